This design comes from an exercise in tuning for small area and a short achievable clock period on the open sky130 flow, not from production work.
Where RTL was checked, it was by simulation tests only, not by an equivalence proof against the original.
Runs are listed by start time; runs that overlapped did not see each other's results, and the first one shown may already differ from the original design.
The series may have gaps, and a smaller design here may also do less where the tests do not look.
Only the layout flow was run in runs 2 to 8; the RTL was not checked for function there.

[flow/run.sh]
#!/bin/bash
# synth_recipe.tcl (not shown) runs the flow's synth.tcl, then flattens the netlist and writes it again
# the make line also repeats each setting of config.mk as NAME=value (left out here)
make -C /OpenROAD-flow-scripts/flow DESIGN_CONFIG=/design/flow/config.mk WORK_HOME=/design/flow/orfs CLKGATE_MAP_FILE= SYNTH_SCRIPT=/design/flow/synth_recipe.tcl finish
[flow/config.mk]
export PLATFORM = sky130hd
export DESIGN_NAME = fir_gen
export DESIGN_NICKNAME = fir_gen
export VERILOG_FILES = /design/flow/design.v
export SDC_FILE = /design/flow/constraint.sdc
export NUM_CORES = 4
export LEC_CHECK = 0
export CAP_MARGIN = 20
export CORE_MARGIN = 2
export CORE_UTILIZATION = 40
export SLEW_MARGIN = 20
[flow/constraint.sdc]
create_clock -name core_clock -period 6.0 [get_ports {clk}]
set_input_delay 1.2000 -clock core_clock [delete_from_list [all_inputs] [get_ports {clk}]]
set_output_delay 1.2000 -clock core_clock [all_outputs]
set_load 0.01 [all_outputs]
[flow/design.v]
module fir_gen 
#(parameter W1 = 9,  
            W2 = 18,   
            W3 = 19,   
            W4 = 11,   
            L  = 15)   
  (input clk,                      
   input reset,                    
   input Load_x,                   
   input  signed [W1-1:0] x_in,    
   input  signed [W1-1:0] c_in,    
   output signed [W4-1:0] y_out);  
  reg  signed [W1-1:0]  x;
  wire signed [W3-1:0]  y;
  reg  signed [W1-1:0] c [0:14];   
  wire signed [W2-1:0] p [0:14];   
  reg  signed [W3-1:0] a [0:14];   
  always @(posedge clk or posedge reset) 
    begin: Load
    integer k;   
    if (reset) begin   
      for (k=0; k<=L-1; k=k+1) c[k] <= 0;
      x <= 0;
    end else if (! Load_x) begin
      c[14] <= c_in;   
      c[13] <= c[14];  
      c[12] <= c[13];
      c[11] <= c[12];
      c[10] <= c[11];
      c[9] <= c[10];
      c[8] <= c[9];
      c[7] <= c[8];
      c[6] <= c[7];
      c[5] <= c[6];
      c[4] <= c[5];
      c[3] <= c[4];
      c[2] <= c[3];
      c[1] <= c[2];
      c[0] <= c[1];
    end else
      x <= x_in;  
  end
  always @(posedge clk or posedge reset) 
  begin: SOP
    integer k;   
    if (reset)   
      for (k=0; k<=3; k=k+1) a[k] <= 0;
    else begin  
      a[0] <= p[0] + a[1];
      a[1] <= p[1] + a[2];
      a[2] <= p[2] + a[3];
      a[3] <= p[3] + a[4];
      a[4] <= p[4] + a[5];
      a[5] <= p[5] + a[6];
      a[6] <= p[6] + a[7];
      a[7] <= p[7] + a[8];
      a[8] <= p[8] + a[9];
      a[9] <= p[9] + a[10];
      a[10] <= p[10] + a[11];
      a[11] <= p[11] + a[12];
      a[12] <= p[12] + a[13];
      a[13] <= p[13] + a[14];
      a[14] <= p[14];  
    end
  end
  assign y = a[0];
  genvar I;  
  generate
    for (I=0; I<L; I=I+1) begin : MulGen
      assign p[I] = x * c[I];
    end
  endgenerate
  assign y_out = y[W3-1:W3-W4];
endmodule
==> out/results.ini, run 1 <==
[place]
io_buffers=31
place_area_um2=73400
place_hpwl_um=121000
place_congestion=0.841

[floorplanning]
rows=152
start_util_pct=40.4
die-area_um2=177000
die_w_um=421
die_y_um=421
core-area_um2=172000
boundaryPins=32

[worst_setup_path]
r2r-end=a[9][18]$_DFFE_PN_
cp_max_fo=45
critPathBufInv=4
r2r_setup_slack_ns=0.27
cp_top_family=adder cells
r2r.worst_path.cells=18
crit_required_ns=6.42
cpMaxStageDelayCell=dfrtp_4
slowest_delay_ns=0.65
end_kind=register
cp_cell_sequence=buf_12 > nand2_1 > fa_1 > fa_1 > inv_1 > fa_1 > fa_1 > inv_1 > fa_1 > inv_1 > ha_1 > and3_1 > a221o_1 > a21o_1 > a211o_1 > a31o_2 > a21oi_2 > xnor2_1
cp_common_cell=fa_1
cp-start-kind=register
setup.worst_path.class=register to register
worstReg2RegStart=x[2]$_DFFE_PP0P_
critPathArrivalTime_ns=6.15

[clock_tree]
root_buffer=clkbuf_16
cts.reportedPaths.clkPinSlew_ns=0.06
cts_tree=yes
cts_sinks=420
htreeDepth=2
clock_latency_ns=0.70
cts_buffers=58
holdBufCountCts=0
cts_buffer_depth=3

[hold_path]
whs_endpoint=a[2][0]$_DFF_PP0_
holdPathStages=1
hold_start=a[3][0]$_DFF_PP0_
hold_class=register to register

[yosys]
avgSynthCellArea_um2=9.76
synth_warnings=3
synthFlopType=dfrtp_1
syn_inst=7122
synthArstFlopShare_pct=50.5
synth.top_cells.by_count=inv_1, fa_1, nand2_1
syn_area_um2=69500
synth_top_cell_area_share_pct=37.1
ys_top_cells_by_area=fa_1, ha_1, inv_1, edfxtp_1, dfrtp_1
ys_seq_area_share_pct=16.6
synth_edf_count=208
synth_largest_area_cell=fa_1
ys_ff_latch=420
synth.distinct_cells=71
synth.most_common_cell=inv_1

[layout]
antennaDiodeCount=0
area_delta_synth_final_pct=8.60
layout-drive-gt1-share_pct=6.40
finalNetCount=9154
seq_area_um2=11600
multi_input_comb_area_um2=49800
final_area_um2=75500
fillers=16400

[timing]
setup-violations-final=0
clock_skew_ns=0.0453
finalCritPeriodShare_pct=95.6
final_max_slew_viol_count=0
clock.fmax_mhz=174
fin_crit_ns=5.73
setup_tns_ns=0
rsz0062_at_grt=no
slew_headroom_pct=47.0
report.final.hold_viol_count=0
tightest_slew_ns=0.794

[detailed_routing]
first_pass_iters=5
avgViaCountPerCell=4.80
wire_per_inst_um=16.1
ant_nets=0
first_iter_violations=1903
drt_wl_total_um=152000
vias=45500
drcViolationCount=0

[global_route]
overflow=0
grt_pass1_vias=50800
grt_pass1_wl_um=261000
antenna_found_initial=0
grt_max_degree=104
groute.usage.overall_pct=18.3

[run_status]
status=timing/DRC/antenna clean

[run]
maxCapViolCount=0

-- routing by layer --
metal,share of wire (%),vias to the layer above,track usage (%)
met1,44,23300,24.0
met5,0,-,0
met3,3.8,173,1.81
met4,2.3,0,4.03
met2,50,753,32.5
li1,-,21200,-
-- timing repair --
action / CTS / global route
setup buffers: 0 / 3
gates resized for setup: 0 / 7
setup endpoints to repair: 0 / 10
-- registers in the layout (all words and copies together), names as in the netlist --
signal / flops
c: 135
a: 276
x: 9
-- layout by cell type (no fill, tap or decap), types with 8 or more instances in the layout --
master | synthesis | final
mux2_2 | 132 | 132
clkbuf_1 | 270 | 8
dfrtp_4 | 0 | 9
a211oi_1 | 22 | 22
o21ai_0 | 80 | 79
buf_12 | 0 | 29
a31o_2 | 10 | 10
nor2_1 | 210 | 210
nand2_1 | 748 | 746
inv_1 | 1886 | 1885
nor2b_1 | 26 | 26
dfrtp_1 | 212 | 203
a31oi_1 | 8 | 8
buf_4 | 0 | 153
a21o_1 | 70 | 70
ha_1 | 735 | 735
clkdlybuf4s50_1 | 0 | 30
nor3_1 | 22 | 22
edfxtp_1 | 208 | 208
fa_1 | 1287 | 1286
clkbuf_16 | 0 | 61
xnor2_1 | 235 | 235
a21oi_1 | 156 | 156
clkinv_1 | 13 | 17
and2_1 | 413 | 413
o21bai_1 | 38 | 38
o21a_1 | 35 | 35
nand3_1 | 20 | 20
clkinvlp_4 | 0 | 8
and3_1 | 18 | 18
nand2b_1 | 50 | 50
xor2_1 | 63 | 63
o31ai_1 | 17 | 17
-- worst reg2reg max path, delay by kind of cell, from the launching register on --
| family | cells | cell delay, ns |
|---|---|---|
| AOI/OAI and AO/OA | 5 | 1.19 |
| xor gates and xnor gates | 1 | 0.07 |
| adders and majority gates | 6 | 2.70 |
| buffers and inverters | 4 | 0.47 |
| DFF | 1 | 0.65 |
| and+or+nand+nor | 2 | 0.37 |
-- kinds of logic after synthesis --
| kind of cell | Yosys count | share of synthesized area, % |
|---|---|---|
| muxes | 134 | 2.17 |
| and+or+nand+nor | 1544 | 10.4 |
| AOI/OAI and AO/OA | 520 | 4.95 |
| adders and majority gates | 2022 | 50.3 |
| xor gates and xnor gates | 298 | 3.75 |
| buffers and inverters | 2184 | 11.8 |
| DFF | 420 | 16.6 |
-- metrics by stage --
stage	utilization (%)	hold slack, ns	setup slack [ns]	std cells
6_report	43.9	0.526	0.266	9471
5_1_grt	43.9	0.548	0.00168	9471
4_1_cts	43.8	0.528	0.147	9469
3_5_place_dp	42.6	0.505	0.130	9359
3_3_place_gp	42.6	0.469	0.217	9359
2_1_floorplan	-	0.456	-2.19	7122
-- worst max path at each step --
stage	endpoint	depth (start not counted)	from	slack [ns]
5_1_grt	a[4][18]$_DFFE_PN_	18	x[8]$_DFFE_PP0P_	0.002
4_1_cts	a[6][17]$_DFFE_PN_	17	x[6]$_DFFE_PP0P_	0.15
6_report	a[9][18]$_DFFE_PN_	18	x[2]$_DFFE_PP0P_	0.27
3_3_place_gp	a[4][18]$_DFFE_PN_	18	x[6]$_DFFE_PP0P_	0.22
2_1_floorplan	a[10][0]$_DFFE_PN_	1	reset	-2.19
3_5_place_dp	a[6][17]$_DFFE_PN_	17	x[6]$_DFFE_PP0P_	0.13
-- area by class of cell --
class                           instances  share of cell area, %
Sequential cell                       420                   15.3
Inverter                             1899                   9.45
Clock inverter                         36                  0.567
Multi-Input combinational cell       4518                   65.9
Tap cell                             2310                   3.83
Timing Repair Buffer                  214                   2.72
Clock buffer                           74                   2.15
Power of run 1 is left out: the tool's default activity adds up to more than one toggle a clock period on the data nets, which glitch-free logic cannot reach.
## Run 2: large edit since run 1, in outline
flow/design.v: 74 -> 3503 lines; modules unchanged: 0
  fir_gen: edited, 74 -> 3503 lines, shown in part
==> module fir_gen as of run 2, first 49 of 3503 lines <==
module fir_gen (
  input clk, input reset, input Load_x,
  input signed [8:0] x_in, input signed [8:0] c_in,
  output signed [10:0] y_out);
  reg [8:0] c [0:14];
  reg [8:0] x;
  reg [18:0] s14, k14;
  reg [18:0] s13, k13;
  reg [18:0] s12, k12;
  reg [18:0] s11, k11;
  reg [18:0] s10, k10;
  reg [18:0] s9, k9;
  reg [18:0] s8, k8;
  reg [18:0] s7, k7;
  reg [18:0] s6, k6;
  reg [18:0] s5, k5;
  reg [18:0] s4, k4;
  reg [18:0] s3, k3;
  reg [18:0] s2, k2;
  reg [18:0] s1, k1;
  reg [18:0] q0;
  reg [18:0] q1;
  reg [18:0] q2;
  reg [10:0] y;
  assign y_out = y;
  integer k;
  always @(posedge clk or posedge reset)
    if (reset) begin
      for (k = 0; k < 15; k = k + 1) c[k] <= 9'd0;
    end else if (!Load_x) begin
      c[14] <= c_in;
      for (k = 0; k < 14; k = k + 1) c[k] <= c[k+1];
    end
  wire b14_o1 = c[14][0] ^ 1'b0;
  wire b14_w2 = c[14][1] & ~c[14][0];
  wire b14_p3 = ((b14_o1 & x[0])) ^ c[14][1];
  wire b14_p4 = ((b14_o1 & x[1]) | (b14_w2 & x[0])) ^ c[14][1];
  wire b14_p5 = ((b14_o1 & x[2]) | (b14_w2 & x[1])) ^ c[14][1];
  wire b14_p6 = ((b14_o1 & x[3]) | (b14_w2 & x[2])) ^ c[14][1];
  wire b14_p7 = ((b14_o1 & x[4]) | (b14_w2 & x[3])) ^ c[14][1];
  wire b14_p8 = ((b14_o1 & x[5]) | (b14_w2 & x[4])) ^ c[14][1];
  wire b14_p9 = ((b14_o1 & x[6]) | (b14_w2 & x[5])) ^ c[14][1];
  wire b14_p10 = ((b14_o1 & x[7]) | (b14_w2 & x[6])) ^ c[14][1];
  wire b14_p11 = ((b14_o1 & x[8]) | (b14_w2 & x[7])) ^ c[14][1];
  wire b14_p12 = ~(((b14_o1 & x[8]) | (b14_w2 & x[8])) ^ c[14][1]);
  wire b14_o13 = c[14][2] ^ c[14][1];
  wire b14_w14 = (c[14][3] & ~c[14][2] & ~c[14][1]) | (~c[14][3] & c[14][2] & c[14][1]);
  wire b14_p15 = ((b14_o13 & x[0])) ^ c[14][3];
  wire b14_p16 = ((b14_o13 & x[1]) | (b14_w14 & x[0])) ^ c[14][3];
==> out/results.ini, run 2 <==
[run_status]
status=timing/DRC/antenna clean

[layout]
antennaDiodeCount=0
largest_reg_flops=135
seq_area_um2=15300
multi_input_comb_area_um2=40200
finalNetCount=7866
layout_commonest_cell=inv_1
area_delta_synth_final_pct=6.51
final_cell_mix=inv_1, fa_1, nand2_1, o21ai_0, dfxtp_1
layout-drive-gt1-share_pct=6.81
fillers=14900
regMostFlops=c

[detailed_routing]
ant_nets=0
vias=47700
avgViaCountPerCell=5.33
first_pass_iters=6
drcViolationCount=0
drt_wl_total_um=165000
first_iter_violations=3690
wire_per_inst_um=18.4

[clock_tree]
cts_buffers=85
cts_tree=yes
holdBufCountCts=0
htreeDepth=3
clock_latency_ns=0.70
cts_sinks=727
cts_resized=0
cts_setup_buffers=0
cts.reportedPaths.clkPinSlew_ns=0.06
cts_buffer_depth=3
root_buffer=clkbuf_16

[floorplanning]
die_w_um=399
die-area_um2=159000
rows=144
core-area_um2=154000
die_y_um=399
start_util_pct=40.4
boundaryPins=32

[yosys]
synth_edf_count=0
synth_warnings=2
avgSynthCellArea_um2=8.55
synth_largest_area_cell=fa_1
ys_ff_latch=727
synth.distinct_cells=55
synth.top_cells.by_count=inv_1, fa_1, nand2_1
synth.most_common_cell=inv_1
ys_top_cells_by_area=fa_1, dfxtp_1, inv_1, dfrtp_1, o21ai_0
synthFlopType=dfxtp_1
syn_inst=7290
synth_top_cell_area_share_pct=24.5
ys_seq_area_share_pct=24.4
syn_area_um2=62400
synthArstFlopShare_pct=18.6

[timing]
tightest_slew_ns=1.12
finalCritPeriodShare_pct=77.0
final_max_slew_viol_count=0
rsz0062_at_grt=no
slew_headroom_pct=25.2
report.final.hold_viol_count=0
clock_skew_ns=0.0300
setup_tns_ns=0
clock.fmax_mhz=217
setup-violations-final=0
fin_crit_ns=4.62

[place]
place_congestion=0.835
place_hpwl_um=113000
io_buffers=31

[worst_setup_path]
crit_required_ns=6.57
cpMaxStageDelayCell=dfxtp_4
cp-start-kind=register
setup.worst_path.class=register to register
slowest_delay_ns=0.85
cp_common_cell=fa_1
cp_max_fo=66
end_kind=register
critPathBufInv=3
critPathArrivalTime_ns=5.18
cp_top_family=adder cells
cp_cell_sequence=buf_4 > nand2_1 > nand2_1 > o21ai_0 > o22ai_1 > a21oi_1 > fa_1 > inv_1 > fa_1 > fa_1 > inv_1 > fa_1

[global_route]
grt_pass1_vias=46800
grt_max_degree=101
groute.usage.overall_pct=21.0
overflow=0
antenna_found_initial=0
grt_pass1_wl_um=265000

[hold_path]
hold_class=register to register

[run]
maxCapViolCount=0

==> run 2: path summary, 6_finish.rpt <==
path | slack, ns | startpoint | end | cells after the start
worst max-delay path | 1.38 | x[6]$_DFF_P_ | k8[10]$_DFF_P_ | 12
worst min-delay path | 0.32 | k2[0]$_DFF_P_ | k1[0]$_DFF_P_ | 0
worst max register to register | 1.38 | x[6]$_DFF_P_ | k8[10]$_DFF_P_ | 12
worst min register to register | 0.32 | k2[0]$_DFF_P_ | k1[0]$_DFF_P_ | 0
max in group asynchronous | 3.91 | reset | c[4][4]$_DFFE_PP0N_ | 3
min in group asynchronous | 0.93 | reset | c[13][5]$_DFFE_PP0N_ | 2
==> run 2: worst register-to-register path: cells and delay by family (launching register included) <==
family | cells | cell delay, ns
flops | 1 | 0.85
buf+inv | 3 | 0.98
fa+ha+maj | 4 | 2.07
simple gates | 2 | 0.25
compound gates | 3 | 0.34
==> run 2: cell type report <==
type	count	share of cell area (%)
Clock buffer	119	3.78
Sequential cell	727	23.0
Inverter	1041	5.89
Timing Repair Buffer	170	2.30
Multi-Input combinational cell	4814	60.6
Tap cell	2044	3.85
Clock inverter	41	0.612
==> run 2: stage by stage <==
step	util [%]	hold slack [ns]	instance area (um^2)	setup WS, ns	instances
6_report	43.0	0.319	66400	1.38	8956
5_1_grt	43.0	0.318	66400	1.16	8956
4_1_cts	43.0	0.318	66400	1.43	8955
3_5_place_dp	41.1	0.316	63500	1.46	8795
3_3_place_gp	41.1	0.311	63500	1.51	8795
2_1_floorplan	-	0.310	62400	1.19	7290
==> run 2: cells by family (layout without fill, tap and decap cells) <==
| family | after synthesis | in the layout | synth area share [%] |
|---|---|---|---|
| buf+inv | 1749 | 1371 | 11.1 |
| compound gates | 1737 | 1737 | 16.2 |
| simple gates | 1473 | 1473 | 9.44 |
| fa+ha+maj | 1199 | 1199 | 32.5 |
| flops | 727 | 727 | 24.4 |
| xor+xnor | 213 | 213 | 2.99 |
| mux | 192 | 192 | 3.37 |
==> run 2: layer usage <==
metal | vias up | track usage, % | share of wire [%]
li1 | 22600 | - | -
met1 | 23500 | 28.3 | 44
met2 | 1377 | 35.5 | 48
met3 | 252 | 2.20 | 5.0
met4 | 0 | 6.25 | 2.5
met5 | - | 0 | 0
Power of run 2 is not shown: the default activity estimate is doubtful for this run.
==> run 3: changes to the inputs <==
--- a/flow/config.mk
+++ b/flow/config.mk
@@ -7,5 +7,7 @@
 export LEC_CHECK = 0
+export ABC_CLOCK_PERIOD_IN_PS = 2800
 export CAP_MARGIN = 20
 export CORE_MARGIN = 2
-export CORE_UTILIZATION = 40
+export CORE_UTILIZATION = 55
+export SETUP_SLACK_MARGIN = 3.2
 export SLEW_MARGIN = 20
==> out/results.ini, run 3 <==
[run_status]
status=timing/DRC/antenna clean

[timing]
fin_crit_ns=3.73
setup_tns_ns=0
slew_headroom_pct=41.0
report.final.hold_viol_count=0
final_max_slew_viol_count=0
clock_skew_ns=0.0305
holdWs_ns=0.321
finalCritPeriodShare_pct=62.1
rsz0062_at_grt=yes
setup-violations-final=0
clock.fmax_mhz=268
tightest_slew_ns=0.884

[clock_tree]
cts_buffer_depth=3
holdBufCountCts=0
htreeDepth=3
root_buffer=clkbuf_16
cts_tree=yes
cts_sinks=727
clock_latency_ns=0.69
cts_buffers=90
cts.reportedPaths.clkPinSlew_ns=0.06

[run]
maxCapViolCount=0

[hold_path]
hold_class=register to register

[yosys]
synth_top_cell_area_share_pct=24.5
synth.most_common_cell=inv_1
synth_warnings=2
synthFlopType=dfxtp_1
syn_area_um2=62400
synth_edf_count=0
synth.distinct_cells=55
synthArstFlopShare_pct=18.6
avgSynthCellArea_um2=8.55
synth.top_cells.by_count=inv_1, fa_1, nand2_1
ys_seq_area_share_pct=24.4
ys_top_cells_by_area=fa_1, dfxtp_1, inv_1, dfrtp_1, o21ai_0
syn_inst=7290
ys_ff_latch=727
synth_largest_area_cell=fa_1

[detailed_routing]
avgViaCountPerCell=6.06
first_pass_iters=9
wire_per_inst_um=25.4
vias=55500
ant_nets=0
drcViolationCount=0
drt_wl_total_um=232000
first_iter_violations=6376

[place]
dp_cells=8239
place_area_um2=63800
place_hpwl_um=111000
io_buffers=31
place_congestion=0.846

[global_route]
grt_pass1_vias=52700
antenna_found_initial=8
grt_max_degree=100
overflow=0
grt_pass1_wl_um=330000
groute.usage.overall_pct=37.7

[worst_setup_path]
critPathBufInv=4
slowest_delay_ns=0.57
crit_required_ns=6.56
cp_top_family=adder cells
end_kind=register
setup.worst_path.class=register to register
critPathArrivalTime_ns=4.29
cp_max_fo=18
cp-start-kind=register
cp_cell_sequence=buf_12 > inv_16 > a211oi_2 > nor2_1 > a221oi_2 > fa_1 > inv_2 > fa_2 > fa_2 > inv_1 > fa_1
cpMaxStageDelayCell=fa_2

[floorplanning]
core-area_um2=112000
rows=123
die_w_um=341
die-area_um2=116000
die_y_um=341
boundaryPins=32
start_util_pct=55.4

[layout]
largest_reg_flops=135
final_area_um2=82600
regMostFlops=c
final_cell_mix=inv_1, nand2_1, dfxtp_1, nor2_1, o21ai_0
layout-drive-gt1-share_pct=36.0
fillers=7884
finalNetCount=8601
layout_commonest_cell=inv_1
area_delta_synth_final_pct=32.4
stdcell_count=9156

run 3: worst paths after layout:
check	slack, ns	startpoint	to	depth (start not counted)
worst min register to register	0.32	k10[0]$_DFF_P_	k9[0]$_DFF_P_	0
max in group asynchronous	3.83	reset	c[5][6]$_DFFE_PP0N_	3
min in group asynchronous	0.87	reset	c[13][5]$_DFFE_PP0N_	2
worst max register to register	2.27	x[8]$_DFF_P_	k1[10]$_DFF_P_	11
worst max-delay path	2.27	x[8]$_DFF_P_	k1[10]$_DFF_P_	11
worst min-delay path	0.32	k10[0]$_DFF_P_	k9[0]$_DFF_P_	0
run 3: cell families after synthesis:
group           share of synthesized area [%]
compound gates                           16.2
simple gates                             9.44
buf+inv                                  11.1
xor+xnor                                 2.99
flops                                    24.4
fa+ha+maj                                32.5
mux                                      3.37
run 3: stage by stage:
step                setup WS [ns]  util, %
floorplan                    2.67        -
global placement             2.03     56.8
detailed placement           1.97     56.8
CTS                          2.51     69.2
global route                 2.27     73.4
finish                       2.27     73.4
run 3: area by class of cell:
type / instances / area [um^2] / share of cell area [%]
Multi-Input combinational cell: 4814 / 45400 / 54.9
Timing Repair Buffer: 898 / 12600 / 15.2
Tap cell: 1500 / 1880 / 2.27
Antenna cell: 5 / 12.5 / 0.0151
Inverter: 1041 / 4030 / 4.88
Clock buffer: 124 / 2650 / 3.21
Clock inverter: 45 / 583 / 0.706
Timing Repair inverter: 2 / 28.8 / 0.0348
Sequential cell: 727 / 15500 / 18.7
run 3: timing repair:
item | 4_1_cts | 5_1_grt
gates resized for setup | 1339 | 815
buffers inserted | 451 | 173
pin swaps | 438 | 440
setup endpoints to repair | 455 | 419
cloned | 96 | 23
run 3: worst register-to-register path, delay by kind of cell (launching register included):
family / cells / cell delay [ns]
flops: 1 / 0.50
buf+inv: 4 / 0.40
compound gates: 2 / 0.64
fa+ha+maj: 4 / 1.98
simple gates: 1 / 0.07
run 3: layer usage:
| layer | routed length (um) | GRT usage [%] |
|---|---|---|
| met5 | 34 | 0 |
| met2 | 101000 | 58.0 |
| met1 | 90900 | 51.8 |
| met4 | 13700 | 17.3 |
| met3 | 26600 | 7.18 |
Power of run 3 is not shown: the default activity estimate is doubtful for this run.
--- run 4: outline of the changes from run 3 ---
flow/design.v: 3503 -> 3097 lines; modules unchanged: 0
  fir_gen: edited, 3503 -> 3089 lines, shown in part
  fir_fa: new, 4 lines
  fir_ha: new, 4 lines
==> module fir_gen, changes in run 4, first 63 of 6554 lines <==
@@ -6,19 +6,34 @@
   reg [8:0] x;
-  reg [18:0] s14, k14;
-  reg [18:0] s13, k13;
-  reg [18:0] s12, k12;
-  reg [18:0] s11, k11;
-  reg [18:0] s10, k10;
-  reg [18:0] s9, k9;
-  reg [18:0] s8, k8;
-  reg [18:0] s7, k7;
-  reg [18:0] s6, k6;
-  reg [18:0] s5, k5;
-  reg [18:0] s4, k4;
-  reg [18:0] s3, k3;
-  reg [18:0] s2, k2;
-  reg [18:0] s1, k1;
+  reg [10:0] x3;
+  wire [10:0] x3_in = {x_in[8], x_in[8], x_in} + {x_in[8], x_in, 1'b0};
+  reg [18:0] a14_0;
+  reg [18:0] a14_1;
+  reg [18:0] a13_0;
+  reg [18:0] a13_1;
+  reg [18:0] a12_0;
+  reg [18:0] a12_1;
+  reg [18:0] a11_0;
+  reg [18:0] a11_1;
+  reg [18:0] a10_0;
+  reg [18:0] a10_1;
+  reg [18:0] a9_0;
+  reg [18:0] a9_1;
+  reg [18:0] a8_0;
+  reg [18:0] a8_1;
+  reg [18:0] a7_0;
+  reg [18:0] a7_1;
+  reg [18:0] a6_0;
+  reg [18:0] a6_1;
+  reg [18:0] a5_0;
+  reg [18:0] a5_1;
+  reg [18:0] a4_0;
+  reg [18:0] a4_1;
+  reg [18:0] a3_0;
+  reg [18:0] a3_1;
+  reg [18:0] a2_0;
+  reg [18:0] a2_1;
+  reg [18:0] a1_0;
+  reg [18:0] a1_1;
   reg [18:0] q0;
   reg [18:0] q1;
-  reg [18:0] q2;
   reg [10:0] y;
@@ -33,2892 +48,2472 @@
     end
-  wire b14_o1 = c[14][0] ^ 1'b0;
-  wire b14_w2 = c[14][1] & ~c[14][0];
-  wire b14_p3 = ((b14_o1 & x[0])) ^ c[14][1];
-  wire b14_p4 = ((b14_o1 & x[1]) | (b14_w2 & x[0])) ^ c[14][1];
-  wire b14_p5 = ((b14_o1 & x[2]) | (b14_w2 & x[1])) ^ c[14][1];
-  wire b14_p6 = ((b14_o1 & x[3]) | (b14_w2 & x[2])) ^ c[14][1];
-  wire b14_p7 = ((b14_o1 & x[4]) | (b14_w2 & x[3])) ^ c[14][1];
-  wire b14_p8 = ((b14_o1 & x[5]) | (b14_w2 & x[4])) ^ c[14][1];
-  wire b14_p9 = ((b14_o1 & x[6]) | (b14_w2 & x[5])) ^ c[14][1];
-  wire b14_p10 = ((b14_o1 & x[7]) | (b14_w2 & x[6])) ^ c[14][1];
-  wire b14_p11 = ((b14_o1 & x[8]) | (b14_w2 & x[7])) ^ c[14][1];
==> module fir_fa as of run 4 <==
module fir_fa (input a, input b, input c, output s, output co);
  assign s = a ^ b ^ c;
  assign co = (a & b) | (a & c) | (b & c);
endmodule
==> module fir_ha as of run 4 <==
module fir_ha (input a, input b, output s, output co);
  assign s = a ^ b;
  assign co = a & b;
endmodule
--- a/flow/config.mk
+++ b/flow/config.mk
@@ -7,3 +7,3 @@
 export LEC_CHECK = 0
-export ABC_CLOCK_PERIOD_IN_PS = 2800
+export ABC_CLOCK_PERIOD_IN_PS = 2700
 export CAP_MARGIN = 20
@@ -11,3 +11,5 @@
 export CORE_UTILIZATION = 55
-export SETUP_SLACK_MARGIN = 3.2
+export SETUP_SLACK_MARGIN = 3.3
 export SLEW_MARGIN = 20
+export SYNTH_HIERARCHICAL = 1
+export SYNTH_MINIMUM_KEEP_SIZE = 0
==> out/results.ini, run 4 <==
[run_status]
status=timing/DRC/antenna clean

[timing]
fin_crit_ns=3.51
final_max_slew_viol_count=0
setup-violations-final=0
rsz0062_at_grt=yes
finalCritPeriodShare_pct=58.4
slew_headroom_pct=36.3
setup_tns_ns=0
clock.fmax_mhz=285
tightest_slew_ns=0.956
report.final.hold_viol_count=0
clock_skew_ns=0.0243

[detailed_routing]
wire_per_inst_um=26.9
drt_wl_total_um=185000
avgViaCountPerCell=6.26
drcViolationCount=0
first_pass_iters=6
vias=43200
ant_nets=0
first_iter_violations=4113

[floorplanning]
boundaryPins=32
die-area_um2=98100
die_w_um=313
start_util_pct=55.4
rows=113
die_y_um=313
core-area_um2=94900

[worst_setup_path]
worst-path-stages=12
cp-start-kind=register
slowest_delay_ns=0.56
crit_required_ns=6.56
r2r.worst_path.cells=12
worstReg2RegStart=c[5][2]$_DFFE_PP0N_
crit_path_end=a5_1[6]$_DFF_P_
critPathBufInv=4
cp_common_cell=buf_6
cp_top_family=adder cells
cpMaxStageDelayCell=fa_2
critPathLaunch=c[5][2]$_DFFE_PP0N_
cp_cell_sequence=buf_6 > buf_6 > buf_6 > buf_6 > xnor2_4 > nor3_4 > a22o_1 > a221oi_2 > xnor2_2 > fa_2 > fa_2 > fa_2
critPathArrivalTime_ns=4.06
r2r-end=a5_1[6]$_DFF_P_
setup.worst_path.class=register to register
cp_max_fo=5
r2r_setup_slack_ns=2.49
end_kind=register

[run]
maxCapViolCount=0

[place]
place_area_um2=56300
place_hpwl_um=102000
place_congestion=0.845
io_buffers=31

[clock_tree]
htreeDepth=3
cts_buffers=87
cts_sinks=727
holdBufCountCts=0
root_buffer=clkbuf_16
cts_tree=yes
cts.reportedPaths.clkPinSlew_ns=0.06
cts_buffer_depth=3
clock_latency_ns=0.69

[layout]
regMostFlops=c
final_area_um2=71100
layout_commonest_cell=dfxtp_1
fin_util_pct=75.0
finalNetCount=6404
largest_reg_flops=135
final_cell_mix=dfxtp_1, buf_4, fa_2, xnor2_1, nand2_1
area_delta_synth_final_pct=35.3
layout-drive-gt1-share_pct=41.5

[yosys]
synth.top_cells.by_count=dfxtp_1, fa_1, xnor2_1
synth.most_common_cell=dfxtp_1
ys_seq_area_share_pct=29.0
synth_edf_count=0
ys_ff_latch=727
ys_top_cells_by_area=dfxtp_1, fa_1, xnor2_1, ha_1, dfrtp_1
syn_inst=5184
synth_top_cell_area_share_pct=22.5
synth.distinct_cells=70
avgSynthCellArea_um2=10.1
synth_largest_area_cell=dfxtp_1
synthFlopType=dfxtp_1
synth_warnings=9
synthArstFlopShare_pct=18.6
syn_area_um2=52600

[global_route]
groute.usage.overall_pct=37.3
grt_max_degree=111
grt_pass1_wl_um=275000
grt_pass1_vias=43100
overflow=0
antenna_found_initial=2

[hold_path]
hold_class=register to register

-- run 4: modules after synthesis (local to each module, per instance) --
| module | flops+latches | times used | area (um^2) | cells inside |
|---|---|---|---|---|
| fir_ha | 0 | 245 | 12.5 | 1 |
| fir_gen | 727 | 1 | 38700 | 4398 |
| fir_fa | 0 | 541 | 20.0 | 1 |
-- run 4: worst min path at each step --
stage                     depth (start not counted)               end             start  slack [ns]
final                                             0   a3_1[0]$_DFF_P_   a4_1[0]$_DFF_P_        0.33
after global routing                              0  a13_1[0]$_DFF_P_  a14_1[0]$_DFF_P_        0.33
after floorplan                                   0  a10_1[0]$_DFF_P_  a11_1[0]$_DFF_P_        0.31
after detailed placement                          0   a1_1[0]$_DFF_P_   a2_1[0]$_DFF_P_        0.31
after global placement                            0  a13_1[0]$_DFF_P_  a14_1[0]$_DFF_P_        0.31
after CTS                                         0   a1_1[0]$_DFF_P_   a2_1[0]$_DFF_P_        0.33
-- run 4: layout make-up --
cell class | count | area [um^2]
Antenna cell | 1 | 2.50
Clock buffer | 112 | 2440
Clock inverter | 51 | 591
Fill cell | 6380 | 23700
Inverter | 113 | 517
Multi-Input combinational cell | 3810 | 41200
Sequential cell | 727 | 15500
Tap cell | 1265 | 1580
Timing Repair Buffer | 822 | 9270
Timing Repair inverter | 3 | 22.5
-- run 4: worst register-to-register path: cells and delay by family, from the launching register on --
kind,cells,cell delay (ns)
xor gates and xnor gates,2,0.40
AOI/OAI and AO/OA,2,0.47
buffers and inverters,4,0.49
DFF,1,0.47
adders and majority gates,3,1.47
and+or+nand+nor,1,0.09
-- run 4: timing repair --
item | 4_1_cts | 5_1_grt
resized for setup | 1009 | 329
pin swaps | 488 | 384
gates cloned | 36 | 3
setup buffers | 526 | 143
endpoints found under the setup margin | 482 | 416
-- run 4: metrics by stage --
step,cells,hold slack (ns),setup slack (ns)
after CTS,6757,0.329,2.52
after global placement,6032,0.310,1.54
after global routing,6903,0.332,2.40
after floorplan,5184,0.310,2.57
final,6904,0.326,2.49
after detailed placement,6032,0.314,1.53
-- run 4: metal layers --
layer	global-route usage, %	routed length [um]
met5	0	0
met1	49.7	75300
met3	6.24	13800
met2	59.9	86800
met4	16.7	9540
-- run 4: cell families after synthesis --
family | count (synthesis) | synth area share, %
AOI/OAI and AO/OA | 1202 | 15.9
xor gates and xnor gates | 570 | 9.49
adders and majority gates | 824 | 27.3
buffers and inverters | 650 | 4.85
DFF | 727 | 29.0
muxes | 237 | 5.06
and+or+nand+nor | 974 | 8.39
Power of run 4 is not shown: default switching activity piles up to over one toggle a cycle in this logic, so the estimate is an artifact.
==> run 5: too many edits to list; what changed since run 4 <==
flow/design.v: 3097 -> 2749 lines; modules unchanged: 2
  fir_gen: edited, 3089 -> 2741 lines, shown in part
==> module fir_gen, changes in run 5, first 45 of 5718 lines <==
@@ -4,3 +4,4 @@
   output signed [10:0] y_out);
-  reg [8:0] c [0:14];
+  reg [11:0] cm [0:14];   
+  reg [2:0] cs [0:14];    
   reg [8:0] x;
@@ -38,2 +39,16 @@
   reg [18:0] q1;
+  wire [9:0] cx = {c_in, 1'b0};
+  wire [11:0] cin_m;
+  wire [2:0] cin_s;
+  genvar j;
+  generate for (j = 0; j < 3; j = j + 1) begin : rec
+    wire p = cx[3*j+2] ^ cx[3*j+3];
+    wire q = cx[3*j+1] ^ cx[3*j+3];
+    wire r = cx[3*j] ^ cx[3*j+3];
+    assign cin_m[4*j]   = ~p & (q ^ r);
+    assign cin_m[4*j+1] = (~p & q & r) | (p & ~q & ~r);
+    assign cin_m[4*j+2] = p & (q ^ r);
+    assign cin_m[4*j+3] = p & q & r;
+    assign cin_s[j] = cx[3*j+3];
+  end endgenerate
   reg [10:0] y;
@@ -43,2477 +58,2118 @@
     if (reset) begin
-      for (k = 0; k < 15; k = k + 1) c[k] <= 9'd0;
+      for (k = 0; k < 15; k = k + 1) begin cm[k] <= 12'd0; cs[k] <= 3'd0; end
     end else if (!Load_x) begin
-      c[14] <= c_in;
-      for (k = 0; k < 14; k = k + 1) c[k] <= c[k+1];
+      cm[14] <= cin_m;
+      cs[14] <= cin_s;
+      for (k = 0; k < 14; k = k + 1) begin cm[k] <= cm[k+1]; cs[k] <= cs[k+1]; end
     end
-  wire b14_e1 = c[14][1] ^ c[14][2];
-  wire b14_e2 = c[14][0] ^ c[14][2];
-  wire b14_e3 = 1'b0 ^ c[14][2];
-  wire b14_m4 = ~b14_e1 & (b14_e2 ^ b14_e3);
-  wire b14_m5 = (~b14_e1 & b14_e2 & b14_e3) | (b14_e1 & ~b14_e2 & ~b14_e3);
-  wire b14_m6 = b14_e1 & (b14_e2 ^ b14_e3);
-  wire b14_m7 = b14_e1 & b14_e2 & b14_e3;
-  wire b14_p8 = ((b14_m4 & x[0]) | (b14_m6 & x3[0])) ^ c[14][2];
-  wire b14_p9 = ((b14_m4 & x[1]) | (b14_m5 & x[0]) | (b14_m6 & x3[1])) ^ c[14][2];
-  wire b14_p10 = ((b14_m4 & x[2]) | (b14_m5 & x[1]) | (b14_m6 & x3[2]) | (b14_m7 & x[0])) ^ c[14][2];
-  wire b14_p11 = ((b14_m4 & x[3]) | (b14_m5 & x[2]) | (b14_m6 & x3[3]) | (b14_m7 & x[1])) ^ c[14][2];
--- a/flow/config.mk
+++ b/flow/config.mk
@@ -7,3 +7,2 @@
 export LEC_CHECK = 0
-export ABC_CLOCK_PERIOD_IN_PS = 2700
 export CAP_MARGIN = 20
@@ -11,3 +10,3 @@
 export CORE_UTILIZATION = 55
-export SETUP_SLACK_MARGIN = 3.3
+export SETUP_SLACK_MARGIN = 2.6
 export SLEW_MARGIN = 20
==> out/results.ini, run 5 <==
[yosys]
synth.distinct_cells=53
ys_top_cells_by_area=dfxtp_1, fa_1, dfrtp_1, xnor2_1, ha_1
synth_edf_count=0
ys_ff_latch=813
ys_seq_area_share_pct=35.8
syn_area_um2=48600
synth_warnings=11
avgSynthCellArea_um2=12.5
synthArstFlopShare_pct=27.7
synth_top_cell_area_share_pct=24.2
synthFlopType=dfxtp_1
syn_inst=3901
synth.most_common_cell=dfxtp_1
synth.top_cells.by_count=dfxtp_1, fa_1, xnor2_1
synth_largest_area_cell=dfxtp_1

[detailed_routing]
first_pass_iters=7
ant_nets=0
drt_wl_total_um=141000
avgViaCountPerCell=6.52
wire_per_inst_um=29.0
drcViolationCount=0
vias=31800
first_iter_violations=2707

[worst_setup_path]
setup.worst_path.class=input port to register
end_kind=register
crit_required_ns=6.62
critPathArrivalTime_ns=3.95
cp_max_fo=11
cp-start-kind=input port

[layout]
final_area_um2=52600
layout-drive-gt1-share_pct=12.7
stdcell_count=4876
largest_reg_flops=180
final_cell_mix=dfxtp_1, fa_1, xnor2_1, a221oi_1, a22o_1
reg.largest.list=cm x180, cs x45
fillers=6944
area_delta_synth_final_pct=8.28
regMostFlops=cm
layout_commonest_cell=dfxtp_1
finalNetCount=4462
antennaDiodeCount=0

[clock_tree]
cts_buffers=93
cts_sinks=813
cts_buffer_depth=3
htreeDepth=3
cts.reportedPaths.clkPinSlew_ns=0.06
cts_tree=yes
root_buffer=clkbuf_16
clock_latency_ns=0.68

[timing]
tightest_slew_ns=1.14
clock_skew_ns=0.0258
holdWs_ns=0.321
report.final.hold_viol_count=0
slew_headroom_pct=23.8
final_max_slew_viol_count=0
finalCritPeriodShare_pct=55.6
clock.fmax_mhz=300
fin_crit_ns=3.34
rsz0062_at_grt=no
setup-violations-final=0
setup_tns_ns=0

[place]
io_buffers=31
place_area_um2=49000
place_congestion=0.875
place_hpwl_um=86900
dp_cells=4679

[global_route]
antenna_found_initial=7
grt_pass1_wl_um=214000
grt_pass1_vias=33900
overflow=0
groute.usage.overall_pct=31.1
grt_max_degree=122

[hold_path]
hold_class=register to register

[floorplanning]
die_w_um=301
start_util_pct=55.7
core-area_um2=87200
boundaryPins=32
die_y_um=301
die-area_um2=90700
rows=108

[run]
maxCapViolCount=0

[run_status]
status=timing/DRC/antenna clean

## run 5: layout make-up
class,count,area [um^2],area share (%)
clock buffers,132,2710,5.15
clock inverters,44,445,0.847
inverters,75,285,0.542
multi-input cells,2580,29200,55.6
flip-flops and latches,813,17500,33.2
well taps,1155,1450,2.75
repair buffers,77,1000,1.91
## run 5: what timing repair did
item	4_1_cts	5_1_grt
pin swaps	1	11
gates resized for setup	22	23
setup buffers	10	11
endpoints found under the hold margin	0	0
hold buffers	0	0
setup endpoints to repair	231	80
## run 5: logic make-up (layout without fill, tap and decap cells)
group,Yosys count,after routing,share of synthesized area (%)
AO/OA/AOI/OAI,910,910,15.6
flip-flops,813,813,35.8
adder cells (fa/ha/maj),801,801,28.7
XOR/XNOR,544,544,9.82
buffers and inverters,508,328,4.12
multiplexers,212,212,4.91
AND/OR/NAND/NOR,113,113,1.00
## run 5: stage by stage
stage / utilization [%] / setup WS, ns
after floorplan: - / 1.86
after global placement: 56.2 / 1.42
after detailed placement: 56.2 / 1.35
after CTS: 60.1 / 2.58
after global routing: 60.3 / 2.60
final: 60.3 / 2.66
## run 5: final timing paths
check / startpoint / to / slack (ns) / depth (start not counted)
hold reg to reg: a8_1[0]$_DFF_P_ / a7_1[0]$_DFF_P_ / 0.32 / 0
max in group asynchronous: reset / cm[6][9]$_DFFE_PP0N_ / 3.83 / 3
hold / removal: a8_1[0]$_DFF_P_ / a7_1[0]$_DFF_P_ / 0.32 / 0
min in group asynchronous: reset / cm[14][7]$_DFFE_PP0N_ / 0.93 / 2
setup reg to reg: x3[0]$_DFF_P_ / a10_1[7]$_DFF_P_ / 2.68 / 6
setup / recovery: x_in[8] / q1[9]$_DFF_P_ / 2.66 / 8
## run 5: worst max-delay path, cell delays in order
cell and delay (ns):
clkdlybuf4s50_1 0.68, ha_1 0.37, nor4_2 0.28, nor3_2 0.12, a221oi_2 0.27, xnor2_1 0.16
ha_2 0.33, fa_2 0.53
## run 5: layer usage
layer / routed length [um] / global-route usage, %
met1: 57200 / 41.1
met2: 68000 / 51.5
met3: 10200 / 5.33
met4: 5930 / 11.6
met5: 0 / 0
## run 5: modules after synthesis, one instance, submodules excluded
module | cell area (um^2) | flops+latches | cells inside | times used
fir_ha | 12.5 | 0 | 1 | 248
fir_fa | 20.0 | 0 | 1 | 523
fir_gen | 35000 | 813 | 3130 | 1
Power of run 5 is left out for the same reason.
==> run 6: changes to the inputs <==
--- a/flow/config.mk
+++ b/flow/config.mk
@@ -10,3 +10,2 @@
 export CORE_UTILIZATION = 55
-export SETUP_SLACK_MARGIN = 2.6
 export SLEW_MARGIN = 20
==> out/results.ini, run 6 <==
[run_status]
status=timing/DRC/antenna clean

[yosys]
synth_top_cell_area_share_pct=24.2
synthFlopType=dfxtp_1
ys_ff_latch=813
synth_largest_area_cell=dfxtp_1
syn_inst=3901
synth_compound_area_share_pct=15.6
synth.top_cells.by_count=dfxtp_1, fa_1, xnor2_1
synth.most_common_cell=dfxtp_1
synth_top_family_by_area=adder cells
synth_edf_count=0
synth_mux_area_share_pct=4.91
ys_seq_area_share_pct=35.8
avgSynthCellArea_um2=12.5
synth-xor-area-share_pct=9.82
synth.distinct_cells=53
ys_top_cells_by_area=dfxtp_1, fa_1, dfrtp_1, xnor2_1, ha_1
synth-simple-area-share_pct=1.00
synthAdderAreaFrac_pct=28.7
syn_area_um2=48600
synthArstFlopShare_pct=27.7
synth_warnings=11

[timing]
tightest_slew_ns=1.14
finalCritPeriodShare_pct=66.1
setup-violations-final=0
slew_headroom_pct=23.8
clock_skew_ns=0.0271
final_max_slew_viol_count=0
fin_crit_ns=3.96
rsz0062_at_grt=no
setup_tns_ns=0
report.final.hold_viol_count=0
clock.fmax_mhz=252

[detailed_routing]
drcViolationCount=0
wire_per_inst_um=27.8
ant_nets=0
drt_wl_total_um=135000
vias=31500
first_iter_violations=2533
first_pass_iters=7
avgViaCountPerCell=6.48

[place]
place_hpwl_um=87600
io_buffers=31
place_congestion=0.883
dp_cells=4683
place_area_um2=49000

[worst_setup_path]
cpMaxStageDelayCell=clkdlybuf4s50_1
crit_required_ns=6.54
cp_cell_sequence=clkdlybuf4s50_1 > ha_1 > fa_1 > a21oi_2 > o211ai_2 > nor4_2 > nor3_2 > a221oi_2 > xnor2_1 > ha_1 > fa_1
critPathArrivalTime_ns=4.50
cp_max_fo=13
cp-start-kind=input port
end_kind=register
critPathBufInv=1
setup.worst_path.class=input port to register
cp_top_family=adder cells
slowest_delay_ns=0.66

[global_route]
grt_pass1_vias=33500
groute.usage.overall_pct=30.4
grt_pass1_wl_um=209000
grt_max_degree=155
antenna_found_initial=5
overflow=0

[clock_tree]
holdBufCountCts=0
cts_setup_buffers=0
cts_buffers=92
cts_buffer_depth=3
cts_resized=0
htreeDepth=3
root_buffer=clkbuf_16
cts_tree=yes
clock_latency_ns=0.68
cts_sinks=813
cts.reportedPaths.clkPinSlew_ns=0.06

[layout]
reg.largest.list=cm x180, cs x45
regMostFlops=cm
area_delta_synth_final_pct=7.34
antennaDiodeCount=0
seq_area_um2=17500
fillers=7018
fin_util_pct=59.8
stdcell_count=4857
finalNetCount=4445
largest_reg_flops=180
layout_commonest_cell=dfxtp_1
layout-drive-gt1-share_pct=11.6
multi_input_comb_area_um2=29200
final_area_um2=52100
final_cell_mix=dfxtp_1, fa_1, xnor2_1, a221oi_1, a22o_1

[floorplanning]
die-area_um2=90700
die_y_um=301
boundaryPins=32
rows=108
die_w_um=301
core-area_um2=87200
start_util_pct=55.7

[run]
maxCapViolCount=0

[hold_path]
hold_class=register to register

run 6: cell count changes in the layout (fill, tap and decap cells not counted), sizes merged:
| cell | previous run | this run |
|---|---|---|
| buf | 50 | 31 |
| clkbuf | 136 | 135 |
| clkinv | 28 | 19 |
| clkinvlp | 5 | 7 |
| clkdlybuf4s50 | 22 | 30 |
| dlygate4sd2 | 1 | 0 |
| inv | 79 | 80 |
run 6: worst reg2reg max path, cell delays in order (launching register included):
cell and delay, ns:
dfxtp_4 0.94, buf_4 0.53, o41ai_1 0.18, xnor2_1 0.40, inv_1 0.13, fa_1 0.58
fa_1 0.44, fa_1 0.49
run 6: cells by family (layout without fill, tap and decap cells):
group | after synthesis | in the layout
adders and majority gates | 801 | 801
muxes | 212 | 212
and+or+nand+nor | 113 | 113
xor gates and xnor gates | 544 | 544
AOI/OAI and AO/OA | 910 | 910
buffers and inverters | 508 | 309
DFF | 813 | 813
run 6: Yosys stat by module (local to each module, per instance):
module   cells  flops+latches  times used
fir_gen   3130            813           1
fir_ha       1              0         248
fir_fa       1              0         523
run 6: through the flow:
step	setup slack [ns]	hold slack (ns)
detailed placement	1.38	0.312
global placement	1.44	0.310
CTS	2.10	0.325
finish	2.04	0.324
floorplan	1.86	0.310
global route	1.82	0.331
run 6: layout make-up:
cell class	count	share of cell area, %
flip-flops and latches	813	33.5
multi-input cells	2580	55.9
repair buffers	61	1.24
inverters	75	0.547
clock buffers	135	5.20
clock inverters	38	0.792
well taps	1155	2.77
run 6: path summary, 6_finish.rpt:
path                            startpoint  slack [ns]               endpoint  cells past startpoint
hold reg to reg            a6_1[0]$_DFF_P_        0.32        a5_1[0]$_DFF_P_                      0
min in group asynchronous            reset        0.82  cm[12][7]$_DFFE_PP0N_                      2
setup reg to reg              x[8]$_DFF_P_        2.20      a13_1[11]$_DFF_P_                      7
setup / recovery                   x_in[1]        2.04          q1[9]$_DFF_P_                     11
max in group asynchronous            reset        3.94   cm[5][8]$_DFFE_PP0N_                      3
hold / removal             a6_1[0]$_DFF_P_        0.32        a5_1[0]$_DFF_P_                      0
run 6: per-layer routing:
layer,GRT usage (%),part of all wire [%],up-vias
met4,10.6,3.7,0
met3,5.34,6.6,339
li1,-,-,13500
met5,0,0,-
met1,39.7,41,16400
met2,50.9,49,1247
Power of run 6 is left out for the same reason.
==> run 7: too many edits to list; what changed since run 6 <==
flow/design.v: 2749 -> 2323 lines; modules unchanged: 2
  fir_gen: edited, 2741 -> 2315 lines, shown in part
==> module fir_gen, changes in run 7, first 32 of 4683 lines <==
@@ -101,45 +101,45 @@
   wire r14_s37, r14_c37;
-  fir_ha u37 (.a(b14_p7), .b(b14_p16), .s(r14_s37), .co(r14_c37));
+  fir_fa u37 (.a(cs[14][1]), .b(b14_p4), .c(b14_p13), .s(r14_s37), .co(r14_c37));
   wire r14_s38, r14_c38;
-  fir_ha u38 (.a(b14_p8), .b(b14_p17), .s(r14_s38), .co(r14_c38));
+  fir_fa u38 (.a(b14_p5), .b(b14_p14), .c(r14_c37), .s(r14_s38), .co(r14_c38));
   wire r14_s39, r14_c39;
-  fir_ha u39 (.a(b14_p9), .b(b14_p18), .s(r14_s39), .co(r14_c39));
+  fir_fa u39 (.a(b14_p6), .b(b14_p15), .c(r14_c38), .s(r14_s39), .co(r14_c39));
   wire r14_s40, r14_c40;
-  fir_ha u40 (.a(b14_p10), .b(b14_p19), .s(r14_s40), .co(r14_c40));
+  fir_fa u40 (.a(cs[14][2]), .b(b14_p7), .c(b14_p16), .s(r14_s40), .co(r14_c40));
   wire r14_s41, r14_c41;
-  fir_ha u41 (.a(b14_p11), .b(b14_p20), .s(r14_s41), .co(r14_c41));
+  fir_ha u41 (.a(b14_p25), .b(r14_s40), .s(r14_s41), .co(r14_c41));
   wire r14_s42, r14_c42;
-  fir_fa u42 (.a(b14_p12), .b(b14_p21), .c(b14_p30), .s(r14_s42), .co(r14_c42));
+  fir_fa u42 (.a(b14_p8), .b(b14_p17), .c(b14_p26), .s(r14_s42), .co(r14_c42));
   wire r14_s43, r14_c43;
-  fir_ha u43 (.a(b14_p22), .b(b14_p31), .s(r14_s43), .co(r14_c43));
+  fir_fa u43 (.a(r14_c40), .b(r14_s42), .c(r14_c41), .s(r14_s43), .co(r14_c43));
   wire r14_s44, r14_c44;
-  fir_ha u44 (.a(b14_p23), .b(b14_p32), .s(r14_s44), .co(r14_c44));
+  fir_fa u44 (.a(b14_p9), .b(b14_p18), .c(b14_p27), .s(r14_s44), .co(r14_c44));
   wire r14_s45, r14_c45;
-  fir_ha u45 (.a(b14_p4), .b(b14_p13), .s(r14_s45), .co(r14_c45));
+  fir_ha u45 (.a(r14_c42), .b(r14_s44), .s(r14_s45), .co(r14_c45));
   wire r14_s46, r14_c46;
-  fir_ha u46 (.a(b14_p5), .b(b14_p14), .s(r14_s46), .co(r14_c46));
+  fir_fa u46 (.a(b14_p10), .b(b14_p19), .c(b14_p28), .s(r14_s46), .co(r14_c46));
   wire r14_s47, r14_c47;
--- a/flow/config.mk
+++ b/flow/config.mk
@@ -10,2 +10,3 @@
 export CORE_UTILIZATION = 55
+export SETUP_SLACK_MARGIN = 2.8
 export SLEW_MARGIN = 20
==> out/results.ini, run 7 <==
[floorplanning]
core-area_um2=80300
die-area_um2=83200
start_util_pct=55.5
die_y_um=289
boundaryPins=32
die_w_um=289
rows=104

[yosys]
ys_ff_latch=728
syn_inst=3621
synthAdderAreaFrac_pct=26.7
synthFlopType=dfxtp_1
synth_compound_area_share_pct=16.8
syn_area_um2=44500
synth-simple-area-share_pct=1.19
ys_top_cells_by_area=fa_1, dfxtp_1, dfrtp_1, xnor2_1, a221oi_1
avgSynthCellArea_um2=12.3
synth.most_common_cell=fa_1
synthArstFlopShare_pct=30.9
synth_warnings=11
synth_largest_area_cell=fa_1
synth-xor-area-share_pct=10.6
synth.distinct_cells=44
synth_top_cell_area_share_pct=23.9
synth_edf_count=0
synth.top_cells.by_count=fa_1, dfxtp_1, xnor2_1
ys_seq_area_share_pct=35.3
synth_mux_area_share_pct=5.36
synth_top_family_by_area=adder cells

[global_route]
antenna_found_initial=0
grtUsageMet3_pct=5.47
met2_usage_pct=52.2
groute.usage.overall_pct=31.1
busiest_layer=met2
overflow=0
grt_max_degree=136
grt_pass1_vias=31200
grt_pass1_wl_um=196000
use_met1_pct=40.1

[clock_tree]
cts_buffer_depth=3
cts.reportedPaths.clkPinSlew_ns=0.06
cts_tree=yes
cts_sinks=728
root_buffer=clkbuf_16
htreeDepth=3
cts_buffers=82
clock_latency_ns=0.63

[timing]
setup_tns_ns=0
tightest_slew_ns=0.907
finalCritPeriodShare_pct=56.4
report.final.hold_viol_count=0
clock_skew_ns=0.0244
final_max_slew_viol_count=0
slew_headroom_pct=39.5
setup-violations-final=0
rsz0062_at_grt=yes
fin_crit_ns=3.38
clock.fmax_mhz=296

[layout]
layout-drive-gt1-share_pct=14.0
final_cell_mix=fa_1, dfxtp_1, xnor2_1, a22o_1, a221oi_1
finalNetCount=4031
reg.largest.list=cm x180, cs x45
regMostFlops=cm
area_delta_synth_final_pct=9.10
layout_commonest_cell=fa_1
fillers=6282
antennaDiodeCount=0
largest_reg_flops=180

[detailed_routing]
first_iter_violations=3038
first_pass_iters=6
avgViaCountPerCell=6.65
drt_wl_total_um=132000
drcViolationCount=0
vias=30000
ant_nets=0
wire_per_inst_um=29.2

[worst_setup_path]
cpMaxStageDelayCell=fa_2
crit_required_ns=6.56
critPathArrivalTime_ns=3.94
end_kind=register
cp-start-kind=input port
setup.worst_path.class=input port to register
cp_common_cell=fa_2
critPathLaunch=x_in[1]
slowest_delay_ns=0.53
worstReg2RegStart=x[2]$_DFF_P_
cp_max_fo=4
cp_cell_sequence=buf_12 > ha_4 > fa_2 > a21o_1 > a221o_1 > nor4_4 > nor3_4 > a221oi_2 > xnor2_1 > ha_2 > fa_2

[run_status]
status=timing/DRC/antenna clean

[hold_path]
hold_start=a13_1[18]$_DFF_P_
hold_class=register to register

[place]
io_buffers=31
place_hpwl_um=81400
place_congestion=0.866

[run]
maxCapViolCount=0

run 7: cell types whose count changed after synthesis, moves of 6 or more:
cell      delta
buf_2       -74
ha_1       -179
xnor2_1      -6
buf_1       +15
fa_1         +8
o21ai_1      -8
inv_1       -12
a21boi_0     +6
clkbuf_1    +58
dfxtp_1     -85
run 7: area by class of cell:
cell class	count	area [um^2]	area share, %
repair buffers	107	1240	2.55
inverters	63	240	0.495
clock buffers	128	2510	5.17
well taps	1060	1330	2.73
multi-input cells	2398	27200	56.0
flip-flops and latches	728	15800	32.4
clock inverters	24	305	0.628
run 7: metrics by stage:
stage / setup WS (ns) / utilization [%] / instance area, um^2 / hold WS [ns] / std cells
3_3_place_gp: 1.16 / 56.2 / 45100 / 0.421 / 4324
3_5_place_dp: 1.14 / 56.2 / 45100 / 0.419 / 4324
5_1_grt: 2.52 / 60.5 / 48600 / 0.432 / 4508
4_1_cts: 2.69 / 60.1 / 48200 / 0.420 / 4489
2_1_floorplan: 1.86 / - / 44600 / 0.399 / 3621
6_report: 2.62 / 60.5 / 48600 / 0.418 / 4508
run 7: path summary, 6_finish.rpt:
check	end	slack, ns	cells past startpoint
max	q1[9]$_DFF_P_	2.62	11
min reg2reg	a12_0[18]$_DFF_P_	0.42	1
min in group asynchronous	cm[5][9]$_DFFE_PP0N_	1.12	3
max in group asynchronous	cm[14][2]$_DFFE_PP0N_	4.14	3
min	a12_0[18]$_DFF_P_	0.42	1
max reg2reg	a11_0[5]$_DFF_P_	2.87	7
run 7: what timing repair did:
action,CTS,global route
endpoints found under the setup margin,178,59
pin swaps,7,13
resized for setup,62,17
hold buffers,0,0
setup buffers,13,18
gates cloned,0,1
run 7: cells by family (layout without fill, tap and decap cells):
logic type / Yosys count / count (layout)
compound gates: 901 / 901
xor+xnor: 538 / 538
fa+ha+maj: 630 / 630
buf+inv: 495 / 322
flops: 728 / 728
mux: 212 / 212
simple gates: 117 / 117
run 7: layer usage:
| layer | part of all wire (%) | vias up |
|---|---|---|
| met4 | 4.6 | 0 |
| met5 | 0 | - |
| li1 | - | 12500 |
| met2 | 49 | 1540 |
| met3 | 7.6 | 373 |
| met1 | 39 | 15500 |
run 7: worst max-delay path: cells and delay by family:
family / cells / cell delay [ns]
AOI/OAI and AO/OA: 3 / 0.83
xor gates and xnor gates: 1 / 0.16
adders and majority gates: 4 / 1.33
buffers and inverters: 1 / 0.11
and+or+nand+nor: 2 / 0.30
run 7: per-module statistics from Yosys, one instance, submodules excluded:
module   flip-flops and latches  copies in the design  area (um^2)  cells
fir_gen                     728                     1        33000   3020
fir_ha                        0                    70         12.5      1
fir_fa                        0                   531         20.0      1
Power of run 7 is not shown: the default activity estimate is doubtful for this run.
==> run 8: changes to the inputs <==
--- a/flow/config.mk
+++ b/flow/config.mk
@@ -9,4 +9,4 @@
 export CORE_MARGIN = 2
-export CORE_UTILIZATION = 55
-export SETUP_SLACK_MARGIN = 2.8
+export CORE_UTILIZATION = 60
+export SETUP_SLACK_MARGIN = 3.1
 export SLEW_MARGIN = 20
==> out/results.ini, run 8 <==
[floorplanning]
rows=99
die_y_um=276
die-area_um2=76400
boundaryPins=32
core-area_um2=73200
die_w_um=276
start_util_pct=60.8

[timing]
final_max_slew_viol_count=0
setup-violations-final=0
fin_crit_ns=3.37
slew_headroom_pct=36.7
tightest_slew_ns=0.948
setup_tns_ns=0
report.final.hold_viol_count=0
finalCritPeriodShare_pct=56.2
clock_skew_ns=0.0332
clock.fmax_mhz=297
rsz0062_at_grt=yes

[detailed_routing]
drcViolationCount=0
ant_nets=0
wire_per_inst_um=29.8
met3_length_um=11400
first_iter_violations=3388
wl_met1_um=53600
dr_wl_met2_um=61700
vias=30500
first_pass_iters=7
drt_wl_total_um=133000
avgViaCountPerCell=6.83
dr.max_layer_used=met4

[yosys]
synth.most_common_cell=fa_1
synth.distinct_cells=44
synthArstFlopShare_pct=30.9
syn_area_um2=44500
synth_warnings=11
ys_seq_area_share_pct=35.3
ys_ff_latch=728
avgSynthCellArea_um2=12.3
ys_top_cells_by_area=fa_1, dfxtp_1, dfrtp_1, xnor2_1, a221oi_1
synth_largest_area_cell=fa_1
synthFlopType=dfxtp_1
synth_edf_count=0
syn_inst=3621
synth_top_cell_area_share_pct=23.9
synth.top_cells.by_count=fa_1, dfxtp_1, xnor2_1

[worst_setup_path]
cpMaxStageDelayCell=fa_2
cp-start-kind=input port
critPathBufInv=1
r2r_setup_slack_ns=3.09
r2r-end=y[10]$_DFF_P_
r2r.worst_path.cells=10
slowest_delay_ns=0.53
cp_top_family=adder cells
setup.worst_path.class=input port to register
cp_common_cell=fa_2
end_kind=register
crit_required_ns=6.57
critPathArrivalTime_ns=3.95
worstReg2RegStart=a1_0[11]$_DFF_P_
cp_max_fo=5
cp_cell_sequence=buf_12 > ha_4 > fa_2 > a21o_1 > a221o_1 > nor4_4 > nor3_4 > a221oi_2 > xnor2_1 > ha_2 > fa_2

[layout]
reg.largest.list=cm x180, cs x45
layout_commonest_cell=fa_1
area_delta_synth_final_pct=11.2
largest_reg_flops=180
finalNetCount=4077
regMostFlops=cm
layout-drive-gt1-share_pct=17.6
final_cell_mix=fa_1, dfxtp_1, xnor2_1, a22o_1, a221oi_1

[clock_tree]
cts_tree=yes
root_buffer=clkbuf_16
cts_buffer_depth=3
cts_buffers=82
clock_latency_ns=0.64
htreeDepth=3
cts.reportedPaths.clkPinSlew_ns=0.06
cts_sinks=728

[hold_path]
hold_start=a5_0[18]$_DFF_P_
whs_endpoint=a4_0[18]$_DFF_P_
hold_class=register to register
holdPathStages=1

[run]
maxCapViolCount=0

[global_route]
overflow=0
grt_pass1_wl_um=201000
groute.usage.overall_pct=34.7
grt_max_degree=149
grt_pass1_vias=31400
antenna_found_initial=3

[place]
place_congestion=0.839
place_hpwl_um=77400
io_buffers=31

[run_status]
status=timing/DRC/antenna clean

-- run 8: cell counts after synthesis --
No cell type changed its count.
-- run 8: layer usage --
metal  global-route usage [%]  up-vias
met5                        0        -
met4                     14.5        0
met3                     5.85      357
met2                     54.3     1655
met1                     48.2    15800
li1                         -    12600
-- run 8: kinds of logic (layout without fill, tap and decap cells) --
family,Yosys count,after routing,synth area share (%)
adder cells (fa/ha/maj),630,630,26.7
buffers and inverters,495,369,4.18
flip-flops,728,728,35.3
AO/OA/AOI/OAI,901,901,16.8
AND/OR/NAND/NOR,117,117,1.19
multiplexers,212,212,5.36
other,0,3,0
XOR/XNOR,538,538,10.6
-- run 8: worst max path at each step --
stage / from / endpoint / cells after the start
floorplan: reset / cm[0][0]$_DFFE_PP0N_ / 1
global placement: x_in[1] / q1[7]$_DFF_P_ / 11
detailed placement: x_in[1] / q1[7]$_DFF_P_ / 11
CTS: x_in[1] / q1[9]$_DFF_P_ / 11
global route: x_in[1] / q1[9]$_DFF_P_ / 11
finish: x_in[1] / q1[9]$_DFF_P_ / 11
-- run 8: worst reg2reg max path: stages, from the launching register on --
cell,delay [ns]
dfxtp_2,0.33
fa_1,0.56
fa_1,0.46
ha_4,0.30
and3_4,0.19
buf_4,0.11
nand2_1,0.08
o221ai_4,0.25
nor4b_2,0.09
a311o_1,0.29
xnor2_1,0.13
-- run 8: timing repair --
action | CTS | global route
hold buffers | 0 | 0
gates cloned | 1 | 2
endpoints found under the setup margin | 335 | 112
pin swaps | 37 | 31
resized for setup | 120 | 83
buffers inserted | 59 | 20
-- run 8: area by class of cell --
class | count | area, um^2
clock inverter | 24 | 290
inverter | 63 | 240
fill | 5282 | 23700
timing repair buffer | 153 | 1890
clock buffer | 129 | 2410
multi-input combinational | 2398 | 27700
sequential | 728 | 15800
antenna | 3 | 7.51
tap | 959 | 1200
-- run 8: metrics by stage --
stage / util [%] / hold WS [ns] / setup slack, ns / std cells / area, um^2
2_1_floorplan: - / 0.399 / 1.86 / 3621 / 44600
3_3_place_gp: 61.4 / 0.419 / 1.13 / 4218 / 45000
3_5_place_dp: 61.4 / 0.419 / 1.09 / 4218 / 45000
4_1_cts: 66.7 / 0.428 / 2.67 / 4431 / 48800
5_1_grt: 67.6 / 0.450 / 2.53 / 4456 / 49500
6_report: 67.7 / 0.424 / 2.63 / 4457 / 49500
-- run 8: per-module statistics from Yosys, one instance, submodules excluded --
module | times used | cells | flip-flops and latches
fir_ha | 70 | 1 | 0
fir_fa | 531 | 1 | 0
fir_gen | 1 | 3020 | 728
Power of run 8 is not shown: the default activity estimate is doubtful for this run.
## Run 9: large edit since run 8, in outline
flow/design.v: 2323 -> 2410 lines; modules unchanged: 2
  fir_gen: edited, 2315 -> 2398 lines, shown in part
  fir_cpa: new, 4 lines
==> module fir_gen, changes in run 9, first 35 of 969 lines <==
@@ -9,2 +9,4 @@
   wire [10:0] x3_in = {x_in[8], x_in[8], x_in} + {x_in[8], x_in, 1'b0};
+  reg [8:0] xn;     
+  reg [10:0] x3n;   
   reg [18:0] a14_0;
@@ -53,2 +55,16 @@
   end endgenerate
+  reg [14:0] c0r;
+  wire [9:0] c1_raw;
+  wire [14:0] c1_r4;
+  generate for (j = 0; j < 3; j = j + 1) begin : raw1
+    wire [2:0] mag = {cm[1][4*j+3], cm[1][4*j+1] | cm[1][4*j+2], cm[1][4*j] | cm[1][4*j+2]};
+    wire [9:0] v = cs[1][j] ? (~{7'd0, mag} + 10'd1) : {7'd0, mag};
+  end endgenerate
+  assign c1_raw = raw1[0].v + (raw1[1].v << 3) + (raw1[2].v << 6);
+  wire [10:0] c1x = {c1_raw[8], c1_raw[8:0], 1'b0};
+  generate for (j = 0; j < 5; j = j + 1) begin : rec4
+    assign c1_r4[3*j]   = c1x[2*j+1] ^ c1x[2*j];
+    assign c1_r4[3*j+1] = (c1x[2*j+2] & ~c1x[2*j+1] & ~c1x[2*j]) | (~c1x[2*j+2] & c1x[2*j+1] & c1x[2*j]);
+    assign c1_r4[3*j+2] = c1x[2*j+2];
+  end endgenerate
   reg [10:0] y;
@@ -59,2 +75,3 @@
       for (k = 0; k < 15; k = k + 1) begin cm[k] <= 12'd0; cs[k] <= 3'd0; end
+      c0r <= 15'd0;
     end else if (!Load_x) begin
@@ -63,39 +80,40 @@
       for (k = 0; k < 14; k = k + 1) begin cm[k] <= cm[k+1]; cs[k] <= cs[k+1]; end
+      c0r <= c1_r4;
     end
-  wire b14_p1 = ((cm[14][0] & x[0]) | (cm[14][2] & x3[0])) ^ cs[14][0];
-  wire b14_p2 = ((cm[14][0] & x[1]) | (cm[14][1] & x[0]) | (cm[14][2] & x3[1])) ^ cs[14][0];
-  wire b14_p3 = ((cm[14][0] & x[2]) | (cm[14][1] & x[1]) | (cm[14][2] & x3[2]) | (cm[14][3] & x[0])) ^ cs[14][0];
-  wire b14_p4 = ((cm[14][0] & x[3]) | (cm[14][1] & x[2]) | (cm[14][2] & x3[3]) | (cm[14][3] & x[1])) ^ cs[14][0];
-  wire b14_p5 = ((cm[14][0] & x[4]) | (cm[14][1] & x[3]) | (cm[14][2] & x3[4]) | (cm[14][3] & x[2])) ^ cs[14][0];
==> module fir_cpa as of run 9 <==
module fir_cpa (input [18:0] a, input [18:0] b, output [10:0] s);
  wire [18:0] t = a + b;
  assign s = t[18:8];
endmodule
--- a/flow/config.mk
+++ b/flow/config.mk
@@ -9,4 +9,4 @@
 export CORE_MARGIN = 2
-export CORE_UTILIZATION = 60
-export SETUP_SLACK_MARGIN = 3.1
+export CORE_UTILIZATION = 55
+export SETUP_SLACK_MARGIN = 2.9
 export SLEW_MARGIN = 20
==> out/results.ini, run 9 <==
[floorplanning]
boundaryPins=32
die-area_um2=85400
rows=105
die_y_um=292
die_w_um=292
start_util_pct=55.6
core-area_um2=82100

[place]
place_congestion=0.885
io_buffers=31
dp_cells=4625
place_hpwl_um=82600
pre_cts_ws_ns=1.81

[layout]
fillers=6547
largest_reg_flops=168
seq_area_um2=16200
layout_commonest_cell=fa_1
regMostFlops=cm
area_delta_synth_final_pct=9.28
reg.largest.list=cm x168, cs x42
final_cell_mix=fa_1, dfxtp_1, xnor2_1, a221oi_1, dfrtp_1
layout-drive-gt1-share_pct=12.8
stdcell_count=4811
multi_input_comb_area_um2=27700
finalNetCount=4354
fin_util_pct=60.8

[yosys]
ys_ff_latch=749
synth_warnings=11
synth.most_common_cell=fa_1
ys_seq_area_share_pct=35.3
synth.distinct_cells=63
synthArstFlopShare_pct=29.9
ys_top_cells_by_area=fa_1, dfxtp_1, dfrtp_1, xnor2_1, a221oi_1
avgSynthCellArea_um2=11.8
synthFlopType=dfxtp_1
synth_largest_area_cell=fa_1
synth_top_cell_area_share_pct=24.2
syn_area_um2=45700
synth_edf_count=0
synth.top_cells.by_count=fa_1, dfxtp_1, xnor2_1
syn_inst=3859

[global_route]
grt_pass1_wl_um=202000
groute.usage.overall_pct=30.8
overflow=0
antenna_found_initial=4
grt_pass1_vias=33100
grt_max_degree=138

[worst_setup_path]
cp-start-kind=register
crit_required_ns=6.51
slowest_delay_ns=0.45
end_kind=register
cpMaxStageDelayCell=dfrtp_2
cp_max_fo=3
setup.worst_path.class=register to register
critPathBufInv=1
cp_top_family=adder cells
cp_cell_sequence=or2_4 > inv_2 > ha_4 > ha_4 > nand2_1 > o21ai_1 > ha_1 > ha_1 > a21o_1 > a21oi_2 > xnor2_2 > xnor3_1 > mux2_4
critPathArrivalTime_ns=3.62

[timing]
clock_skew_ns=0.0317
rsz0062_at_grt=yes
report.final.hold_viol_count=0
finalCritPeriodShare_pct=51.8
setup_tns_ns=0
final_max_slew_viol_count=0
slew_headroom_pct=32.7
setup-violations-final=0
clock.fmax_mhz=322
tightest_slew_ns=1.01
worst_slack_ns=2.89
fin_crit_ns=3.11

[clock_tree]
root_buffer=clkbuf_16
cts_buffers=86
htreeDepth=3
cts.reportedPaths.clkPinSlew_ns=0.06
clock_latency_ns=0.65
cts_tree=yes
cts_sinks=749
cts_buffer_depth=3
holdBufCountCts=0

[run_status]
status=timing/DRC/antenna clean

[detailed_routing]
avgViaCountPerCell=6.45
wire_per_inst_um=27.0
first_pass_iters=6
ant_nets=0
first_iter_violations=2944
vias=31000
drt_wl_total_um=130000
drcViolationCount=0

[run]
maxCapViolCount=0

[hold_path]
hold_class=register to register

[run 9: cell count changes in the layout (fill, tap and decap cells not counted), sizes merged, moves of 54 or more]
cell   before  now
a22o      297  154
o22ai       0  141
nor2       13   81
inv        67  125
buf       127   72
mux2      212  158
[run 9: logic make-up (layout without fill, tap and decap cells)]
family	after synthesis	in the layout	share of synthesized area, %
adder cells (fa/ha/maj)	666	666	27.3
XOR/XNOR	565	565	10.9
AO/OA/AOI/OAI	952	952	15.9
AND/OR/NAND/NOR	228	228	2.13
flip-flops	749	749	35.3
other	1	4	0.00821
buffers and inverters	538	417	4.50
multiplexers	160	160	3.94
[run 9: final cells by class]
class / instances / share of cell area, %
flip-flops and latches: 749 / 32.4
inverters: 154 / 1.22
well taps: 1070 / 2.68
clock buffers: 116 / 4.99
multi-input cells: 2573 / 55.6
diodes: 2 / 0.0100
clock inverters: 44 / 0.995
repair buffers: 103 / 2.10
[run 9: metrics by stage]
step	hold slack [ns]	cell area, um^2
6_report	0.425	49900
5_1_grt	0.442	49900
4_1_cts	0.431	49600
3_5_place_dp	0.424	46400
3_3_place_gp	0.419	46400
2_1_floorplan	0.360	45900
[run 9: metal layers]
metal  vias up  part of all wire (%)  GRT usage, %
met1     16000                    41          41.0
met2      1390                    48          50.2
met4         4                   3.8          11.6
met3       364                   7.6          6.07
li1      13300                     -             -
met5         -                 0.018             0
[run 9: final timing paths]
path,slack (ns),cells past startpoint,from,end
min in group asynchronous,1.04,2,reset,cs[14][0]$_DFFE_PP0N_
min,0.42,1,a3_0[18]$_DFF_P_,a2_0[18]$_DFF_P_
max reg2reg,2.89,13,cm[1][4]$_DFFE_PP0N_,c0r[12]$_DFFE_PP0N_
max,2.89,13,cm[1][4]$_DFFE_PP0N_,c0r[12]$_DFFE_PP0N_
min reg2reg,0.42,1,a3_0[18]$_DFF_P_,a2_0[18]$_DFF_P_
max in group asynchronous,3.67,3,reset,cm[7][4]$_DFFE_PP0N_
[run 9: Yosys stat by module (local to each module, per instance)]
module / copies in the design / cells inside / flops+latches
fir_ha: 67 / 1 / 0
fir_cpa: 1 / 111 / 0
fir_fa: 549 / 1 / 0
fir_gen: 1 / 3132 / 749
[run 9: timing repair]
action | in CTS | in global routing
setup buffers | 13 | 11
gates resized for setup | 65 | 48
endpoints found under the setup margin | 223 | 85
pin swaps | 4 | 12
Power of run 9 is not shown: the default activity estimate is doubtful for this run.
==> run 10: changes to the inputs <==
--- a/flow/config.mk
+++ b/flow/config.mk
@@ -10,3 +10,3 @@
 export CORE_UTILIZATION = 55
-export SETUP_SLACK_MARGIN = 2.9
+export SETUP_SLACK_MARGIN = 3.2
 export SLEW_MARGIN = 20
==> out/results.ini, run 10 <==
[detailed_routing]
wire_per_inst_um=28.2
drt_wl_total_um=138000
avgViaCountPerCell=6.57
drcViolationCount=0
first_iter_violations=2963
first_pass_iters=6
vias=32000
ant_nets=0

[worst_setup_path]
cp_cell_sequence=buf_4 > o41a_1 > fa_1 > ha_4 > a21oi_2 > xnor2_2 > xnor3_1 > mux2_4
setup.worst_path.class=register to register
cp-start-kind=register
critPathArrivalTime_ns=3.51
cp_max_fo=12
end_kind=register
critPathBufInv=1
cp_top_family=adder cells
slowest_delay_ns=0.56
cpMaxStageDelayCell=fa_1
crit_required_ns=6.50

[yosys]
synth-simple-area-share_pct=2.13
synthArstFlopShare_pct=29.9
synth_warnings=11
synth_largest_area_cell=fa_1
synth.most_common_cell=fa_1
synth.distinct_cells=63
avgSynthCellArea_um2=11.8
synth-xor-area-share_pct=10.9
ys_seq_area_share_pct=35.3
synth_mux_area_share_pct=3.94
ys_top_cells_by_area=fa_1, dfxtp_1, dfrtp_1, xnor2_1, a221oi_1
synth.top_cells.by_count=fa_1, dfxtp_1, xnor2_1
synth_top_cell_area_share_pct=24.2
synthFlopType=dfxtp_1
synthAdderAreaFrac_pct=27.3
ys_ff_latch=749
synth_top_family_by_area=adder cells
synth_edf_count=0
syn_inst=3859
synth_compound_area_share_pct=15.9
syn_area_um2=45700

[timing]
clock_skew_ns=0.0327
tightest_slew_ns=0.939
final_max_slew_viol_count=0
slew_headroom_pct=37.4
setup-violations-final=0
clock.fmax_mhz=332
setup_tns_ns=0
report.final.hold_viol_count=0
rsz0062_at_grt=yes
fin_crit_ns=3.01
finalCritPeriodShare_pct=50.2

[layout]
regMostFlops=cm
layout-drive-gt1-share_pct=21.7
final_cell_mix=fa_1, dfxtp_1, xnor2_1, a221oi_1, mux2_2
largest_reg_flops=168
finalNetCount=4424
layout_commonest_cell=fa_1
area_delta_synth_final_pct=14.9
reg.largest.list=cm x168, cs x42

[floorplanning]
start_util_pct=55.6
die_w_um=292
boundaryPins=32
die_y_um=292
die-area_um2=85400
rows=105
core-area_um2=82100

[clock_tree]
htreeDepth=3
cts_buffer_depth=3
cts_buffers=85
cts_tree=yes
holdBufCountCts=0
cts.reportedPaths.clkPinSlew_ns=0.06
clock_latency_ns=0.65
cts_sinks=749
root_buffer=clkbuf_16

[hold_path]
hold_class=register to register

[global_route]
grt_pass1_wl_um=208000
groute.usage.overall_pct=31.8
grt_pass1_vias=33500
antenna_found_initial=3
grt_max_degree=132
overflow=0

[place]
place_congestion=0.881
place_hpwl_um=82600
io_buffers=31

[run_status]
status=timing/DRC/antenna clean

[run]
maxCapViolCount=0

run 10: cell type report:
| type | count | area [um^2] |
|---|---|---|
| clock buffers | 108 | 2400 |
| diodes | 1 | 2.50 |
| repair inverters | 1 | 11.3 |
| fillers | 6273 | 29600 |
| clock inverters | 50 | 709 |
| flip-flops and latches | 749 | 16300 |
| well taps | 1070 | 1340 |
| repair buffers | 173 | 1990 |
| multi-input cells | 2573 | 29100 |
| inverters | 154 | 671 |
run 10: final timing paths:
kind / slack, ns / endpoint / cells after the start / from
hold reg to reg: 0.43 / a5_0[18]$_DFF_P_ / 1 / a6_1[18]$_DFF_P_
max in group asynchronous: 3.65 / cs[1][1]$_DFFE_PP0N_ / 3 / reset
setup reg to reg: 2.99 / c0r[12]$_DFFE_PP0N_ / 8 / cm[1][4]$_DFFE_PP0N_
setup / recovery: 2.99 / c0r[12]$_DFFE_PP0N_ / 8 / cm[1][4]$_DFFE_PP0N_
min in group asynchronous: 1.03 / cm[14][2]$_DFFE_PP0N_ / 2 / reset
hold / removal: 0.43 / a5_0[18]$_DFF_P_ / 1 / a6_1[18]$_DFF_P_
run 10: per-layer routing:
layer / wire length, um / global-route usage, % / part of all wire, % / vias to the layer above
met1: 55500 / 42.5 / 40 / 16600
met5: 37 / 0 / 0.027 / -
met3: 10200 / 5.85 / 7.4 / 410
li1: - / - / - / 13400
met4: 6180 / 11.9 / 4.5 / 6
met2: 65700 / 52.0 / 48 / 1563
run 10: what timing repair did:
action	in CTS	in global routing
resized for setup	209	268
buffers inserted	52	35
pin swaps	22	54
endpoints found under the setup margin	384	182
gates cloned	4	3
run 10: per-module statistics from Yosys (local to each module, per instance):
| module | times used | cells inside | flip-flops and latches | cell area (um^2) |
|---|---|---|---|---|
| fir_gen | 1 | 3132 | 749 | 33000 |
| fir_cpa | 1 | 111 | 0 | 815 |
| fir_fa | 549 | 1 | 0 | 20.0 |
| fir_ha | 67 | 1 | 0 | 12.5 |
run 10: per-stage QoR:
stage | instance area [um^2] | setup WS [ns] | util, % | hold slack, ns | std cells
after floorplan | 46000 | 1.88 | - | 0.360 | 3860
after global placement | 46400 | 1.82 | 56.6 | 0.418 | 4626
after detailed placement | 46400 | 1.81 | 56.6 | 0.425 | 4626
after CTS | 50900 | 3.01 | 61.9 | 0.434 | 4840
after global routing | 52500 | 2.94 | 63.9 | 0.452 | 4878
final | 52500 | 2.99 | 63.9 | 0.429 | 4879
run 10: kinds of logic (layout without fill, tap and decap cells):
family / after synthesis / after routing
mux: 160 / 160
compound gates: 952 / 952
buf+inv: 538 / 486
fa+ha+maj: 666 / 666
xor+xnor: 565 / 565
simple gates: 228 / 228
flops: 749 / 749
other cells: 1 / 3
Power of run 10 is not shown: the default activity estimate is doubtful for this run.
==> run 11: changes to the inputs <==
--- a/flow/design.v
+++ b/flow/design.v
@@ -55,15 +55,15 @@
   end endgenerate
-  reg [14:0] c0r;
-  wire [9:0] c1_raw;
-  wire [14:0] c1_r4;
-  generate for (j = 0; j < 3; j = j + 1) begin : raw1
-    wire [2:0] mag = {cm[1][4*j+3], cm[1][4*j+1] | cm[1][4*j+2], cm[1][4*j] | cm[1][4*j+2]};
-    wire [9:0] v = cs[1][j] ? (~{7'd0, mag} + 10'd1) : {7'd0, mag};
+  reg [8:0] c0raw;
+  wire [9:0] c0_raw;
+  wire [14:0] c0r;
+  generate for (j = 0; j < 3; j = j + 1) begin : raw0
+    wire [2:0] mag = {cm[0][4*j+3], cm[0][4*j+1] | cm[0][4*j+2], cm[0][4*j] | cm[0][4*j+2]};
+    wire [9:0] v = cs[0][j] ? (~{7'd0, mag} + 10'd1) : {7'd0, mag};
   end endgenerate
-  assign c1_raw = raw1[0].v + (raw1[1].v << 3) + (raw1[2].v << 6);
-  wire [10:0] c1x = {c1_raw[8], c1_raw[8:0], 1'b0};
+  assign c0_raw = raw0[0].v + (raw0[1].v << 3) + (raw0[2].v << 6);
+  wire [10:0] c0x = {c0raw[8], c0raw, 1'b0};
   generate for (j = 0; j < 5; j = j + 1) begin : rec4
-    assign c1_r4[3*j]   = c1x[2*j+1] ^ c1x[2*j];
-    assign c1_r4[3*j+1] = (c1x[2*j+2] & ~c1x[2*j+1] & ~c1x[2*j]) | (~c1x[2*j+2] & c1x[2*j+1] & c1x[2*j]);
-    assign c1_r4[3*j+2] = c1x[2*j+2];
+    assign c0r[3*j]   = c0x[2*j+1] ^ c0x[2*j];
+    assign c0r[3*j+1] = (c0x[2*j+2] & ~c0x[2*j+1] & ~c0x[2*j]) | (~c0x[2*j+2] & c0x[2*j+1] & c0x[2*j]);
+    assign c0r[3*j+2] = c0x[2*j+2];
   end endgenerate
@@ -75,3 +75,2 @@
       for (k = 0; k < 15; k = k + 1) begin cm[k] <= 12'd0; cs[k] <= 3'd0; end
-      c0r <= 15'd0;
     end else if (!Load_x) begin
@@ -80,3 +79,2 @@
       for (k = 0; k < 14; k = k + 1) begin cm[k] <= cm[k+1]; cs[k] <= cs[k+1]; end
-      c0r <= c1_r4;
     end
@@ -1841,69 +1839,71 @@
   wire f_s1175, f_c1175;
-  fir_fa u1175 (.a(q0[0]), .b(q1[0]), .c(a1_0[0]), .s(f_s1175), .co(f_c1175));
+  fir_ha u1175 (.a(q0[0]), .b(q1[0]), .s(f_s1175), .co(f_c1175));
   wire f_s1176, f_c1176;
-  fir_fa u1176 (.a(q0[1]), .b(a1_0[1]), .c(f_c1175), .s(f_s1176), .co(f_c1176));
+  fir_ha u1176 (.a(q0[4]), .b(q1[4]), .s(f_s1176), .co(f_c1176));
   wire f_s1177, f_c1177;
-  fir_fa u1177 (.a(q0[2]), .b(q1[2]), .c(a1_0[2]), .s(f_s1177), .co(f_c1177));
+  fir_ha u1177 (.a(q0[5]), .b(q1[5]), .s(f_s1177), .co(f_c1177));
   wire f_s1178, f_c1178;
-  fir_fa u1178 (.a(q0[3]), .b(q1[3]), .c(a1_0[3]), .s(f_s1178), .co(f_c1178));
+  fir_fa u1178 (.a(q0[6]), .b(q1[6]), .c(a1_0[6]), .s(f_s1178), .co(f_c1178));
   wire f_s1179, f_c1179;
-  fir_fa u1179 (.a(q0[4]), .b(q1[4]), .c(a1_0[4]), .s(f_s1179), .co(f_c1179));
+  fir_ha u1179 (.a(q0[7]), .b(q1[7]), .s(f_s1179), .co(f_c1179));
   wire f_s1180, f_c1180;
-  fir_fa u1180 (.a(a1_1[4]), .b(f_c1178), .c(f_s1179), .s(f_s1180), .co(f_c1180));
+  fir_fa u1180 (.a(q0[8]), .b(q1[8]), .c(a1_0[8]), .s(f_s1180), .co(f_c1180));
   wire f_s1181, f_c1181;
-  fir_fa u1181 (.a(q0[5]), .b(q1[5]), .c(a1_0[5]), .s(f_s1181), .co(f_c1181));
+  fir_fa u1181 (.a(q0[9]), .b(q1[9]), .c(a1_0[9]), .s(f_s1181), .co(f_c1181));
   wire f_s1182, f_c1182;
-  fir_ha u1182 (.a(f_c1179), .b(f_s1181), .s(f_s1182), .co(f_c1182));
+  fir_fa u1182 (.a(q0[10]), .b(q1[10]), .c(a1_0[10]), .s(f_s1182), .co(f_c1182));
   wire f_s1183, f_c1183;
-  fir_fa u1183 (.a(q0[6]), .b(q1[6]), .c(a1_0[6]), .s(f_s1183), .co(f_c1183));
+  fir_fa u1183 (.a(q0[11]), .b(q1[11]), .c(a1_0[11]), .s(f_s1183), .co(f_c1183));
   wire f_s1184, f_c1184;
-  fir_fa u1184 (.a(a1_1[6]), .b(f_c1181), .c(f_s1183), .s(f_s1184), .co(f_c1184));
+  fir_fa u1184 (.a(q0[12]), .b(q1[12]), .c(a1_0[12]), .s(f_s1184), .co(f_c1184));
   wire f_s1185, f_c1185;
-  fir_fa u1185 (.a(q0[7]), .b(q1[7]), .c(a1_0[7]), .s(f_s1185), .co(f_c1185));
+  fir_fa u1185 (.a(q0[13]), .b(q1[13]), .c(a1_0[13]), .s(f_s1185), .co(f_c1185));
   wire f_s1186, f_c1186;
-  fir_ha u1186 (.a(f_c1183), .b(f_s1185), .s(f_s1186), .co(f_c1186));
+  fir_fa u1186 (.a(q0[14]), .b(q1[14]), .c(a1_0[14]), .s(f_s1186), .co(f_c1186));
   wire f_s1187, f_c1187;
-  fir_fa u1187 (.a(q0[8]), .b(q1[8]), .c(a1_0[8]), .s(f_s1187), .co(f_c1187));
+  fir_fa u1187 (.a(q0[15]), .b(q1[15]), .c(a1_0[15]), .s(f_s1187), .co(f_c1187));
   wire f_s1188, f_c1188;
-  fir_fa u1188 (.a(a1_1[8]), .b(f_c1185), .c(f_s1187), .s(f_s1188), .co(f_c1188));
+  fir_fa u1188 (.a(q0[16]), .b(q1[16]), .c(a1_0[16]), .s(f_s1188), .co(f_c1188));
   wire f_s1189, f_c1189;
-  fir_fa u1189 (.a(q0[9]), .b(q1[9]), .c(a1_0[9]), .s(f_s1189), .co(f_c1189));
-  wire f_s1190, f_c1190;
-  fir_fa u1190 (.a(a1_1[9]), .b(f_c1187), .c(f_s1189), .s(f_s1190), .co(f_c1190));
+  fir_fa u1189 (.a(q0[17]), .b(q1[17]), .c(a1_0[17]), .s(f_s1189), .co(f_c1189));
+  wire f_s1190 = q0[18] ^ 1'b1;
   wire f_s1191, f_c1191;
-  fir_fa u1191 (.a(q0[10]), .b(q1[10]), .c(a1_0[10]), .s(f_s1191), .co(f_c1191));
+  fir_ha u1191 (.a(f_s1175), .b(a1_0[0]), .s(f_s1191), .co(f_c1191));
   wire f_s1192, f_c1192;
-  fir_fa u1192 (.a(a1_1[10]), .b(f_c1189), .c(f_s1191), .s(f_s1192), .co(f_c1192));
+  fir_fa u1192 (.a(f_c1175), .b(q0[1]), .c(a1_0[1]), .s(f_s1192), .co(f_c1192));
   wire f_s1193, f_c1193;
-  fir_fa u1193 (.a(q0[11]), .b(q1[11]), .c(a1_0[11]), .s(f_s1193), .co(f_c1193));
+  fir_fa u1193 (.a(q0[2]), .b(q1[2]), .c(a1_0[2]), .s(f_s1193), .co(f_c1193));
   wire f_s1194, f_c1194;
-  fir_fa u1194 (.a(a1_1[11]), .b(f_c1191), .c(f_s1193), .s(f_s1194), .co(f_c1194));
+  fir_fa u1194 (.a(q0[3]), .b(q1[3]), .c(a1_0[3]), .s(f_s1194), .co(f_c1194));
   wire f_s1195, f_c1195;
-  fir_fa u1195 (.a(q0[12]), .b(q1[12]), .c(a1_0[12]), .s(f_s1195), .co(f_c1195));
+  fir_fa u1195 (.a(f_s1176), .b(a1_0[4]), .c(a1_1[4]), .s(f_s1195), .co(f_c1195));
   wire f_s1196, f_c1196;
-  fir_fa u1196 (.a(a1_1[12]), .b(f_c1193), .c(f_s1195), .s(f_s1196), .co(f_c1196));
+  fir_fa u1196 (.a(f_c1176), .b(f_s1177), .c(a1_0[5]), .s(f_s1196), .co(f_c1196));
   wire f_s1197, f_c1197;
-  fir_fa u1197 (.a(q0[13]), .b(q1[13]), .c(a1_0[13]), .s(f_s1197), .co(f_c1197));
+  fir_fa u1197 (.a(f_c1177), .b(f_s1178), .c(a1_1[6]), .s(f_s1197), .co(f_c1197));
   wire f_s1198, f_c1198;
-  fir_fa u1198 (.a(a1_1[13]), .b(f_c1195), .c(f_s1197), .s(f_s1198), .co(f_c1198));
+  fir_fa u1198 (.a(f_c1178), .b(f_s1179), .c(a1_0[7]), .s(f_s1198), .co(f_c1198));
   wire f_s1199, f_c1199;
-  fir_fa u1199 (.a(q0[14]), .b(q1[14]), .c(a1_0[14]), .s(f_s1199), .co(f_c1199));
+  fir_fa u1199 (.a(f_c1179), .b(f_s1180), .c(a1_1[8]), .s(f_s1199), .co(f_c1199));
   wire f_s1200, f_c1200;
-  fir_fa u1200 (.a(a1_1[14]), .b(f_c1197), .c(f_s1199), .s(f_s1200), .co(f_c1200));
+  fir_fa u1200 (.a(f_c1180), .b(f_s1181), .c(a1_1[9]), .s(f_s1200), .co(f_c1200));
   wire f_s1201, f_c1201;
-  fir_fa u1201 (.a(q0[15]), .b(q1[15]), .c(a1_0[15]), .s(f_s1201), .co(f_c1201));
+  fir_fa u1201 (.a(f_c1181), .b(f_s1182), .c(a1_1[10]), .s(f_s1201), .co(f_c1201));
   wire f_s1202, f_c1202;
-  fir_fa u1202 (.a(a1_1[15]), .b(f_c1199), .c(f_s1201), .s(f_s1202), .co(f_c1202));
+  fir_fa u1202 (.a(f_c1182), .b(f_s1183), .c(a1_1[11]), .s(f_s1202), .co(f_c1202));
   wire f_s1203, f_c1203;
-  fir_fa u1203 (.a(q0[16]), .b(q1[16]), .c(a1_0[16]), .s(f_s1203), .co(f_c1203));
+  fir_fa u1203 (.a(f_c1183), .b(f_s1184), .c(a1_1[12]), .s(f_s1203), .co(f_c1203));
   wire f_s1204, f_c1204;
-  fir_fa u1204 (.a(a1_1[16]), .b(f_c1201), .c(f_s1203), .s(f_s1204), .co(f_c1204));
+  fir_fa u1204 (.a(f_c1184), .b(f_s1185), .c(a1_1[13]), .s(f_s1204), .co(f_c1204));
   wire f_s1205, f_c1205;
-  fir_fa u1205 (.a(q0[17]), .b(q1[17]), .c(a1_0[17]), .s(f_s1205), .co(f_c1205));
+  fir_fa u1205 (.a(f_c1185), .b(f_s1186), .c(a1_1[14]), .s(f_s1205), .co(f_c1205));
   wire f_s1206, f_c1206;
-  fir_fa u1206 (.a(a1_1[17]), .b(f_c1203), .c(f_s1205), .s(f_s1206), .co(f_c1206));
-  wire f_s1207 = 1'b1 ^ q0[18] ^ a1_0[18];
-  wire f_s1208 = f_c1205 ^ f_s1207;
-  wire [18:0] fa = {f_s1208, f_c1204, f_c1202, f_c1200, f_c1198, f_c1196, f_c1194, f_c1192, f_c1190, f_c1188, f_c1186, f_s1186, f_c1182, f_s1182, f_s1180, f_c1177, f_s1177, f_s1176, a1_1[0]};
-  wire [18:0] fb = {f_c1206, f_s1206, f_s1204, f_s1202, f_s1200, f_s1198, f_s1196, f_s1194, f_s1192, f_s1190, f_s1188, f_c1184, f_s1184, f_c1180, 1'b0, f_s1178, f_c1176, 1'b0, f_s1175};
+  fir_fa u1206 (.a(f_c1186), .b(f_s1187), .c(a1_1[15]), .s(f_s1206), .co(f_c1206));
+  wire f_s1207, f_c1207;
+  fir_fa u1207 (.a(f_c1187), .b(f_s1188), .c(a1_1[16]), .s(f_s1207), .co(f_c1207));
+  wire f_s1208, f_c1208;
+  fir_fa u1208 (.a(f_c1188), .b(f_s1189), .c(a1_1[17]), .s(f_s1208), .co(f_c1208));
+  wire f_s1209 = f_c1189 ^ f_s1190 ^ a1_0[18];
+  wire [18:0] fa = {f_c1208, f_c1207, f_c1206, f_c1205, f_c1204, f_c1203, f_c1202, f_c1201, f_c1200, f_c1199, f_c1198, f_c1197, f_c1196, f_c1195, f_c1194, f_c1193, f_c1192, f_c1191, f_s1191};
+  wire [18:0] fb = {f_s1209, f_s1208, f_s1207, f_s1206, f_s1205, f_s1204, f_s1203, f_s1202, f_s1201, f_s1200, f_s1199, f_s1198, f_s1197, f_s1196, f_s1195, f_s1194, f_s1193, f_s1192, a1_1[0]};
   wire [10:0] fs_hi;
@@ -1914,2 +1914,3 @@
       x3 <= x3_in;
+      c0raw <= c0_raw[8:0];
       xn <= ~x_in;
@@ -2403,4 +2404,210 @@
 module fir_cpa (input [18:0] a, input [18:0] b, output [10:0] s);
-  wire [18:0] t = a + b;
-  assign s = t[18:8];
+  wire [18:0] p0 = a ^ b;
+  wire [18:0] g0 = a & b;
+  wire [18:0] g1, p1;
+  assign g1[0] = g0[0];
+  assign p1[0] = p0[0];
+  assign g1[1] = g0[1] | (p0[1] & g0[0]);
+  assign p1[1] = p0[1] & p0[0];
+  assign g1[2] = g0[2] | (p0[2] & g0[1]);
+  assign p1[2] = p0[2] & p0[1];
+  assign g1[3] = g0[3] | (p0[3] & g0[2]);
+  assign p1[3] = p0[3] & p0[2];
+  assign g1[4] = g0[4] | (p0[4] & g0[3]);
+  assign p1[4] = p0[4] & p0[3];
+  assign g1[5] = g0[5] | (p0[5] & g0[4]);
+  assign p1[5] = p0[5] & p0[4];
+  assign g1[6] = g0[6] | (p0[6] & g0[5]);
+  assign p1[6] = p0[6] & p0[5];
+  assign g1[7] = g0[7] | (p0[7] & g0[6]);
+  assign p1[7] = p0[7] & p0[6];
+  assign g1[8] = g0[8] | (p0[8] & g0[7]);
+  assign p1[8] = p0[8] & p0[7];
+  assign g1[9] = g0[9] | (p0[9] & g0[8]);
+  assign p1[9] = p0[9] & p0[8];
+  assign g1[10] = g0[10] | (p0[10] & g0[9]);
+  assign p1[10] = p0[10] & p0[9];
+  assign g1[11] = g0[11] | (p0[11] & g0[10]);
+  assign p1[11] = p0[11] & p0[10];
+  assign g1[12] = g0[12] | (p0[12] & g0[11]);
+  assign p1[12] = p0[12] & p0[11];
+  assign g1[13] = g0[13] | (p0[13] & g0[12]);
+  assign p1[13] = p0[13] & p0[12];
+  assign g1[14] = g0[14] | (p0[14] & g0[13]);
+  assign p1[14] = p0[14] & p0[13];
+  assign g1[15] = g0[15] | (p0[15] & g0[14]);
+  assign p1[15] = p0[15] & p0[14];
+  assign g1[16] = g0[16] | (p0[16] & g0[15]);
+  assign p1[16] = p0[16] & p0[15];
+  assign g1[17] = g0[17] | (p0[17] & g0[16]);
+  assign p1[17] = p0[17] & p0[16];
+  assign g1[18] = g0[18] | (p0[18] & g0[17]);
+  assign p1[18] = p0[18] & p0[17];
+  wire [18:0] g2, p2;
+  assign g2[0] = g1[0];
+  assign p2[0] = p1[0];
+  assign g2[1] = g1[1];
+  assign p2[1] = p1[1];
+  assign g2[2] = g1[2] | (p1[2] & g1[0]);
+  assign p2[2] = p1[2] & p1[0];
+  assign g2[3] = g1[3] | (p1[3] & g1[1]);
+  assign p2[3] = p1[3] & p1[1];
+  assign g2[4] = g1[4] | (p1[4] & g1[2]);
+  assign p2[4] = p1[4] & p1[2];
+  assign g2[5] = g1[5] | (p1[5] & g1[3]);
+  assign p2[5] = p1[5] & p1[3];
+  assign g2[6] = g1[6] | (p1[6] & g1[4]);
+  assign p2[6] = p1[6] & p1[4];
+  assign g2[7] = g1[7] | (p1[7] & g1[5]);
+  assign p2[7] = p1[7] & p1[5];
+  assign g2[8] = g1[8] | (p1[8] & g1[6]);
+  assign p2[8] = p1[8] & p1[6];
+  assign g2[9] = g1[9] | (p1[9] & g1[7]);
+  assign p2[9] = p1[9] & p1[7];
+  assign g2[10] = g1[10] | (p1[10] & g1[8]);
+  assign p2[10] = p1[10] & p1[8];
+  assign g2[11] = g1[11] | (p1[11] & g1[9]);
+  assign p2[11] = p1[11] & p1[9];
+  assign g2[12] = g1[12] | (p1[12] & g1[10]);
+  assign p2[12] = p1[12] & p1[10];
+  assign g2[13] = g1[13] | (p1[13] & g1[11]);
+  assign p2[13] = p1[13] & p1[11];
+  assign g2[14] = g1[14] | (p1[14] & g1[12]);
+  assign p2[14] = p1[14] & p1[12];
+  assign g2[15] = g1[15] | (p1[15] & g1[13]);
+  assign p2[15] = p1[15] & p1[13];
+  assign g2[16] = g1[16] | (p1[16] & g1[14]);
+  assign p2[16] = p1[16] & p1[14];
+  assign g2[17] = g1[17] | (p1[17] & g1[15]);
+  assign p2[17] = p1[17] & p1[15];
+  assign g2[18] = g1[18] | (p1[18] & g1[16]);
+  assign p2[18] = p1[18] & p1[16];
+  wire [18:0] g3, p3;
+  assign g3[0] = g2[0];
+  assign p3[0] = p2[0];
+  assign g3[1] = g2[1];
+  assign p3[1] = p2[1];
+  assign g3[2] = g2[2];
+  assign p3[2] = p2[2];
+  assign g3[3] = g2[3];
+  assign p3[3] = p2[3];
+  assign g3[4] = g2[4] | (p2[4] & g2[0]);
+  assign p3[4] = p2[4] & p2[0];
+  assign g3[5] = g2[5] | (p2[5] & g2[1]);
+  assign p3[5] = p2[5] & p2[1];
+  assign g3[6] = g2[6] | (p2[6] & g2[2]);
+  assign p3[6] = p2[6] & p2[2];
+  assign g3[7] = g2[7] | (p2[7] & g2[3]);
+  assign p3[7] = p2[7] & p2[3];
+  assign g3[8] = g2[8] | (p2[8] & g2[4]);
+  assign p3[8] = p2[8] & p2[4];
+  assign g3[9] = g2[9] | (p2[9] & g2[5]);
+  assign p3[9] = p2[9] & p2[5];
+  assign g3[10] = g2[10] | (p2[10] & g2[6]);
+  assign p3[10] = p2[10] & p2[6];
+  assign g3[11] = g2[11] | (p2[11] & g2[7]);
+  assign p3[11] = p2[11] & p2[7];
+  assign g3[12] = g2[12] | (p2[12] & g2[8]);
+  assign p3[12] = p2[12] & p2[8];
+  assign g3[13] = g2[13] | (p2[13] & g2[9]);
+  assign p3[13] = p2[13] & p2[9];
+  assign g3[14] = g2[14] | (p2[14] & g2[10]);
+  assign p3[14] = p2[14] & p2[10];
+  assign g3[15] = g2[15] | (p2[15] & g2[11]);
+  assign p3[15] = p2[15] & p2[11];
+  assign g3[16] = g2[16] | (p2[16] & g2[12]);
+  assign p3[16] = p2[16] & p2[12];
+  assign g3[17] = g2[17] | (p2[17] & g2[13]);
+  assign p3[17] = p2[17] & p2[13];
+  assign g3[18] = g2[18] | (p2[18] & g2[14]);
+  assign p3[18] = p2[18] & p2[14];
+  wire [18:0] g4, p4;
+  assign g4[0] = g3[0];
+  assign p4[0] = p3[0];
+  assign g4[1] = g3[1];
+  assign p4[1] = p3[1];
+  assign g4[2] = g3[2];
+  assign p4[2] = p3[2];
+  assign g4[3] = g3[3];
+  assign p4[3] = p3[3];
+  assign g4[4] = g3[4];
+  assign p4[4] = p3[4];
+  assign g4[5] = g3[5];
+  assign p4[5] = p3[5];
+  assign g4[6] = g3[6];
+  assign p4[6] = p3[6];
+  assign g4[7] = g3[7];
+  assign p4[7] = p3[7];
+  assign g4[8] = g3[8] | (p3[8] & g3[0]);
+  assign p4[8] = p3[8] & p3[0];
+  assign g4[9] = g3[9] | (p3[9] & g3[1]);
+  assign p4[9] = p3[9] & p3[1];
+  assign g4[10] = g3[10] | (p3[10] & g3[2]);
+  assign p4[10] = p3[10] & p3[2];
+  assign g4[11] = g3[11] | (p3[11] & g3[3]);
+  assign p4[11] = p3[11] & p3[3];
+  assign g4[12] = g3[12] | (p3[12] & g3[4]);
+  assign p4[12] = p3[12] & p3[4];
+  assign g4[13] = g3[13] | (p3[13] & g3[5]);
+  assign p4[13] = p3[13] & p3[5];
+  assign g4[14] = g3[14] | (p3[14] & g3[6]);
+  assign p4[14] = p3[14] & p3[6];
+  assign g4[15] = g3[15] | (p3[15] & g3[7]);
+  assign p4[15] = p3[15] & p3[7];
+  assign g4[16] = g3[16] | (p3[16] & g3[8]);
+  assign p4[16] = p3[16] & p3[8];
+  assign g4[17] = g3[17] | (p3[17] & g3[9]);
+  assign p4[17] = p3[17] & p3[9];
+  assign g4[18] = g3[18] | (p3[18] & g3[10]);
+  assign p4[18] = p3[18] & p3[10];
+  wire [18:0] g5, p5;
+  assign g5[0] = g4[0];
+  assign p5[0] = p4[0];
+  assign g5[1] = g4[1];
+  assign p5[1] = p4[1];
+  assign g5[2] = g4[2];
+  assign p5[2] = p4[2];
+  assign g5[3] = g4[3];
+  assign p5[3] = p4[3];
+  assign g5[4] = g4[4];
+  assign p5[4] = p4[4];
+  assign g5[5] = g4[5];
+  assign p5[5] = p4[5];
+  assign g5[6] = g4[6];
+  assign p5[6] = p4[6];
+  assign g5[7] = g4[7];
+  assign p5[7] = p4[7];
+  assign g5[8] = g4[8];
+  assign p5[8] = p4[8];
+  assign g5[9] = g4[9];
+  assign p5[9] = p4[9];
+  assign g5[10] = g4[10];
+  assign p5[10] = p4[10];
+  assign g5[11] = g4[11];
+  assign p5[11] = p4[11];
+  assign g5[12] = g4[12];
+  assign p5[12] = p4[12];
+  assign g5[13] = g4[13];
+  assign p5[13] = p4[13];
+  assign g5[14] = g4[14];
+  assign p5[14] = p4[14];
+  assign g5[15] = g4[15];
+  assign p5[15] = p4[15];
+  assign g5[16] = g4[16] | (p4[16] & g4[0]);
+  assign p5[16] = p4[16] & p4[0];
+  assign g5[17] = g4[17] | (p4[17] & g4[1]);
+  assign p5[17] = p4[17] & p4[1];
+  assign g5[18] = g4[18] | (p4[18] & g4[2]);
+  assign p5[18] = p4[18] & p4[2];
+  assign s[0] = p0[8] ^ g5[7];
+  assign s[1] = p0[9] ^ g5[8];
+  assign s[2] = p0[10] ^ g5[9];
+  assign s[3] = p0[11] ^ g5[10];
+  assign s[4] = p0[12] ^ g5[11];
+  assign s[5] = p0[13] ^ g5[12];
+  assign s[6] = p0[14] ^ g5[13];
+  assign s[7] = p0[15] ^ g5[14];
+  assign s[8] = p0[16] ^ g5[15];
+  assign s[9] = p0[17] ^ g5[16];
+  assign s[10] = p0[18] ^ g5[17];
 endmodule
--- a/flow/config.mk
+++ b/flow/config.mk
@@ -10,3 +10,3 @@
 export CORE_UTILIZATION = 55
-export SETUP_SLACK_MARGIN = 3.2
+export SETUP_SLACK_MARGIN = 2.9
 export SLEW_MARGIN = 20
==> out/results.ini, run 11 <==
[run_status]
status=timing/DRC/antenna clean

[yosys]
synth_top_cell_area_share_pct=23.4
syn_area_um2=47200
ys_seq_area_share_pct=34.6
synth.most_common_cell=fa_1
syn_inst=3876
synth_largest_area_cell=fa_1
synth.top_cells.by_count=fa_1, dfxtp_1, xnor2_1
avgSynthCellArea_um2=12.2
synthArstFlopShare_pct=29.6
synth.distinct_cells=64
ys_ff_latch=759
ys_top_cells_by_area=fa_1, dfxtp_1, dfrtp_1, xnor2_1, a221oi_2
synth_warnings=11
synth_edf_count=0
synthFlopType=dfxtp_1

[layout]
reg.largest.list=cm x180, cs x45
regMostFlops=cm
finalNetCount=4353
layout-drive-gt1-share_pct=15.9
final_cell_mix=fa_1, dfxtp_1, xnor2_1, dfrtp_1, mux2_2
fillers=7019
largest_reg_flops=180
antennaDiodeCount=0
area_delta_synth_final_pct=7.87
layout_commonest_cell=fa_1

[detailed_routing]
wire_per_inst_um=27.3
ant_nets=0
drt_wl_total_um=133000
vias=31100
first_iter_violations=2633
first_pass_iters=6
avgViaCountPerCell=6.38
drcViolationCount=0

[hold_path]
holdPathStages=1
hold_class=register to register
hold_start=a9_0[18]$_DFF_P_
whs_endpoint=a8_0[18]$_DFF_P_

[timing]
final_max_slew_viol_count=0
clock_skew_ns=0.0259
clock.fmax_mhz=322
setup-violations-final=0
finalCritPeriodShare_pct=51.8
tightest_slew_ns=1.08
rsz0062_at_grt=yes
holdWs_ns=0.423
fin_crit_ns=3.11
report.final.hold_viol_count=0
setup_tns_ns=0
slew_headroom_pct=27.9

[floorplanning]
die-area_um2=88200
rows=107
die_w_um=297
core-area_um2=85100
boundaryPins=32
start_util_pct=55.5
die_y_um=297

[clock_tree]
holdBufCountCts=0
cts.reportedPaths.clkPinSlew_ns=0.06
clock_latency_ns=0.66
cts_sinks=759
cts_tree=yes
root_buffer=clkbuf_16
cts_buffers=87
htreeDepth=3
cts_buffer_depth=3

[worst_setup_path]
worstReg2RegStart=x3[7]$_DFF_P_
r2r-end=a2_1[8]$_DFF_P_
cp_max_fo=21
end_kind=register
r2r_setup_slack_ns=2.89
cp-start-kind=register
setup.worst_path.class=register to register
crit_required_ns=6.52
r2r.worst_path.cells=6
critPathArrivalTime_ns=3.62

[global_route]
grt_max_degree=146
grt_pass1_wl_um=208000
overflow=0
antenna_found_initial=0
grt_pass1_vias=33300
groute.usage.overall_pct=30.6

[place]
place_hpwl_um=86000
io_buffers=31
place_congestion=0.843

[run]
maxCapViolCount=0

[run 11: cell type report]
cell class | count | area, um^2 | area share [%]
multi-input combinational | 2585 | 28600 | 56.1
sequential | 759 | 16400 | 32.2
clock buffer | 129 | 2570 | 5.05
tap | 1144 | 1430 | 2.81
timing repair buffer | 83 | 893 | 1.75
inverter | 149 | 618 | 1.21
clock inverter | 33 | 478 | 0.938
[run 11: worst max-delay path by stage]
stage	start	to	slack [ns]	cells after the start
final	x3[7]$_DFF_P_	a2_1[8]$_DFF_P_	2.89	6
after global routing	q0[11]$_DFF_P_	y[10]$_DFF_P_	2.89	9
after floorplan	reset	cm[0][0]$_DFFE_PP0N_	1.86	1
after detailed placement	x_in[6]	q1[10]$_DFF_P_	1.47	8
after CTS	x_in[8]	q1[10]$_DFF_P_	2.88	8
after global placement	x_in[6]	q1[10]$_DFF_P_	1.51	8
[run 11: cell families after synthesis]
kind of cell             count (synthesis)  synth area share, %
XOR/XNOR                               528                 9.79
AO/OA/AOI/OAI                          961                 17.3
multiplexers                           194                 4.58
adder cells (fa/ha/maj)                668                 26.5
AND/OR/NAND/NOR                        234                 2.14
flip-flops                             759                 34.6
buffers and inverters                  532                 5.19
[run 11: metal layers]
| metal | share of wire (%) | wire (um) | up-vias | global-route usage [%] |
|---|---|---|---|---|
| met5 | 0 | 0 | - | 0 |
| met4 | 3.6 | 4830 | 0 | 10.8 |
| met3 | 7.0 | 9270 | 328 | 5.35 |
| met2 | 48 | 63700 | 1266 | 49.5 |
| met1 | 42 | 55500 | 16200 | 41.8 |
| li1 | - | - | 13400 | - |
[run 11: modules after synthesis (local to each module, per instance)]
module	cells inside	cell area [um^2]	times used	flops+latches
fir_gen	3177	34700	1	759
fir_fa	1	20.0	547	0
fir_ha	1	12.5	70	0
fir_cpa	82	667	1	0
[run 11: critical path, cell delays in order, from the launching register on]
cell and delay [ns]:
dfxtp_2 0.98, a22o_1 0.26, a221oi_2 0.05, xnor2_1 0.22, fa_1 0.46, fa_1 0.54
fa_1 0.42
[run 11: stage by stage]
| stage | util (%) | setup WS, ns | area [um^2] | std cells |
|---|---|---|---|---|
| floorplan | - | 1.86 | 47400 | 3876 |
| global placement | 55.8 | 1.51 | 47500 | 4714 |
| detailed placement | 55.9 | 1.47 | 47600 | 4715 |
| CTS | 59.7 | 2.88 | 50800 | 4881 |
| global route | 59.8 | 2.89 | 50900 | 4882 |
| finish | 59.8 | 2.89 | 50900 | 4882 |
[run 11: repair_timing]
item | CTS | global route
cloned | 1 | 0
pin swaps | 4 | 2
buffers inserted | 3 | 1
resized for setup | 74 | 38
endpoints found under the setup margin | 241 | 66
endpoints found under the hold margin | 0 | 0
Power of run 11 is not shown: the default activity estimate is doubtful for this run.
==> run 12: changes to the inputs <==
--- a/flow/config.mk
+++ b/flow/config.mk
@@ -9,4 +9,4 @@
 export CORE_MARGIN = 2
-export CORE_UTILIZATION = 55
-export SETUP_SLACK_MARGIN = 2.9
+export CORE_UTILIZATION = 68
+export SETUP_SLACK_MARGIN = 3.0
 export SLEW_MARGIN = 20
==> out/results.ini, run 12 <==
[timing]
setup_tns_ns=0
clock.fmax_mhz=332
tightest_slew_ns=0.873
slew_headroom_pct=41.8
final_max_slew_viol_count=0
clock_skew_ns=0.0327
finalCritPeriodShare_pct=50.2
setup-violations-final=0
rsz0062_at_grt=no
fin_crit_ns=3.01
report.final.hold_viol_count=0

[yosys]
ys_seq_area_share_pct=34.6
synth_compound_area_share_pct=17.3
synthFlopType=dfxtp_1
ys_top_cells_by_area=fa_1, dfxtp_1, dfrtp_1, xnor2_1, a221oi_2
synthAdderAreaFrac_pct=26.5
syn_inst=3876
synth_top_family_by_area=adder cells
ys_ff_latch=759
synth_edf_count=0
synth.top_cells.by_count=fa_1, dfxtp_1, xnor2_1
avgSynthCellArea_um2=12.2
synth_warnings=11
synth_largest_area_cell=fa_1
synth-xor-area-share_pct=9.79
synth-simple-area-share_pct=2.14
synth_mux_area_share_pct=4.58
syn_area_um2=47200
synthArstFlopShare_pct=29.6
synth.most_common_cell=fa_1
synth.distinct_cells=64
synth_top_cell_area_share_pct=23.4

[clock_tree]
holdBufCountCts=0
clock_latency_ns=0.64
cts_tree=yes
cts_sinks=759
cts.reportedPaths.clkPinSlew_ns=0.06
cts_buffers=82
root_buffer=clkbuf_16
cts_buffer_depth=3
htreeDepth=3

[floorplanning]
die_y_um=268
boundaryPins=32
start_util_pct=68.7
rows=96
die_w_um=268
die-area_um2=71600
core-area_um2=68700

[worst_setup_path]
cp_max_fo=39
r2r.worst_path.cells=9
cp-start-kind=register
crit_required_ns=6.50
critPathArrivalTime_ns=3.52
end_kind=register
setup.worst_path.class=register to register

[layout]
stdcell_count=4668
finalNetCount=4357
reg.largest.list=cm x180, cs x45
layout-drive-gt1-share_pct=17.0
regMostFlops=cm
fillers=4646
largest_reg_flops=180
final_cell_mix=fa_1, dfxtp_1, xnor2_1, dfrtp_1, mux2_2
area_delta_synth_final_pct=8.04
layout_commonest_cell=fa_1
antennaDiodeCount=0

[place]
place_hpwl_um=81300
place_congestion=0.876
io_buffers=31
dp_cells=4495

[global_route]
grt_pass1_vias=34100
grt_pass1_wl_um=200000
antenna_found_initial=2
groute.usage.overall_pct=36.6
grt_max_degree=181
overflow=0

[run]
maxCapViolCount=0

[detailed_routing]
drt_wl_total_um=129000
wire_per_inst_um=27.6
first_pass_iters=6
drcViolationCount=0
vias=31800
avgViaCountPerCell=6.80
first_iter_violations=3673
ant_nets=0

[hold_path]
hold_class=register to register
holdPathStages=1

[run_status]
status=timing/DRC/antenna clean

-- run 12: changes by cell type in the layout (fill, tap and decap cells not counted), moves of 5 or more --
cell,change
clkbuf_1,-11
clkbuf_16,+7
o41ai_2,+6
dfxtp_2,-7
o41ai_1,-7
dfxtp_4,+6
dfrtp_2,+10
dfrtp_1,-10
clkinv_2,+5
clkbuf_8,-8
buf_8,+7
-- run 12: path summary, 6_finish.rpt --
path / slack, ns / endpoint / start
setup / recovery: 2.99 / a10_1[9]$_DFF_P_ / xn[7]$_DFF_P_
hold / removal: 0.43 / a8_0[18]$_DFF_P_ / a9_0[18]$_DFF_P_
setup reg to reg: 2.99 / a10_1[9]$_DFF_P_ / xn[7]$_DFF_P_
hold reg to reg: 0.43 / a8_0[18]$_DFF_P_ / a9_0[18]$_DFF_P_
max in group asynchronous: 3.49 / cm[1][4]$_DFFE_PP0N_ / reset
min in group asynchronous: 1.00 / cs[13][0]$_DFFE_PP0N_ / reset
-- run 12: critical path: stages, from the launching register on --
cell      delay [ns]
dfxtp_4         0.41
buf_12          0.20
inv_2           0.06
buf_12          0.18
a22o_1          0.27
a221oi_2        0.20
xnor2_1         0.14
fa_2            0.42
fa_1            0.52
fa_1            0.42
-- run 12: routing by layer --
layer	global-route usage (%)	routed length [um]	vias to the layer above
met5	0	18	-
met4	19.4	7320	2
met3	7.39	11100	510
met2	58.3	60600	1716
met1	47.7	49900	16200
li1	-	-	13400
-- run 12: final cells by class --
cell class                 count  area [um^2]  area share (%)
multi-input combinational   2585        28700            56.3
clock buffer                 117         2570            5.04
tap                          931         1160            2.28
sequential                   759        16400            32.2
clock inverter                35          378           0.741
inverter                     149          643            1.26
timing repair buffer          92         1090            2.14
-- run 12: repair_timing --
action                     4_1_cts  5_1_grt
setup endpoints to repair      314      105
cloned                           1        1
setup buffers                    3       15
pin swaps                        1        4
gates resized for setup        112       76
-- run 12: kinds of logic (layout without fill, tap and decap cells) --
family | Yosys count | count (layout)
DFF | 759 | 759
xor gates and xnor gates | 528 | 528
and+or+nand+nor | 234 | 234
buffers and inverters | 532 | 393
AOI/OAI and AO/OA | 961 | 961
muxes | 194 | 194
adders and majority gates | 668 | 668
-- run 12: per-module statistics from Yosys, one instance, submodules excluded --
module   cells  times used  flip-flops and latches  area, um^2
fir_gen   3177           1                     759       34700
fir_cpa     82           1                       0         667
fir_fa       1         547                       0        20.0
fir_ha       1          70                       0        12.5
-- run 12: through the flow --
| step | setup slack [ns] | utilization (%) | hold slack, ns | instance area (um^2) |
|---|---|---|---|---|
| 6_report | 2.99 | 74.3 | 0.426 | 51000 |
| 3_3_place_gp | 1.45 | 68.8 | 0.415 | 47300 |
| 3_5_place_dp | 1.41 | 68.8 | 0.414 | 47300 |
| 5_1_grt | 2.94 | 74.3 | 0.449 | 51000 |
| 2_1_floorplan | 1.86 | - | 0.326 | 47400 |
| 4_1_cts | 2.99 | 73.5 | 0.428 | 50500 |
Power of run 12 is not shown: the default activity estimate is doubtful for this run.
==> run 13: changes to the inputs <==
==> flow/design.v: back to that of run 9 <==
==> out/results.ini, run 13 <==
[run_status]
status=timing/DRC/antenna clean

[detailed_routing]
avgViaCountPerCell=6.89
dr_wl_met2_um=60900
wire_per_inst_um=27.7
drcViolationCount=0
first_pass_iters=9
ant_nets=0
met3_length_um=11900
drt_wl_total_um=128000
dr.max_layer_used=met5
wl_met1_um=49000
first_iter_violations=3598
vias=31900

[timing]
fin_crit_ns=3.02
clock_skew_ns=0.0374
slew_headroom_pct=35.8
report.final.hold_viol_count=0
holdWs_ns=0.424
worst_slack_ns=2.98
final_max_slew_viol_count=0
finalCritPeriodShare_pct=50.4
tightest_slew_ns=0.963
setup_tns_ns=0
setup-violations-final=0
clock.fmax_mhz=331
rsz0062_at_grt=yes

[clock_tree]
cts_tree=yes
cts.reportedPaths.clkPinSlew_ns=0.06
cts_buffers=83
holdBufCountCts=0
clock_latency_ns=0.65
root_buffer=clkbuf_16
cts_buffer_depth=3
htreeDepth=3
cts_sinks=749

[worst_setup_path]
critPathArrivalTime_ns=3.53
cp-start-kind=register
end_kind=register
cp_max_fo=3
worstReg2RegStart=cm[1][4]$_DFFE_PP0N_
setup.worst_path.class=register to register
crit_required_ns=6.51
critPathLaunch=cm[1][4]$_DFFE_PP0N_

[yosys]
synth_edf_count=0
ys_seq_area_share_pct=35.3
synth_top_cell_area_share_pct=24.2
synth_largest_area_cell=fa_1
avgSynthCellArea_um2=11.8
synth.top_cells.by_count=fa_1, dfxtp_1, xnor2_1
synth.most_common_cell=fa_1
synth_warnings=11
synthArstFlopShare_pct=29.9
ys_ff_latch=749
synth.distinct_cells=63
ys_top_cells_by_area=fa_1, dfxtp_1, dfrtp_1, xnor2_1, a221oi_1
syn_inst=3859
syn_area_um2=45700
synthFlopType=dfxtp_1

[layout]
layout_commonest_cell=fa_1
finalNetCount=4368
reg.largest.list=cm x168, cs x42
final_cell_mix=fa_1, dfxtp_1, xnor2_1, a221oi_1, dfrtp_1
fin_util_pct=74.7
layout-drive-gt1-share_pct=13.8
regMostFlops=cm
fillers=4494
largest_reg_flops=168
area_delta_synth_final_pct=9.29

[hold_path]
hold_start=a9_0[18]$_DFF_P_
hold_class=register to register

[global_route]
grt_max_degree=131
grt_pass1_vias=33700
overflow=0
antenna_found_initial=3
groute.usage.overall_pct=37.3
grt_pass1_wl_um=199000

[floorplanning]
start_util_pct=68.4
boundaryPins=32
die-area_um2=69200
die_w_um=263
rows=95
core-area_um2=66800
die_y_um=263

[place]
place_hpwl_um=80100
pre_cts_ws_ns=1.81
place_congestion=0.907
io_buffers=31

[run]
maxCapViolCount=0

==> run 13: cell type report <==
type / count / area, um^2 / share of cell area (%)
clock inverter: 35 / 404 / 0.810
clock buffer: 119 / 2440 / 4.90
timing repair buffer: 120 / 1290 / 2.58
multi-input combinational: 2573 / 27900 / 55.9
tap: 873 / 1090 / 2.19
sequential: 749 / 16200 / 32.4
antenna: 3 / 7.51 / 0.0150
inverter: 154 / 607 / 1.22
==> run 13: metal layers <==
metal	up-vias	GRT usage [%]
met1	16100	49.3
met3	494	7.58
met2	1943	60.1
met4	4	16.4
li1	13300	-
met5	-	0
==> run 13: critical path, cell delays in order (launching register included) <==
cell and delay [ns]:
dfrtp_2 0.43, or2_4 0.26, inv_4 0.06, ha_4 0.13
ha_4 0.18, nand2_1 0.05, o21ai_1 0.07, ha_1 0.32
ha_1 0.28, a21o_1 0.17, a21oi_2 0.19, xnor2_2 0.15
xnor3_1 0.33, mux2_4 0.27
==> run 13: kinds of logic after synthesis <==
group	Yosys count	share of synthesized area, %
compound gates	952	15.9
flops	749	35.3
fa+ha+maj	666	27.3
xor+xnor	565	10.9
buf+inv	538	4.50
simple gates	228	2.13
mux	160	3.94
other cells	1	0.00821
==> run 13: worst paths after layout <==
path,depth (start not counted),slack (ns),to
max,13,2.98,c0r[12]$_DFFE_PP0N_
min,1,0.42,a8_0[18]$_DFF_P_
max reg2reg,13,2.98,c0r[12]$_DFFE_PP0N_
min reg2reg,1,0.42,a8_0[18]$_DFF_P_
max in group asynchronous,3,3.65,cm[1][4]$_DFFE_PP0N_
min in group asynchronous,2,1.02,cm[14][1]$_DFFE_PP0N_
==> run 13: repair_timing <==
action | 4_1_cts | 5_1_grt
setup endpoints to repair | 279 | 125
buffers inserted | 18 | 14
pin swaps | 4 | 10
gates resized for setup | 81 | 84
cloned | 0 | 4
==> run 13: per-module statistics from Yosys (local to each module, per instance) <==
module | times used | cells inside | area [um^2]
fir_gen | 1 | 3132 | 33000
fir_cpa | 1 | 111 | 815
fir_ha | 67 | 1 | 12.5
fir_fa | 549 | 1 | 20.0
==> run 13: stage by stage <==
stage | area [um^2] | cells
after floorplan | 46000 | 3860
after global placement | 46200 | 4433
after detailed placement | 46200 | 4433
after CTS | 49400 | 4605
after global routing | 49900 | 4623
final | 49900 | 4626
Power of run 13 is left out: the tool's default activity adds up to more than one toggle a clock period on the data nets, which glitch-free logic cannot reach.
==> run 14: changes to the inputs <==
==> flow/design.v: back to that of run 11 <==
--- a/flow/config.mk
+++ b/flow/config.mk
@@ -9,3 +9,3 @@
 export CORE_MARGIN = 2
-export CORE_UTILIZATION = 68
+export CORE_UTILIZATION = 76
 export SETUP_SLACK_MARGIN = 3.0
==> out/results.ini, run 14 <==
[yosys]
synthFlopType=dfxtp_1
synth_top_cell_area_share_pct=23.4
ys_seq_area_share_pct=34.6
synth.most_common_cell=fa_1
synth_edf_count=0
synth.distinct_cells=64
ys_ff_latch=759
syn_area_um2=47200
synthArstFlopShare_pct=29.6
avgSynthCellArea_um2=12.2
syn_inst=3876
synth_warnings=11
ys_top_cells_by_area=fa_1, dfxtp_1, dfrtp_1, xnor2_1, a221oi_2
synth_largest_area_cell=fa_1
synth.top_cells.by_count=fa_1, dfxtp_1, xnor2_1

[global_route]
antenna_found_initial=3
grt_pass1_vias=34900
overflow=0
grt_max_degree=139
groute.usage.overall_pct=42.2
grt_pass1_wl_um=205000

[worst_setup_path]
r2r-end=a11_1[10]$_DFF_P_
r2r.worst_path.cells=9
setup.worst_path.class=register to register
worstReg2RegStart=xn[8]$_DFF_P_
slowest_delay_ns=0.53
crit_path_end=a11_1[10]$_DFF_P_
r2r_setup_slack_ns=2.96
cp-start-kind=register
end_kind=register
cp_common_cell=fa_1
critPathArrivalTime_ns=3.56
cp_max_fo=18
cpMaxStageDelayCell=fa_1
crit_required_ns=6.52
critPathLaunch=xn[8]$_DFF_P_
cp_cell_sequence=buf_12 > inv_4 > buf_12 > o21ai_0 > o221ai_1 > xor2_1 > fa_1 > fa_1 > fa_1

[clock_tree]
cts.reportedPaths.clkPinSlew_ns=0.06
cts_buffer_depth=3
cts_buffers=81
clock_latency_ns=0.65
cts_tree=yes
htreeDepth=3
root_buffer=clkbuf_16
cts_sinks=759

[place]
place_hpwl_um=82400
place_congestion=0.888
io_buffers=31

[floorplanning]
core-area_um2=61600
die_y_um=253
die-area_um2=64100
rows=91
boundaryPins=32
die_w_um=253
start_util_pct=76.7

[detailed_routing]
ant_nets=0
wire_per_inst_um=29.5
vias=33300
drt_wl_total_um=135000
avgViaCountPerCell=7.26
first_iter_violations=4482
drcViolationCount=0
first_pass_iters=10

[hold_path]
hold_start=a9_0[18]$_DFF_P_
hold_class=register to register

[layout]
finalNetCount=4367
final_cell_mix=fa_1, dfxtp_1, xnor2_1, dfrtp_1, mux2_2
area_delta_synth_final_pct=7.95
layout-drive-gt1-share_pct=17.5
fillers=3198
largest_reg_flops=180
layout_commonest_cell=fa_1
regMostFlops=cm
reg.largest.list=cm x180, cs x45
fin_util_pct=82.8

[timing]
setup-violations-final=0
final_max_slew_viol_count=0
fin_crit_ns=3.04
setup_tns_ns=0
finalCritPeriodShare_pct=50.7
clock_skew_ns=0.0258
slew_headroom_pct=39.5
tightest_slew_ns=0.908
clock.fmax_mhz=329
report.final.hold_viol_count=0
rsz0062_at_grt=yes
holdWs_ns=0.427

[run]
maxCapViolCount=0

[run_status]
status=timing/DRC/antenna clean

run 14: changes by cell type in the layout (fill, tap and decap cells not counted), sizes merged, moves of 8 or more:
cell and delta:
o21ai +21, mux2 +17, xor2 +8, mux2i +17
xnor2 -44, dfxtp +9, a22oi -26, a221oi +19
clkinvlp -8, buf -15
run 14: worst min-delay path by stage:
| stage | slack [ns] | depth (start not counted) | endpoint |
|---|---|---|---|
| 2_1_floorplan | 0.33 | 0 | q1[0]$_DFF_P_ |
| 3_3_place_gp | 0.41 | 1 | a8_0[18]$_DFF_P_ |
| 3_5_place_dp | 0.42 | 1 | a8_0[18]$_DFF_P_ |
| 4_1_cts | 0.43 | 1 | a8_0[18]$_DFF_P_ |
| 5_1_grt | 0.44 | 1 | a12_0[18]$_DFF_P_ |
| 6_report | 0.43 | 1 | a8_0[18]$_DFF_P_ |
run 14: per-stage QoR:
stage | worst slack, ns | instances | cell area [um^2]
after global placement | 1.49 | 4410 | 47200
final | 2.96 | 4584 | 51000
after CTS | 2.95 | 4566 | 50400
after detailed placement | 1.49 | 4410 | 47200
after floorplan | 1.86 | 3876 | 47400
after global routing | 2.98 | 4583 | 51000
run 14: cells by family (layout without fill, tap and decap cells):
group           after synthesis  after routing  synth area share [%]
compound gates              961            961                  17.3
xor+xnor                    528            528                  9.79
mux                         194            194                  4.58
buf+inv                     532            402                  5.19
simple gates                234            234                  2.14
flops                       759            759                  34.6
fa+ha+maj                   668            668                  26.5
other cells                   0              1                     0
run 14: final cells by class:
cell class	instances	area [um^2]	share of cell area (%)
Tap cell	837	1050	2.05
Antenna cell	1	2.50	0.00491
Clock inverter	29	320	0.628
Inverter	149	628	1.23
Multi-Input combinational cell	2585	28900	56.6
Clock buffer	121	2420	4.75
Timing Repair Buffer	103	1290	2.54
Sequential cell	759	16400	32.2
run 14: metal layers:
layer	wire [um]	global-route usage, %	vias up
met5	22	0	-
met4	9690	27.1	4
met3	15300	10.9	782
met2	62000	65.1	2485
met1	48200	53.4	16600
li1	-	-	13400
run 14: modules after synthesis (local to each module, per instance):
module   flip-flops and latches  copies in the design  cells inside
fir_gen                     759                     1          3177
fir_cpa                       0                     1            82
fir_fa                        0                   547             1
fir_ha                        0                    70             1
run 14: critical path, delay by kind of cell (launching register included):
| family | cells | cell delay (ns) |
|---|---|---|
| buffers and inverters | 3 | 0.51 |
| XOR/XNOR | 1 | 0.25 |
| flip-flops | 1 | 0.40 |
| AO/OA/AOI/OAI | 2 | 0.33 |
| adder cells (fa/ha/maj) | 3 | 1.41 |
run 14: timing repair:
item                                    in CTS  in global routing
gates cloned                                 2                  3
buffers inserted                             4                 13
endpoints found under the hold margin        0                  0
endpoints found under the setup margin     328                118
hold buffers                                 0                  0
pin swaps                                    1                  5
gates resized for setup                    127                 98
Power of run 14 is not shown: the default activity estimate is doubtful for this run.
==> run 15: changes to the inputs <==
==> flow/design.v: back to that of run 9 <==
--- a/flow/config.mk
+++ b/flow/config.mk
@@ -9,3 +9,4 @@
 export CORE_MARGIN = 2
-export CORE_UTILIZATION = 76
+export CORE_UTILIZATION = 68
+export PLACE_DENSITY = 0.75
 export SETUP_SLACK_MARGIN = 3.0
==> out/results.ini, run 15 <==
[clock_tree]
cts.reportedPaths.clkPinSlew_ns=0.06
htreeDepth=3
root_buffer=clkbuf_16
cts_buffer_depth=3
cts_buffers=82
holdBufCountCts=0
cts_sinks=749
cts_tree=yes
clock_latency_ns=0.65

[place]
place_hpwl_um=79200
io_buffers=31
place_congestion=0.887

[worst_setup_path]
cp-start-kind=register
end_kind=register
crit_required_ns=6.51
critPathArrivalTime_ns=3.51
setup.worst_path.class=register to register
cp_max_fo=3

[yosys]
synth_largest_area_cell=fa_1
synth.top_cells.by_count=fa_1, dfxtp_1, xnor2_1
ys_top_cells_by_area=fa_1, dfxtp_1, dfrtp_1, xnor2_1, a221oi_1
synth_top_cell_area_share_pct=24.2
synth.most_common_cell=fa_1
synthArstFlopShare_pct=29.9
synth.distinct_cells=63
ys_seq_area_share_pct=35.3
ys_ff_latch=749
synth_edf_count=0
syn_area_um2=45700
avgSynthCellArea_um2=11.8
synth_warnings=11
syn_inst=3859
synthFlopType=dfxtp_1

[detailed_routing]
wire_per_inst_um=27.9
avgViaCountPerCell=6.93
wl_met1_um=48300
first_iter_violations=3797
dr_wl_met2_um=60500
drcViolationCount=0
dr.max_layer_used=met5
first_pass_iters=9
vias=32000
ant_nets=0
drt_wl_total_um=129000
met3_length_um=12800

[floorplanning]
start_util_pct=68.4
die-area_um2=69200
core-area_um2=66800
rows=95
die_y_um=263
boundaryPins=32
die_w_um=263

[global_route]
grt_pass1_vias=34000
grt_max_degree=135
antenna_found_initial=1
grt_pass1_wl_um=200000
groute.usage.overall_pct=37.3
overflow=0

[timing]
clock.fmax_mhz=332
rsz0062_at_grt=yes
clock_skew_ns=0.0349
final_max_slew_viol_count=0
report.final.hold_viol_count=0
holdWs_ns=0.426
finalCritPeriodShare_pct=50.1
tightest_slew_ns=0.935
slew_headroom_pct=37.7
fin_crit_ns=3.01
setup-violations-final=0
setup_tns_ns=0

[layout]
largest_reg_flops=168
fillers=4390
reg.largest.list=cm x168, cs x42
layout_commonest_cell=fa_1
multi_input_comb_area_um2=28000
finalNetCount=4370
area_delta_synth_final_pct=9.52
final_cell_mix=fa_1, dfxtp_1, xnor2_1, a221oi_1, dfrtp_1
fin_util_pct=74.9
seq_area_um2=16200
layout-drive-gt1-share_pct=14.2
regMostFlops=cm

[hold_path]
hold_class=register to register

[run]
maxCapViolCount=0

[run_status]
status=timing/DRC/antenna clean

-- run 15: cell count changes after synthesis, sizes merged, moves of 4 or more --
cell / change
a22oi: +26
a221oi: -19
nand2: -7
clkinv: +4
buf: -123
dfxtp: -9
a21oi: -4
nor3: +6
mux2: -17
xnor2: +44
clkbuf: +124
xor2: -8
mux2i: -17
o21ai: -21
-- run 15: cell type report --
| class | instances | share of cell area [%] |
|---|---|---|
| Antenna cell | 1 | 0.00500 |
| Clock buffer | 123 | 5.03 |
| Clock inverter | 27 | 0.480 |
| Inverter | 154 | 1.23 |
| Multi-Input combinational cell | 2573 | 55.9 |
| Sequential cell | 749 | 32.4 |
| Tap cell | 873 | 2.18 |
| Timing Repair Buffer | 121 | 2.70 |
| Timing Repair inverter | 2 | 0.0300 |
-- run 15: cells by family (layout without fill, tap and decap cells) --
group,Yosys count,count (layout),share of synthesized area [%]
flip-flops,749,749,35.3
buffers and inverters,538,427,4.50
XOR/XNOR,565,565,10.9
other,1,3,0.00821
multiplexers,160,160,3.94
adder cells (fa/ha/maj),666,666,27.3
AO/OA/AOI/OAI,952,952,15.9
AND/OR/NAND/NOR,228,228,2.13
-- run 15: modules after synthesis (local to each module, per instance) --
module,cells,area [um^2],times used
fir_fa,1,20.0,549
fir_gen,3132,33000,1
fir_ha,1,12.5,67
fir_cpa,111,815,1
-- run 15: final timing paths --
| path | from | end | slack [ns] | depth (start not counted) |
|---|---|---|---|---|
| max | cm[1][6]$_DFFE_PP0N_ | c0r[12]$_DFFE_PP0N_ | 2.99 | 14 |
| min | a7_0[18]$_DFF_P_ | a6_0[18]$_DFF_P_ | 0.43 | 1 |
| max reg2reg | cm[1][6]$_DFFE_PP0N_ | c0r[12]$_DFFE_PP0N_ | 2.99 | 14 |
| min reg2reg | a7_0[18]$_DFF_P_ | a6_0[18]$_DFF_P_ | 0.43 | 1 |
| max in group asynchronous | reset | cm[6][4]$_DFFE_PP0N_ | 3.67 | 3 |
| min in group asynchronous | reset | cs[14][1]$_DFFE_PP0N_ | 1.09 | 2 |
-- run 15: critical path, stage by stage, from the launching register on --
cell and delay [ns]:
dfrtp_2 0.42, or2_4 0.26, inv_2 0.07, ha_4 0.13, ha_4 0.18, nand2_1 0.07
o21ai_1 0.08, ha_1 0.31, inv_1 0.10, fa_2 0.23, inv_1 0.05, a21o_1 0.18
a21oi_2 0.19, xnor3_1 0.33, mux2_4 0.27
-- run 15: metal layers --
metal / up-vias / global-route usage, %
li1: 13300 / -
met1: 16200 / 48.6
met2: 1966 / 59.6
met3: 591 / 8.39
met4: 2 / 18.3
met5: - / 0
-- run 15: metrics by stage --
step | setup WS, ns | std cells | instance area, um^2
finish | 2.99 | 4623 | 50000
global route | 2.92 | 4622 | 50000
CTS | 2.92 | 4607 | 49400
detailed placement | 1.79 | 4430 | 46200
global placement | 1.81 | 4430 | 46200
floorplan | 1.88 | 3860 | 46000
-- run 15: what timing repair did --
| item | in CTS | in global routing |
|---|---|---|
| setup buffers | 24 | 13 |
| endpoints found under the setup margin | 297 | 108 |
| resized for setup | 94 | 109 |
| pin swaps | 8 | 12 |
| cloned | 3 | 2 |
Power of run 15 is not shown: default switching activity piles up to over one toggle a cycle in this logic, so the estimate is an artifact.
--- run 16: outline of the changes from run 15 ---
flow/design.v: 2410 -> 2670 lines; modules unchanged: 2
  fir_gen: edited, 2398 -> 2442 lines, shown in part
  fir_cpa: edited, 4 -> 214 lines
  fir_xor2: new, 3 lines
  fir_and2: new, 3 lines
==> module fir_gen, changes in run 16, first 39 of 4323 lines <==
@@ -9,2 +9,8 @@
   wire [10:0] x3_in = {x_in[8], x_in[8], x_in} + {x_in[8], x_in, 1'b0};
+  reg [9:0] xc;     
+  reg [10:0] x3c;   
+  reg [9:0] xd;     
+  reg [10:0] x3d;   
+  wire [9:0] xc_in = ~{x_in[8], x_in} + 10'd1;
+  wire [10:0] x3c_in = ~{x_in[8], x_in[8], x_in} + ~{x_in[8], x_in, 1'b0} + 11'd2;
   reg [8:0] xn;     
@@ -56,14 +62,14 @@
   reg [14:0] c0r;
-  wire [9:0] c1_raw;
-  wire [14:0] c1_r4;
-  generate for (j = 0; j < 3; j = j + 1) begin : raw1
-    wire [2:0] mag = {cm[1][4*j+3], cm[1][4*j+1] | cm[1][4*j+2], cm[1][4*j] | cm[1][4*j+2]};
-    wire [9:0] v = cs[1][j] ? (~{7'd0, mag} + 10'd1) : {7'd0, mag};
+  wire [9:0] c0_raw;
+  wire [14:0] c0_r4;
+  generate for (j = 0; j < 3; j = j + 1) begin : raw0
+    wire [2:0] mag = {cm[0][4*j+3], cm[0][4*j+1] | cm[0][4*j+2], cm[0][4*j] | cm[0][4*j+2]};
+    wire [9:0] v = cs[0][j] ? (~{7'd0, mag} + 10'd1) : {7'd0, mag};
   end endgenerate
-  assign c1_raw = raw1[0].v + (raw1[1].v << 3) + (raw1[2].v << 6);
-  wire [10:0] c1x = {c1_raw[8], c1_raw[8:0], 1'b0};
+  assign c0_raw = raw0[0].v + (raw0[1].v << 3) + (raw0[2].v << 6);
+  wire [10:0] c0x = {c0_raw[8], c0_raw[8:0], 1'b0};
   generate for (j = 0; j < 5; j = j + 1) begin : rec4
-    assign c1_r4[3*j]   = c1x[2*j+1] ^ c1x[2*j];
-    assign c1_r4[3*j+1] = (c1x[2*j+2] & ~c1x[2*j+1] & ~c1x[2*j]) | (~c1x[2*j+2] & c1x[2*j+1] & c1x[2*j]);
-    assign c1_r4[3*j+2] = c1x[2*j+2];
+    assign c0_r4[3*j]   = c0x[2*j+1] ^ c0x[2*j];
+    assign c0_r4[3*j+1] = (c0x[2*j+2] & ~c0x[2*j+1] & ~c0x[2*j]) | (~c0x[2*j+2] & c0x[2*j+1] & c0x[2*j]);
+    assign c0_r4[3*j+2] = c0x[2*j+2];
   end endgenerate
@@ -75,3 +81,2 @@
       for (k = 0; k < 15; k = k + 1) begin cm[k] <= 12'd0; cs[k] <= 3'd0; end
-      c0r <= 15'd0;
     end else if (!Load_x) begin
@@ -80,280 +85,270 @@
==> module fir_cpa as of run 16 <==
module fir_cpa (input [18:0] a, input [18:0] b, output [10:0] s);
  wire [18:0] p0, g0;
  genvar i;
  generate for (i = 0; i < 19; i = i + 1) begin : pg
    fir_xor2 ux (.a(a[i]), .b(b[i]), .s(p0[i]));
    fir_and2 ua (.a(a[i]), .b(b[i]), .s(g0[i]));
  end endgenerate
  wire [18:0] g1, p1;
  assign g1[0] = g0[0];
  assign p1[0] = p0[0];
  assign g1[1] = g0[1] | (p0[1] & g0[0]);
  assign p1[1] = p0[1] & p0[0];
  assign g1[2] = g0[2] | (p0[2] & g0[1]);
  assign p1[2] = p0[2] & p0[1];
  assign g1[3] = g0[3] | (p0[3] & g0[2]);
  assign p1[3] = p0[3] & p0[2];
  assign g1[4] = g0[4] | (p0[4] & g0[3]);
  assign p1[4] = p0[4] & p0[3];
  assign g1[5] = g0[5] | (p0[5] & g0[4]);
  assign p1[5] = p0[5] & p0[4];
  assign g1[6] = g0[6] | (p0[6] & g0[5]);
  assign p1[6] = p0[6] & p0[5];
  assign g1[7] = g0[7] | (p0[7] & g0[6]);
  assign p1[7] = p0[7] & p0[6];
  assign g1[8] = g0[8] | (p0[8] & g0[7]);
  assign p1[8] = p0[8] & p0[7];
  assign g1[9] = g0[9] | (p0[9] & g0[8]);
  assign p1[9] = p0[9] & p0[8];
  assign g1[10] = g0[10] | (p0[10] & g0[9]);
  assign p1[10] = p0[10] & p0[9];
  assign g1[11] = g0[11] | (p0[11] & g0[10]);
  assign p1[11] = p0[11] & p0[10];
  assign g1[12] = g0[12] | (p0[12] & g0[11]);
  assign p1[12] = p0[12] & p0[11];
  assign g1[13] = g0[13] | (p0[13] & g0[12]);
  assign p1[13] = p0[13] & p0[12];
  assign g1[14] = g0[14] | (p0[14] & g0[13]);
  assign p1[14] = p0[14] & p0[13];
  assign g1[15] = g0[15] | (p0[15] & g0[14]);
  assign p1[15] = p0[15] & p0[14];
  assign g1[16] = g0[16] | (p0[16] & g0[15]);
  assign p1[16] = p0[16] & p0[15];
  assign g1[17] = g0[17] | (p0[17] & g0[16]);
  assign p1[17] = p0[17] & p0[16];
  assign g1[18] = g0[18] | (p0[18] & g0[17]);
  assign p1[18] = p0[18] & p0[17];
  wire [18:0] g2, p2;
  assign g2[0] = g1[0];
  assign p2[0] = p1[0];
  assign g2[1] = g1[1];
  assign p2[1] = p1[1];
  assign g2[2] = g1[2] | (p1[2] & g1[0]);
  assign p2[2] = p1[2] & p1[0];
  assign g2[3] = g1[3] | (p1[3] & g1[1]);
  assign p2[3] = p1[3] & p1[1];
  assign g2[4] = g1[4] | (p1[4] & g1[2]);
  assign p2[4] = p1[4] & p1[2];
  assign g2[5] = g1[5] | (p1[5] & g1[3]);
  assign p2[5] = p1[5] & p1[3];
  assign g2[6] = g1[6] | (p1[6] & g1[4]);
  assign p2[6] = p1[6] & p1[4];
  assign g2[7] = g1[7] | (p1[7] & g1[5]);
  assign p2[7] = p1[7] & p1[5];
  assign g2[8] = g1[8] | (p1[8] & g1[6]);
  assign p2[8] = p1[8] & p1[6];
  assign g2[9] = g1[9] | (p1[9] & g1[7]);
  assign p2[9] = p1[9] & p1[7];
  assign g2[10] = g1[10] | (p1[10] & g1[8]);
  assign p2[10] = p1[10] & p1[8];
  assign g2[11] = g1[11] | (p1[11] & g1[9]);
  assign p2[11] = p1[11] & p1[9];
  assign g2[12] = g1[12] | (p1[12] & g1[10]);
  assign p2[12] = p1[12] & p1[10];
  assign g2[13] = g1[13] | (p1[13] & g1[11]);
  assign p2[13] = p1[13] & p1[11];
  assign g2[14] = g1[14] | (p1[14] & g1[12]);
  assign p2[14] = p1[14] & p1[12];
  assign g2[15] = g1[15] | (p1[15] & g1[13]);
  assign p2[15] = p1[15] & p1[13];
  assign g2[16] = g1[16] | (p1[16] & g1[14]);
  assign p2[16] = p1[16] & p1[14];
  assign g2[17] = g1[17] | (p1[17] & g1[15]);
  assign p2[17] = p1[17] & p1[15];
  assign g2[18] = g1[18] | (p1[18] & g1[16]);
  assign p2[18] = p1[18] & p1[16];
  wire [18:0] g3, p3;
  assign g3[0] = g2[0];
  assign p3[0] = p2[0];
  assign g3[1] = g2[1];
  assign p3[1] = p2[1];
  assign g3[2] = g2[2];
  assign p3[2] = p2[2];
  assign g3[3] = g2[3];
  assign p3[3] = p2[3];
  assign g3[4] = g2[4] | (p2[4] & g2[0]);
  assign p3[4] = p2[4] & p2[0];
  assign g3[5] = g2[5] | (p2[5] & g2[1]);
  assign p3[5] = p2[5] & p2[1];
  assign g3[6] = g2[6] | (p2[6] & g2[2]);
  assign p3[6] = p2[6] & p2[2];
  assign g3[7] = g2[7] | (p2[7] & g2[3]);
  assign p3[7] = p2[7] & p2[3];
  assign g3[8] = g2[8] | (p2[8] & g2[4]);
  assign p3[8] = p2[8] & p2[4];
  assign g3[9] = g2[9] | (p2[9] & g2[5]);
  assign p3[9] = p2[9] & p2[5];
  assign g3[10] = g2[10] | (p2[10] & g2[6]);
  assign p3[10] = p2[10] & p2[6];
  assign g3[11] = g2[11] | (p2[11] & g2[7]);
  assign p3[11] = p2[11] & p2[7];
  assign g3[12] = g2[12] | (p2[12] & g2[8]);
  assign p3[12] = p2[12] & p2[8];
  assign g3[13] = g2[13] | (p2[13] & g2[9]);
  assign p3[13] = p2[13] & p2[9];
  assign g3[14] = g2[14] | (p2[14] & g2[10]);
  assign p3[14] = p2[14] & p2[10];
  assign g3[15] = g2[15] | (p2[15] & g2[11]);
  assign p3[15] = p2[15] & p2[11];
  assign g3[16] = g2[16] | (p2[16] & g2[12]);
  assign p3[16] = p2[16] & p2[12];
  assign g3[17] = g2[17] | (p2[17] & g2[13]);
  assign p3[17] = p2[17] & p2[13];
  assign g3[18] = g2[18] | (p2[18] & g2[14]);
  assign p3[18] = p2[18] & p2[14];
  wire [18:0] g4, p4;
  assign g4[0] = g3[0];
  assign p4[0] = p3[0];
  assign g4[1] = g3[1];
  assign p4[1] = p3[1];
  assign g4[2] = g3[2];
  assign p4[2] = p3[2];
  assign g4[3] = g3[3];
  assign p4[3] = p3[3];
  assign g4[4] = g3[4];
  assign p4[4] = p3[4];
  assign g4[5] = g3[5];
  assign p4[5] = p3[5];
  assign g4[6] = g3[6];
  assign p4[6] = p3[6];
  assign g4[7] = g3[7];
  assign p4[7] = p3[7];
  assign g4[8] = g3[8] | (p3[8] & g3[0]);
  assign p4[8] = p3[8] & p3[0];
  assign g4[9] = g3[9] | (p3[9] & g3[1]);
  assign p4[9] = p3[9] & p3[1];
  assign g4[10] = g3[10] | (p3[10] & g3[2]);
  assign p4[10] = p3[10] & p3[2];
  assign g4[11] = g3[11] | (p3[11] & g3[3]);
  assign p4[11] = p3[11] & p3[3];
  assign g4[12] = g3[12] | (p3[12] & g3[4]);
  assign p4[12] = p3[12] & p3[4];
  assign g4[13] = g3[13] | (p3[13] & g3[5]);
  assign p4[13] = p3[13] & p3[5];
  assign g4[14] = g3[14] | (p3[14] & g3[6]);
  assign p4[14] = p3[14] & p3[6];
  assign g4[15] = g3[15] | (p3[15] & g3[7]);
  assign p4[15] = p3[15] & p3[7];
  assign g4[16] = g3[16] | (p3[16] & g3[8]);
  assign p4[16] = p3[16] & p3[8];
  assign g4[17] = g3[17] | (p3[17] & g3[9]);
  assign p4[17] = p3[17] & p3[9];
  assign g4[18] = g3[18] | (p3[18] & g3[10]);
  assign p4[18] = p3[18] & p3[10];
  wire [18:0] g5, p5;
  assign g5[0] = g4[0];
  assign p5[0] = p4[0];
  assign g5[1] = g4[1];
  assign p5[1] = p4[1];
  assign g5[2] = g4[2];
  assign p5[2] = p4[2];
  assign g5[3] = g4[3];
  assign p5[3] = p4[3];
  assign g5[4] = g4[4];
  assign p5[4] = p4[4];
  assign g5[5] = g4[5];
  assign p5[5] = p4[5];
  assign g5[6] = g4[6];
  assign p5[6] = p4[6];
  assign g5[7] = g4[7];
  assign p5[7] = p4[7];
  assign g5[8] = g4[8];
  assign p5[8] = p4[8];
  assign g5[9] = g4[9];
  assign p5[9] = p4[9];
  assign g5[10] = g4[10];
  assign p5[10] = p4[10];
  assign g5[11] = g4[11];
  assign p5[11] = p4[11];
  assign g5[12] = g4[12];
  assign p5[12] = p4[12];
  assign g5[13] = g4[13];
  assign p5[13] = p4[13];
  assign g5[14] = g4[14];
  assign p5[14] = p4[14];
  assign g5[15] = g4[15];
  assign p5[15] = p4[15];
  assign g5[16] = g4[16] | (p4[16] & g4[0]);
  assign p5[16] = p4[16] & p4[0];
  assign g5[17] = g4[17] | (p4[17] & g4[1]);
  assign p5[17] = p4[17] & p4[1];
  assign g5[18] = g4[18] | (p4[18] & g4[2]);
  assign p5[18] = p4[18] & p4[2];
  assign s[0] = p0[8] ^ g5[7];
  assign s[1] = p0[9] ^ g5[8];
  assign s[2] = p0[10] ^ g5[9];
  assign s[3] = p0[11] ^ g5[10];
  assign s[4] = p0[12] ^ g5[11];
  assign s[5] = p0[13] ^ g5[12];
  assign s[6] = p0[14] ^ g5[13];
  assign s[7] = p0[15] ^ g5[14];
  assign s[8] = p0[16] ^ g5[15];
  assign s[9] = p0[17] ^ g5[16];
  assign s[10] = p0[18] ^ g5[17];
endmodule
==> module fir_xor2 as of run 16 <==
module fir_xor2 (input a, input b, output s);
  assign s = a ^ b;
endmodule
==> module fir_and2 as of run 16 <==
module fir_and2 (input a, input b, output s);
  assign s = a & b;
endmodule
--- a/flow/config.mk
+++ b/flow/config.mk
@@ -10,3 +10,2 @@
 export CORE_UTILIZATION = 68
-export PLACE_DENSITY = 0.75
 export SETUP_SLACK_MARGIN = 3.0
==> out/results.ini, run 16 <==
[clock_tree]
cts_buffer_depth=3
root_buffer=clkbuf_16
cts_sinks=814
cts.reportedPaths.clkPinSlew_ns=0.06
htreeDepth=3
cts_buffers=87
clock_latency_ns=0.64
cts_tree=yes

[layout]
reg.largest.list=cm x180, cs x45
regMostFlops=cm
layout-drive-gt1-share_pct=11.8
largest_reg_flops=180
final_cell_mix=dfxtp_1, fa_1, xnor2_1, a221oi_1, dfrtp_1
finalNetCount=4596
area_delta_synth_final_pct=8.42
layout_commonest_cell=dfxtp_1

[place]
place_congestion=0.897
io_buffers=31
place_hpwl_um=87100

[yosys]
syn_area_um2=48100
syn_inst=4107
ys_ff_latch=814
ys_seq_area_share_pct=36.2
synth.top_cells.by_count=dfxtp_1, fa_1, xnor2_1
synth_edf_count=0
synth_warnings=11
synth_top_cell_area_share_pct=24.5
synth.distinct_cells=68
ys_top_cells_by_area=dfxtp_1, fa_1, dfrtp_1, xnor2_1, a221oi_1
synthFlopType=dfxtp_1
avgSynthCellArea_um2=11.7
synth.most_common_cell=dfxtp_1
synth_largest_area_cell=dfxtp_1
synthArstFlopShare_pct=27.6

[global_route]
grt_pass1_vias=34800
grt_max_degree=144
antenna_found_initial=1
overflow=0
groute.usage.overall_pct=36.5
grt_pass1_wl_um=206000

[worst_setup_path]
cp-start-kind=register
cp_common_cell=fa_1
slowest_delay_ns=0.66
cp_max_fo=14
setup.worst_path.class=register to register
crit_required_ns=6.51
critPathArrivalTime_ns=3.54
end_kind=register
cp_cell_sequence=clkinvlp_2 > a221oi_1 > xnor2_1 > fa_1 > fa_1
cpMaxStageDelayCell=clkinvlp_2
r2r_setup_slack_ns=2.98

[detailed_routing]
ant_nets=0
wire_per_inst_um=26.7
first_iter_violations=4121
drcViolationCount=0
vias=33400
drt_wl_total_um=131000
avgViaCountPerCell=6.77
first_pass_iters=9

[timing]
setup-violations-final=0
clock.fmax_mhz=331
finalCritPeriodShare_pct=50.4
final_max_slew_viol_count=0
clock_skew_ns=0.0260
fin_crit_ns=3.02
setup_tns_ns=0
tightest_slew_ns=0.952
slew_headroom_pct=36.4
report.final.hold_viol_count=0
rsz0062_at_grt=yes

[floorplanning]
start_util_pct=68.7
die_w_um=270
core-area_um2=70000
die_y_um=270
rows=97
boundaryPins=32
die-area_um2=72900

[run_status]
status=timing/DRC/antenna clean

[run]
maxCapViolCount=0

[hold_path]
hold_class=register to register

[run 16: cell types whose count changed in the layout (fill, tap and decap cells not counted), sizes merged, moves of 10 or more]
cell    before  now
a221oi     295  314
a22oi       54   44
and2         2   20
buf         92   64
clkinv      49   65
dfxtp      525  589
mux2       158  146
nand2      103  133
o21ai      130  165
xnor2      455  522
xor2       109   99
[run 16: worst paths after layout]
kind	startpoint	end	cells after the start
worst max-delay path	xn[5]$_DFF_P_	a7_1[10]$_DFF_P_	5
worst min-delay path	a3_0[18]$_DFF_P_	a2_0[18]$_DFF_P_	1
worst max register to register	xn[5]$_DFF_P_	a7_1[10]$_DFF_P_	5
worst min register to register	a3_0[18]$_DFF_P_	a2_0[18]$_DFF_P_	1
max in group asynchronous	reset	cs[4][2]$_DFFE_PP0N_	4
min in group asynchronous	reset	cm[13][2]$_DFFE_PP0N_	2
[run 16: per-stage QoR]
stage               util, %  cells  hold slack, ns  cell area (um^2)  setup slack, ns
detailed placement     69.3   4737           0.416             48500             1.71
global route           74.5   4922           0.450             52200             2.96
global placement       69.3   4737           0.409             48500             1.67
CTS                    74.2   4913           0.424             52000             2.99
floorplan                 -   4107           0.329             48300             1.86
finish                 74.5   4923           0.421             52200             2.98
[run 16: cell families after synthesis]
group | Yosys count | share of synthesized area (%)
xor+xnor | 621 | 11.3
buf+inv | 565 | 4.62
mux | 148 | 3.46
fa+ha+maj | 666 | 25.9
flops | 814 | 36.2
simple gates | 286 | 2.58
compound gates | 1007 | 15.9
[run 16: what timing repair did]
item                       in CTS  in global routing
hold buffers                    0                  0
pin swaps                       1                  5
gates cloned                    4                  1
setup endpoints to repair     216                 83
setup buffers                  10                  8
resized for setup              81                 54
[run 16: cell type report]
class / instances / area (um^2)
antenna: 1 / 2.50
clock buffer: 131 / 2760
clock inverter: 31 / 477
fill: 4703 / 17900
inverter: 183 / 749
multi-input combinational: 2728 / 28700
sequential: 814 / 17500
tap: 940 / 1180
timing repair buffer: 90 / 788
timing repair inverter: 5 / 32.5
[run 16: modules after synthesis, one instance, submodules excluded]
| module | cell area, um^2 | cells inside |
|---|---|---|
| fir_fa | 20.0 | 1 |
| fir_cpa | 443 | 60 |
| fir_gen | 35600 | 3393 |
| fir_ha | 12.5 | 1 |
| fir_xor2 | 8.76 | 1 |
| fir_and2 | 6.26 | 1 |
[run 16: metal layers]
metal / GRT usage [%] / up-vias / wire [um]
met5: 0 / - / 0
met4: 14.0 / 0 / 5440
met3: 8.01 / 471 / 13300
met2: 58.7 / 1994 / 62600
met1: 48.8 / 16900 / 49900
li1: - / 14000 / -
[run 16: worst max-delay path, delay by kind of cell (launching register included)]
family	cells	cell delay, ns
adders and majority gates	2	1.01
buffers and inverters	1	0.66
DFF	1	0.55
AOI/OAI and AO/OA	1	0.53
xor gates and xnor gates	1	0.14
Power of run 16 is not shown: the default activity estimate is doubtful for this run.
==> run 17: too many edits to list; what changed since run 16 <==
flow/design.v: 2670 -> 2627 lines; modules unchanged: 5
  fir_gen: edited, 2442 -> 2399 lines, shown in part
==> module fir_gen as of run 17, first 64 of 2399 lines <==
module fir_gen (
  input clk, input reset, input Load_x,
  input signed [8:0] x_in, input signed [8:0] c_in,
  output signed [10:0] y_out);
  reg [11:0] cm [0:14];   
  reg [2:0] cs [0:14];    
  reg [8:0] x;
  reg [10:0] x3;
  wire [10:0] x3_in = {x_in[8], x_in[8], x_in} + {x_in[8], x_in, 1'b0};
  reg [8:0] xn;     
  reg [10:0] x3n;   
  reg [18:0] a14_0;
  reg [18:0] a14_1;
  reg [18:0] a13_0;
  reg [18:0] a13_1;
  reg [18:0] a12_0;
  reg [18:0] a12_1;
  reg [18:0] a11_0;
  reg [18:0] a11_1;
  reg [18:0] a10_0;
  reg [18:0] a10_1;
  reg [18:0] a9_0;
  reg [18:0] a9_1;
  reg [18:0] a8_0;
  reg [18:0] a8_1;
  reg [18:0] a7_0;
  reg [18:0] a7_1;
  reg [18:0] a6_0;
  reg [18:0] a6_1;
  reg [18:0] a5_0;
  reg [18:0] a5_1;
  reg [18:0] a4_0;
  reg [18:0] a4_1;
  reg [18:0] a3_0;
  reg [18:0] a3_1;
  reg [18:0] a2_0;
  reg [18:0] a2_1;
  reg [18:0] a1_0;
  reg [18:0] a1_1;
  reg [18:0] q0;
  reg [18:0] q1;
  wire [9:0] cx = {c_in, 1'b0};
  wire [11:0] cin_m;
  wire [2:0] cin_s;
  genvar j;
  generate for (j = 0; j < 3; j = j + 1) begin : rec
    wire p = cx[3*j+2] ^ cx[3*j+3];
    wire q = cx[3*j+1] ^ cx[3*j+3];
    wire r = cx[3*j] ^ cx[3*j+3];
    assign cin_m[4*j]   = ~p & (q ^ r);
    assign cin_m[4*j+1] = (~p & q & r) | (p & ~q & ~r);
    assign cin_m[4*j+2] = p & (q ^ r);
    assign cin_m[4*j+3] = p & q & r;
    assign cin_s[j] = cx[3*j+3];
  end endgenerate
  reg [14:0] c0r;
  wire [9:0] c0_raw;
  wire [14:0] c0_r4;
  generate for (j = 0; j < 3; j = j + 1) begin : raw0
    wire [2:0] mag = {cm[0][4*j+3], cm[0][4*j+1] | cm[0][4*j+2], cm[0][4*j] | cm[0][4*j+2]};
    wire [9:0] v = cs[0][j] ? (~{7'd0, mag} + 10'd1) : {7'd0, mag};
  end endgenerate
  assign c0_raw = raw0[0].v + (raw0[1].v << 3) + (raw0[2].v << 6);
  wire [10:0] c0x = {c0_raw[8], c0_raw[8:0], 1'b0};
--- a/flow/config.mk
+++ b/flow/config.mk
@@ -10,3 +10,3 @@
 export CORE_UTILIZATION = 68
-export SETUP_SLACK_MARGIN = 3.0
+export SETUP_SLACK_MARGIN = 3.2
 export SLEW_MARGIN = 20
==> out/results.ini, run 17 <==
[run_status]
status=timing/DRC/antenna clean

[global_route]
antenna_found_initial=1
grt_pass1_vias=33900
grt_pass1_wl_um=203000
grt_max_degree=149
overflow=0
groute.usage.overall_pct=37.7

[detailed_routing]
avgViaCountPerCell=6.87
vias=32200
ant_nets=0
first_iter_violations=3418
drt_wl_total_um=135000
wire_per_inst_um=28.7
drcViolationCount=0
first_pass_iters=9

[clock_tree]
htreeDepth=3
clock_latency_ns=0.65
root_buffer=clkbuf_16
cts_buffers=84
cts.reportedPaths.clkPinSlew_ns=0.06
cts_sinks=764
cts_tree=yes
cts_buffer_depth=3

[timing]
setup-violations-final=0
tightest_slew_ns=1.15
setup_tns_ns=0
clock_skew_ns=0.0381
fin_crit_ns=2.90
report.final.hold_viol_count=0
final_max_slew_viol_count=0
rsz0062_at_grt=yes
clock.fmax_mhz=345
slew_headroom_pct=23.1
finalCritPeriodShare_pct=48.4

[yosys]
ys_ff_latch=764
synth.most_common_cell=fa_1
synthFlopType=dfxtp_1
synth_edf_count=0
synth_warnings=11
synth_top_cell_area_share_pct=23.5
ys_seq_area_share_pct=35.0
synthArstFlopShare_pct=29.5
synth.top_cells.by_count=fa_1, dfxtp_1, xnor2_1
synth_largest_area_cell=fa_1
syn_inst=3856
syn_area_um2=46900
ys_top_cells_by_area=fa_1, dfxtp_1, dfrtp_1, xnor2_1, a221oi_2
synth.distinct_cells=58
avgSynthCellArea_um2=12.2

[worst_setup_path]
slowest_delay_ns=0.54
critPathArrivalTime_ns=3.39
cp_max_fo=11
cp_cell_sequence=o41ai_2 > xnor2_2 > fa_1 > fa_1 > xnor2_1 > xnor2_2
r2r_setup_slack_ns=3.10
cpMaxStageDelayCell=o41ai_2
cp_top_family=adder cells
setup.worst_path.class=register to register
cp-start-kind=register
end_kind=register
r2r-end=a1_0[18]$_DFF_P_
critPathBufInv=0
worstReg2RegStart=cm[1][11]$_DFFE_PP0N_
r2r.worst_path.cells=6
crit_required_ns=6.49

[layout]
regMostFlops=cm
layout_commonest_cell=fa_1
largest_reg_flops=180
multi_input_comb_area_um2=29200
area_delta_synth_final_pct=11.9
final_cell_mix=fa_1, dfxtp_1, xnor2_1, a221oi_2, mux2_2
antennaDiodeCount=0
seq_area_um2=16600
fillers=4259
reg.largest.list=cm x180, cs x45
layout-drive-gt1-share_pct=22.8
finalNetCount=4405

[floorplanning]
die-area_um2=71200
core-area_um2=68500
die_w_um=267
die_y_um=267
rows=96
boundaryPins=32
start_util_pct=68.6

[hold_path]
whs_endpoint=a6_0[18]$_DFF_P_
hold_start=a7_0[18]$_DFF_P_
holdPathStages=1
hold_class=register to register

[place]
place_hpwl_um=80800
io_buffers=31
place_congestion=0.893

[run]
maxCapViolCount=0

## run 17: cell types whose count changed in the layout (fill, tap and decap cells not counted), moves of 36 or more
cell      change
a221oi_1    -190
a221oi_2    +167
buf_4        +41
dfrtp_1      -75
dfrtp_2      +71
dfxtp_1      -48
nand2_1      -36
xnor2_1      -81
## run 17: cells by family (layout without fill, tap and decap cells)
group,Yosys count,count (layout),share of synthesized area (%)
multiplexers,170,170,4.08
adder cells (fa/ha/maj),650,650,26.1
flip-flops,764,764,35.0
buffers and inverters,534,484,4.74
XOR/XNOR,582,582,10.9
AO/OA/AOI/OAI,932,932,17.1
AND/OR/NAND/NOR,224,224,2.08
## run 17: worst reg2reg max path: stages, from the launching register on
cell	delay (ns)
dfrtp_2	0.51
o41ai_2	0.54
xnor2_2	0.21
fa_1	0.42
fa_1	0.44
xnor2_1	0.19
xnor2_2	0.44
## run 17: worst max path at each step
stage	endpoint	startpoint	depth (start not counted)	slack, ns
CTS	a7_1[15]$_DFF_P_	cm[7][4]$_DFFE_PP0N_	6	3.20
floorplan	cm[0][0]$_DFFE_PP0N_	reset	1	1.86
global route	a1_0[18]$_DFF_P_	cm[1][11]$_DFFE_PP0N_	6	3.09
detailed placement	q1[8]$_DFF_P_	x_in[6]	6	1.73
finish	a1_0[18]$_DFF_P_	cm[1][11]$_DFFE_PP0N_	6	3.10
global placement	q1[8]$_DFF_P_	x_in[6]	6	1.71
## run 17: Yosys stat by module, one instance, submodules excluded
module    cells  area, um^2  copies in the design  flops+latches
fir_gen    3143       34400                     1            764
fir_cpa      60         443                     1              0
fir_fa        1        20.0                   547              0
fir_ha        1        12.5                    70              0
fir_xor2      1        8.76                    18              0
fir_and2      1        6.26                    18              0
## run 17: what timing repair did
| action | 4_1_cts | 5_1_grt |
|---|---|---|
| buffers inserted | 25 | 58 |
| pin swaps | 3 | 21 |
| cloned | 2 | 7 |
| hold buffers | 0 | 0 |
| setup endpoints to repair | 376 | 141 |
| resized for setup | 196 | 184 |
## run 17: cell type report
type / instances / area share [%]
clock buffer: 133 / 5.10
clock inverter: 25 / 0.600
inverter: 154 / 1.26
multi-input combinational: 2558 / 55.6
sequential: 764 / 31.6
tap: 882 / 2.10
timing repair buffer: 171 / 3.70
timing repair inverter: 1 / 0.00953
## run 17: through the flow
stage          setup slack [ns]  utilization, %  std cells  hold WS [ns]  area [um^2]
3_3_place_gp               1.71            69.0       4438         0.415        47300
5_1_grt                    3.09            76.7       4688         0.437        52500
3_5_place_dp               1.73            69.0       4438         0.412        47300
6_report                   3.10            76.7       4688         0.419        52500
4_1_cts                    3.20            74.7       4623         0.421        51200
2_1_floorplan              1.86               -       3856         0.326        47200
## run 17: per-layer routing
layer	up-vias	wire length (um)	share of wire [%]	track usage [%]
met5	-	13	0.0097	0
met1	16300	50300	37	48.1
met4	2	8270	6.1	18.8
met3	598	12500	9.3	8.23
met2	1884	63500	47	61.1
li1	13400	-	-	-
Power of run 17 is not shown: the default activity estimate is doubtful for this run.
==> run 18: changes to the inputs <==
--- a/flow/config.mk
+++ b/flow/config.mk
@@ -10,3 +10,3 @@
 export CORE_UTILIZATION = 68
-export SETUP_SLACK_MARGIN = 3.2
+export SETUP_SLACK_MARGIN = 3.4
 export SLEW_MARGIN = 20
==> out/results.ini, run 18 <==
[global_route]
antenna_found_initial=7
groute.usage.overall_pct=42.6
grt_pass1_vias=36200
grt_pass1_wl_um=226000
overflow=0
grt_max_degree=148

[place]
dp_cells=4442
place_hpwl_um=80600
io_buffers=31
place_congestion=0.891
place_area_um2=47300

[detailed_routing]
vias=37100
ant_nets=0
avgViaCountPerCell=7.35
first_iter_violations=5199
wire_per_inst_um=34.2
drcViolationCount=0
first_pass_iters=10
drt_wl_total_um=173000

[clock_tree]
cts_tree=yes
root_buffer=clkbuf_16
htreeDepth=3
cts.reportedPaths.clkPinSlew_ns=0.06
cts_sinks=764
cts_buffers=83
cts_buffer_depth=3
clock_latency_ns=0.68

[layout]
layout-drive-gt1-share_pct=40.8
final_area_um2=59000
largest_reg_flops=180
reg.largest.list=cm x180, cs x45
final_cell_mix=dfxtp_1, xnor2_1, fa_1, buf_4, fa_2
fillers=3024
finalNetCount=4759
regMostFlops=cm
stdcell_count=5046
area_delta_synth_final_pct=25.7
layout_commonest_cell=dfxtp_1

[yosys]
synth_top_cell_area_share_pct=23.5
syn_inst=3856
synthArstFlopShare_pct=29.5
synth_warnings=11
ys_ff_latch=764
synth_largest_area_cell=fa_1
synth_edf_count=0
synth.most_common_cell=fa_1
ys_seq_area_share_pct=35.0
synth.top_cells.by_count=fa_1, dfxtp_1, xnor2_1
synth.distinct_cells=58
synthFlopType=dfxtp_1
avgSynthCellArea_um2=12.2
syn_area_um2=46900
ys_top_cells_by_area=fa_1, dfxtp_1, dfrtp_1, xnor2_1, a221oi_2

[worst_setup_path]
setup.worst_path.class=register to register
r2r_setup_slack_ns=3.13
r2r.worst_path.cells=9
cp-start-kind=register
crit_required_ns=6.52
r2r-end=a1_1[10]$_DFF_P_
end_kind=register
critPathArrivalTime_ns=3.39
slowest_delay_ns=0.55
worstReg2RegStart=x[8]$_DFF_P_
cpMaxStageDelayCell=fa_2
cp_cell_sequence=buf_12 > buf_4 > buf_4 > o21ai_0 > nand2_2 > xor2_2 > fa_2 > fa_2 > fa_1
cp_max_fo=5

[floorplanning]
die_y_um=267
rows=96
boundaryPins=32
die-area_um2=71200
start_util_pct=68.6
die_w_um=267
core-area_um2=68500

[hold_path]
whs_endpoint=a3_0[18]$_DFF_P_
holdPathStages=1
hold_class=register to register
hold_start=a4_1[18]$_DFF_P_

[timing]
clock_skew_ns=0.0296
rsz0062_at_grt=yes
setup_tns_ns=0
finalCritPeriodShare_pct=47.8
setup-violations-final=0
slew_headroom_pct=19.0
clock.fmax_mhz=349
tightest_slew_ns=1.22
report.final.hold_viol_count=0
fin_crit_ns=2.87
final_max_slew_viol_count=0

[run]
maxCapViolCount=0

[run_status]
status=timing/DRC/antenna clean

==> run 18: cell types whose count changed in the layout (fill, tap and decap cells not counted), sizes merged <==
| cell | previous run | this run |
|---|---|---|
| clkdlybuf4s15 | 1 | 0 |
| clkinv | 37 | 28 |
| dlygate4sd2 | 0 | 11 |
| clkbuf | 140 | 127 |
| clkdlybuf4s50 | 21 | 10 |
| bufbuf | 2 | 17 |
| inv | 125 | 137 |
| buf | 140 | 478 |
| bufinv | 6 | 9 |
| clkinvlp | 12 | 20 |
| diode | 0 | 5 |
==> run 18: kinds of logic (layout without fill, tap and decap cells) <==
group,count (synthesis),count (layout),synth area share (%)
fa+ha+maj,650,650,26.1
simple gates,224,224,2.08
other cells,0,5,0
flops,764,764,35.0
buf+inv,534,837,4.74
compound gates,932,932,17.1
xor+xnor,582,582,10.9
mux,170,170,4.08
==> run 18: critical path, delay by kind of cell, from the launching register on <==
kind | cells | cell delay, ns
AOI/OAI and AO/OA | 1 | 0.15
adders and majority gates | 3 | 1.37
and+or+nand+nor | 1 | 0.13
buffers and inverters | 3 | 0.44
xor gates and xnor gates | 1 | 0.18
DFF | 1 | 0.45
==> run 18: modules after synthesis (local to each module, per instance) <==
module | times used | flip-flops and latches | cells inside
fir_gen | 1 | 764 | 3143
fir_cpa | 1 | 0 | 60
fir_fa | 547 | 0 | 1
fir_ha | 70 | 0 | 1
fir_xor2 | 18 | 0 | 1
fir_and2 | 18 | 0 | 1
==> run 18: metrics by stage <==
step / worst slack [ns] / hold WS, ns / utilization (%)
finish: 3.13 / 0.426 / 86.2
global route: 2.83 / 0.437 / 86.2
CTS: 3.27 / 0.431 / 80.6
detailed placement: 1.65 / 0.422 / 69.1
global placement: 1.68 / 0.414 / 69.1
floorplan: 1.86 / 0.326 / -
==> run 18: cell type report <==
class                           count  area (um^2)  share of cell area, %
Antenna cell                        5         12.5                 0.0212
Clock buffer                      119         2520                   4.27
Clock inverter                     37          475                  0.806
Inverter                          154          772                   1.31
Multi-Input combinational cell   2558        31500                   53.3
Sequential cell                   764        16800                   28.4
Tap cell                          882         1100                   1.87
Timing Repair Buffer              524         5880                   9.97
Timing Repair inverter              3         25.0                 0.0424
==> run 18: per-layer routing <==
metal	share of wire (%)	track usage, %	vias up
met4	11	29.5	8
li1	-	-	14100
met3	13	11.3	1392
met1	33	52.6	18400
met5	0.047	0	-
met2	44	65.5	3176
==> run 18: what timing repair did <==
item                       CTS  global route
pin swaps                  164           262
setup endpoints to repair  439           285
cloned                      29             7
resized for setup          662           449
hold buffers                 0             0
buffers inserted           211           196
==> run 18: worst max-delay path by stage <==
stage	slack, ns	cells after the start	end	start
after floorplan	1.86	1	cm[0][0]$_DFFE_PP0N_	reset
after global placement	1.68	6	q1[10]$_DFF_P_	x_in[6]
after detailed placement	1.65	6	q1[10]$_DFF_P_	x_in[6]
after CTS	3.27	7	a2_1[15]$_DFF_P_	x[8]$_DFF_P_
after global routing	2.83	8	a8_1[9]$_DFF_P_	xn[2]$_DFF_P_
final	3.13	9	a1_1[10]$_DFF_P_	x[8]$_DFF_P_
Power of run 18 is not shown: the default activity estimate is doubtful for this run.
==> run 19: changes to the inputs <==
--- a/flow/config.mk
+++ b/flow/config.mk
@@ -10,3 +10,4 @@
 export CORE_UTILIZATION = 68
-export SETUP_SLACK_MARGIN = 3.4
+export CTS_BUF_LIST = sky130_fd_sc_hd__clkbuf_8
+export SETUP_SLACK_MARGIN = 3.2
 export SLEW_MARGIN = 20
==> out/results.ini, run 19 <==
[run_status]
status=timing/DRC/antenna clean

[floorplanning]
die_w_um=267
start_util_pct=68.6
boundaryPins=32
die-area_um2=71200
core-area_um2=68500
rows=96
die_y_um=267

[clock_tree]
htreeDepth=4
cts_buffer_depth=3
cts_tree=yes
root_buffer=clkbuf_8
holdBufCountCts=0
clock_latency_ns=0.79
cts.reportedPaths.clkPinSlew_ns=0.06
cts_buffers=133
cts_sinks=764

[worst_setup_path]
end_kind=register
cp_cell_sequence=buf_4 > o22ai_1 > a221oi_1 > xnor2_1 > fa_1 > fa_1 > fa_1
critPathBufInv=1
cp-start-kind=register
r2r-end=a11_0[7]$_DFF_P_
cp_max_fo=21
cp_common_cell=fa_1
cp_top_family=adder cells
setup.worst_path.class=register to register
critPathArrivalTime_ns=3.55
crit_required_ns=6.68
slowest_delay_ns=0.46
r2r_setup_slack_ns=3.13
cpMaxStageDelayCell=fa_1
worstReg2RegStart=x3n[5]$_DFF_P_
r2r.worst_path.cells=7

[hold_path]
hold_start=a7_0[18]$_DFF_P_
whs_endpoint=a6_0[18]$_DFF_P_
hold_class=register to register
holdPathStages=1

[yosys]
synth_warnings=11
ys_seq_area_share_pct=35.0
synth_top_cell_area_share_pct=23.5
synth.most_common_cell=fa_1
syn_area_um2=46900
synthFlopType=dfxtp_1
synth.distinct_cells=58
syn_inst=3856
ys_top_cells_by_area=fa_1, dfxtp_1, dfrtp_1, xnor2_1, a221oi_2
ys_ff_latch=764
synth.top_cells.by_count=fa_1, dfxtp_1, xnor2_1
synth_edf_count=0
synth_largest_area_cell=fa_1
avgSynthCellArea_um2=12.2
synthArstFlopShare_pct=29.5

[detailed_routing]
vias=32600
ant_nets=0
wire_per_inst_um=28.2
first_pass_iters=9
avgViaCountPerCell=6.83
drt_wl_total_um=135000
first_iter_violations=3555
drcViolationCount=0

[place]
place_hpwl_um=80800
io_buffers=31
place_congestion=0.893

[timing]
setup-violations-final=0
tightest_slew_ns=1.11
report.final.hold_viol_count=0
finalCritPeriodShare_pct=47.9
final_max_slew_viol_count=0
rsz0062_at_grt=yes
clock.fmax_mhz=348
slew_headroom_pct=26.1
clock_skew_ns=0.0506
setup_tns_ns=0
fin_crit_ns=2.87

[global_route]
antenna_found_initial=6
overflow=0
groute.usage.overall_pct=37.6
grt_max_degree=149
grt_pass1_vias=34200
grt_pass1_wl_um=202000

[layout]
finalNetCount=4447
fillers=4393
largest_reg_flops=180
regMostFlops=cm
layout-drive-gt1-share_pct=23.4
reg.largest.list=cm x180, cs x45
area_delta_synth_final_pct=11.2
final_cell_mix=fa_1, dfxtp_1, xnor2_1, mux2_2, clkbuf_8
layout_commonest_cell=fa_1

[run]
maxCapViolCount=0

==> run 19: cell types whose count changed in the layout (fill, tap and decap cells not counted), sizes merged, moves of 9 or more <==
cell	delta
buf	-352
clkinvlp	-9
bufbuf	-13
clkinv	+19
clkbuf	+55
inv	+31
==> run 19: worst reg2reg max path, delay by kind of cell (launching register included) <==
family / cells / cell delay (ns)
fa+ha+maj: 3 / 1.31
compound gates: 2 / 0.52
buf+inv: 1 / 0.42
flops: 1 / 0.34
xor+xnor: 1 / 0.17
==> run 19: per-layer routing <==
metal	wire, um	global-route usage (%)	up-vias
met3	13200	8.06	657
li1	-	-	13500
met1	49600	48.0	16400
met5	23	0	-
met4	9080	20.7	4
met2	62800	60.2	2042
==> run 19: repair_timing <==
| item | 4_1_cts | 5_1_grt |
|---|---|---|
| endpoints found under the setup margin | 377 | 167 |
| hold endpoints to repair | 0 | 0 |
| pin swaps | 5 | 31 |
| buffers inserted | 29 | 46 |
| gates resized for setup | 186 | 188 |
| cloned | 4 | 6 |
==> run 19: worst max-delay path by stage <==
stage                    startpoint                   end  slack [ns]  cells past startpoint
3_5_place_dp                x_in[6]         q1[8]$_DFF_P_        1.73                      6
6_report             x3n[5]$_DFF_P_      a11_0[7]$_DFF_P_        3.13                      7
4_1_cts                x[7]$_DFF_P_      a4_1[10]$_DFF_P_        3.18                      7
3_3_place_gp                x_in[6]         q1[8]$_DFF_P_        1.71                      6
2_1_floorplan                 reset  cm[0][0]$_DFFE_PP0N_        1.86                      1
5_1_grt        cm[2][5]$_DFFE_PP0N_      a2_1[15]$_DFF_P_        3.10                      6
==> run 19: area by class of cell <==
class | instances | area [um^2] | area share [%]
Clock inverter | 74 | 404 | 0.774
Antenna cell | 1 | 2.50 | 0.00480
Sequential cell | 764 | 16600 | 31.8
Inverter | 154 | 662 | 1.27
Multi-Input combinational cell | 2558 | 29100 | 55.8
Clock buffer | 169 | 2330 | 4.46
Tap cell | 882 | 1100 | 2.11
Timing Repair Buffer | 165 | 1940 | 3.72
==> run 19: cells by family after synthesis <==
family / after synthesis / share of synthesized area [%]
simple gates: 224 / 2.08
xor+xnor: 582 / 10.9
mux: 170 / 4.08
flops: 764 / 35.0
buf+inv: 534 / 4.74
compound gates: 932 / 17.1
fa+ha+maj: 650 / 26.1
==> run 19: stage by stage <==
stage	util [%]	worst slack, ns	instances	instance area, um^2	hold slack (ns)
final	76.2	3.13	4767	52200	0.419
after global routing	76.2	3.10	4767	52200	0.438
after CTS	74.4	3.18	4714	50900	0.421
after detailed placement	69.0	1.73	4438	47300	0.412
after global placement	69.0	1.71	4438	47300	0.415
after floorplan	-	1.86	3856	47200	0.326
==> run 19: Yosys stat by module (local to each module, per instance) <==
module / cells / flip-flops and latches / times used / area [um^2]
fir_and2: 1 / 0 / 18 / 6.26
fir_cpa: 60 / 0 / 1 / 443
fir_fa: 1 / 0 / 547 / 20.0
fir_gen: 3143 / 764 / 1 / 34400
fir_ha: 1 / 0 / 70 / 12.5
fir_xor2: 1 / 0 / 18 / 8.76
Power of run 19 is not shown: the default activity estimate is doubtful for this run.
==> run 20: changes to the inputs <==
--- a/flow/config.mk
+++ b/flow/config.mk
@@ -10,3 +10,2 @@
 export CORE_UTILIZATION = 68
-export CTS_BUF_LIST = sky130_fd_sc_hd__clkbuf_8
 export SETUP_SLACK_MARGIN = 3.2
@@ -15 +14,2 @@
 export SYNTH_MINIMUM_KEEP_SIZE = 0
+export TNS_END_PERCENT = 5
==> out/results.ini, run 20 <==
[worst_setup_path]
critPathLaunch=x3[7]$_DFF_P_
crit_required_ns=6.49
end_kind=register
critPathArrivalTime_ns=3.49
cp_max_fo=21
setup.worst_path.class=register to register
cp-start-kind=register
worstReg2RegStart=x3[7]$_DFF_P_

[yosys]
ys_seq_area_share_pct=35.0
synthAdderAreaFrac_pct=26.1
synth_edf_count=0
synth_top_family_by_area=adder cells
synthArstFlopShare_pct=29.5
synth_largest_area_cell=fa_1
avgSynthCellArea_um2=12.2
synth-simple-area-share_pct=2.08
ys_top_cells_by_area=fa_1, dfxtp_1, dfrtp_1, xnor2_1, a221oi_2
synth_warnings=11
synth.most_common_cell=fa_1
syn_inst=3856
synth-xor-area-share_pct=10.9
synth_mux_area_share_pct=4.08
synthFlopType=dfxtp_1
ys_ff_latch=764
synth.distinct_cells=58
synth_compound_area_share_pct=17.1
synth.top_cells.by_count=fa_1, dfxtp_1, xnor2_1
syn_area_um2=46900
synth_top_cell_area_share_pct=23.5

[global_route]
groute.usage.overall_pct=36.9
overflow=0
grt_max_degree=154
grt_pass1_vias=33800
antenna_found_initial=1
grt_pass1_wl_um=200000

[clock_tree]
cts_buffers=83
holdBufCountCts=0
htreeDepth=3
cts_sinks=764
cts_buffer_depth=3
cts.reportedPaths.clkPinSlew_ns=0.06
cts_tree=yes
root_buffer=clkbuf_16
clock_latency_ns=0.65

[timing]
rsz0062_at_grt=yes
tightest_slew_ns=0.991
finalCritPeriodShare_pct=50.0
setup-violations-final=0
clock.fmax_mhz=333
clock_skew_ns=0.0231
report.final.hold_viol_count=0
final_max_slew_viol_count=0
slew_headroom_pct=33.9
fin_crit_ns=3.00
setup_tns_ns=0

[floorplanning]
die_w_um=267
die-area_um2=71200
start_util_pct=68.6
boundaryPins=32
core-area_um2=68500
die_y_um=267
rows=96

[run_status]
status=timing/DRC/antenna clean

[detailed_routing]
ant_nets=0
avgViaCountPerCell=6.87
met3_length_um=12700
drcViolationCount=0
drt_wl_total_um=131000
vias=31900
dr_wl_met2_um=61300
wire_per_inst_um=28.1
first_iter_violations=3829
dr.max_layer_used=met4
wl_met1_um=49100
first_pass_iters=7

[run]
maxCapViolCount=0

[layout]
final_cell_mix=fa_1, dfxtp_1, xnor2_1, dfrtp_1, mux2_2
finalNetCount=4366
largest_reg_flops=180
layout_commonest_cell=fa_1
antennaDiodeCount=0
area_delta_synth_final_pct=9.63
reg.largest.list=cm x180, cs x45
regMostFlops=cm
layout-drive-gt1-share_pct=18.6

[place]
place_congestion=0.887
io_buffers=31
place_hpwl_um=80500

[hold_path]
hold_class=register to register
hold_start=a5_0[18]$_DFF_P_

[run 20: cell counts after synthesis]
Identical to the previous run, type by type.
[run 20: area by class of cell]
cell class | instances | area, um^2
clock buffers | 113 | 2360
multi-input cells | 2558 | 28800
fillers | 4400 | 17000
inverters | 154 | 644
flip-flops and latches | 764 | 16500
clock inverters | 42 | 536
repair buffers | 134 | 1520
well taps | 882 | 1100
[run 20: worst paths after layout]
kind	endpoint	cells after the start	slack, ns
max	a1_1[8]$_DFF_P_	6	3.00
min	a4_0[18]$_DFF_P_	1	0.42
max reg2reg	a1_1[8]$_DFF_P_	6	3.00
min reg2reg	a4_0[18]$_DFF_P_	1	0.42
max in group asynchronous	cm[2][4]$_DFFE_PP0N_	3	3.51
min in group asynchronous	cs[13][1]$_DFFE_PP0N_	2	1.05
[run 20: layer usage]
| metal | up-vias | global-route usage (%) |
|---|---|---|
| met2 | 1881 | 58.3 |
| met1 | 16200 | 48.0 |
| met4 | 0 | 18.1 |
| li1 | 13300 | - |
| met3 | 566 | 8.99 |
| met5 | - | 0 |
[run 20: cell families after synthesis]
logic type	after synthesis
XOR/XNOR	582
multiplexers	170
AO/OA/AOI/OAI	932
flip-flops	764
buffers and inverters	534
AND/OR/NAND/NOR	224
adder cells (fa/ha/maj)	650
[run 20: critical path, cell delays in order (launching register included)]
cell      delay [ns]
dfxtp_2         0.92
a22o_1          0.26
a221oi_2        0.05
xnor2_1         0.18
fa_1            0.45
fa_1            0.53
fa_1            0.45
[run 20: repair_timing]
item,in CTS,in global routing
resized for setup,146,104
pin swaps,3,21
cloned,1,6
hold endpoints to repair,0,0
setup endpoints to repair,357,245
setup buffers,12,33
[run 20: metrics by stage]
step           hold WS [ns]  std cells  area [um^2]  util [%]  setup slack [ns]
3_5_place_dp          0.418       4440        47200      68.9              1.63
2_1_floorplan         0.326       3856        46900         -              1.86
4_1_cts               0.427       4608        50600      73.9              3.09
6_report              0.424       4647        51500      75.2              3.00
3_3_place_gp          0.408       4440        47200      68.9              1.62
5_1_grt               0.438       4647        51500      75.2              2.96
[run 20: Yosys stat by module, one instance, submodules excluded]
module / times used / flops+latches / cells / cell area, um^2
fir_xor2: 18 / 0 / 1 / 8.76
fir_fa: 547 / 0 / 1 / 20.0
fir_gen: 1 / 764 / 3143 / 34400
fir_cpa: 1 / 0 / 60 / 443
fir_ha: 70 / 0 / 1 / 12.5
fir_and2: 18 / 0 / 1 / 6.26
Power of run 20 is not shown: the default activity estimate is doubtful for this run.
==> run 21: changes to the inputs <==
--- a/flow/config.mk
+++ b/flow/config.mk
@@ -10,3 +10,3 @@
 export CORE_UTILIZATION = 68
-export SETUP_SLACK_MARGIN = 3.2
+export SETUP_SLACK_MARGIN = 3.3
 export SLEW_MARGIN = 20
==> out/results.ini, run 21 <==
[run_status]
status=timing/DRC/antenna clean

[worst_setup_path]
cp_top_family=adder cells
setup.worst_path.class=register to register
cpMaxStageDelayCell=fa_1
cp-start-kind=register
cp_common_cell=fa_1
critPathBufInv=2
crit_required_ns=6.52
end_kind=register
r2r-end=a12_1[9]$_DFF_P_
crit_path_end=a12_1[9]$_DFF_P_
critPathArrivalTime_ns=3.33
cp_cell_sequence=buf_12 > inv_12 > a22o_1 > a221oi_2 > xnor2_1 > fa_2 > fa_1 > fa_1
worst-path-stages=8
r2r.worst_path.cells=8
critPathLaunch=xn[7]$_DFF_P_
cp_max_fo=40
slowest_delay_ns=0.52
worstReg2RegStart=xn[7]$_DFF_P_
r2r_setup_slack_ns=3.19

[timing]
clock_skew_ns=0.0239
report.final.hold_viol_count=0
rsz0062_at_grt=yes
holdWs_ns=0.424
slew_headroom_pct=34.3
final_max_slew_viol_count=0
tightest_slew_ns=0.986
setup_tns_ns=0
clock.fmax_mhz=355
fin_crit_ns=2.81
setup-violations-final=0
finalCritPeriodShare_pct=46.9

[floorplanning]
die_w_um=267
die_y_um=267
core-area_um2=68500
rows=96
start_util_pct=68.6
die-area_um2=71200
boundaryPins=32

[yosys]
synth.distinct_cells=58
synth_warnings=11
synth.most_common_cell=fa_1
ys_ff_latch=764
ys_top_cells_by_area=fa_1, dfxtp_1, dfrtp_1, xnor2_1, a221oi_2
syn_inst=3856
synth_largest_area_cell=fa_1
synthFlopType=dfxtp_1
synth.top_cells.by_count=fa_1, dfxtp_1, xnor2_1
ys_seq_area_share_pct=35.0
synthArstFlopShare_pct=29.5
synth_top_cell_area_share_pct=23.5
synth_edf_count=0
avgSynthCellArea_um2=12.2
syn_area_um2=46900

[layout]
area_delta_synth_final_pct=12.2
reg.largest.list=cm x180, cs x45
layout-drive-gt1-share_pct=23.3
largest_reg_flops=180
regMostFlops=cm
final_cell_mix=fa_1, dfxtp_1, xnor2_1, a221oi_2, mux2_2
finalNetCount=4438
fillers=4206
layout_commonest_cell=fa_1

[hold_path]
hold_class=register to register

[clock_tree]
cts_sinks=764
root_buffer=clkbuf_16
cts.reportedPaths.clkPinSlew_ns=0.07
holdBufCountCts=0
cts_tree=yes
htreeDepth=3
clock_latency_ns=0.64
cts_buffer_depth=3
cts_buffers=83

[place]
place_congestion=0.887
io_buffers=31
place_hpwl_um=80500

[detailed_routing]
drt_wl_total_um=134000
vias=32500
ant_nets=0
first_pass_iters=9
wire_per_inst_um=28.3
avgViaCountPerCell=6.89
first_iter_violations=3820
drcViolationCount=0

[global_route]
grt_pass1_wl_um=202000
grt_max_degree=154
groute.usage.overall_pct=37.2
antenna_found_initial=2
overflow=0
grt_pass1_vias=33900

[run]
maxCapViolCount=0

[run 21: cell counts after synthesis]
Identical to the previous run, type by type.
[run 21: layer usage]
metal	vias to the layer above	share of wire, %	track usage [%]
li1	13500	-	-
met1	16600	37	48.4
met2	1921	47	58.6
met3	580	9.6	8.97
met4	0	6.0	18.5
met5	-	0	0
[run 21: worst register-to-register path, delay by kind of cell, from the launching register on]
family	cells	cell delay [ns]
compound gates	2	0.55
xor+xnor	1	0.16
fa+ha+maj	3	1.36
buf+inv	2	0.24
flops	1	0.40
[run 21: what timing repair did]
action                     in CTS  in global routing
setup buffers                  28                 87
pin swaps                       3                 58
setup endpoints to repair     397                317
resized for setup             166                253
gates cloned                    2                  7
[run 21: logic make-up after synthesis]
kind of cell    share of synthesized area, %
simple gates                            2.08
mux                                     4.08
xor+xnor                                10.9
buf+inv                                 4.74
flops                                   35.0
compound gates                          17.1
fa+ha+maj                               26.1
[run 21: worst min path at each step]
stage | from | endpoint | slack, ns | depth (start not counted)
finish | a5_0[18]$_DFF_P_ | a4_0[18]$_DFF_P_ | 0.42 | 1
floorplan | c0r[2]$_DFF_P_ | q1[0]$_DFF_P_ | 0.33 | 0
detailed placement | a5_0[18]$_DFF_P_ | a4_0[18]$_DFF_P_ | 0.42 | 1
CTS | a5_0[18]$_DFF_P_ | a4_0[18]$_DFF_P_ | 0.43 | 1
global route | a5_0[18]$_DFF_P_ | a4_0[18]$_DFF_P_ | 0.44 | 1
global placement | a5_0[18]$_DFF_P_ | a4_0[18]$_DFF_P_ | 0.41 | 1
[run 21: metrics by stage]
step	setup WS, ns	instance area [um^2]	cells	utilization (%)
after floorplan	1.86	46900	3856	-
after global placement	1.62	47200	4440	68.9
after detailed placement	1.63	47200	4440	68.9
after CTS	3.09	50800	4625	74.2
after global routing	3.15	52700	4719	76.9
final	3.19	52700	4722	77.0
[run 21: area by class of cell]
cell class / instances / area (um^2) / area share (%)
multi-input combinational: 2558 / 29100 / 55.3
tap: 882 / 1100 / 2.09
antenna: 3 / 7.51 / 0.0142
clock buffer: 113 / 2360 / 4.48
clock inverter: 42 / 536 / 1.02
timing repair buffer: 206 / 2230 / 4.24
sequential: 764 / 16600 / 31.6
inverter: 154 / 666 / 1.26
[run 21: Yosys stat by module (local to each module, per instance)]
module	cells	copies in the design	area, um^2	flops+latches
fir_and2	1	18	6.26	0
fir_cpa	60	1	443	0
fir_fa	1	547	20.0	0
fir_gen	3143	1	34400	764
fir_ha	1	70	12.5	0
fir_xor2	1	18	8.76	0
Power of run 21 is not shown: the default activity estimate is doubtful for this run.
==> run 22: changes to the inputs <==
--- a/flow/config.mk
+++ b/flow/config.mk
@@ -9,4 +9,4 @@
 export CORE_MARGIN = 2
-export CORE_UTILIZATION = 68
-export SETUP_SLACK_MARGIN = 3.3
+export CORE_UTILIZATION = 70
+export SETUP_SLACK_MARGIN = 3.1
 export SLEW_MARGIN = 20
@@ -14,2 +14 @@
 export SYNTH_MINIMUM_KEEP_SIZE = 0
-export TNS_END_PERCENT = 5
==> out/results.ini, run 22 <==
[global_route]
grt_pass1_wl_um=200000
grt_pass1_vias=34000
groute.usage.overall_pct=37.3
grt_max_degree=165
overflow=0
antenna_found_initial=0

[timing]
rsz0062_at_grt=yes
clock.fmax_mhz=332
worst_slack_ns=2.99
slew_headroom_pct=28.7
setup_tns_ns=0
report.final.hold_viol_count=0
setup-violations-final=0
clock_skew_ns=0.0379
final_max_slew_viol_count=0
tightest_slew_ns=1.07
fin_crit_ns=3.01
finalCritPeriodShare_pct=50.2

[clock_tree]
cts_sinks=764
cts.reportedPaths.clkPinSlew_ns=0.06
cts_buffers=81
root_buffer=clkbuf_16
cts_buffer_depth=3
cts_tree=yes
htreeDepth=3
holdBufCountCts=0
clock_latency_ns=0.65

[floorplanning]
start_util_pct=71.0
core-area_um2=66100
die_w_um=263
boundaryPins=32
die-area_um2=69100
die_y_um=263
rows=94

[worst_setup_path]
cp_max_fo=16
r2r-end=a8_0[7]$_DFF_P_
crit_required_ns=6.51
end_kind=register
r2r_setup_slack_ns=2.99
cpMaxStageDelayCell=fa_2
critPathArrivalTime_ns=3.53
r2r.worst_path.cells=7
cp_cell_sequence=buf_6 > o22ai_1 > a221oi_4 > xnor2_2 > fa_2 > fa_1 > fa_1
worstReg2RegStart=x3n[6]$_DFF_P_
cp_common_cell=fa_1
slowest_delay_ns=0.51
crit_path_end=a8_0[7]$_DFF_P_
cp-start-kind=register
critPathLaunch=x3n[6]$_DFF_P_
setup.worst_path.class=register to register

[yosys]
synth.top_cells.by_count=fa_1, dfxtp_1, xnor2_1
ys_ff_latch=764
syn_inst=3856
ys_top_cells_by_area=fa_1, dfxtp_1, dfrtp_1, xnor2_1, a221oi_2
synthFlopType=dfxtp_1
avgSynthCellArea_um2=12.2
synth_edf_count=0
syn_area_um2=46900
synth_top_cell_area_share_pct=23.5
synth.distinct_cells=58
synthArstFlopShare_pct=29.5
synth_warnings=11
synth.most_common_cell=fa_1
ys_seq_area_share_pct=35.0
synth_largest_area_cell=fa_1

[layout]
fin_util_pct=77.9
layout_commonest_cell=fa_1
final_cell_mix=fa_1, dfxtp_1, xnor2_1, dfrtp_1, mux2_2
area_delta_synth_final_pct=9.70
final_area_um2=51500
multi_input_comb_area_um2=29000
fillers=4009
reg.largest.list=cm x180, cs x45
layout-drive-gt1-share_pct=19.6
regMostFlops=cm
largest_reg_flops=180
finalNetCount=4366
seq_area_um2=16500

[run]
maxCapViolCount=0

[place]
place_hpwl_um=80200
place_area_um2=47200
pre_cts_ws_ns=1.71
place_congestion=0.879
io_buffers=31

[detailed_routing]
drt_wl_total_um=130000
vias=32300
wire_per_inst_um=28.1
first_iter_violations=3726
first_pass_iters=9
avgViaCountPerCell=6.98
ant_nets=0
drcViolationCount=0

[hold_path]
hold_class=register to register

[run_status]
status=timing/DRC/antenna clean

[run 22: worst max-delay path, delay by kind of cell, from the launching register on]
kind	cells	cell delay, ns
flip-flops	1	0.49
AO/OA/AOI/OAI	2	0.53
buffers and inverters	1	0.31
XOR/XNOR	1	0.21
adder cells (fa/ha/maj)	3	1.35
[run 22: repair_timing]
| item | CTS | global route |
|---|---|---|
| gates resized for setup | 152 | 127 |
| endpoints found under the setup margin | 298 | 113 |
| setup buffers | 6 | 41 |
| pin swaps | 3 | 20 |
| gates cloned | 2 | 5 |
[run 22: routing by layer]
layer | vias up | wire, um | track usage [%]
met3 | 601 | 12300 | 7.55
met2 | 2055 | 61400 | 60.1
met5 | - | 0 | 0
met4 | 0 | 7460 | 18.5
met1 | 16300 | 48700 | 48.7
li1 | 13300 | - | -
[run 22: layout make-up]
| cell class | instances | area share (%) |
|---|---|---|
| multi-input cells | 2558 | 56.3 |
| flip-flops and latches | 764 | 32.1 |
| clock buffers | 121 | 4.74 |
| repair buffers | 136 | 3.08 |
| well taps | 864 | 2.10 |
| inverters | 154 | 1.25 |
| clock inverters | 27 | 0.423 |
| diodes | 2 | 0.00972 |
[run 22: per-module statistics from Yosys, one instance, submodules excluded]
module | flops+latches | cells inside | times used
fir_and2 | 0 | 1 | 18
fir_gen | 764 | 3143 | 1
fir_fa | 0 | 1 | 547
fir_ha | 0 | 1 | 70
fir_xor2 | 0 | 1 | 18
fir_cpa | 0 | 60 | 1
[run 22: worst min path at each step]
stage / startpoint / end / cells after the start
2_1_floorplan: c0r[2]$_DFF_P_ / q1[0]$_DFF_P_ / 0
3_3_place_gp: a9_0[18]$_DFF_P_ / a8_0[18]$_DFF_P_ / 1
3_5_place_dp: a9_0[18]$_DFF_P_ / a8_0[18]$_DFF_P_ / 1
4_1_cts: a5_0[18]$_DFF_P_ / a4_0[18]$_DFF_P_ / 1
5_1_grt: a4_1[18]$_DFF_P_ / a3_0[18]$_DFF_P_ / 1
6_report: a13_1[18]$_DFF_P_ / a12_0[18]$_DFF_P_ / 1
[run 22: logic make-up after synthesis]
group           count (synthesis)  share of synthesized area [%]
flops                         764                           35.0
mux                           170                           4.08
buf+inv                       534                           4.74
fa+ha+maj                     650                           26.1
compound gates                932                           17.1
xor+xnor                      582                           10.9
simple gates                  224                           2.08
[run 22: through the flow]
step	hold WS (ns)	instances
after detailed placement	0.421	4422
after CTS	0.433	4578
after floorplan	0.326	3856
final	0.429	4626
after global placement	0.414	4422
after global routing	0.443	4624
Power of run 22 is not shown: the default activity estimate is doubtful for this run.
==> run 23: changes to the inputs <==
--- a/flow/config.mk
+++ b/flow/config.mk
@@ -9,4 +9,4 @@
 export CORE_MARGIN = 2
-export CORE_UTILIZATION = 70
-export SETUP_SLACK_MARGIN = 3.1
+export CORE_UTILIZATION = 68
+export SETUP_SLACK_MARGIN = 3.45
 export SLEW_MARGIN = 20
@@ -14 +14,2 @@
 export SYNTH_MINIMUM_KEEP_SIZE = 0
+export TNS_END_PERCENT = 5
==> out/results.ini, run 23 <==
[timing]
setup_tns_ns=0
fin_crit_ns=2.85
rsz0062_at_grt=yes
finalCritPeriodShare_pct=47.5
slew_headroom_pct=34.9
clock_skew_ns=0.0252
clock.fmax_mhz=351
final_max_slew_viol_count=0
tightest_slew_ns=0.977
setup-violations-final=0
report.final.hold_viol_count=0

[run_status]
status=timing/DRC/antenna clean

[place]
io_buffers=31
place_congestion=0.887
place_hpwl_um=80500

[clock_tree]
root_buffer=clkbuf_16
cts_buffers=83
cts.reportedPaths.clkPinSlew_ns=0.06
cts_buffer_depth=3
holdBufCountCts=0
cts_tree=yes
htreeDepth=3
cts_sinks=764
clock_latency_ns=0.65

[global_route]
grt_pass1_wl_um=212000
groute.usage.overall_pct=39.5
grt_pass1_vias=34900
overflow=0
antenna_found_initial=5
grt_max_degree=154

[yosys]
synth.most_common_cell=fa_1
avgSynthCellArea_um2=12.2
ys_seq_area_share_pct=35.0
ys_ff_latch=764
synthFlopType=dfxtp_1
synth_edf_count=0
synthArstFlopShare_pct=29.5
synth_top_cell_area_share_pct=23.5
synth_warnings=11
syn_area_um2=46900
synth.distinct_cells=58
synth.top_cells.by_count=fa_1, dfxtp_1, xnor2_1
synth_largest_area_cell=fa_1
ys_top_cells_by_area=fa_1, dfxtp_1, dfrtp_1, xnor2_1, a221oi_2
syn_inst=3856

[layout]
seq_area_um2=16700
final_cell_mix=fa_1, dfxtp_1, xnor2_1, buf_4, mux2_2
layout_commonest_cell=fa_1
regMostFlops=cm
reg.largest.list=cm x180, cs x45
largest_reg_flops=180
multi_input_comb_area_um2=29600
area_delta_synth_final_pct=15.9
finalNetCount=4533
fillers=3916
layout-drive-gt1-share_pct=27.7

[detailed_routing]
ant_nets=0
avgViaCountPerCell=7.05
vias=34000
wire_per_inst_um=30.0
drt_wl_total_um=145000
first_iter_violations=4194
first_pass_iters=10
drcViolationCount=0

[hold_path]
hold_class=register to register
holdPathStages=1

[floorplanning]
boundaryPins=32
die_y_um=267
core-area_um2=68500
die_w_um=267
rows=96
start_util_pct=68.6
die-area_um2=71200

[worst_setup_path]
cp_max_fo=14
setup.worst_path.class=register to register
crit_required_ns=6.52
end_kind=register
r2r.worst_path.cells=5
cp_cell_sequence=xor2_1 > inv_1 > fa_1 > fa_1 > ha_1
critPathArrivalTime_ns=3.38
slowest_delay_ns=0.87
cp-start-kind=register
cpMaxStageDelayCell=dfrtp_1
cp_common_cell=fa_1

[run]
maxCapViolCount=0

## run 23: repair_timing
item / in CTS / in global routing
hold endpoints to repair: 0 / 0
pin swaps: 46 / 52
gates resized for setup: 407 / 183
setup endpoints to repair: 426 / 505
setup buffers: 106 / 92
cloned: 15 / 6
## run 23: worst paths after layout
path                                             from                     to  slack [ns]
min in group asynchronous                       reset  cs[13][1]$_DFFE_PP0N_        1.05
worst max-delay path            cs[10][0]$_DFFE_PP0N_      a10_0[12]$_DFF_P_        3.15
worst min register to register       a5_0[18]$_DFF_P_       a4_0[18]$_DFF_P_        0.42
worst min-delay path                 a5_0[18]$_DFF_P_       a4_0[18]$_DFF_P_        0.42
worst max register to register  cs[10][0]$_DFFE_PP0N_      a10_0[12]$_DFF_P_        3.15
max in group asynchronous                       reset   cm[1][4]$_DFFE_PP0N_        3.52
## run 23: kinds of logic after synthesis
kind of cell               after synthesis  synth area share (%)
and+or+nand+nor                        224                  2.08
adders and majority gates              650                  26.1
buffers and inverters                  534                  4.74
AOI/OAI and AO/OA                      932                  17.1
muxes                                  170                  4.08
xor gates and xnor gates               582                  10.9
DFF                                    764                  35.0
## run 23: critical path, delay by kind of cell, from the launching register on
kind / cells / cell delay, ns
buffers and inverters: 1 / 0.11
DFF: 1 / 0.87
adders and majority gates: 3 / 1.23
xor gates and xnor gates: 1 / 0.51
## run 23: cell type report
class	count	area share [%]
Antenna cell	2	0.00920
Clock buffer	113	4.34
Clock inverter	42	0.984
Inverter	154	1.30
Multi-Input combinational cell	2558	54.5
Sequential cell	764	30.7
Tap cell	882	2.03
Timing Repair Buffer	299	6.19
Timing Repair inverter	2	0.0322
## run 23: through the flow
stage	hold slack, ns	cell area, um^2	util [%]	setup slack, ns	cells
3_5_place_dp	0.418	47200	68.9	1.63	4440
3_3_place_gp	0.408	47200	68.9	1.62	4440
2_1_floorplan	0.326	46900	-	1.86	3856
6_report	0.425	54400	79.4	3.15	4816
4_1_cts	0.427	52700	77.0	3.30	4716
5_1_grt	0.438	54400	79.4	3.11	4814
## run 23: per-layer routing
layer,global-route usage [%],part of all wire [%]
met4,23.3,7.8
met1,50.2,36
met2,61.4,46
met3,10.1,11
met5,0,0.021
## run 23: per-module statistics from Yosys, one instance, submodules excluded
| module | flip-flops and latches | area (um^2) | times used | cells |
|---|---|---|---|---|
| fir_ha | 0 | 12.5 | 70 | 1 |
| fir_gen | 764 | 34400 | 1 | 3143 |
| fir_cpa | 0 | 443 | 1 | 60 |
| fir_and2 | 0 | 6.26 | 18 | 1 |
| fir_xor2 | 0 | 8.76 | 18 | 1 |
| fir_fa | 0 | 20.0 | 547 | 1 |
Power of run 23 is not shown: the default activity estimate is doubtful for this run.

[separate check: timing with driven ports]
Ports are ideal in the flow. The routed layouts listed here were re-timed in OpenROAD. Step 1 assumes that a clkbuf_16 drives the clock port and a buf_2 every other input. Step 2 times the ports against the registers' clock, not the clock port: input delays grow and output delays shrink by t, the midpoint of the rising clock arrivals with the driver on. Slacks: ideal ports / drivers / drivers and shift; pairs: ideal ports / drivers.
| run | t (ns) | setup slack, ns | worst slew at a driven data input, ns |
|---|---|---|---|
| run 1 | 0.754 | 0.266 / 0.266 / 0.266 | 0.05 |
| run 2 | 0.764 | 1.383 / 1.383 / 1.383 | 0.04 |
| run 3 | 0.753 | 2.274 / 2.274 / 2.274 | 0.06 |
| run 4 | 0.750 | 2.494 / 2.494 / 2.377 | 0.15 |
| run 5 | 0.731 | 2.664 / 2.681 / 1.963 | 0.16 |
| run 6 | 0.739 | 2.037 / 2.086 / 1.347 | 0.15 |
| run 7 | 0.693 | 2.618 / 2.628 / 1.936 | 0.09 |
| run 8 | 0.699 | 2.628 / 2.645 / 1.946 | 0.16 |
| run 9 | 0.705 | 2.893 / 2.893 / 2.274 | 0.11 |
| run 10 | 0.700 | 2.988 / 2.988 / 2.556 | 0.10 |
| run 11 | 0.716 | 2.891 / 2.891 / 2.314 | 0.08 |
| run 12 | 0.688 | 2.989 / 2.989 / 2.426 | 0.08 |
| run 13 | 0.701 | 2.977 / 2.977 / 2.392 | 0.11 |
| run 14 | 0.699 | 2.959 / 2.959 / 2.437 | 0.08 |
| run 15 | 0.704 | 2.991 / 2.991 / 2.374 | 0.10 |
| run 16 | 0.703 | 2.976 / 2.976 / 2.336 | 0.09 |
| run 17 | 0.704 | 3.099 / 3.099 / 2.543 | 0.12 |
| run 18 | 0.724 | 3.132 / 3.132 / 2.599 | 0.15 |
| run 19 | 0.837 | 3.128 / 3.128 / 2.430 | 0.11 |
| run 20 | 0.697 | 2.997 / 2.997 / 2.508 | 0.11 |
| run 21 | 0.697 | 3.185 / 3.185 / 2.562 | 0.14 |
| run 22 | 0.692 | 2.989 / 2.989 / 2.405 | 0.09 |
| run 23 | 0.703 | 3.147 / 3.147 / 2.565 | 0.15 |
After both steps setup and hold are still met in every run listed. For run 5, which loses most, drivers alone change the setup slack by +0.017 ns; drivers and shift together by -0.701 ns.
